Context: an optimization exercise on an open-source flow, tuned for small area. The choices shown serve that exercise and are no tape-out recipe. In this exercise RTL edits were held to simulation tests only and were not proved equivalent to the original. The runs stand in the order in which they began. Some may have run side by side, so a run need not build on the results above it, and the first need not be the original design. Some runs may be left out. An edit can pass the tests and still lose a function that they never use. The clock port is modelled as an ideal driver; clocking choices that lean on that would not hold on a real chip. No activity file was given, so power comes from the tool's default toggle rates.

===== design/flow/config.mk =====
export PLATFORM = sky130hd
export DESIGN_NAME = vga_top
export DESIGN_NICKNAME = vga_top
export VERILOG_FILES = /design/flow/design.v
export SDC_FILE = /design/flow/constraint.sdc
export NUM_CORES = 4
export LEC_CHECK = 0
export CAP_MARGIN = 20
export CORE_MARGIN = 2
export CORE_UTILIZATION = 40
export PLACE_DENSITY = 0.6
export SLEW_MARGIN = 20

===== design/flow/constraint.sdc =====
create_clock -name core_clock -period 20.0 [get_ports {ClkPort}]
set_input_delay 4.0000 -clock core_clock [delete_from_list [all_inputs] [get_ports {ClkPort}]]
set_output_delay 4.0000 -clock core_clock [all_outputs]
set_load 0.01 [all_outputs]

===== design/flow/design.v =====
module LFSR    (
out             ,   
enable          ,   
clk             ,   
reset               
);
output [7:0] out;
input enable, clk, reset;
reg [7:0] out;
wire        linear_feedback;
assign linear_feedback = !(out[7] ^ out[3]);
always @(posedge clk, posedge reset)
if (reset) begin  
  out <= 8'b0 ;
end else if (enable) begin
  out <= {out[6],out[5],
          out[4],out[3],
          out[2],out[1],
          out[0], linear_feedback};
end 
endmodule  
`timescale 1ns / 1ps
module VGA_generator(RGB_in, vga_r, vga_g, vga_b);
    input wire [7: 0] RGB_in;
    output wire [2: 0] vga_r, vga_g;
    output wire [1: 0] vga_b;
    assign vga_r = RGB_in[7: 5];
    assign vga_g = RGB_in[4: 2];
    assign vga_b = RGB_in[1: 0];
endmodule
module hvsync_generator(clk, reset,vga_h_sync, vga_v_sync, inDisplayArea, CounterX, CounterY);
input clk;
input reset;
output vga_h_sync, vga_v_sync;
output inDisplayArea;
output [9:0] CounterX;
output [9:0] CounterY;
reg [9:0] CounterX;
reg [9:0] CounterY;
reg vga_HS, vga_VS;
reg inDisplayArea;
always @(posedge clk, posedge reset)
begin
   if(reset)
      CounterX <= 0;
   else if(CounterX==10'h320)
	   CounterX <= 0;
   else
	   CounterX <= CounterX +1;
end
always @(posedge clk, posedge reset)
begin
   if(reset)
      CounterY<=0; 
   else if(CounterY==10'h209)     
      CounterY<=0;
   else if(CounterX==10'h320)     
      CounterY <= CounterY + 1;
end
always @(posedge clk, posedge reset)
begin
   if(reset)
   begin
	vga_HS <= 0;
	vga_VS <= 0;
   end
   else
   begin
	vga_HS <= (CounterX>655 && CounterX<752); 	 
	vga_VS <= (CounterY==490 ||CounterY==491); 	 
   end
end 
always @(posedge clk, posedge reset)
   if(reset)
      inDisplayArea<=0;
   else
	   inDisplayArea <= (CounterX<640) && (CounterY<480);
assign vga_h_sync = ~vga_HS;
assign vga_v_sync = ~vga_VS;
endmodule
`timescale 1ns / 1ps
module X_RAM_NOREAD(clk,ce,reset,Start, Stop, Ack, out_pipe, out_coin,
	X_Edge_OO_L,
	X_Edge_O1_L,
	X_Edge_O2_L,
	X_Edge_O3_L,
	X_Edge_O4_L,
	X_Edge_OO_R,
	X_Edge_O1_R,
	X_Edge_O2_R,
	X_Edge_O3_R,
	X_Edge_O4_R,
	X_Coin_OO_L,
	X_Coin_O1_L,
	X_Coin_O2_L,
	X_Coin_O3_L,
	X_Coin_O4_L,
	X_Coin_OO_R,
	X_Coin_O1_R,
	X_Coin_O2_R,
	X_Coin_O3_R,
	X_Coin_O4_R,
	shift_Coin,
	Q_Initial,
	Q_Count,
	Q_Stop);
 input clk,ce,reset;
 input Start, Stop, Ack;
 output [9:0] X_Edge_OO_L;
 output [9:0] X_Edge_O1_L;
 output [9:0] X_Edge_O2_L;
 output [9:0] X_Edge_O3_L;
 output [9:0] X_Edge_O4_L;
 output [9:0] X_Edge_OO_R;
 output [9:0] X_Edge_O1_R;
 output [9:0] X_Edge_O2_R;
 output [9:0] X_Edge_O3_R;
 output [9:0] X_Edge_O4_R;
 output [9:0] X_Coin_OO_L;
 output [9:0] X_Coin_O1_L;
 output [9:0] X_Coin_O2_L;
 output [9:0] X_Coin_O3_L;
 output [9:0] X_Coin_O4_L;
 output [9:0] X_Coin_OO_R;
 output [9:0] X_Coin_O1_R;
 output [9:0] X_Coin_O2_R;
 output [9:0] X_Coin_O3_R;
 output [9:0] X_Coin_O4_R;
 output shift_Coin;
 output	[2:0] out_pipe;
 output  [2:0] out_coin;
 output 	Q_Initial, Q_Count, Q_Stop;
 reg [9:0] array_X_Left [4:0];  
 reg [9:0] array_X_Right [4:0];  
 reg [9:0] array_X_Coin_Left [4:0];  
 reg [9:0] array_X_Coin_Right [4:0];  
 reg [2:0] out_pipe;
 reg [2:0] out_coin;
 reg shift_Coin;
 reg[2:0] state;
 parameter PIPE_WIDTH = 61;
 parameter COIN_WIDTH = 20;
 parameter INTERVAL = 142;
 localparam
			QInitial = 3'b001,
			QCount	= 3'b010,
			QStop = 3'b100;
	assign {Q_Stop, Q_Count,
			Q_Initial } = state;
	parameter X0_init = 0;
	parameter X1_init = INTERVAL;
	parameter X2_init = 2*INTERVAL;
	parameter X3_init = 3*INTERVAL;
	parameter X4_init = 4*INTERVAL;
	parameter X0_init_2 = PIPE_WIDTH;
	parameter X1_init_2 = PIPE_WIDTH + INTERVAL;
	parameter X2_init_2 = PIPE_WIDTH + 2*INTERVAL;
	parameter X3_init_2 = PIPE_WIDTH + 3*INTERVAL;
	parameter X4_init_2 = PIPE_WIDTH + 4*INTERVAL;
	parameter X0_init_coin = 0;
	parameter X1_init_coin = INTERVAL;
	parameter X2_init_coin = 2*INTERVAL;
	parameter X3_init_coin = 3*INTERVAL;
	parameter X4_init_coin = 4*INTERVAL;
	parameter X0_init_coin_2 = COIN_WIDTH;
	parameter X1_init_coin_2 = COIN_WIDTH + INTERVAL;
	parameter X2_init_coin_2 = COIN_WIDTH + 2*INTERVAL;
	parameter X3_init_coin_2 = COIN_WIDTH + 3*INTERVAL;
	parameter X4_init_coin_2 = COIN_WIDTH + 4*INTERVAL;
	reg [2:0] out_temp_1;
	reg [2:0] out_temp_2;
	reg [2:0] out_temp_3;
	reg [2:0] out_temp_4;
	reg [2:0] out_coin_1;
	reg [2:0] out_coin_2;
	reg [2:0] out_coin_3;
	reg [2:0] out_coin_4;
integer i;
 always @ (posedge clk, posedge reset)
	begin  : X_RAM_logic
		if(reset)
		begin
			state <= QInitial;
			shift_Coin <= 0;
						array_X_Left[0] <= X0_init;
						array_X_Left[1] <= X1_init;
						array_X_Left[2] <= X2_init;
						array_X_Left[3] <= X3_init;
						array_X_Left[4] <= X4_init;
						array_X_Right[0] <= X0_init_2;
						array_X_Right[1] <= X1_init_2;
						array_X_Right[2] <= X2_init_2;
						array_X_Right[3] <= X3_init_2;
						array_X_Right[4] <= X4_init_2;
						array_X_Coin_Left[0] <= X0_init_coin;
						array_X_Coin_Left[1] <= X1_init_coin;
						array_X_Coin_Left[2] <= X2_init_coin;
						array_X_Coin_Left[3] <= X3_init_coin;
						array_X_Coin_Left[4] <= X4_init_coin;
						array_X_Coin_Right[0] <= X0_init_coin_2;
						array_X_Coin_Right[1] <= X1_init_coin_2;
						array_X_Coin_Right[2] <= X2_init_coin_2;
						array_X_Coin_Right[3] <= X3_init_coin_2;
						array_X_Coin_Right[4] <= X4_init_coin_2;
						out_pipe <= 2;  
						out_temp_1 <= 3;
						out_temp_2 <= 4;
						out_temp_3 <= 0;
						out_temp_4 <= 1;
						out_coin <= 2;  
						out_coin_1 <= 3;
						out_coin_2 <= 4;
						out_coin_3 <= 0;
						out_coin_4 <= 1;
		end
		else if (ce)
		begin
			case(state)	 
				QInitial:
				begin
						array_X_Left[0] <= X0_init;
						array_X_Left[1] <= X1_init;
						array_X_Left[2] <= X2_init;
						array_X_Left[3] <= X3_init;
						array_X_Left[4] <= X4_init;
						array_X_Right[0] <= X0_init_2;
						array_X_Right[1] <= X1_init_2;
						array_X_Right[2] <= X2_init_2;
						array_X_Right[3] <= X3_init_2;
						array_X_Right[4] <= X4_init_2;
						array_X_Coin_Left[0] <= X0_init_coin;
						array_X_Coin_Left[1] <= X1_init_coin;
						array_X_Coin_Left[2] <= X2_init_coin;
						array_X_Coin_Left[3] <= X3_init_coin;
						array_X_Coin_Left[4] <= X4_init_coin;
						array_X_Coin_Right[0] <= X0_init_coin_2;
						array_X_Coin_Right[1] <= X1_init_coin_2;
						array_X_Coin_Right[2] <= X2_init_coin_2;
						array_X_Coin_Right[3] <= X3_init_coin_2;
						array_X_Coin_Right[4] <= X4_init_coin_2;
						out_pipe <= 2;  
						out_temp_1 <= 3;
						out_temp_2 <= 4;
						out_temp_3 <= 0;
						out_temp_4 <= 1;
						out_coin <= 2;  
						out_coin_1 <= 3;
						out_coin_2 <= 4;
						out_coin_3 <= 0;
						out_coin_4 <= 1;
					if(Start)  
						state <= QCount;
				end	
				QCount:
				begin
					if(Stop)
					begin
						state <= QStop;
					end
						for(i = 0; i < 5; i = i + 1)  
						begin
							array_X_Left[i] <= array_X_Left[i]-10'd1;
							array_X_Right[i] <= array_X_Right[i]-10'd1;
							array_X_Coin_Left[i] <= array_X_Coin_Left[i]-10'd1;
							array_X_Coin_Right[i] <= array_X_Coin_Right[i]-10'd1;
							if(array_X_Left[i] == 0)
							begin
								array_X_Left[i] <= 0;
							end
							if(array_X_Right[i] == 0)
							begin
								array_X_Left[i] <= 10'd640;
								array_X_Right[i] <= 10'd640 + PIPE_WIDTH;
							end
							if(array_X_Coin_Left[i] == 0)
							begin
								array_X_Coin_Left[i] <= 0;
							end
							if(array_X_Coin_Right[i] == 0)
							begin
								array_X_Coin_Left[i] <= 10'd640 + PIPE_WIDTH - COIN_WIDTH;
								array_X_Coin_Right[i] <= 10'd640 + PIPE_WIDTH;
							end
						end
						if(array_X_Right[out_pipe] < 230)  
						begin  
							out_pipe <= out_pipe + 1;
							if(out_pipe == 4)
								out_pipe <= 0;
							out_temp_1 <= out_temp_1 + 1;
							if(out_temp_1 == 4)
								out_temp_1 <= 0;
							out_temp_2 <= out_temp_2 + 1;
							if(out_temp_2 == 4)
								out_temp_2 <= 0;
							out_temp_3 <= out_temp_3 + 1;
							if(out_temp_3 == 4)
								out_temp_3 <= 0;
							out_temp_4 <= out_temp_4 + 1;
							if(out_temp_4 == 4)
								out_temp_4 <= 0;	
						end
						if(array_X_Coin_Right[out_coin] < 230)  
						begin  
							out_coin <= out_coin + 1;
							if(out_coin == 4)
								out_coin <= 0;
							out_coin_1 <= out_coin_1 + 1;
							if(out_coin_1 == 4)
								out_coin_1 <= 0;
							out_coin_2 <= out_coin_2 + 1;
							if(out_coin_2 == 4)
								out_coin_2 <= 0;
							out_coin_3 <= out_coin_3 + 1;
							if(out_coin_3 == 4)
								out_coin_3 <= 0;
							out_coin_4 <= out_coin_4 + 1;
							if(out_coin_4 == 4)
								out_coin_4 <= 0;
						end
						if(array_X_Coin_Right[out_coin] == 230)
							shift_Coin <= 1;
						else shift_Coin <= 0;
				end  
				QStop:
				begin
					if(Ack)
						state <= QInitial;
				end
				default:
					state <= 3'b000;
			endcase
		end
	end
 assign X_Edge_OO_L = array_X_Left[out_pipe];
 assign X_Edge_O1_L = array_X_Left[out_temp_1];
 assign X_Edge_O2_L = array_X_Left[out_temp_2];
 assign X_Edge_O3_L = array_X_Left[out_temp_3];
 assign X_Edge_O4_L = array_X_Left[out_temp_4];
 assign X_Edge_OO_R = array_X_Right[out_pipe];
 assign X_Edge_O1_R = array_X_Right[out_temp_1];
 assign X_Edge_O2_R = array_X_Right[out_temp_2];
 assign X_Edge_O3_R = array_X_Right[out_temp_3];
 assign X_Edge_O4_R = array_X_Right[out_temp_4];
 assign X_Coin_OO_L = array_X_Coin_Left[out_coin];
 assign X_Coin_O1_L = array_X_Coin_Left[out_coin_1];
 assign X_Coin_O2_L = array_X_Coin_Left[out_coin_2];
 assign X_Coin_O3_L = array_X_Coin_Left[out_coin_3];
 assign X_Coin_O4_L = array_X_Coin_Left[out_coin_4];
 assign X_Coin_OO_R = array_X_Coin_Right[out_coin];
 assign X_Coin_O1_R = array_X_Coin_Right[out_coin_1];
 assign X_Coin_O2_R = array_X_Coin_Right[out_coin_2];
 assign X_Coin_O3_R = array_X_Coin_Right[out_coin_3];
 assign X_Coin_O4_R = array_X_Coin_Right[out_coin_4];
endmodule
`timescale 1ns / 1ps
module Y_ROM(clk, reset, I, IC,
	YEdge0T, YEdge0B,
	YEdge1T, YEdge1B,
	YEdge2T, YEdge2B,
	YEdge3T, YEdge3B,
	YEdge4T, YEdge4B,
	YCoin0, YCoin1, YCoin2, YCoin3, YCoin4
	);
	parameter ET0 = 50;
	parameter ET1 = 100;
	parameter ET2 = 150;
	parameter ET3 = 110;
	parameter ET4 = 80;
	parameter EB0 = 400 - 50;
	parameter EB1 = 400 - 80;
	parameter EB2 = 400 - 30;
	parameter EB3 = 400 - 50;
	parameter EB4 = 400 - 10;
	reg [9:0] C0;
	reg [9:0] C1;
	reg [9:0] C2;
	reg [9:0] C3;
	reg [9:0] C4;
	reg [2:0] IC_prev;
	input [2:0] I;
	input [2:0] IC;
	input clk;
	input reset;
	output [9:0] YEdge0T;
	output [9:0] YEdge0B;
	output [9:0] YEdge1T;
	output [9:0] YEdge1B;
	output [9:0] YEdge2T;
	output [9:0] YEdge2B;
	output [9:0] YEdge3T;
	output [9:0] YEdge3B;
	output [9:0] YEdge4T;
	output [9:0] YEdge4B;
	output [9:0] YCoin0;
	output [9:0] YCoin1;
	output [9:0] YCoin2;
	output [9:0] YCoin3;
	output [9:0] YCoin4;
	reg [9:0] YEdge0T;
	reg [9:0] YEdge0B;
	reg [9:0] YEdge1T;
	reg [9:0] YEdge1B;
	reg [9:0] YEdge2T;
	reg [9:0] YEdge2B;
	reg [9:0] YEdge3T;
	reg [9:0] YEdge3B;
	reg [9:0] YEdge4T;
	reg [9:0] YEdge4B;
	reg [9:0] YCoin0;
	reg [9:0] YCoin1;
	reg [9:0] YCoin2;
	reg [9:0] YCoin3;
	reg [9:0] YCoin4;	
	wire [12:0] random;
	wire [7:0] lfsr_out;
	assign random = {5'b00000, lfsr_out};
	wire enable = IC[0] & ~IC_prev[0];
	LFSR lfsr(.clk(clk), .reset(reset), .out(lfsr_out), .enable(enable));
   always @(*)
         case (I)
            3'b000: 
				begin 
					YEdge0T = ET0;
					YEdge0B = EB0;
					YEdge1T = ET1;
					YEdge1B = EB1;
					YEdge2T = ET2;
					YEdge2B = EB2;
					YEdge3T = ET3;
					YEdge3B = EB3;
					YEdge4T = ET4;
					YEdge4B = EB4;
				end
            3'b001:
				begin 
					YEdge0T = ET1;
					YEdge0B = EB1;
					YEdge1T = ET2;
					YEdge1B = EB2;
					YEdge2T = ET3;
					YEdge2B = EB3;
					YEdge3T = ET4;
					YEdge3B = EB4;
					YEdge4T = ET0;
					YEdge4B = EB0;
				end
            3'b010:
				begin 
					YEdge0T = ET2;
					YEdge0B = EB2;
					YEdge1T = ET3;
					YEdge1B = EB3;
					YEdge2T = ET4;
					YEdge2B = EB4;
					YEdge3T = ET0;
					YEdge3B = EB0;
					YEdge4T = ET1;
					YEdge4B = EB1;
				end
            3'b011:
				begin 
					YEdge0T = ET3;
					YEdge0B = EB3;
					YEdge1T = ET4;
					YEdge1B = EB4;
					YEdge2T = ET0;
					YEdge2B = EB0;
					YEdge3T = ET1;
					YEdge3B = EB1;
					YEdge4T = ET2;
					YEdge4B = EB2;
				end
			3'b100:
				begin 
					YEdge0T = ET4;
					YEdge0B = EB4;
					YEdge1T = ET0;
					YEdge1B = EB0;
					YEdge2T = ET1;
					YEdge2B = EB1;
					YEdge3T = ET2;
					YEdge3B = EB2;
					YEdge4T = ET3;
					YEdge4B = EB3;
				end
            default:
				begin 
					YEdge0T = 10'd0;
					YEdge0B = 10'd0;
					YEdge1T = 10'd0;
					YEdge1B = 10'd0;
					YEdge2T = 10'd0;
					YEdge2B = 10'd0;
					YEdge3T = 10'd0;
					YEdge3B = 10'd0;
					YEdge4T = 10'd0;
					YEdge4B = 10'd0;
				end
         endcase	 
	always @(*)  
         case (IC)
            3'b000: 
				begin 
					YCoin0 = C0;
					YCoin1 = C1;
					YCoin2 = (ET2+10)+random%((EB2-30)-(ET2+10));
					YCoin3 = C3;
					YCoin4 = C4;	
				end
            3'b001:
				begin 
					YCoin0 = C1;
					YCoin1 = C2;
					YCoin2 = (ET3+10)+random%((EB3-30)-(ET3+10));
					YCoin3 = C4;
					YCoin4 = C0;	
				end
            3'b010:
				begin 
					YCoin0 = C2;
					YCoin1 = C3;
					YCoin2 = (ET4+10)+random%((EB4-30)-(ET4+10));
					YCoin3 = C0;
					YCoin4 = C1;	
				end
            3'b011:
				begin 
					YCoin0 = C3;
					YCoin1 = C4;
					YCoin2 = (ET0+10)+random%((EB0-30)-(ET0+10));
					YCoin3 = C1;
					YCoin4 = C2;	
				end
			3'b100:
				begin 
					YCoin0 = C4;
					YCoin1 = C0;
					YCoin2 = (ET1+10)+random%((EB1-30)-(ET1+10));
					YCoin3 = C2;
					YCoin4 = C3;
				end
            default:
				begin 
					YCoin0 = 10'd0;
					YCoin1 = 10'd0;
					YCoin2 = 10'd0;
					YCoin3 = 10'd0;
					YCoin4 = 10'd0;
				end
         endcase
	always @(posedge clk, posedge reset)
	if (reset)
	begin
		IC_prev <= 3'd2;
		C0 <= (ET0+10);
		C1 <= (ET1+10);
		C2 <= (ET2+10);
		C3 <= (ET3+10);
		C4 <= (ET4+10);
	end
	else if (IC != IC_prev)
	begin
		IC_prev <= IC;
         case (IC)
            3'b000: 
				begin 
					C2 <= (ET2+10)+random%((EB2-30)-(ET2+10));
				end
            3'b001:
				begin 
					C3 <= (ET3+10)+random%((EB3-30)-(ET3+10));
				end
            3'b010:
				begin 
					C4 <= (ET4+10)+random%((EB4-30)-(ET4+10));
				end
            3'b011:
				begin 
					C0 <= (ET0+10)+random%((EB0-30)-(ET0+10));	
				end
			3'b100:
				begin 
					C1 <= (ET1+10)+random%((EB1-30)-(ET1+10));
				end
			default: ;
         endcase
	end
endmodule
`timescale 1ns / 1ps
module obstacle_logic(
	Clk,reset,
	Q_Initial,
	Q_Check,
	Q_Lose, 
	Start, Ack, 
	X_Edge_Left,
	X_Edge_Right,
	Y_Edge_Top,
	Y_Edge_Bottom,
	Bird_X_L, Bird_X_R, Bird_Y_T, Bird_Y_B
	);
input 	Clk, reset, Start, Ack;
input [9:0] Bird_X_L;  
input [9:0] Bird_Y_T;  
input [9:0] Bird_X_R;  
input [9:0] Bird_Y_B;  
input	[9:0] X_Edge_Left;  
input	[9:0] X_Edge_Right;  
input	[9:0] Y_Edge_Top;  
input	[9:0] Y_Edge_Bottom;  
output 	Q_Initial,
			Q_Check, Q_Lose;
reg [2:0] state;
integer loseCounter;
assign {Q_Lose, Q_Check,
			Q_Initial } = state;
localparam
			QInitial = 3'b001,
			QCheck	= 3'b010,
			QLose 	= 3'b100;
always @ (posedge Clk, posedge reset)
begin
	if(reset)
	begin
		state <= QInitial;
		loseCounter <= 0;
	end
	else
	begin
		case(state)
			QInitial:
			begin
				if(Start)  
					state <= QCheck;
			end	
			QCheck:
			begin
				if( (Bird_Y_B >= Y_Edge_Bottom || Bird_Y_T <= Y_Edge_Top)
					&& (Bird_X_R > X_Edge_Left && Bird_X_L < X_Edge_Right) )
					begin
						state <= QLose;
					end
			end	
			QLose:
			begin
				loseCounter <= loseCounter+1;
				if(Ack && loseCounter>=1600)
					begin						
						state <= QInitial;
						loseCounter <= 0;
					end
			end
			default:
				state <= 3'b000;
		endcase
	end
end
endmodule
`timescale 1ns / 1ps
module coin_logic(
	Clk,reset,
	get_Zero,
	Start, Ack, 
	X_Coin_OO_L,
	X_Coin_OO_R,
	Y_Coin_00,
	Bird_X_L, Bird_X_R, Bird_Y_T, Bird_Y_B,
	Score
	);
	input 	Clk, reset, Start, Ack;
	input [9:0] Bird_X_L;  
	input [9:0] Bird_Y_T;  
	input [9:0] Bird_X_R;  
	input [9:0] Bird_Y_B;  
	input [9:0] X_Coin_OO_L;  
	input [9:0] X_Coin_OO_R;  
	input [9:0] Y_Coin_00;
	output [1:0] get_Zero;
	output [9:0] Score;
	reg [1:0] get_Zero;
	reg [1:0] pre_Get_Zero;
	reg [9:0] Score;
	parameter COIN_HEIGHT = 20;
	always @ (posedge Clk, posedge reset)
	begin
		if(reset)
		begin
			Score = 0;
			get_Zero = 0;
			pre_Get_Zero = 0;
		end
		else begin
			if(((Bird_Y_B >= Y_Coin_00 && Bird_Y_B <= Y_Coin_00+COIN_HEIGHT) || (Bird_Y_T <= Y_Coin_00+COIN_HEIGHT && Bird_Y_T >= Y_Coin_00))
				&& (Bird_X_R > X_Coin_OO_L && Bird_X_L < X_Coin_OO_R))
				begin
					pre_Get_Zero = get_Zero;
					get_Zero = 1;
				end
			else 
			begin	
				pre_Get_Zero = get_Zero;
				get_Zero = 0;
			end
			if (!pre_Get_Zero && get_Zero)
				Score = Score + 4'd1;
		end
	end
endmodule
`timescale 1ns / 1ps
module flight_control(Clk, ce, reset, Start, Ack, Stop, BtnU, BtnD, Bird_X_L, Bird_X_R, Bird_Y_T, Bird_Y_B,
   q_Initial, q_Flight, q_Stop);
input 	Clk, ce, reset, Start, Ack, Stop;
input 	BtnU, BtnD;
output [9:0] Bird_X_L;
output [9:0] Bird_X_R;
output [9:0] Bird_Y_T;
output [9:0] Bird_Y_B;
output q_Initial, q_Flight, q_Stop;
reg [2:0] state;
assign {q_Stop, q_Flight, q_Initial} = state;
reg [9:0] Bird_X_L;
reg [9:0] Bird_X_R;
reg [9:0] Bird_Y_T;
reg [9:0] Bird_Y_B;
localparam
			QInitial = 3'b001,
			QFlight	= 3'b010,
			QStop 	= 3'b100;
parameter step = 4;
parameter MIN_BIRD_Y = step;
parameter MAX_BIRD_Y = 767 - 128;
always @ (posedge Clk, posedge reset)
begin	
	if(reset)
	begin
		state <= QInitial;
		Bird_X_L <= 10'd230;
		Bird_X_R <= 10'd249;
		Bird_Y_T <= 10'd220;
		Bird_Y_B <= 10'd239;
	end
	else if (ce)
	begin
		case(state)
			QInitial:
			begin
				if(Start)  
					state <= QFlight;
				Bird_X_L <= 10'd230;  
				Bird_X_R <= 10'd249;  
				Bird_Y_T <= 10'd220; 
				Bird_Y_B <= 10'd239;  
			end	
			QFlight:
			begin
				if(Stop)
					state <= QStop;
				else 
				begin
					if (BtnU & Bird_Y_T > MIN_BIRD_Y)
						begin
						Bird_Y_T <= Bird_Y_T - step;
						Bird_Y_B <= Bird_Y_B - step;
						end
					else if (BtnD & Bird_Y_B < MAX_BIRD_Y)
						begin
						Bird_Y_T <= Bird_Y_T + step;
						Bird_Y_B <= Bird_Y_B + step;
						end
				end
			end	
			QStop:
			begin
				if(Ack)
					state <= QInitial;
			end
			default:
				state <= 3'b000;
		endcase
	end
end
endmodule
`timescale 1ns / 1ps
module vga_top(ClkPort, BtnR, BtnC, BtnU, BtnD,
	vga_h_sync, vga_v_sync, vga_r, vga_g, vga_b,
	An0, An1, An2, An3,
	Ca, Cb, Cc, Cd, Ce, Cf, Cg, Dp);
	input 	ClkPort;
	input 	BtnR, BtnC, BtnU, BtnD;
	output 	vga_h_sync, vga_v_sync;
	output [2:0] vga_r;
	output [2:0] vga_g;
	output [1:0] vga_b;
	output 	An0, An1, An2, An3;
	output	Ca, Cb, Cc, Cd, Ce, Cf, Cg, Dp;
	wire	Reset, sys_clk;
	wire [2:0] X_Index;  
	wire [2:0] X_Index_Coin;  
	wire [9:0] X_Edge_OO_L;
	wire [9:0] X_Edge_OO_R;
	wire [9:0] X_Edge_O1_L;
	wire [9:0] X_Edge_O1_R;
	wire [9:0] X_Edge_O2_L;
	wire [9:0] X_Edge_O2_R;
	wire [9:0] X_Edge_O3_L;
	wire [9:0] X_Edge_O3_R;
	wire [9:0] X_Edge_O4_L;
	wire [9:0] X_Edge_O4_R;
	wire [9:0] X_Coin_OO_L;
	wire [9:0] X_Coin_O1_L;
	wire [9:0] X_Coin_O2_L;
	wire [9:0] X_Coin_O3_L;
	wire [9:0] X_Coin_O4_L;
	wire [9:0] X_Coin_OO_R;
	wire [9:0] X_Coin_O1_R;
	wire [9:0] X_Coin_O2_R;
	wire [9:0] X_Coin_O3_R;
	wire [9:0] X_Coin_O4_R;
	wire [9:0] Y_Edge_00_Top;
	wire [9:0] Y_Edge_00_Bottom;
	wire [9:0] Y_Edge_01_Top;
	wire [9:0] Y_Edge_01_Bottom;
	wire [9:0] Y_Edge_02_Top;
	wire [9:0] Y_Edge_02_Bottom;
	wire [9:0] Y_Edge_03_Top;
	wire [9:0] Y_Edge_03_Bottom;
	wire [9:0] Y_Edge_04_Top;
	wire [9:0] Y_Edge_04_Bottom;
	wire [9:0] Y_Coin_00;
	wire [9:0] Y_Coin_01;
	wire [9:0] Y_Coin_02;
	wire [9:0] Y_Coin_03;
	wire [9:0] Y_Coin_04;
	reg [4:0] Show_Coin;
	wire [1:0] get_Zero;
	wire shift_Coin;
	wire q_Initial, q_Check, q_Lose;
	wire q_InitialX, q_Count, q_Stop;
	wire q_InitialF, q_Flight, q_StopF;
	wire [9:0]	Score;
	wire [9:0] Bird_X_L;
	wire [9:0] Bird_Y_T;
	wire [9:0] Bird_X_R;
	wire [9:0] Bird_Y_B;
	wire [1:0] 	ssdscan_clk;
	assign sys_clk = ClkPort;
	assign Reset = BtnR;
	reg [11:0]	DIV_CLK;
	always @ (posedge sys_clk, posedge Reset)  
	begin : CLOCK_DIVIDER
      if (Reset)
			begin
				DIV_CLK <= 0;
			end
      else
			DIV_CLK <= DIV_CLK + 1'b1;
	end	
	wire tick_x     = (DIV_CLK[8:0] == 9'h0ff);  
	wire tick_fly   = (DIV_CLK[9:0] == 10'h1ff);  
	wire tick_flash = (DIV_CLK[11:0] == 12'h7ff);  
	wire inDisplayArea;
	wire [9:0] CounterX;
	wire [9:0] CounterY;
	hvsync_generator syncgen(.clk(sys_clk), .reset(Reset),.vga_h_sync(vga_h_sync), .vga_v_sync(vga_v_sync), .inDisplayArea(inDisplayArea), .CounterX(CounterX), .CounterY(CounterY));
	always @ (posedge sys_clk, posedge Reset)
	begin
	if (Reset)
		Show_Coin <= 5'b00000;
	else if (tick_x)
	begin
	if (q_Initial)
		Show_Coin <= 5'b00000;
	if (get_Zero != 2'b00)
	begin
		Show_Coin[0] <= 0;
	end
	if (shift_Coin)
	begin
		if (Show_Coin[4] == 1) Show_Coin[3] <= 1;
		else Show_Coin[3] <= 0;
		if (Show_Coin[0] == 1) Show_Coin[4] <= 1;
		else Show_Coin[4] <= 0;
		if (Show_Coin[1] == 1) Show_Coin[0] <= 1;
		else Show_Coin[0] <= 0;
		if (Show_Coin[2] == 1) Show_Coin[1] <= 1;
		else Show_Coin[1] <= 0;
		Show_Coin[2] <= 1;
	end
	end
	end
	reg [7:0] RGB_in;
	VGA_generator generator(RGB_in, vga_r, vga_g, vga_b);
	reg Flash_Blue;
	always @(posedge sys_clk, posedge Reset)
		if (Reset)
			Flash_Blue <= 0;
		else if (tick_flash)
		begin
			Flash_Blue <= 0;
			if (q_Lose)
				Flash_Blue <= ~Flash_Blue;				
		end
	wire Bird = (CounterY>=(Bird_Y_T) && CounterY<=(Bird_Y_B) && 
		CounterX>=(Bird_X_L) && CounterX<=(Bird_X_R));
	wire Pipe = ((CounterX>=X_Edge_OO_L && CounterX<=X_Edge_OO_R && (CounterY<=Y_Edge_00_Top || CounterY>=Y_Edge_00_Bottom)) ||
		(CounterX>=X_Edge_O1_L && CounterX<=X_Edge_O1_R && (CounterY<=Y_Edge_01_Top || CounterY>=Y_Edge_01_Bottom)) ||
		(CounterX>=X_Edge_O2_L && CounterX<=X_Edge_O2_R && (CounterY<=Y_Edge_02_Top || CounterY>=Y_Edge_02_Bottom)) ||
		(CounterX>=X_Edge_O3_L && CounterX<=X_Edge_O3_R && (CounterY<=Y_Edge_03_Top || CounterY>=Y_Edge_03_Bottom)) ||
		(CounterX>=X_Edge_O4_L && CounterX<=X_Edge_O4_R && (CounterY<=Y_Edge_04_Top || CounterY>=Y_Edge_04_Bottom)));
	wire Coin_0 = Show_Coin[0] && CounterX>=X_Coin_OO_L && CounterX<=X_Coin_OO_R && CounterY>=Y_Coin_00 && CounterY<=Y_Coin_00+20;
	wire Coin_1 = Show_Coin[1] && CounterX>=X_Coin_O1_L && CounterX<=X_Coin_O1_R && CounterY>=Y_Coin_01 && CounterY<=Y_Coin_01+20;
	wire Coin_2 = Show_Coin[2] && CounterX>=X_Coin_O2_L && CounterX<=X_Coin_O2_R && CounterY>=Y_Coin_02 && CounterY<=Y_Coin_02+20;
	wire Coin_3 = Show_Coin[3] && CounterX>=X_Coin_O3_L && CounterX<=X_Coin_O3_R && CounterY>=Y_Coin_03 && CounterY<=Y_Coin_03+20;
	wire Coin_4 = Show_Coin[4] && CounterX>=X_Coin_O4_L && CounterX<=X_Coin_O4_R && CounterY>=Y_Coin_04 && CounterY<=Y_Coin_04+20;
	wire R = Bird;
	wire G = Pipe;
	wire B = Flash_Blue || Coin_0 || Coin_1 || Coin_2 || Coin_3 || Coin_4;
	always @(posedge sys_clk, posedge Reset)
	begin
		if (Reset)
			RGB_in <= 8'd0;
		else
		begin
			RGB_in[7:5] <= {R & inDisplayArea, R & inDisplayArea, R & inDisplayArea};
			RGB_in[4:2] <= {G & inDisplayArea, G & inDisplayArea, G & inDisplayArea};
			RGB_in[1:0] <= {B & inDisplayArea, B & inDisplayArea};
		end
	end
	reg 	[3:0]	SSD;
	wire 	[3:0]	SSD0, SSD1, SSD2, SSD3;
	assign SSD0 = Score[9:0]%10; 
	assign SSD1 = (Score[9:0]/10)%10;
	assign SSD2 = (Score[9:0]/100)%10;
	assign SSD3 = 0;
	assign ssdscan_clk = DIV_CLK[8:7];	
	assign An0	= !(~(ssdscan_clk[1]) && ~(ssdscan_clk[0]));   
	assign An1	= !(~(ssdscan_clk[1]) &&  (ssdscan_clk[0]));   
	assign An2	= !( (ssdscan_clk[1]) && ~(ssdscan_clk[0]));   
	assign An3	= !( (ssdscan_clk[1]) &&  (ssdscan_clk[0]));   
	always @ (*)
	begin : SSD_SCAN_OUT
		case (ssdscan_clk) 
				  2'b00: SSD =     SSD0 ;
				  2'b01: SSD =     SSD1;
				  2'b10: SSD =     SSD2;
				  2'b11: SSD =     SSD3;
		endcase 
	end
	reg [6:0]  SSD_CATHODES;
	assign {Ca, Cb, Cc, Cd, Ce, Cf, Cg, Dp} = {SSD_CATHODES, 1'b1};
	always @ (*) 
	begin : HEX_TO_SSD
		case (SSD)		
			4'b1111: SSD_CATHODES = 7'b1111111 ;  
			4'b0000: SSD_CATHODES = 7'b0000001 ;  
			4'b0001: SSD_CATHODES = 7'b1001111 ;  
			4'b0010: SSD_CATHODES = 7'b0010010 ;  
			4'b0011: SSD_CATHODES = 7'b0000110 ;  
			4'b0100: SSD_CATHODES = 7'b1001100 ;  
			4'b0101: SSD_CATHODES = 7'b0100100 ;  
			4'b0110: SSD_CATHODES = 7'b0100000 ;  
			4'b0111: SSD_CATHODES = 7'b0001111 ;  
			4'b1000: SSD_CATHODES = 7'b0000000 ;  
			4'b1001: SSD_CATHODES = 7'b0000100 ;  
			4'b1010: SSD_CATHODES = 7'b0001000 ;  
			default: SSD_CATHODES = 7'b1111111 ;
		endcase
	end
	X_RAM_NOREAD x_ram(.clk(sys_clk),.ce(tick_x),.reset(BtnR),.Start(BtnC), .Stop(q_Lose), .Ack(BtnD), .out_pipe(X_Index), .out_coin(X_Index_Coin),
		.X_Edge_OO_L(X_Edge_OO_L), .X_Edge_O1_L(X_Edge_O1_L), .X_Edge_O2_L(X_Edge_O2_L), .X_Edge_O3_L(X_Edge_O3_L),.X_Edge_O4_L(X_Edge_O4_L), 
		.X_Edge_OO_R(X_Edge_OO_R), .X_Edge_O1_R(X_Edge_O1_R), .X_Edge_O2_R(X_Edge_O2_R), .X_Edge_O3_R(X_Edge_O3_R), .X_Edge_O4_R(X_Edge_O4_R), 
		.X_Coin_OO_L(X_Coin_OO_L), .X_Coin_O1_L(X_Coin_O1_L), .X_Coin_O2_L(X_Coin_O2_L), .X_Coin_O3_L(X_Coin_O3_L), .X_Coin_O4_L(X_Coin_O4_L),
		.X_Coin_OO_R(X_Coin_OO_R), .X_Coin_O1_R(X_Coin_O1_R), .X_Coin_O2_R(X_Coin_O2_R), .X_Coin_O3_R(X_Coin_O3_R), .X_Coin_O4_R(X_Coin_O4_R),
		.shift_Coin(shift_Coin),
		.Q_Initial(q_InitialX), .Q_Count(q_Count), .Q_Stop(q_Stop));	
	Y_ROM y_rom(.clk(sys_clk), .reset(BtnR), .I(X_Index), .IC(X_Index_Coin),
		.YEdge0T(Y_Edge_00_Top), 
		.YEdge0B(Y_Edge_00_Bottom),
		.YEdge1T(Y_Edge_01_Top), 
		.YEdge1B(Y_Edge_01_Bottom),
		.YEdge2T(Y_Edge_02_Top),
		.YEdge2B(Y_Edge_02_Bottom),
		.YEdge3T(Y_Edge_03_Top),
		.YEdge3B(Y_Edge_03_Bottom),
		.YEdge4T(Y_Edge_04_Top),
		.YEdge4B(Y_Edge_04_Bottom),
		.YCoin0(Y_Coin_00), 
		.YCoin1(Y_Coin_01),
		.YCoin2(Y_Coin_02),
		.YCoin3(Y_Coin_03),
		.YCoin4(Y_Coin_04)
		);
	obstacle_logic obs_log(.Clk(sys_clk),.reset(BtnR),.Q_Initial(q_Initial),.Q_Check(q_Check),.Q_Lose(q_Lose),
		.Start(BtnC), .Ack(BtnC), 
		.X_Edge_Left(X_Edge_OO_L),
		.X_Edge_Right(X_Edge_OO_R),
		.Y_Edge_Top(Y_Edge_00_Top),
		.Y_Edge_Bottom(Y_Edge_00_Bottom),
		.Bird_X_L(Bird_X_L), .Bird_X_R(Bird_X_R), .Bird_Y_T(Bird_Y_T), .Bird_Y_B(Bird_Y_B));
	coin_logic coin_log(.Clk(sys_clk),.reset(BtnR), .Score(Score),
		.Start(BtnC), .Ack(BtnC), 
		.X_Coin_OO_L(X_Coin_OO_L),
		.X_Coin_OO_R(X_Coin_OO_R),
		.Y_Coin_00(Y_Coin_00),
		.get_Zero(get_Zero),
		.Bird_X_L(Bird_X_L), .Bird_X_R(Bird_X_R), .Bird_Y_T(Bird_Y_T), .Bird_Y_B(Bird_Y_B));
	flight_control flight_control(.Clk(sys_clk), .ce(tick_fly), .reset(BtnR), .Start(BtnC), .Ack(BtnC), .Stop(q_Lose),
		.BtnU(BtnU), .BtnD(BtnD), .Bird_X_L(Bird_X_L),  .Bird_X_R(Bird_X_R), .Bird_Y_T(Bird_Y_T),  .Bird_Y_B(Bird_Y_B),
		.q_Initial(q_InitialF), .q_Flight(q_Flight), .q_Stop(q_StopF));
endmodule

===== design/flow/run.sh =====
#!/bin/bash
# synth_recipe.tcl (not shown) runs the flow's synth.tcl, then flattens the netlist and writes it again
# the make line also repeats each setting of config.mk as NAME=value (left out here)
make -C /OpenROAD-flow-scripts/flow DESIGN_CONFIG=/design/flow/config.mk WORK_HOME=/design/flow/orfs CLKGATE_MAP_FILE= SYNTH_SCRIPT=/design/flow/synth_recipe.tcl finish

==> results.sh, run 1 <==
export IMPL_status="no timing/DRC/antenna violations"
export IMPL_reg2reg_depth=23
export IMPL_drt_total_wl_um=151000
export IMPL_final_hold_violation_count=0
export IMPL_ys_flop_type="dfrtp_1"
export IMPL_critPathRequiredTime_ps=16000
export IMPL_power_frac_seq=0.440
export IMPL_crit_path_max_incr_delay_ps=490
export IMPL_drv_slew=0
export IMPL_synth_mux_area_frac=0.00977
export IMPL_hpwl_um=103000
export IMPL_globalplace_congestion=0.916
export IMPL_critPathCapture="Cd"
export IMPL_drcViolationCount=0
export IMPL_area_delta_synth_final_pct=7.48
export IMPL_r2r_start="x_ram.out_coin[0]$_DFFE_PP0P_"
export IMPL_synthAdderAreaFrac=0.164
export IMPL_overflow=0
export IMPL_synth_area_leaders="ha_1 (16%), dfrtp_1 (16%), dfstp_2 (7.5%)"
export IMPL_grt_max_degree=75
export IMPL_core_area_um2=109000
export IMPL_fmax_ghz=0.0531
export IMPL_initial_core_util=0.403
export IMPL_synth_distinct_cells=117
export IMPL_cts_root_buf="clkbuf_16"
export IMPL_max_slew_margin=0.185
export IMPL_use_met3=0.0504
export IMPL_nets=5958
export IMPL_grt_use_met1=0.365
export IMPL_dp_cells=6723
export IMPL_power_leakage_nw=18.7
export IMPL_die_h_um=335
export IMPL_place_ws_ps=71.4
export IMPL_avgSynthCellArea_um2=7.77
export IMPL_synth_edf_count=0
export IMPL_vias=43400
export IMPL_crit_type="reg2out"
export IMPL_utilization=0.433
export IMPL_die_width_um=335
export IMPL_io_buffers=25
export IMPL_synth_top_family_by_area="compound AO/OA/AOI/OAI gates"
export IMPL_yosysTopAreaCell="ha_1"
export IMPL_drive_above_1_share=0.0907
export IMPL_grt_pass1_wl_um=235000
export IMPL_netSwitchingFraction=0.252
export IMPL_antenna_found_initial=1
export IMPL_worst_slack_ps=1160
export IMPL_irDropWorstVdd_uv=56.2
export IMPL_viasPerCell=6.34
export IMPL_synth_compound_gate_area_share=0.288
export IMPL_placed_area_um2=44900
export IMPL_fin_crit_sh=0.942
export IMPL_htree_levels=2
export IMPL_yosys_area_top_type_share=0.163
export IMPL_synth_commonest_cells="o21ai_0 (590), ha_1 (571), a22oi_1 (406)"
export IMPL_yosysMostFrequentCell="o21ai_0"
export IMPL_synth_seq_cells=403
export IMPL_yosysWarnings=12
export IMPL_finalSetupViolCount=0
export IMPL_worst_slew_pin_slew_ps=1220
export IMPL_worst_skew_pair_late_latency_ps=650
export IMPL_dr_pass1_iters=9
export IMPL_ios=27
export IMPL_grt_pass1_vias=40000
export IMPL_numCtsBuffers=51
export IMPL_path_clk_slew_ps=60
export IMPL_reg2reg_slack_ps=13110
export IMPL_synthXorXnorAreaFrac=0.0348
export IMPL_p_switching_uw=489
export IMPL_hold_class="reg2reg"
export IMPL_synthSimpleGateAreaFrac=0.208
export IMPL_grtUsageMet2=0.399
export IMPL_grt_total_usage=0.259
export IMPL_ys_async_sr_fraction=1.00
export IMPL_dr_first_iter_drc_count=5291
export IMPL_yosysSeqAreaShare=0.234
export IMPL_row_count=121
export IMPL_intPower_mw=1.45
export IMPL_worstReg2RegEnd="coin_log.Score[7]$_DFFE_PP0P_"
export IMPL_crit_path_start="DIV_CLK[7]$_DFF_PP0_"
export IMPL_fin_area_um2=47100
export IMPL_timing_hold_ws_ps=406
export IMPL_crit_fanout=40
export IMPL_cts_sinks=403
export IMPL_end_kind="output port"
export IMPL_crit_path_frequent_cell="nand2_1"
export IMPL_p_per_area_nw_per_um2=41.2
export IMPL_min_delay_start="x_ram.out_coin[1]$_DFFE_PP1P_"
export IMPL_fin_worst_skew_ps=36.3
export IMPL_max_cap_viol_count=0
export IMPL_grt_busiest_layer="met2"
export IMPL_antenna_cells=0
export IMPL_synthesis_area_um2=43800
export IMPL_start_kind="flop"
export IMPL_clock_path_buffers=3
export IMPL_dieArea_um2=112000
export IMPL_critical_path_arrival_ps=14840
export IMPL_period_needed_ps=18840
export IMPL_wl_per_cell_um=22.1
export IMPL_p_clk_frac=0.514
export IMPL_synthCells=5633
export IMPL_cts_tree="done"
export IMPL_fin_cells=6838
export IMPL_worst_path_max_delay_cell="clkdlybuf4s50_1"
export IMPL_final_antenna_net_count=0
export IMPL_combPwrFrac=0.045
## cell type report
| cell class | instances | area, um^2 |
|---|---|---|
| multi-input combinational | 4525 | 31100 |
| timing repair buffer | 155 | 1230 |
| tap | 1414 | 1770 |
| sequential | 403 | 10200 |
| clock buffer | 64 | 1420 |
| inverter | 245 | 927 |
| clock inverter | 32 | 369 |
| fill | 10800 | 61600 |
## cell families (layout without fill, tap and decap cells)
family | count (synthesis) | count (layout)
simple gates | 1802 | 1802
other cells | 1 | 1
fa+ha+maj | 574 | 574
flops | 403 | 403
xor+xnor | 172 | 172
compound gates | 1938 | 1938
mux | 38 | 38
buf+inv | 705 | 496
## flip-flops by register name, indices dropped and copies added (netlist names), 5 cells and up
signal	flops
Show_Coin	5
x_ram.array_X_Coin_Right	50
y_rom.C1	10
y_rom.C2	10
obs_log.loseCounter	32
coin_log.Score	10
DIV_CLK	12
x_ram.array_X_Left	50
y_rom.lfsr.out	8
y_rom.C4	9
x_ram.array_X_Right	50
x_ram.array_X_Coin_Left	50
y_rom.C3	10
flight_control.Bird_Y_B	9
syncgen.CounterX	10
syncgen.CounterY	10
y_rom.C0	9
flight_control.Bird_Y_T	8
## power groups by stage
stage	clock network [mW]	registers, mW	logic (mW)
6_report	0.997	0.854	0.0880
5_1_grt	1.05	0.856	0.101
4_1_cts	1.02	0.853	0.0899
3_5_place_dp	0	0.867	0.0894
3_3_place_gp	0	0.867	0.0881
2_1_floorplan	0	0.862	0.0696
## per-stage QoR
stage	total power [mW]	TNS, ps
after floorplan	0.932	0
after global placement	0.955	0
after detailed placement	0.956	0
after CTS	1.97	0
after global routing	2.01	-6.36
final	1.94	0
## how the worst min path moves through the flow
stage / to / slack [ps] / depth (start not counted)
CTS: y_rom.IC_prev[1]$_DFFE_PP1P_ / 410 / 0
global placement: y_rom.IC_prev[1]$_DFFE_PP1P_ / 390 / 0
floorplan: DIV_CLK[0]$_DFF_PP0_ / 440 / 1
finish: y_rom.IC_prev[1]$_DFFE_PP1P_ / 410 / 0
global route: y_rom.IC_prev[1]$_DFFE_PP1P_ / 410 / 0
detailed placement: y_rom.IC_prev[1]$_DFFE_PP1P_ / 400 / 0
## timing repair
item	4_1_cts	5_1_grt
buffers inserted	3	16
gates resized for setup	8	27
hold buffers	0	0
pin swaps	2	12
endpoints found under the setup margin	7	7
## layout by cell type (no fill, tap or decap), drive strengths merged, types with 30 or more instances in the layout
cell type / instances
a21o: 80
a21oi: 361
a222oi: 39
a22oi: 406
a31oi: 72
and2: 35
buf: 130
clkbuf: 64
dfrtp: 278
dfstp: 125
ha: 571
inv: 249
nand2: 390
nand2b: 120
nand3: 260
nand4: 71
nor2: 391
nor2b: 124
nor3: 148
nor4: 52
o21ai: 603
o31ai: 41
or3: 76
or4: 30
xnor2: 123
xor2: 49
## worst max-delay path: cells and delay by family (launching register included)
family | cells | cell delay [ps]
AO/OA/AOI/OAI | 25 | 4570
AND/OR/NAND/NOR | 24 | 3930
adder cells (fa/ha/maj) | 9 | 2830
buffers and inverters | 8 | 1580
XOR/XNOR | 4 | 790
flip-flops | 1 | 410
multiplexers | 1 | 70
## layer usage
metal  share of wire  vias to the layer above  wire length [um]
met3           0.097                      274             14600
met5        0.000086                        -                13
li1                -                    20400                 -
met1            0.44                    20700             66400
met4           0.029                        2              4340
met2            0.43                     2024             65400
==> run 2: changes to the inputs <==
==> design/flow/design.v (replaced) <==
`timescale 1ns / 1ps
module vga_top(ClkPort, BtnR, BtnC, BtnU, BtnD,
	vga_h_sync, vga_v_sync, vga_r, vga_g, vga_b,
	An0, An1, An2, An3,
	Ca, Cb, Cc, Cd, Ce, Cf, Cg, Dp);
	input 	ClkPort;
	input 	BtnR, BtnC, BtnU, BtnD;
	output 	vga_h_sync, vga_v_sync;
	output [2:0] vga_r;
	output [2:0] vga_g;
	output [1:0] vga_b;
	output 	An0, An1, An2, An3;
	output	Ca, Cb, Cc, Cd, Ce, Cf, Cg, Dp;
	wire clk = ClkPort;
	wire rst = BtnR;
	function [9:0] coin_y;
		input [2:0] j;
		input [3:0] l;
		begin
			case ({j, l})
				{3'd0, 4'd0}: coin_y = 60;  {3'd0, 4'd1}: coin_y = 61;
				{3'd0, 4'd2}: coin_y = 63;  {3'd0, 4'd3}: coin_y = 67;
				{3'd0, 4'd4}: coin_y = 75;  {3'd0, 4'd5}: coin_y = 90;
				{3'd0, 4'd6}: coin_y = 120; {3'd0, 4'd7}: coin_y = 180;
				{3'd0, 4'd8}: coin_y = 300; {3'd0, 4'd9}: coin_y = 284;
				{3'd0, 4'd10}: coin_y = 252; {3'd0, 4'd11}: coin_y = 188;
				{3'd1, 4'd0}: coin_y = 110; {3'd1, 4'd1}: coin_y = 111;
				{3'd1, 4'd2}: coin_y = 113; {3'd1, 4'd3}: coin_y = 117;
				{3'd1, 4'd4}: coin_y = 125; {3'd1, 4'd5}: coin_y = 140;
				{3'd1, 4'd6}: coin_y = 170; {3'd1, 4'd7}: coin_y = 230;
				{3'd1, 4'd8}: coin_y = 170; {3'd1, 4'd9}: coin_y = 154;
				{3'd1, 4'd10}: coin_y = 122; {3'd1, 4'd11}: coin_y = 238;
				{3'd2, 4'd0}: coin_y = 160; {3'd2, 4'd1}: coin_y = 161;
				{3'd2, 4'd2}: coin_y = 163; {3'd2, 4'd3}: coin_y = 167;
				{3'd2, 4'd4}: coin_y = 175; {3'd2, 4'd5}: coin_y = 190;
				{3'd2, 4'd6}: coin_y = 220; {3'd2, 4'd7}: coin_y = 280;
				{3'd2, 4'd8}: coin_y = 220; {3'd2, 4'd9}: coin_y = 204;
				{3'd2, 4'd10}: coin_y = 172; {3'd2, 4'd11}: coin_y = 288;
				{3'd3, 4'd0}: coin_y = 120; {3'd3, 4'd1}: coin_y = 121;
				{3'd3, 4'd2}: coin_y = 123; {3'd3, 4'd3}: coin_y = 127;
				{3'd3, 4'd4}: coin_y = 135; {3'd3, 4'd5}: coin_y = 150;
				{3'd3, 4'd6}: coin_y = 180; {3'd3, 4'd7}: coin_y = 240;
				{3'd3, 4'd8}: coin_y = 160; {3'd3, 4'd9}: coin_y = 144;
				{3'd3, 4'd10}: coin_y = 312; {3'd3, 4'd11}: coin_y = 248;
				{3'd4, 4'd0}: coin_y = 90;  {3'd4, 4'd1}: coin_y = 91;
				{3'd4, 4'd2}: coin_y = 93;  {3'd4, 4'd3}: coin_y = 97;
				{3'd4, 4'd4}: coin_y = 105; {3'd4, 4'd5}: coin_y = 120;
				{3'd4, 4'd6}: coin_y = 150; {3'd4, 4'd7}: coin_y = 210;
				{3'd4, 4'd8}: coin_y = 330; {3'd4, 4'd9}: coin_y = 314;
				{3'd4, 4'd10}: coin_y = 282; {3'd4, 4'd11}: coin_y = 218;
				default: coin_y = 0;
			endcase
		end
	endfunction
	reg [11:0] div;
	always @(posedge clk, posedge rst)
		if (rst) div <= 0;
		else div <= div + 1'b1;
	wire tick_x     = (div[8:0] == 9'h0ff);
	wire tick_fly   = (div[9:0] == 10'h1ff);
	wire tick_flash = (div[11:0] == 12'h7ff);
	reg [9:0] cx, cy;
	reg hs, vs, de;
	always @(posedge clk, posedge rst)
		if (rst) begin
			cx <= 0; cy <= 0; hs <= 0; vs <= 0; de <= 0;
		end else begin
			cx <= (cx == 10'd800) ? 10'd0 : cx + 1'b1;
			if (cy == 10'd521) cy <= 0;
			else if (cx == 10'd800) cy <= cy + 1'b1;
			hs <= (cx > 655) && (cx < 752);
			vs <= (cy == 490) || (cy == 491);
			de <= (cx < 640) && (cy < 480);
		end
	assign vga_h_sync = ~hs;
	assign vga_v_sync = ~vs;
	reg [1:0] xs;       
	reg [9:0] p;        
	reg [2:0] ic;       
	reg shc;            
	reg [1:0] os;       
	reg [31:0] lc;      
	reg [1:0] fs;       
	reg [7:0] a;        
	reg [4:0] show;
	reg flash;
	reg gz;
	reg [3:0] d0, d1, d2;
	reg th;
	reg [3:0] sc0, sc1, sc2, sc3, sc4;
	reg [3:0] lf;
	reg pend;
	wire q_Lose = (os == 2'd2);
	wire q_Initial = (os == 2'd0);
	wire adv = (p == 10'd270) || (p == 10'd128) || (p == 10'd688) || (p == 10'd546) || (p == 10'd404);
	wire at230 = (p == 10'd271) || (p == 10'd129) || (p == 10'd689) || (p == 10'd547) || (p == 10'd405);
	reg [2:0] ic_n;
	always @(*) begin
		ic_n = ic;
		if (tick_x) begin
			if (xs == 2'd0) ic_n = 3'd2;
			else if (xs == 2'd1 && adv) ic_n = (ic == 3'd4) ? 3'd0 : ic + 1'b1;
		end
	end
	wire chg = (ic_n != ic);
	wire [2:0] icw = (ic_n >= 3'd3) ? ic_n - 3'd3 : ic_n + 3'd2;
	always @(posedge clk, posedge rst)
		if (rst) begin
			xs <= 0; p <= 10'd61; ic <= 3'd2; shc <= 0;
		end else begin
			ic <= ic_n;
			if (tick_x) case (xs)
				2'd0: begin
					p <= 10'd61;
					if (BtnC) xs <= 2'd1;
				end
				2'd1: begin
					if (q_Lose) xs <= 2'd2;
					p <= (p == 0) ? 10'd701 : p - 1'b1;
					shc <= at230;
				end
				default: if (BtnD) xs <= 2'd0;
			endcase
		end
	always @(posedge clk, posedge rst)
		if (rst) begin
			sc0 <= 0; sc1 <= 0; sc2 <= 0; sc3 <= 0; sc4 <= 0; lf <= 0; pend <= 0;
		end else begin
			pend <= chg & ic_n[0] & ~ic[0];
			if (pend) lf <= (lf == 4'd11) ? 4'd0 : lf + 1'b1;
			if (chg) case (icw)
				3'd0: sc0 <= lf;
				3'd1: sc1 <= lf;
				3'd2: sc2 <= lf;
				3'd3: sc3 <= lf;
				default: sc4 <= lf;
			endcase
		end
	always @(posedge clk, posedge rst)
		if (rst) begin
			fs <= 0; a <= 8'd55;
		end else if (tick_fly) case (fs)
			2'd0: begin
				a <= 8'd55;
				if (BtnC) fs <= 2'd1;
			end
			2'd1: begin
				if (q_Lose) fs <= 2'd2;
				else if (BtnU && a > 8'd1) a <= a - 1'b1;
				else if (BtnD && a < 8'd155) a <= a + 1'b1;
			end
			default: if (BtnC) fs <= 2'd0;
		endcase
	wire hx0 = (p >= 231) && (p <= 309);
	wire hx1 = (p >= 89) && (p <= 167);
	wire hx2 = (p >= 649) || (p <= 25);
	wire hx3 = (p >= 507) && (p <= 585);
	wire hx4 = (p >= 365) && (p <= 443);
	wire hit = (hx0 && (a >= 83 || a <= 12)) || (hx1 && (a >= 76 || a <= 25)) ||
		(hx2 && (a >= 88 || a <= 37)) || (hx3 && (a >= 83 || a <= 27)) ||
		(hx4 && (a >= 93 || a <= 20));
	always @(posedge clk, posedge rst)
		if (rst) begin
			os <= 0; lc <= 0;
		end else case (os)
			2'd0: if (BtnC) os <= 2'd1;
			2'd1: if (hit) os <= 2'd2;
			default: begin
				lc <= lc + 1;
				if (BtnC && !lc[31] && lc[30:0] >= 1600) begin
					os <= 2'd0;
					lc <= 0;
				end
			end
		endcase
	wire cx0 = (p >= 272) && (p <= 309);
	wire cx1 = (p >= 130) && (p <= 167);
	wire cx2 = (p >= 690) || (p <= 25);
	wire cx3 = (p >= 548) && (p <= 585);
	wire cx4 = (p >= 406) && (p <= 443);
	reg [2:0] cj;
	reg [3:0] cl;
	always @(*) begin
		cj = 3'd0; cl = sc0;
		if (cx1) begin cj = 3'd1; cl = sc1; end
		if (cx2) begin cj = 3'd2; cl = sc2; end
		if (cx3) begin cj = 3'd3; cl = sc3; end
		if (cx4) begin cj = 3'd4; cl = sc4; end
	end
	wire [9:0] cyc = coin_y(cj, cl);
	wire [10:0] cdiff = {1'b0, a, 2'b00} + 11'd19 - {1'b0, cyc};
	wire ccond = (cx0 || cx1 || cx2 || cx3 || cx4) && (cdiff <= 11'd39);
	always @(posedge clk, posedge rst)
		if (rst) begin
			gz <= 0; d0 <= 0; d1 <= 0; d2 <= 0; th <= 0;
		end else begin
			gz <= ccond;
			if (ccond && !gz) begin
				if (th && d2 == 0 && d1 == 2 && d0 == 3) begin
					th <= 0; d1 <= 0; d0 <= 0;
				end else if (d0 != 9) d0 <= d0 + 1'b1;
				else begin
					d0 <= 0;
					if (d1 != 9) d1 <= d1 + 1'b1;
					else begin
						d1 <= 0;
						if (d2 != 9) d2 <= d2 + 1'b1;
						else begin
							d2 <= 0; th <= 1;
						end
					end
				end
			end
		end
	always @(posedge clk, posedge rst)
		if (rst) show <= 0;
		else if (tick_x) begin
			if (shc) show <= {show[0], show[4], 1'b1, show[2], show[1]};
			else begin
				show <= q_Initial ? 5'b0 : show;
				if (gz) show[0] <= 1'b0;
			end
		end
	always @(posedge clk, posedge rst)
		if (rst) flash <= 0;
		else if (tick_flash) flash <= q_Lose ? ~flash : 1'b0;
	wire [10:0] s = {1'b0, p} + 11'd800 - {1'b0, cx};
	function inr;
		input [10:0] v;
		input integer lo, hi;
		inr = (v >= lo + 800) && (v <= hi + 800);
	endfunction
	wire px0 = inr(s, 0, 61);
	wire px1 = inr(s, -142, -81) || inr(s, 560, 621);
	wire px2 = inr(s, -284, -223) || inr(s, 418, 479);
	wire px3 = inr(s, -426, -365) || inr(s, 276, 337);
	wire px4 = inr(s, -568, -507) || inr(s, 134, 195);
	wire Pipe = (px0 && (cy <= 50 || cy >= 350)) || (px1 && (cy <= 100 || cy >= 320)) ||
		(px2 && (cy <= 150 || cy >= 370)) || (px3 && (cy <= 110 || cy >= 350)) ||
		(px4 && (cy <= 80 || cy >= 390));
	wire kx0 = inr(s, 41, 61);
	wire kx1 = inr(s, -101, -81) || inr(s, 601, 621);
	wire kx2 = inr(s, -243, -223) || inr(s, 459, 479);
	wire kx3 = inr(s, -385, -365) || inr(s, 317, 337);
	wire kx4 = inr(s, -527, -507) || inr(s, 175, 195);
	reg [2:0] kj;
	always @(*) begin
		kj = 3'd0;
		if (kx1) kj = 3'd1;
		if (kx2) kj = 3'd2;
		if (kx3) kj = 3'd3;
		if (kx4) kj = 3'd4;
	end
	wire [2:0] krel = (kj >= ic) ? kj - ic : kj + 3'd5 - ic;
	wire [2:0] ic2 = (ic >= 3'd3) ? ic - 3'd3 : ic + 3'd2;
	reg [3:0] kl;
	always @(*)
		if (kj == ic2) kl = lf;
		else case (kj)
			3'd0: kl = sc0;
			3'd1: kl = sc1;
			3'd2: kl = sc2;
			3'd3: kl = sc3;
			default: kl = sc4;
		endcase
	wire [9:0] kyc = coin_y(kj, kl);
	wire [10:0] kdiff = {1'b0, cy} - {1'b0, kyc};
	wire Coin = (kx0 || kx1 || kx2 || kx3 || kx4) && show[krel] && (kdiff <= 11'd20);
	wire [7:0] bdy = cy[9:2] - a;
	wire Bird = (cx >= 230) && (cx <= 249) && (bdy <= 8'd4);
	reg rr, gg, bb;
	always @(posedge clk, posedge rst)
		if (rst) begin
			rr <= 0; gg <= 0; bb <= 0;
		end else begin
			rr <= Bird & de;
			gg <= Pipe & de;
			bb <= (flash | Coin) & de;
		end
	assign vga_r = {rr, rr, rr};
	assign vga_g = {gg, gg, gg};
	assign vga_b = {bb, bb};
	wire [1:0] scan = div[8:7];
	assign An0 = !(scan == 2'd0);
	assign An1 = !(scan == 2'd1);
	assign An2 = !(scan == 2'd2);
	assign An3 = !(scan == 2'd3);
	reg [3:0] digit;
	always @(*)
		case (scan)
			2'd0: digit = d0;
			2'd1: digit = d1;
			2'd2: digit = d2;
			default: digit = 4'd0;
		endcase
	reg [6:0] seg;
	always @(*)
		case (digit)
			4'd0: seg = 7'b0000001;
			4'd1: seg = 7'b1001111;
			4'd2: seg = 7'b0010010;
			4'd3: seg = 7'b0000110;
			4'd4: seg = 7'b1001100;
			4'd5: seg = 7'b0100100;
			4'd6: seg = 7'b0100000;
			4'd7: seg = 7'b0001111;
			4'd8: seg = 7'b0000000;
			default: seg = 7'b0000100;
		endcase
	assign {Ca, Cb, Cc, Cd, Ce, Cf, Cg, Dp} = {seg, 1'b1};
endmodule
==> run 2 against run 1 <==
Via count is 74% lower. Largest cell class unchanged. Sequential share of layout area is 4.5 points higher. Maximum frequency is 130% higher. Final area is 71% lower. Register-to-register slack worse by 1200 ps. Non-clock buffer count is 123 lower. Clock skew is 25 ps lower. Critical endpoint is now bb$_DFF_PP0_. Global-route usage is 5.6 points lower. First-iteration DRC count is 80% lower. Hold slack better by 53 ps. Critical path depth is 40 lower. Routed wire length is 78% lower.
==> results.sh, run 2 <==
export IMPL_status="no timing/DRC/antenna violations"
export IMPL_fmax_ghz=0.124
export IMPL_dieArea_um2=32900
export IMPL_period_needed_ps=8050
export IMPL_synth_mux_area_frac=0.0532
export IMPL_yosysSeqAreaShare=0.285
export IMPL_synth_distinct_cells=100
export IMPL_drt_total_wl_um=33300
export IMPL_worstReg2RegEnd="bb$_DFF_PP0_"
export IMPL_dp_cells=1901
export IMPL_ff_latch_area_um2=3590
export IMPL_crit_fanout=11
export IMPL_yosysTopAreaCell="dfrtp_1"
export IMPL_synth_top_family_by_area="compound AO/OA/AOI/OAI gates"
export IMPL_synth_seq_cells=143
export IMPL_drive_above_1_share=0.0703
export IMPL_start_kind="flop"
export IMPL_multi_input_area_um2=8280
export IMPL_synth_edf_count=0
export IMPL_globalplace_congestion=0.948
export IMPL_dr_first_iter_drc_count=1074
export IMPL_row_count=64
export IMPL_worst_skew_pair_late_latency_ps=430
export IMPL_grt_busiest_layer="met2"
export IMPL_cts_root_buf="clkbuf_16"
export IMPL_antenna_cells=0
export IMPL_die_width_um=181
export IMPL_synthAdderAreaFrac=0.119
export IMPL_synth_compound_gate_area_share=0.217
export IMPL_yosysWarnings=1
export IMPL_vias=11400
export IMPL_cts_sinks=143
export IMPL_top_register="lc"
export IMPL_synthCells=1550
export IMPL_r2r_start="p[0]$_DFFE_PP1P_"
export IMPL_ys_async_sr_fraction=1.00
export IMPL_min_delay_start="div[11]$_DFF_PP0_"
export IMPL_area_delta_synth_final_pct=8.51
export IMPL_finalSetupViolCount=0
export IMPL_cts_tree="done"
export IMPL_clock_path_buffers=2
export IMPL_wl_per_cell_um=17.2
export IMPL_synthSimpleGateAreaFrac=0.213
export IMPL_use_met3=0.0299
export IMPL_critical_path_arrival_ps=8400
export IMPL_grt_pass1_vias=10500
export IMPL_worst_slew_pin_slew_ps=1010
export IMPL_crit_type="reg2reg"
export IMPL_hpwl_um=24700
export IMPL_ios=27
export IMPL_grt_max_degree=89
export IMPL_largest_register_ffs=32
export IMPL_fin_worst_skew_ps=11.6
export IMPL_reg_largest_list="lc: 32 flops, div: 12 flops"
export IMPL_antenna_found_initial=0
export IMPL_grt_pass1_wl_um=55100
export IMPL_end_kind="flop"
export IMPL_cts_hold_buffers=0
export IMPL_viasPerCell=5.91
export IMPL_synthesis_area_um2=12600
export IMPL_die_h_um=181
export IMPL_final_antenna_net_count=0
export IMPL_min_path_cells=1
export IMPL_final_hold_violation_count=0
export IMPL_final_cell_mix="nor2_1 (175), nand2_1 (146), dfrtp_1 (132)"
export IMPL_synthXorXnorAreaFrac=0.0534
export IMPL_grtUsageMet2=0.320
export IMPL_synth_area_leaders="dfrtp_1 (26%), ha_1 (11%), nor2_1 (5.2%)"
export IMPL_final_common_cell="nor2_1"
export IMPL_avgSynthCellArea_um2=8.12
export IMPL_drcViolationCount=0
export IMPL_synth_commonest_cells="nor2_1 (175), nand2_1 (146), dfrtp_1 (132)"
export IMPL_hold_path_end="div[11]$_DFF_PP0_"
export IMPL_fin_crit_sh=0.402
export IMPL_io_buffers=25
export IMPL_yosys_area_top_type_share=0.262
export IMPL_initial_core_util=0.408
export IMPL_grt_use_met1=0.289
export IMPL_max_cap_viol_count=0
export IMPL_critPathRequiredTime_ps=20350
export IMPL_reg2reg_slack_ps=11950
export IMPL_overflow=0
export IMPL_cts_repair_resized=0
export IMPL_worst_path_max_delay_cell="mux2i_1"
export IMPL_max_slew_margin=0.321
export IMPL_core_area_um2=30800
export IMPL_fin_setup_tns_ps=0
export IMPL_grt_total_usage=0.203
export IMPL_cts_setup_buffers=0
export IMPL_htree_levels=4
export IMPL_numCtsBuffers=17
export IMPL_crit_path_max_incr_delay_ps=700
export IMPL_nets=1647
export IMPL_dr_pass1_iters=6
export IMPL_fin_cells=1933
export IMPL_fillCellCount=3009
export IMPL_ys_flop_type="dfrtp_1"
export IMPL_hold_class="reg2reg"
export IMPL_drv_slew=0
export IMPL_path_clk_slew_ps=70
export IMPL_grt_setup_unrepaired="false"
export IMPL_yosysMostFrequentCell="nor2_1"
export IMPL_reg2reg_depth=31
## run 2: worst max-delay path by stage
stage	end	slack [ps]	from
floorplan	a[3]$_DFFE_PP0P_	12180	BtnR
global placement	bb$_DFF_PP0_	12440	p[0]$_DFFE_PP1P_
detailed placement	bb$_DFF_PP0_	12090	p[0]$_DFFE_PP1P_
CTS	bb$_DFF_PP0_	12050	p[0]$_DFFE_PP1P_
global route	d1[3]$_DFFE_PP0P_	11150	p[0]$_DFFE_PP1P_
finish	bb$_DFF_PP0_	11950	p[0]$_DFFE_PP1P_
## run 2: final cells by class
type                       instances  share of cell area
multi-input combinational       1230               0.606
clock inverter                    12              0.0108
tap                              396              0.0363
sequential                       143               0.263
clock buffer                      20              0.0342
timing repair buffer              32              0.0222
inverter                         100              0.0278
## run 2: critical path: cells and delay by family, from the launching register on
family / cells / cell delay, ps
compound gates: 14 / 3310
simple gates: 7 / 1410
mux: 1 / 700
buf+inv: 4 / 520
fa+ha+maj: 5 / 1430
flops: 1 / 590
## run 2: per-layer routing
metal | vias up | routed length (um)
li1 | 5530 | -
met1 | 5394 | 15800
met2 | 429 | 14900
met3 | 63 | 1980
met4 | 0 | 668
met5 | - | 0
## run 2: logic make-up after synthesis
group | Yosys count
xor+xnor | 75
buf+inv | 177
other cells | 1
fa+ha+maj | 118
mux | 60
flops | 143
simple gates | 561
compound gates | 415
## run 2: metrics by stage
step	utilization	hold slack [ps]	instance area, um^2	setup WS [ps]
floorplan	-	433	12600	12180
detailed placement	0.423	453	13000	12090
CTS	0.443	465	13700	12050
global placement	0.423	450	13000	12440
global route	0.443	493	13700	11150
finish	0.443	459	13700	11950
Power of run 2 is not shown: the default activity estimate is doubtful for this run.
==> run 3: changes to the inputs <==
--- a/design/flow/design.v
+++ b/design/flow/design.v
@@ -61,14 +61,22 @@
 	wire tick_flash = (div[11:0] == 12'h7ff);
-	reg [9:0] cx, cy;
+	reg [2:0] cx1;      
+	reg [7:0] cx0;
+	reg [9:0] cy;
 	reg hs, vs, de;
+	wire eol = (cx1 == 3'd5) && (cx0 == 8'd90);    
 	always @(posedge clk, posedge rst)
 		if (rst) begin
-			cx <= 0; cy <= 0; hs <= 0; vs <= 0; de <= 0;
+			cx1 <= 0; cx0 <= 0; cy <= 0; hs <= 0; vs <= 0; de <= 0;
 		end else begin
-			cx <= (cx == 10'd800) ? 10'd0 : cx + 1'b1;
+			if (eol) begin
+				cx1 <= 0; cx0 <= 0;
+			end else if (cx0 == 8'd141) begin
+				cx1 <= cx1 + 1'b1; cx0 <= 0;
+			end else
+				cx0 <= cx0 + 1'b1;
 			if (cy == 10'd521) cy <= 0;
-			else if (cx == 10'd800) cy <= cy + 1'b1;
-			hs <= (cx > 655) && (cx < 752);
+			else if (eol) cy <= cy + 1'b1;
+			hs <= (cx1 == 3'd4 && cx0 >= 8'd88) || (cx1 == 3'd5 && cx0 <= 8'd41);
 			vs <= (cy == 490) || (cy == 491);
-			de <= (cx < 640) && (cy < 480);
+			de <= (cx1 < 3'd4 || (cx1 == 3'd4 && cx0 < 8'd72)) && (cy < 480);
 		end
@@ -77,4 +85,4 @@
 	reg [1:0] xs;       
-	reg [9:0] p;        
-	reg [2:0] ic;       
+	reg [2:0] w1;       
+	reg [7:0] w0;
 	reg shc;            
@@ -94,32 +102,34 @@
 	wire q_Initial = (os == 2'd0);
-	wire adv = (p == 10'd270) || (p == 10'd128) || (p == 10'd688) || (p == 10'd546) || (p == 10'd404);
-	wire at230 = (p == 10'd271) || (p == 10'd129) || (p == 10'd689) || (p == 10'd547) || (p == 10'd405);
-	reg [2:0] ic_n;
-	always @(*) begin
-		ic_n = ic;
-		if (tick_x) begin
-			if (xs == 2'd0) ic_n = 3'd2;
-			else if (xs == 2'd1 && adv) ic_n = (ic == 3'd4) ? 3'd0 : ic + 1'b1;
-		end
-	end
-	wire chg = (ic_n != ic);
-	wire [2:0] icw = (ic_n >= 3'd3) ? ic_n - 3'd3 : ic_n + 3'd2;
+	wire lo2 = (w1 <= 3'd1);
+	wire [7:0] thr = lo2 ? 8'd136 : 8'd128;
+	wire h = (w0 >= thr);
+	wire [2:0] icx = 3'd7 - w1 - h;           
+	wire [2:0] ic = (icx >= 3'd5) ? icx - 3'd5 : icx;
+	wire adv = (w0 == thr);                   
+	wire at230 = (w0 == thr + 8'd1);
 	always @(posedge clk, posedge rst)
 		if (rst) begin
-			xs <= 0; p <= 10'd61; ic <= 3'd2; shc <= 0;
-		end else begin
-			ic <= ic_n;
-			if (tick_x) case (xs)
-				2'd0: begin
-					p <= 10'd61;
-					if (BtnC) xs <= 2'd1;
-				end
-				2'd1: begin
-					if (q_Lose) xs <= 2'd2;
-					p <= (p == 0) ? 10'd701 : p - 1'b1;
-					shc <= at230;
-				end
-				default: if (BtnD) xs <= 2'd0;
-			endcase
-		end
+			xs <= 0; w1 <= 3'd0; w0 <= 8'd69; shc <= 0;
+		end else if (tick_x) case (xs)
+			2'd0: begin
+				w1 <= 3'd0; w0 <= 8'd69;
+				if (BtnC) xs <= 2'd1;
+			end
+			2'd1: begin
+				if (q_Lose) xs <= 2'd2;
+				if (w1 == 3'd0 && w0 == 8'd8) begin
+					w1 <= 3'd4; w0 <= 8'd141;
+				end else if (w0 == 8'd0) begin
+					w1 <= w1 - 1'b1; w0 <= 8'd141;
+				end else
+					w0 <= w0 - 1'b1;
+				shc <= at230;
+			end
+			default: if (BtnD) xs <= 2'd0;
+		endcase
+	wire restart = tick_x && (xs == 2'd0) && (ic != 3'd2);
+	wire step = tick_x && (xs == 2'd1) && adv;
+	wire chg = restart || step;
+	wire [2:0] icw = restart ? 3'd4 : (ic >= 3'd2) ? ic - 3'd2 : ic + 3'd3;
+	wire rise = restart ? 1'b0 : ((ic == 3'd0) || (ic == 3'd2));
 	always @(posedge clk, posedge rst)
@@ -128,3 +138,3 @@
 		end else begin
-			pend <= chg & ic_n[0] & ~ic[0];
+			pend <= chg & rise;
 			if (pend) lf <= (lf == 4'd11) ? 4'd0 : lf + 1'b1;
@@ -153,10 +163,19 @@
 		endcase
-	wire hx0 = (p >= 231) && (p <= 309);
-	wire hx1 = (p >= 89) && (p <= 167);
-	wire hx2 = (p >= 649) || (p <= 25);
-	wire hx3 = (p >= 507) && (p <= 585);
-	wire hx4 = (p >= 365) && (p <= 443);
-	wire hit = (hx0 && (a >= 83 || a <= 12)) || (hx1 && (a >= 76 || a <= 25)) ||
-		(hx2 && (a >= 88 || a <= 37)) || (hx3 && (a >= 83 || a <= 27)) ||
-		(hx4 && (a >= 93 || a <= 20));
+	function ycond;
+		input [2:0] j;
+		input [7:0] a;
+		case (j)
+			3'd0: ycond = (a >= 83 || a <= 12);
+			3'd1: ycond = (a >= 76 || a <= 25);
+			3'd2: ycond = (a >= 88 || a <= 37);
+			3'd3: ycond = (a >= 83 || a <= 27);
+			default: ycond = (a >= 93 || a <= 20);
+		endcase
+	endfunction
+	wire hup = lo2 ? (w0 >= 8'd97) : (w0 >= 8'd89);
+	wire hlo = (w1 <= 3'd2) ? (w0 <= 8'd33) : (w0 <= 8'd25);
+	wire [2:0] jup = (w1 == 3'd0) ? 3'd1 : (w1 == 3'd1) ? 3'd0 : 3'd6 - w1;
+	wire [2:0] jlo = (w1 <= 3'd2) ? 3'd2 - w1 : 3'd7 - w1;
+	wire hit = (hup && ycond(jup, a)) || (hlo && ycond(jlo, a));
+	wire lose_exit = BtnC && !lc[31] && lc[30:0] >= 1600;
 	always @(posedge clk, posedge rst)
@@ -164,30 +183,15 @@
 			os <= 0; lc <= 0;
-		end else case (os)
-			2'd0: if (BtnC) os <= 2'd1;
-			2'd1: if (hit) os <= 2'd2;
-			default: begin
-				lc <= lc + 1;
-				if (BtnC && !lc[31] && lc[30:0] >= 1600) begin
-					os <= 2'd0;
-					lc <= 0;
-				end
-			end
-		endcase
-	wire cx0 = (p >= 272) && (p <= 309);
-	wire cx1 = (p >= 130) && (p <= 167);
-	wire cx2 = (p >= 690) || (p <= 25);
-	wire cx3 = (p >= 548) && (p <= 585);
-	wire cx4 = (p >= 406) && (p <= 443);
-	reg [2:0] cj;
-	reg [3:0] cl;
-	always @(*) begin
-		cj = 3'd0; cl = sc0;
-		if (cx1) begin cj = 3'd1; cl = sc1; end
-		if (cx2) begin cj = 3'd2; cl = sc2; end
-		if (cx3) begin cj = 3'd3; cl = sc3; end
-		if (cx4) begin cj = 3'd4; cl = sc4; end
-	end
-	wire [9:0] cyc = coin_y(cj, cl);
-	wire [10:0] cdiff = {1'b0, a, 2'b00} + 11'd19 - {1'b0, cyc};
-	wire ccond = (cx0 || cx1 || cx2 || cx3 || cx4) && (cdiff <= 11'd39);
+		end else begin
+			lc <= (q_Lose && !lose_exit) ? lc + 1'b1 : 32'd0;
+			case (os)
+				2'd0: if (BtnC) os <= 2'd1;
+				2'd1: if (hit) os <= 2'd2;
+				default: if (lose_exit) os <= 2'd0;
+			endcase
+		end
+	wire cnear = lo2 ? (w0 >= 8'd138) : (w0 >= 8'd130);
+	wire cfar = (w1 <= 3'd2) ? (w0 <= 8'd33) : (w0 <= 8'd25);
+	reg [6:0] yc;
+	wire [7:0] cdiff = a - {1'b0, yc} + 8'd4;
+	wire ccond = (cnear || cfar) && (cdiff <= 8'd9);
 	always @(posedge clk, posedge rst)
@@ -226,35 +230,28 @@
 		else if (tick_flash) flash <= q_Lose ? ~flash : 1'b0;
-	wire [10:0] s = {1'b0, p} + 11'd800 - {1'b0, cx};
-	function inr;
-		input [10:0] v;
-		input integer lo, hi;
-		inr = (v >= lo + 800) && (v <= hi + 800);
-	endfunction
-	wire px0 = inr(s, 0, 61);
-	wire px1 = inr(s, -142, -81) || inr(s, 560, 621);
-	wire px2 = inr(s, -284, -223) || inr(s, 418, 479);
-	wire px3 = inr(s, -426, -365) || inr(s, 276, 337);
-	wire px4 = inr(s, -568, -507) || inr(s, 134, 195);
-	wire Pipe = (px0 && (cy <= 50 || cy >= 350)) || (px1 && (cy <= 100 || cy >= 320)) ||
-		(px2 && (cy <= 150 || cy >= 370)) || (px3 && (cy <= 110 || cy >= 350)) ||
-		(px4 && (cy <= 80 || cy >= 390));
-	wire kx0 = inr(s, 41, 61);
-	wire kx1 = inr(s, -101, -81) || inr(s, 601, 621);
-	wire kx2 = inr(s, -243, -223) || inr(s, 459, 479);
-	wire kx3 = inr(s, -385, -365) || inr(s, 317, 337);
-	wire kx4 = inr(s, -527, -507) || inr(s, 175, 195);
-	reg [2:0] kj;
-	always @(*) begin
-		kj = 3'd0;
-		if (kx1) kj = 3'd1;
-		if (kx2) kj = 3'd2;
-		if (kx3) kj = 3'd3;
-		if (kx4) kj = 3'd4;
-	end
-	wire [2:0] krel = (kj >= ic) ? kj - ic : kj + 3'd5 - ic;
-	wire [2:0] ic2 = (ic >= 3'd3) ? ic - 3'd3 : ic + 3'd2;
+	wire [8:0] dx = {1'b0, w0} - {1'b0, cx0};
+	wire bx = dx[8];
+	wire [7:0] rx = bx ? dx[7:0] + 8'd142 : dx[7:0];
+	wire [3:0] cxb = {1'b0, cx1} + bx;
+	wire mpos = ({1'b0, w1} > cxb);
+	wire pipe_x = mpos ? (rx <= 8'd61) : (rx >= 8'd8) && (rx <= 8'd69);
+	wire coin_x = mpos ? (rx >= 8'd41) && (rx <= 8'd61) : (rx >= 8'd49) && (rx <= 8'd69);
+	wire [3:0] jt = {1'b0, cx1} + bx + 4'd5 - w1;
+	wire [2:0] pj = (jt >= 4'd5) ? jt - 4'd5 : jt;
+	wire [3:0] kt = {1'b0, cx1} + bx + h + 4'd3;
+	wire [2:0] kk = (kt >= 4'd10) ? kt - 4'd10 : (kt >= 4'd5) ? kt - 4'd5 : kt;
+	reg pyc;
+	always @(*)
+		case (pj)
+			3'd0: pyc = (cy <= 50 || cy >= 350);
+			3'd1: pyc = (cy <= 100 || cy >= 320);
+			3'd2: pyc = (cy <= 150 || cy >= 370);
+			3'd3: pyc = (cy <= 110 || cy >= 350);
+			default: pyc = (cy <= 80 || cy >= 390);
+		endcase
+	wire Pipe = pipe_x && pyc;
+	wire [2:0] tj = coin_x ? pj : ic;
 	reg [3:0] kl;
 	always @(*)
-		if (kj == ic2) kl = lf;
-		else case (kj)
+		if (coin_x && kk == 3'd2) kl = lf;
+		else case (tj)
 			3'd0: kl = sc0;
@@ -265,7 +262,10 @@
 		endcase
-	wire [9:0] kyc = coin_y(kj, kl);
+	wire [9:0] kyc = coin_y(tj, kl);
 	wire [10:0] kdiff = {1'b0, cy} - {1'b0, kyc};
-	wire Coin = (kx0 || kx1 || kx2 || kx3 || kx4) && show[krel] && (kdiff <= 11'd20);
+	always @(posedge clk, posedge rst)
+		if (rst) yc <= 7'd40;
+		else if (!coin_x) yc <= kyc[8:2];
+	wire Coin = coin_x && show[kk] && (kdiff <= 11'd20);
 	wire [7:0] bdy = cy[9:2] - a;
-	wire Bird = (cx >= 230) && (cx <= 249) && (bdy <= 8'd4);
+	wire Bird = (cx1 == 3'd1) && (cx0 >= 8'd88) && (cx0 <= 8'd107) && (bdy <= 8'd4);
 	reg rr, gg, bb;
--- a/design/flow/config.mk
+++ b/design/flow/config.mk
@@ -7,2 +7,3 @@
 export LEC_CHECK = 0
+export ABC_AREA = 1
 export CAP_MARGIN = 20
==> run 3 against run 2 <==
Final area decreased by 5.3%. Synthesized cell count grew 6.1%. Clock skew is essentially flat. Area after synthesis decreased by 6.6%. Global-route usage decreased by 0.68 points. Routed wire length decreased by 12%. Largest cell class unchanged.
==> results.sh, run 3 <==
export IMPL_antenna_found_initial=0
export IMPL_r2r_start="w0[0]$_DFFE_PP1P_"
export IMPL_hold_class="reg2reg"
export IMPL_ys_flop_type="dfrtp_1"
export IMPL_place_ws_ps=11180
export IMPL_fin_area_um2=12900
export IMPL_dr_pass1_iters=5
export IMPL_die_width_um=175
export IMPL_grt_max_degree=93
export IMPL_min_path_cells=1
export IMPL_period_needed_ps=8890
export IMPL_reg_largest_list="lc: 32 flops, div: 12 flops, cy: 10 flops"
export IMPL_clock_path_buffers=2
export IMPL_row_count=62
export IMPL_cts_repair_resized=0
export IMPL_fillCellCount=2932
export IMPL_drcViolationCount=0
export IMPL_p_per_area_nw_per_um2=53.7
export IMPL_avgSynthCellArea_um2=7.15
export IMPL_final_cell_mix="nand2_1 (313), inv_1 (275), nor2_1 (174)"
export IMPL_hpwl_um=22100
export IMPL_grtUsageMet2=0.309
export IMPL_ios=27
export IMPL_use_met3=0.0340
export IMPL_grt_pass1_wl_um=49300
export IMPL_dr_first_iter_drc_count=766
export IMPL_multi_input_area_um2=6780
export IMPL_synth_seq_cells=149
export IMPL_globalplace_congestion=0.884
export IMPL_cts_tree="done"
export IMPL_drt_total_wl_um=29200
export IMPL_max_slew_margin=0.397
export IMPL_synthCells=1645
export IMPL_crit_fanout=22
export IMPL_synthXorXnorAreaFrac=0.0320
export IMPL_ff_latch_area_um2=3740
export IMPL_cts_root_buf="clkbuf_16"
export IMPL_dp_cells=2028
export IMPL_worst_skew_pair_late_latency_ps=440
export IMPL_end_kind="flop"
export IMPL_worstReg2RegEnd="bb$_DFF_PP0_"
export IMPL_yosysMostFrequentCell="nand2_1"
export IMPL_grt_total_usage=0.196
export IMPL_grt_busiest_layer="met2"
export IMPL_reg2reg_depth=48
export IMPL_synth_top_family_by_area="simple AND/OR/NAND/NOR gates"
export IMPL_fin_setup_tns_ps=0
export IMPL_worst_slack_ps=11110
export IMPL_hold_path_end="div[0]$_DFF_PP0_"
export IMPL_die_h_um=175
export IMPL_start_kind="flop"
export IMPL_nets=1777
export IMPL_power_leakage_nw=6.25
export IMPL_path_buf_inv=7
export IMPL_crit_path_max_incr_delay_ps=790
export IMPL_fin_cells=2060
export IMPL_ys_async_sr_fraction=1.00
export IMPL_largest_register_ffs=32
export IMPL_final_common_cell="nand2_1"
export IMPL_crit_type="reg2reg"
export IMPL_max_cap_viol_count=0
export IMPL_synthesis_area_um2=11800
export IMPL_antenna_cells=0
export IMPL_worst_slew_pin_slew_ps=904
export IMPL_yosys_area_top_type_share=0.296
export IMPL_worst_path_max_delay_cell="o21ai_2"
export IMPL_synthAdderAreaFrac=0.118
export IMPL_area_delta_synth_final_pct=10.1
export IMPL_critical_path_arrival_ps=9240
export IMPL_grt_pass1_vias=9995
export IMPL_htree_levels=4
export IMPL_grt_setup_unrepaired="false"
export IMPL_cts_setup_buffers=0
export IMPL_cp_top_family="compound AO/OA/AOI/OAI gates"
export IMPL_reg2reg_slack_ps=11110
export IMPL_finalSetupViolCount=0
export IMPL_min_delay_start="div[0]$_DFF_PP0_"
export IMPL_vias=10600
export IMPL_synth_compound_gate_area_share=0.155
export IMPL_viasPerCell=5.15
export IMPL_critPathRequiredTime_ps=20360
export IMPL_synthSimpleGateAreaFrac=0.271
export IMPL_yosysSeqAreaShare=0.318
export IMPL_irDropWorstVdd_uv=55.7
export IMPL_crit_path_frequent_cell="inv_1"
export IMPL_dieArea_um2=30800
export IMPL_drv_slew=0
export IMPL_synth_commonest_cells="nand2_1 (313), inv_1 (276), nor2_1 (174)"
export IMPL_wl_per_cell_um=14.2
export IMPL_cts_sinks=149
export IMPL_final_antenna_net_count=0
export IMPL_top_register="lc"
export IMPL_overflow=0
export IMPL_io_buffers=25
export IMPL_synth_edf_count=0
export IMPL_yosysWarnings=1
export IMPL_final_hold_violation_count=0
export IMPL_synth_area_leaders="dfrtp_1 (30%), ha_1 (11%), nand2_1 (10%)"
export IMPL_grt_use_met1=0.281
export IMPL_synth_mux_area_frac=0
export IMPL_yosysTopAreaCell="dfrtp_1"
export IMPL_fin_worst_skew_ps=11.2
export IMPL_initial_core_util=0.407
export IMPL_numCtsBuffers=17
export IMPL_drive_above_1_share=0.0585
export IMPL_cts_hold_buffers=0
export IMPL_core_area_um2=28900
export IMPL_fin_crit_sh=0.444
export IMPL_synth_distinct_cells=59
export IMPL_path_clk_slew_ps=70
export IMPL_placed_area_um2=12300
export IMPL_status="no timing/DRC/antenna violations"
export IMPL_fmax_ghz=0.113
-- run 3: cell count changes after synthesis, sizes merged, moves of 22 or more --
cell	before	now
nand2	147	329
nor3	32	54
xnor2	41	13
inv	99	281
clkbuf	56	12
mux2	29	0
o21ai	89	128
nand3	55	94
mux2i	30	0
nand2b	22	0
-- run 3: final cells by class --
type,instances,share of cell area
multi-input combinational,1186,0.524
timing repair buffer,27,0.0205
tap,384,0.0371
sequential,149,0.289
inverter,282,0.0822
clock inverter,15,0.0146
clock buffer,17,0.0329
-- run 3: layer usage --
layer	wire, um	part of all wire	vias to the layer above
li1	-	-	5456
met1	14800	0.51	4909
met2	12900	0.44	222
met3	1260	0.043	31
met4	343	0.012	0
met5	0	0	-
-- run 3: how the worst max path moves through the flow --
stage                       from               end  slack (ps)  cells after the start
4_1_cts        w0[0]$_DFFE_PP1P_      bb$_DFF_PP0_       11120                     48
3_5_place_dp   w0[0]$_DFFE_PP1P_      bb$_DFF_PP0_       11180                     48
3_3_place_gp   w0[0]$_DFFE_PP1P_      bb$_DFF_PP0_       11490                     48
2_1_floorplan               BtnR  a[3]$_DFFE_PP0P_       12010                      1
5_1_grt        w0[0]$_DFFE_PP1P_      bb$_DFF_PP0_       10230                     53
6_report       w0[0]$_DFFE_PP1P_      bb$_DFF_PP0_       11110                     48
-- run 3: kinds of logic (layout without fill, tap and decap cells) --
family,Yosys count,in the layout
flip-flops,149,149
buffers and inverters,310,341
XOR/XNOR,43,43
adder cells (fa/ha/maj),109,109
AND/OR/NAND/NOR,722,722
other,1,1
AO/OA/AOI/OAI,311,311
-- run 3: metrics by stage --
| stage | util | hold slack (ps) | total power [mW] |
|---|---|---|---|
| after floorplan | - | 421 | 0.345 |
| after global placement | 0.427 | 448 | 0.357 |
| after detailed placement | 0.427 | 451 | 0.358 |
| after CTS | 0.448 | 461 | 0.704 |
| after global routing | 0.448 | 474 | 0.722 |
| final | 0.448 | 452 | 0.694 |
-- run 3: power breakdown --
group / internal (mW) / switching [mW] / leakage (nW)
clock: 0.190 / 0.153 / 0.296
combinational: 0.0115 / 0.0317 / 3.97
sequential: 0.305 / 0.00325 / 1.98
total: 0.507 / 0.188 / 6.25
==> run 4: changes to the inputs <==
--- a/design/flow/design.v
+++ b/design/flow/design.v
@@ -15,38 +15,44 @@
 	wire rst = BtnR;
-	function [9:0] coin_y;
-		input [2:0] j;
+	function [7:0] coin_v;
+		input [1:0] c;
 		input [3:0] l;
 		begin
-			case ({j, l})
-				{3'd0, 4'd0}: coin_y = 60;  {3'd0, 4'd1}: coin_y = 61;
-				{3'd0, 4'd2}: coin_y = 63;  {3'd0, 4'd3}: coin_y = 67;
-				{3'd0, 4'd4}: coin_y = 75;  {3'd0, 4'd5}: coin_y = 90;
-				{3'd0, 4'd6}: coin_y = 120; {3'd0, 4'd7}: coin_y = 180;
-				{3'd0, 4'd8}: coin_y = 300; {3'd0, 4'd9}: coin_y = 284;
-				{3'd0, 4'd10}: coin_y = 252; {3'd0, 4'd11}: coin_y = 188;
-				{3'd1, 4'd0}: coin_y = 110; {3'd1, 4'd1}: coin_y = 111;
-				{3'd1, 4'd2}: coin_y = 113; {3'd1, 4'd3}: coin_y = 117;
-				{3'd1, 4'd4}: coin_y = 125; {3'd1, 4'd5}: coin_y = 140;
-				{3'd1, 4'd6}: coin_y = 170; {3'd1, 4'd7}: coin_y = 230;
-				{3'd1, 4'd8}: coin_y = 170; {3'd1, 4'd9}: coin_y = 154;
-				{3'd1, 4'd10}: coin_y = 122; {3'd1, 4'd11}: coin_y = 238;
-				{3'd2, 4'd0}: coin_y = 160; {3'd2, 4'd1}: coin_y = 161;
-				{3'd2, 4'd2}: coin_y = 163; {3'd2, 4'd3}: coin_y = 167;
-				{3'd2, 4'd4}: coin_y = 175; {3'd2, 4'd5}: coin_y = 190;
-				{3'd2, 4'd6}: coin_y = 220; {3'd2, 4'd7}: coin_y = 280;
-				{3'd2, 4'd8}: coin_y = 220; {3'd2, 4'd9}: coin_y = 204;
-				{3'd2, 4'd10}: coin_y = 172; {3'd2, 4'd11}: coin_y = 288;
-				{3'd3, 4'd0}: coin_y = 120; {3'd3, 4'd1}: coin_y = 121;
-				{3'd3, 4'd2}: coin_y = 123; {3'd3, 4'd3}: coin_y = 127;
-				{3'd3, 4'd4}: coin_y = 135; {3'd3, 4'd5}: coin_y = 150;
-				{3'd3, 4'd6}: coin_y = 180; {3'd3, 4'd7}: coin_y = 240;
-				{3'd3, 4'd8}: coin_y = 160; {3'd3, 4'd9}: coin_y = 144;
-				{3'd3, 4'd10}: coin_y = 312; {3'd3, 4'd11}: coin_y = 248;
-				{3'd4, 4'd0}: coin_y = 90;  {3'd4, 4'd1}: coin_y = 91;
-				{3'd4, 4'd2}: coin_y = 93;  {3'd4, 4'd3}: coin_y = 97;
-				{3'd4, 4'd4}: coin_y = 105; {3'd4, 4'd5}: coin_y = 120;
-				{3'd4, 4'd6}: coin_y = 150; {3'd4, 4'd7}: coin_y = 210;
-				{3'd4, 4'd8}: coin_y = 330; {3'd4, 4'd9}: coin_y = 314;
-				{3'd4, 4'd10}: coin_y = 282; {3'd4, 4'd11}: coin_y = 218;
-				default: coin_y = 0;
+			case ({c, l})
+				{2'd0, 4'd0}: coin_v = 0;
+				{2'd0, 4'd1}: coin_v = 1;
+				{2'd0, 4'd2}: coin_v = 3;
+				{2'd0, 4'd3}: coin_v = 7;
+				{2'd0, 4'd4}: coin_v = 15;
+				{2'd0, 4'd5}: coin_v = 30;
+				{2'd0, 4'd6}: coin_v = 60;
+				{2'd0, 4'd7}: coin_v = 120;
+				{2'd0, 4'd8}: coin_v = 240;
+				{2'd0, 4'd9}: coin_v = 224;
+				{2'd0, 4'd10}: coin_v = 192;
+				{2'd0, 4'd11}: coin_v = 128;
+				{2'd1, 4'd0}: coin_v = 0;
+				{2'd1, 4'd1}: coin_v = 1;
+				{2'd1, 4'd2}: coin_v = 3;
+				{2'd1, 4'd3}: coin_v = 7;
+				{2'd1, 4'd4}: coin_v = 15;
+				{2'd1, 4'd5}: coin_v = 30;
+				{2'd1, 4'd6}: coin_v = 60;
+				{2'd1, 4'd7}: coin_v = 120;
+				{2'd1, 4'd8}: coin_v = 60;
+				{2'd1, 4'd9}: coin_v = 44;
+				{2'd1, 4'd10}: coin_v = 12;
+				{2'd1, 4'd11}: coin_v = 128;
+				{2'd2, 4'd0}: coin_v = 0;
+				{2'd2, 4'd1}: coin_v = 1;
+				{2'd2, 4'd2}: coin_v = 3;
+				{2'd2, 4'd3}: coin_v = 7;
+				{2'd2, 4'd4}: coin_v = 15;
+				{2'd2, 4'd5}: coin_v = 30;
+				{2'd2, 4'd6}: coin_v = 60;
+				{2'd2, 4'd7}: coin_v = 120;
+				{2'd2, 4'd8}: coin_v = 40;
+				{2'd2, 4'd9}: coin_v = 24;
+				{2'd2, 4'd10}: coin_v = 192;
+				{2'd2, 4'd11}: coin_v = 128;
+				default: coin_v = 0;
 			endcase
@@ -64,3 +70,3 @@
 	reg [9:0] cy;
-	reg hs, vs, de;
+	reg vs, de;
 	wire eol = (cx1 == 3'd5) && (cx0 == 8'd90);    
@@ -68,3 +74,3 @@
 		if (rst) begin
-			cx1 <= 0; cx0 <= 0; cy <= 0; hs <= 0; vs <= 0; de <= 0;
+			cx1 <= 0; cx0 <= 0; cy <= 0; de <= 0;
 		end else begin
@@ -78,6 +84,7 @@
 			else if (eol) cy <= cy + 1'b1;
-			hs <= (cx1 == 3'd4 && cx0 >= 8'd88) || (cx1 == 3'd5 && cx0 <= 8'd41);
-			vs <= (cy == 490) || (cy == 491);
 			de <= (cx1 < 3'd4 || (cx1 == 3'd4 && cx0 < 8'd72)) && (cy < 480);
 		end
+	wire hs = (cx1 == 3'd4 && cx0 >= 8'd89) || (cx1 == 3'd5 && cx0 <= 8'd42);
+	always @(posedge clk)
+		vs <= (cy == 490) || (cy == 491);
 	assign vga_h_sync = ~hs;
@@ -176,17 +183,20 @@
 	wire hlo = (w1 <= 3'd2) ? (w0 <= 8'd33) : (w0 <= 8'd25);
-	wire [2:0] jup = (w1 == 3'd0) ? 3'd1 : (w1 == 3'd1) ? 3'd0 : 3'd6 - w1;
-	wire [2:0] jlo = (w1 <= 3'd2) ? 3'd2 - w1 : 3'd7 - w1;
-	wire hit = (hup && ycond(jup, a)) || (hlo && ycond(jlo, a));
+	wire [2:0] jx = 3'd7 - w1 - hup;          
+	wire hit = (hup || hlo) && ycond((jx >= 3'd5) ? jx - 3'd5 : jx, a);
 	wire lose_exit = BtnC && !lc[31] && lc[30:0] >= 1600;
-	always @(posedge clk, posedge rst)
-		if (rst) begin
-			os <= 0; lc <= 0;
-		end else begin
-			lc <= (q_Lose && !lose_exit) ? lc + 1'b1 : 32'd0;
-			case (os)
-				2'd0: if (BtnC) os <= 2'd1;
-				2'd1: if (hit) os <= 2'd2;
-				default: if (lose_exit) os <= 2'd0;
-			endcase
-		end
+	wire [31:0] lcc;       
+	assign lcc[0] = 1'b1;
+	genvar gi;
+	generate for (gi = 1; gi < 32; gi = gi + 1) begin : lcinc
+		assign lcc[gi] = lcc[gi-1] & lc[gi-1];
+	end endgenerate
+	always @(posedge clk)
+		lc <= (lc ^ lcc) & {32{q_Lose && !lose_exit}};
+	always @(posedge clk, posedge rst)
+		if (rst) os <= 0;
+		else case (os)
+			2'd0: if (BtnC) os <= 2'd1;
+			2'd1: if (hit) os <= 2'd2;
+			default: if (lose_exit) os <= 2'd0;
+		endcase
 	wire cnear = lo2 ? (w0 >= 8'd138) : (w0 >= 8'd130);
@@ -196,7 +206,8 @@
 	wire ccond = (cnear || cfar) && (cdiff <= 8'd9);
+	always @(posedge clk)
+		gz <= ccond;
 	always @(posedge clk, posedge rst)
 		if (rst) begin
-			gz <= 0; d0 <= 0; d1 <= 0; d2 <= 0; th <= 0;
+			d0 <= 0; d1 <= 0; d2 <= 0; th <= 0;
 		end else begin
-			gz <= ccond;
 			if (ccond && !gz) begin
@@ -262,7 +273,16 @@
 		endcase
-	wire [9:0] kyc = coin_y(tj, kl);
-	wire [10:0] kdiff = {1'b0, cy} - {1'b0, kyc};
-	always @(posedge clk, posedge rst)
-		if (rst) yc <= 7'd40;
-		else if (!coin_x) yc <= kyc[8:2];
+	reg [9:0] kb;
+	reg [1:0] kc;
+	always @(*)
+		case (tj)
+			3'd0: begin kb = 10'd60; kc = 2'd0; end
+			3'd1: begin kb = 10'd110; kc = 2'd1; end
+			3'd2: begin kb = 10'd160; kc = 2'd1; end
+			3'd3: begin kb = 10'd120; kc = 2'd2; end
+			default: begin kb = 10'd90; kc = 2'd0; end
+		endcase
+	wire [9:0] ky = cy | {10{~coin_x}};
+	wire [10:0] kdiff = {1'b0, ky} - {1'b0, kb} - {3'b0, coin_v(kc, kl)};
+	always @(posedge clk)
+		if (!coin_x) yc <= ~kdiff[8:2];
 	wire Coin = coin_x && show[kk] && (kdiff <= 11'd20);
@@ -271,10 +291,7 @@
 	reg rr, gg, bb;
-	always @(posedge clk, posedge rst)
-		if (rst) begin
-			rr <= 0; gg <= 0; bb <= 0;
-		end else begin
-			rr <= Bird & de;
-			gg <= Pipe & de;
-			bb <= (flash | Coin) & de;
-		end
+	always @(posedge clk) begin
+		rr <= Bird & de;
+		gg <= Pipe & de;
+		bb <= (flash | Coin) & de;
+	end
 	assign vga_r = {rr, rr, rr};
==> design/flow/flow/run.sh (new file) <==
#!/bin/bash
# Own layout flow: the standard ORFS flow (standard.sh) with changes that
# only affect how the layout is made:
#  - synthesis maps the logic with an area-oriented ABC script
#    (flow/abc_area.script); yosys's own passes, and so the registers, are
#    those of the standard synthesis;
#  - ports are buffered with the smallest buffer;
#  - clock tree synthesis uses clkbuf_8 buffers and no dummy loads.
# Each tool's output stays in orfs/logs; make's own output goes to flow_make.log.
set -euo pipefail
here=$(pwd)
rm -rf "$here/scripts_local"
cp -r "$FLOW_HOME/scripts" "$here/scripts_local"
cp "$here/flow/abc_area.script" "$here/scripts_local/abc_area.script"
bash "$here/standard.sh" "SCRIPTS_DIR=$here/scripts_local" \
	"BUFFER_PORTS_ARGS=-buffer_cell sky130_fd_sc_hd__buf_1" \
	"CTS_ARGS=-sink_clustering_enable -repair_clock_nets -dont_use_dummy_load -sink_clustering_size 30 -sink_clustering_max_diameter 100 -buf_list sky130_fd_sc_hd__clkbuf_8" \
	finish > "$here/flow_make.log" 2>&1
==> design/flow/flow/abc_area.script (new file) <==
strash
&get -n
&deepsyn -T 60
&dch -f
&nf -R 1000
&put
topo
==> design/flow/standard.sh (new file) <==
#!/bin/bash
# synth_recipe.tcl (not shown) runs the flow's synth.tcl, then flattens the netlist and writes it again
# the make line also repeats each setting of config.mk as NAME=value (left out here)
make -C /OpenROAD-flow-scripts/flow DESIGN_CONFIG=/design/flow/config.mk WORK_HOME=/design/flow/orfs CLKGATE_MAP_FILE= SYNTH_SCRIPT=/design/flow/synth_recipe.tcl "${@:-finish}"
removed: design/flow/run.sh
==> run 4 against run 3 <==
Core utilization shrank 1.7 points. Area after synthesis shrank 14%. Clock-buffer cell count did not move. Critical path depth fell by 5. Maximum frequency decreased by 12%. Register-to-register slack lost 1200 ps. Sequential cell count down 1. Cell count fell by 29%. First-iteration DRC count down 32%. Die area down 14%. Via count is 27% lower. Final area is 17% lower. Highest routed layer is now met5.
==> results.sh, run 4 <==
export IMPL_max_cap_viol_count=0
export IMPL_io_buffers=25
export IMPL_ys_flop_type="dfrtp_1"
export IMPL_grt_pass1_vias=7493
export IMPL_ios=27
export IMPL_status="no timing/DRC/antenna violations"
export IMPL_reg2reg_depth=43
export IMPL_hpwl_um=16400
export IMPL_start_kind="flop"
export IMPL_dr_max_layer_used="met5"
export IMPL_drive_above_1_share=0.0275
export IMPL_yosysWarnings=1
export IMPL_initial_core_util=0.403
export IMPL_finalSetupViolCount=0
export IMPL_critPathRequiredTime_ps=20370
export IMPL_crit_fanout=10
export IMPL_crit_path_max_incr_delay_ps=530
export IMPL_crit_type="reg2reg"
export IMPL_cts_sinks=148
export IMPL_hold_class="reg2reg"
export IMPL_critical_path_arrival_ps=10460
export IMPL_die_width_um=163
export IMPL_avgSynthCellArea_um2=9.21
export IMPL_worst_path_max_delay_cell="mux2i_1"
export IMPL_min_path_cells=1
export IMPL_ys_async_sr_fraction=0.703
export IMPL_placed_area_um2=10500
export IMPL_fin_setup_tns_ps=0
export IMPL_fin_area_um2=10800
export IMPL_numCtsBuffers=17
export IMPL_synthesis_area_um2=10100
export IMPL_synth_edf_count=7
export IMPL_fmax_ghz=0.0991
export IMPL_path_clk_slew_ps=80
export IMPL_row_count=58
export IMPL_cts_repair_resized=0
export IMPL_dr_first_iter_drc_count=523
export IMPL_area_delta_synth_final_pct=7.05
export IMPL_cts_hold_buffers=0
export IMPL_viasPerCell=5.35
export IMPL_final_cell_mix="ha_1 (129), dfrtp_1 (96), clkinv_1 (94), nand2_1 (94), nor2_1 (92)"
export IMPL_grt_total_usage=0.171
export IMPL_core_area_um2=25000
export IMPL_die_h_um=163
export IMPL_cts_setup_buffers=0
export IMPL_met1_length_um=10900
export IMPL_end_kind="flop"
export IMPL_fin_crit_sh=0.504
export IMPL_drt_total_wl_um=21600
export IMPL_drcViolationCount=0
export IMPL_reg2reg_slack_ps=9910
export IMPL_dieArea_um2=26400
export IMPL_overflow=0
export IMPL_top_register="lc"
export IMPL_htree_levels=4
export IMPL_reg_largest_list="lc: 32 flops, div: 12 flops, cy: 10 flops"
export IMPL_yosysSeqAreaShare=0.354
export IMPL_synth_seq_cells=148
export IMPL_dp_cells=1441
export IMPL_max_slew_margin=0.457
export IMPL_vias=7803
export IMPL_final_hold_violation_count=0
export IMPL_worst_skew_pair_late_latency_ps=460
export IMPL_yosys_area_top_type_share=0.239
export IMPL_wl_met3_um=817
export IMPL_antenna_found_initial=1
export IMPL_synth_distinct_cells=60
export IMPL_synthCells=1092
export IMPL_drv_slew=0
export IMPL_dr_pass1_iters=5
export IMPL_globalplace_congestion=0.846
export IMPL_dr_wl_met2_um=9620
export IMPL_clock_path_buffers=2
export IMPL_antenna_cells=0
export IMPL_synth_area_leaders="dfrtp_1 (24%), ha_1 (16%), dfxtp_1 (7.4%)"
export IMPL_wl_per_cell_um=14.8
export IMPL_grt_setup_unrepaired="false"
export IMPL_synth_commonest_cells="ha_1 (129), dfrtp_1 (96), clkinv_1 (95)"
export IMPL_fin_worst_skew_ps=31.7
export IMPL_largest_register_ffs=32
export IMPL_grt_pass1_wl_um=36700
export IMPL_yosysMostFrequentCell="ha_1"
export IMPL_cts_root_buf="clkbuf_8"
export IMPL_final_antenna_net_count=0
export IMPL_worst_slew_pin_slew_ps=815
export IMPL_grt_max_degree=66
export IMPL_final_common_cell="ha_1"
export IMPL_period_needed_ps=10090
export IMPL_yosysTopAreaCell="dfrtp_1"
export IMPL_fin_cells=1458
export IMPL_cts_tree="done"
export IMPL_nets=1274
## run 4: changes by cell type in the layout (fill, tap and decap cells not counted), sizes merged, moves of 26 or more
cell and delta:
o21ai -86, a21oi -29, xnor2 +30, inv -288, buf +26, dfxtp +37, nand3 -74, nor3 -28
nand2 -235, nor2 -90, clkinv +90, dfrtp -43, and2 +37
## run 4: area by class of cell
cell class,count,area [um^2]
sequential,148,3560
timing repair buffer,28,116
multi-input combinational,840,6080
clock buffer,17,234
inverter,95,359
fill,2473,14200
tap,330,413
## run 4: routing by layer
layer	global-route usage	vias up
met1	0.238	3751
li1	-	3927
met4	0.0418	2
met3	0.0374	20
met2	0.273	103
met5	0	-
## run 4: worst max-delay path, delay by kind of cell (launching register included)
kind	cells	cell delay, ps
fa+ha+maj	8	2570
buf+inv	2	190
xor+xnor	4	730
flops	1	470
mux	1	530
simple gates	12	2470
compound gates	16	3010
## run 4: path summary, 6_finish.rpt
kind / to / startpoint
max: bb$_DFF_P_ / cx0[0]$_DFF_PP0_
min: div[11]$_DFF_PP0_ / div[11]$_DFF_PP0_
max reg2reg: bb$_DFF_P_ / cx0[0]$_DFF_PP0_
min reg2reg: div[11]$_DFF_PP0_ / div[11]$_DFF_PP0_
max in group asynchronous: cx0[3]$_DFF_PP0_ / BtnR
min in group asynchronous: sc4[3]$_DFFE_PP0P_ / BtnR
## run 4: logic make-up (layout without fill, tap and decap cells)
| kind of cell | count (synthesis) | in the layout | share of synthesized area |
|---|---|---|---|
| flip-flops | 148 | 148 | 0.354 |
| AO/OA/AOI/OAI | 227 | 227 | 0.147 |
| AND/OR/NAND/NOR | 382 | 382 | 0.190 |
| XOR/XNOR | 62 | 62 | 0.0540 |
| multiplexers | 28 | 28 | 0.0306 |
| buffers and inverters | 104 | 140 | 0.0422 |
| adder cells (fa/ha/maj) | 140 | 140 | 0.181 |
| other | 1 | 1 | 0.000373 |
## run 4: metrics by stage
| step | utilization | setup WS (ps) | hold WS (ps) |
|---|---|---|---|
| floorplan | - | 10590 | 435 |
| global placement | 0.422 | 10240 | 458 |
| detailed placement | 0.422 | 9960 | 460 |
| CTS | 0.431 | 9900 | 480 |
| global route | 0.431 | 8750 | 488 |
| finish | 0.431 | 9910 | 482 |
Power of run 4 is not shown: the default activity estimate is doubtful for this run.
==> run 5: changes to the inputs <==
--- a/design/flow/design.v
+++ b/design/flow/design.v
@@ -71,3 +71,3 @@
 	reg vs, de;
-	wire eol = (cx1 == 3'd5) && (cx0 == 8'd90);    
+	wire eol = cx1[2] && cx1[0] && cx0[6] && cx0[4] && cx0[3] && cx0[1];
 	always @(posedge clk, posedge rst)
@@ -78,3 +78,3 @@
 				cx1 <= 0; cx0 <= 0;
-			end else if (cx0 == 8'd141) begin
+			end else if (cx0[7] && cx0[3] && cx0[2] && cx0[0]) begin    
 				cx1 <= cx1 + 1'b1; cx0 <= 0;
@@ -82,3 +82,3 @@
 				cx0 <= cx0 + 1'b1;
-			if (cy == 10'd521) cy <= 0;
+			if (cy[9] && cy[3] && cy[0]) cy <= 0;    
 			else if (eol) cy <= cy + 1'b1;
@@ -146,3 +146,3 @@
 			pend <= chg & rise;
-			if (pend) lf <= (lf == 4'd11) ? 4'd0 : lf + 1'b1;
+			if (pend) lf <= (lf[3] && lf[1] && lf[0]) ? 4'd0 : lf + 1'b1;    
 			if (chg) case (icw)
@@ -165,4 +165,4 @@
 				if (q_Lose) fs <= 2'd2;
-				else if (BtnU && a > 8'd1) a <= a - 1'b1;
-				else if (BtnD && a < 8'd155) a <= a + 1'b1;
+				else if (BtnU && a != 8'd1) a <= a - 1'b1;      
+				else if (BtnD && a != 8'd155) a <= a + 1'b1;
 			end
@@ -213,11 +213,11 @@
 			if (ccond && !gz) begin
-				if (th && d2 == 0 && d1 == 2 && d0 == 3) begin
+				if (th && d1[1] && d0[1] && d0[0]) begin    
 					th <= 0; d1 <= 0; d0 <= 0;
-				end else if (d0 != 9) d0 <= d0 + 1'b1;
+				end else if (!(d0[3] && d0[0])) d0 <= d0 + 1'b1;    
 				else begin
 					d0 <= 0;
-					if (d1 != 9) d1 <= d1 + 1'b1;
+					if (!(d1[3] && d1[0])) d1 <= d1 + 1'b1;
 					else begin
 						d1 <= 0;
-						if (d2 != 9) d2 <= d2 + 1'b1;
+						if (!(d2[3] && d2[0])) d2 <= d2 + 1'b1;
 						else begin
@@ -312,16 +312,12 @@
 		endcase
-	reg [6:0] seg;
-	always @(*)
-		case (digit)
-			4'd0: seg = 7'b0000001;
-			4'd1: seg = 7'b1001111;
-			4'd2: seg = 7'b0010010;
-			4'd3: seg = 7'b0000110;
-			4'd4: seg = 7'b1001100;
-			4'd5: seg = 7'b0100100;
-			4'd6: seg = 7'b0100000;
-			4'd7: seg = 7'b0001111;
-			4'd8: seg = 7'b0000000;
-			default: seg = 7'b0000100;
-		endcase
+	wire [3:0] x = digit;
+	wire [6:0] seg;
+	assign seg[6] = (!x[3] && !x[2] && !x[1] && x[0]) || (x[2] && !x[1] && !x[0]);    
+	assign seg[5] = (x[2] && !x[1] && x[0]) || (x[2] && x[1] && !x[0]);               
+	assign seg[4] = !x[2] && x[1] && !x[0];                                           
+	assign seg[3] = (x[2] && !x[1] && !x[0]) || (x[2] && x[1] && x[0]) ||
+		(!x[3] && !x[2] && !x[1] && x[0]);                                            
+	assign seg[2] = x[0] || (x[2] && !x[1]);                                          
+	assign seg[1] = (!x[2] && x[1]) || (x[1] && x[0]) || (!x[3] && !x[2] && x[0]);    
+	assign seg[0] = (!x[3] && !x[2] && !x[1]) || (x[2] && x[1] && x[0]);              
 	assign {Ca, Cb, Cc, Cd, Ce, Cf, Cg, Dp} = {seg, 1'b1};
==> design/flow/flow/abc_area.script (replaced) <==
strash
&get -n
&deepsyn -T 180
&dch -f
&nf -R 1000
&put
topo
==> run 5 against run 4 <==
Register-to-register slack better by 440 ps. Synthesized cell count is 1.2% lower. Clock-buffer cell count unchanged. First-iteration DRC count down 17%. Routed wire length rose by 1.5%. Non-clock buffer count unchanged. Maximum frequency up 4.6%. Final area down 2.0%. Setup slack gained 440 ps. Clock skew rose by 1.0 ps. Via count shrank 1.2%. Highest routed layer is now met4.
==> results.sh, run 5 <==
export IMPL_status="no timing/DRC/antenna violations"
export IMPL_synthesis_area_um2=9860
export IMPL_initial_core_util=0.407
export IMPL_reg_largest_list="lc: 32 flops, div: 12 flops, cy: 10 flops"
export IMPL_drcViolationCount=0
export IMPL_crit_fanout=10
export IMPL_antenna_found_initial=0
export IMPL_worst_skew_pair_late_latency_ps=460
export IMPL_synth_edf_count=7
export IMPL_largest_register_ffs=32
export IMPL_viasPerCell=5.36
export IMPL_utilization=0.435
export IMPL_final_cell_mix="ha_1 (123), nor2_1 (102), clkinv_1 (96), dfrtp_1 (96), nand2_1 (92)"
export IMPL_path_clk_slew_ps=70
export IMPL_core_area_um2=24200
export IMPL_start_kind="flop"
export IMPL_fin_worst_skew_ps=32.7
export IMPL_max_slew_margin=0.326
export IMPL_synth_seq_cells=148
export IMPL_cts_setup_buffers=0
export IMPL_drt_total_wl_um=21900
export IMPL_yosysTopAreaCell="dfrtp_1"
export IMPL_synth_commonest_cells="ha_1 (123), nor2_1 (102), clkinv_1 (97)"
export IMPL_clock_path_buffers=2
export IMPL_htree_levels=4
export IMPL_synth_distinct_cells=57
export IMPL_crit_path_max_incr_delay_ps=560
export IMPL_fmax_ghz=0.104
export IMPL_yosysSeqAreaShare=0.361
export IMPL_die_h_um=161
export IMPL_yosysMostFrequentCell="ha_1"
export IMPL_overflow=0
export IMPL_fin_crit_sh=0.482
export IMPL_period_needed_ps=9650
export IMPL_dr_first_iter_drc_count=434
export IMPL_dieArea_um2=25900
export IMPL_cts_sinks=148
export IMPL_fin_setup_tns_ps=0
export IMPL_reg2reg_slack_ps=10350
export IMPL_final_hold_violation_count=0
export IMPL_yosys_area_top_type_share=0.244
export IMPL_worst_slew_pin_slew_ps=1010
export IMPL_drv_slew=0
export IMPL_worst_path_max_delay_cell="dfstp_2"
export IMPL_avgSynthCellArea_um2=9.14
export IMPL_globalplace_congestion=0.872
export IMPL_numCtsBuffers=17
export IMPL_grt_pass1_wl_um=37300
export IMPL_ios=27
export IMPL_finalSetupViolCount=0
export IMPL_final_antenna_net_count=0
export IMPL_vias=7708
export IMPL_wl_per_cell_um=15.2
export IMPL_critical_path_arrival_ps=10030
export IMPL_reg2reg_depth=47
export IMPL_critPathRequiredTime_ps=20380
export IMPL_hold_class="reg2reg"
export IMPL_max_cap_viol_count=0
export IMPL_cts_root_buf="clkbuf_8"
export IMPL_synthCells=1079
export IMPL_ys_async_sr_fraction=0.703
export IMPL_top_register="lc"
export IMPL_crit_type="reg2reg"
export IMPL_drive_above_1_share=0.0269
export IMPL_cts_repair_resized=0
export IMPL_final_common_cell="ha_1"
export IMPL_dr_pass1_iters=5
export IMPL_fin_area_um2=10600
export IMPL_min_path_cells=1
export IMPL_cts_hold_buffers=0
export IMPL_ys_flop_type="dfrtp_1"
export IMPL_row_count=57
export IMPL_antenna_cells=0
export IMPL_die_width_um=161
export IMPL_grt_setup_unrepaired="false"
export IMPL_grt_total_usage=0.176
export IMPL_cts_tree="done"
export IMPL_synth_area_leaders="dfrtp_1 (24%), ha_1 (16%), dfxtp_1 (7.5%)"
export IMPL_placed_area_um2=10300
export IMPL_nets=1255
export IMPL_grt_pass1_vias=7524
export IMPL_grt_max_degree=68
export IMPL_hpwl_um=16900
export IMPL_yosysWarnings=1
export IMPL_end_kind="flop"
export IMPL_io_buffers=25
export IMPL_area_delta_synth_final_pct=7.03
==> run 5: changes by cell type in the layout (fill, tap and decap cells not counted), moves of 6 or more <==
cell,change
and2_0,-32
and3_1,+36
ha_1,-6
nand3_1,+12
nor2_1,+10
nor2b_1,-8
o41ai_1,+6
or2_0,-11
==> run 5: per-stage QoR <==
step / hold slack [ps] / setup WS [ps] / std cells
after floorplan: 433 / 11050 / 1079
after global placement: 458 / 10670 / 1422
after detailed placement: 472 / 10380 / 1422
after CTS: 486 / 10310 / 1439
after global routing: 506 / 9000 / 1439
final: 480 / 10350 / 1439
==> run 5: worst max-delay path: cells and delay by family (launching register included) <==
kind            cells  cell delay, ps
xor+xnor            2             560
mux                 2             670
simple gates       12            2110
compound gates     18            2770
buf+inv             6             900
fa+ha+maj           7            2000
flops               1             560
==> run 5: worst paths after layout <==
path                                         from                 to
worst max register to register  w0[0]$_DFFE_PP1P_         bb$_DFF_P_
worst max-delay path            w0[0]$_DFFE_PP1P_         bb$_DFF_P_
max in group asynchronous                    BtnR  w1[0]$_DFFE_PP0P_
min in group asynchronous                    BtnR  lf[1]$_DFFE_PP0P_
worst min register to register      lc[0]$_DFF_P_      lc[0]$_DFF_P_
worst min-delay path                lc[0]$_DFF_P_      lc[0]$_DFF_P_
==> run 5: layout make-up <==
type	count	area, um^2
fillers	2399	13700
multi-input cells	825	5870
flip-flops and latches	148	3560
well taps	324	405
inverters	97	367
clock buffers	17	234
repair buffers	28	116
==> run 5: per-layer routing <==
layer | up-vias | wire length [um] | track usage | share of wire
li1 | 3898 | - | - | -
met1 | 3658 | 11200 | 0.249 | 0.51
met2 | 131 | 9590 | 0.278 | 0.44
met3 | 21 | 762 | 0.0272 | 0.035
met4 | 0 | 348 | 0.0540 | 0.016
met5 | - | 0 | 0 | 0
==> run 5: cell families after synthesis <==
logic type | count (synthesis) | share of synthesized area
compound gates | 217 | 0.140
xor+xnor | 62 | 0.0551
mux | 33 | 0.0365
other cells | 1 | 0.000380
fa+ha+maj | 133 | 0.176
simple gates | 379 | 0.186
buf+inv | 106 | 0.0438
flops | 148 | 0.361
Power of run 5 is not shown: the default activity estimate is doubtful for this run.
==> run 6: changes to the inputs <==
--- a/design/flow/design.v
+++ b/design/flow/design.v
@@ -155,15 +155,14 @@
 		end
+	wire fly = tick_fly && (fs == 2'd1) && !q_Lose;
+	wire a_up = fly && BtnU && (a != 8'd1);                  
+	wire a_dn = fly && !a_up && BtnD && (a != 8'd155);
 	always @(posedge clk, posedge rst)
-		if (rst) begin
-			fs <= 0; a <= 8'd55;
-		end else if (tick_fly) case (fs)
-			2'd0: begin
-				a <= 8'd55;
-				if (BtnC) fs <= 2'd1;
-			end
-			2'd1: begin
-				if (q_Lose) fs <= 2'd2;
-				else if (BtnU && a != 8'd1) a <= a - 1'b1;      
-				else if (BtnD && a != 8'd155) a <= a + 1'b1;
-			end
+		if (rst) a <= 8'd55;
+		else if (tick_fly && fs == 2'd0) a <= 8'd55;
+		else a <= a + {{7{a_up}}, a_up | a_dn};
+	always @(posedge clk, posedge rst)
+		if (rst) fs <= 0;
+		else if (tick_fly) case (fs)
+			2'd0: if (BtnC) fs <= 2'd1;
+			2'd1: if (q_Lose) fs <= 2'd2;
 			default: if (BtnC) fs <= 2'd0;
--- a/design/flow/flow/run.sh
+++ b/design/flow/flow/run.sh
@@ -3,4 +3,5 @@
 # only affect how the layout is made:
-#  - synthesis maps the logic with an area-oriented ABC script
-#    (flow/abc_area.script); yosys's own passes, and so the registers, are
+#  - synthesis maps all logic, adders included, with an area-oriented ABC
+#    script (flow/abc_area.script) instead of first mapping adders to
+#    half/full-adder cells; yosys's own passes, and so the registers, are
 #    those of the standard synthesis;
@@ -15,2 +16,3 @@
 bash "$here/standard.sh" "SCRIPTS_DIR=$here/scripts_local" \
+	"ADDER_MAP_FILE=" \
 	"BUFFER_PORTS_ARGS=-buffer_cell sky130_fd_sc_hd__buf_1" \
==> run 6 against run 5 <==
Via count shrank 0.90%. Clock-buffer cell count is the same. Routed wire length shrank 3.4%. Area after synthesis shrank 12%. Sequential share of layout area grew 4.6 points. Critical endpoint unchanged. Global-route usage grew 2.2 points.
==> results.sh, run 6 <==
export IMPL_fillCellCount=2116
export IMPL_synth_edf_count=7
export IMPL_io_buffers=25
export IMPL_yosysWarnings=1
export IMPL_drt_total_wl_um=21200
export IMPL_die_h_um=151
export IMPL_dieArea_um2=22900
export IMPL_vias=7639
export IMPL_cts_setup_buffers=0
export IMPL_place_ws_ps=9700
export IMPL_cts_sinks=148
export IMPL_crit_type="reg2reg"
export IMPL_worst_path_max_delay_cell="o21ai_1"
export IMPL_multi_input_area_um2=4880
export IMPL_cts_tree="done"
export IMPL_cts_hold_buffers=0
export IMPL_hold_class="reg2reg"
export IMPL_cts_root_buf="clkbuf_8"
export IMPL_globalplace_congestion=0.924
export IMPL_yosysTopAreaCell="dfrtp_1"
export IMPL_crit_fanout=24
export IMPL_htree_levels=4
export IMPL_clock_path_buffers=2
export IMPL_yosysSeqAreaShare=0.411
export IMPL_grt_pass1_vias=7130
export IMPL_initial_core_util=0.410
export IMPL_worst_skew_pair_late_latency_ps=480
export IMPL_utilization=0.439
export IMPL_grt_total_usage=0.198
export IMPL_antenna_cells=0
export IMPL_grt_pass1_wl_um=35800
export IMPL_ff_latch_area_um2=3560
export IMPL_start_kind="flop"
export IMPL_numCtsBuffers=17
export IMPL_critical_path_arrival_ps=10210
export IMPL_worst_slack_ps=10180
export IMPL_core_area_um2=21200
export IMPL_die_width_um=151
export IMPL_max_cap_viol_count=0
export IMPL_dr_first_iter_drc_count=478
export IMPL_antenna_found_initial=0
export IMPL_dr_pass1_iters=6
export IMPL_crit_path_frequent_cell="a21oi_1"
export IMPL_cts_repair_resized=0
export IMPL_yosysMostFrequentCell="nor2_1"
export IMPL_fmax_ghz=0.102
export IMPL_largest_register_ffs=32
export IMPL_crit_path_max_incr_delay_ps=610
export IMPL_final_common_cell="nor2_1"
export IMPL_period_needed_ps=9820
export IMPL_row_count=53
export IMPL_synthesis_area_um2=8670
export IMPL_drcViolationCount=0
export IMPL_viasPerCell=5.67
export IMPL_end_kind="flop"
export IMPL_synth_area_leaders="dfrtp_1 (28%), dfxtp_1 (8.5%), nor2_1 (6.1%)"
export IMPL_worst_slew_pin_slew_ps=992
export IMPL_reg_largest_list="lc: 32 flops, div: 12 flops, cy: 10 flops"
export IMPL_drv_slew=0
export IMPL_avgSynthCellArea_um2=8.36
export IMPL_yosys_area_top_type_share=0.277
export IMPL_synth_distinct_cells=62
export IMPL_hpwl_um=15600
export IMPL_fin_setup_tns_ps=0
export IMPL_ios=27
export IMPL_ys_async_sr_fraction=0.703
export IMPL_synth_seq_cells=148
export IMPL_final_hold_violation_count=0
export IMPL_fin_worst_skew_ps=37.4
export IMPL_finalSetupViolCount=0
export IMPL_final_cell_mix="nor2_1 (141), nand2_1 (103), dfrtp_1 (96)"
export IMPL_timing_hold_ws_ps=470
export IMPL_max_slew_margin=0.337
export IMPL_wl_per_cell_um=15.7
export IMPL_synthCells=1037
export IMPL_fin_crit_sh=0.491
export IMPL_critPathRequiredTime_ps=20380
export IMPL_area_delta_synth_final_pct=7.26
export IMPL_final_antenna_net_count=0
export IMPL_synth_commonest_cells="nor2_1 (141), nand2_1 (103), dfrtp_1 (96)"
export IMPL_drive_above_1_share=0.0270
export IMPL_overflow=0
export IMPL_grt_max_degree=55
export IMPL_status="no timing/DRC/antenna violations"
export IMPL_ys_flop_type="dfrtp_1"
export IMPL_nets=1080
export IMPL_grt_setup_unrepaired="false"
export IMPL_top_register="lc"
export IMPL_path_clk_slew_ps=70
==> run 6: cell count changes after synthesis, moves of 19 or more <==
| cell | before | now |
|---|---|---|
| nor3_1 | 29 | 64 |
| ha_1 | 123 | 0 |
| a21oi_1 | 61 | 91 |
| clkinv_1 | 97 | 41 |
| and3_1 | 45 | 26 |
| nor2_1 | 102 | 141 |
==> run 6: final cells by class <==
type | instances | share of cell area
multi-input combinational | 839 | 0.525
timing repair buffer | 28 | 0.0125
clock buffer | 17 | 0.0252
sequential | 148 | 0.383
inverter | 41 | 0.0168
tap | 275 | 0.0370
==> run 6: cell families (layout without fill, tap and decap cells) <==
logic type,count (synthesis),after routing,share of synthesized area
simple gates,474,474,0.264
xor+xnor,72,72,0.0728
other cells,1,1,0.000433
compound gates,259,259,0.185
mux,28,28,0.0352
fa+ha+maj,5,5,0.00578
flops,148,148,0.411
buf+inv,50,86,0.0256
==> run 6: worst max-delay path: cells and delay by family (launching register included) <==
kind                       cells  cell delay [ps]
xor gates and xnor gates       3              570
AOI/OAI and AO/OA             16             3970
buffers and inverters          3              410
DFF                            1              560
adders and majority gates      5             1860
and+or+nand+nor               14             2380
==> run 6: routing by layer <==
layer  wire length, um  GRT usage
met5                 0          0
met4               611     0.0818
met3               733     0.0301
met2              9190      0.301
met1             10600      0.281
==> run 6: per-stage QoR <==
stage | cells | area, um^2
5_1_grt | 1348 | 9300
3_3_place_gp | 1331 | 9060
4_1_cts | 1348 | 9300
6_report | 1348 | 9300
2_1_floorplan | 1037 | 8670
3_5_place_dp | 1331 | 9060
==> run 6: path summary, 6_finish.rpt <==
check	from	end	slack (ps)	cells past startpoint
setup / recovery	w0[2]$_DFFE_PP1P_	bb$_DFF_P_	10180	41
hold / removal	fs[0]$_DFFE_PP0P_	a[5]$_DFF_PP1_	470	1
setup reg to reg	w0[2]$_DFFE_PP1P_	bb$_DFF_P_	10180	41
hold reg to reg	fs[0]$_DFFE_PP0P_	a[5]$_DFF_PP1_	470	1
max in group asynchronous	BtnR	w0[3]$_DFFE_PP0P_	15230	3
min in group asynchronous	BtnR	div[0]$_DFF_PP0_	3600	2
Power of run 6 is not shown: the default activity estimate is doubtful for this run.
==> run 7: changes to the inputs <==
--- a/design/flow/flow/run.sh
+++ b/design/flow/flow/run.sh
@@ -7,3 +7,4 @@
 #    those of the standard synthesis;
-#  - ports are buffered with the smallest buffer;
+#  - ports, and nets that feed several ports, are buffered with the
+#    smallest buffer;
 #  - clock tree synthesis uses clkbuf_8 buffers and no dummy loads.
@@ -16,3 +17,3 @@
 bash "$here/standard.sh" "SCRIPTS_DIR=$here/scripts_local" \
-	"ADDER_MAP_FILE=" \
+	"ADDER_MAP_FILE=" "MIN_BUF_CELL_AND_PORTS=sky130_fd_sc_hd__buf_1 A X" \
 	"BUFFER_PORTS_ARGS=-buffer_cell sky130_fd_sc_hd__buf_1" \
==> run 7 against run 6 <==
Core utilization increased by 0.14 points. Die area decreased by 0.38%. Critical endpoint unchanged. Register-to-register slack got worse by 360 ps. Critical path type unchanged. Sequential cell count unchanged. Synthesized cell count unchanged. Hold slack got worse by 1.5 ps. Cell count unchanged. First-iteration DRC count decreased by 2.5%.
==> results.sh, run 7 <==
export IMPL_hpwl_um=15600
export IMPL_ys_async_sr_fraction=0.703
export IMPL_grt_use_met1=0.272
export IMPL_r2r_start="w0[2]$_DFFE_PP1P_"
export IMPL_cts_root_buf="clkbuf_8"
export IMPL_critPathRequiredTime_ps=20380
export IMPL_grt_total_usage=0.193
export IMPL_worstReg2RegEnd="bb$_DFF_P_"
export IMPL_cts_sinks=148
export IMPL_synth_distinct_cells=62
export IMPL_crit_path_start="w0[2]$_DFFE_PP1P_"
export IMPL_final_hold_violation_count=0
export IMPL_overflow=0
export IMPL_synthCells=1037
export IMPL_drive_above_1_share=0.0270
export IMPL_synth_commonest_cells="nor2_1 (141), nand2_1 (103), dfrtp_1 (96)"
export IMPL_reg2reg_depth=40
export IMPL_dr_first_iter_drc_count=466
export IMPL_final_antenna_net_count=0
export IMPL_min_delay_start="lc[0]$_DFF_P_"
export IMPL_fin_crit_sh=0.509
export IMPL_reg2reg_slack_ps=9820
export IMPL_synth_edf_count=7
export IMPL_cts_setup_buffers=0
export IMPL_yosys_area_top_type_share=0.278
export IMPL_yosysMostFrequentCell="nor2_1"
export IMPL_clock_path_buffers=2
export IMPL_crit_fanout=24
export IMPL_cts_repair_resized=0
export IMPL_row_count=53
export IMPL_htree_levels=4
export IMPL_status="no timing/DRC/antenna violations"
export IMPL_dieArea_um2=22800
export IMPL_grtUsageMet2=0.307
export IMPL_initial_core_util=0.409
export IMPL_worst_path_max_delay_cell="o21ai_0"
export IMPL_crit_path_max_incr_delay_ps=830
export IMPL_drt_total_wl_um=20900
export IMPL_grt_pass1_vias=6930
export IMPL_fmax_ghz=0.0982
export IMPL_antenna_cells=0
export IMPL_worst_slew_pin_slew_ps=991
export IMPL_ys_flop_type="dfrtp_1"
export IMPL_grt_max_degree=62
export IMPL_vias=7547
export IMPL_use_met3=0.0313
export IMPL_dr_pass1_iters=5
export IMPL_top_register="lc"
export IMPL_synthesis_area_um2=8630
export IMPL_numCtsBuffers=17
export IMPL_antenna_found_initial=0
export IMPL_final_common_cell="nor2_1"
export IMPL_ios=27
export IMPL_core_area_um2=21100
export IMPL_largest_register_ffs=32
export IMPL_yosysTopAreaCell="dfrtp_1"
export IMPL_fin_setup_tns_ps=0
export IMPL_min_path_cells=1
export IMPL_hold_class="reg2reg"
export IMPL_critical_path_arrival_ps=10560
export IMPL_yosysWarnings=1
export IMPL_period_needed_ps=10180
export IMPL_worst_skew_pair_late_latency_ps=460
export IMPL_drcViolationCount=0
export IMPL_globalplace_congestion=0.900
export IMPL_wl_per_cell_um=15.5
export IMPL_io_buffers=25
export IMPL_end_kind="flop"
export IMPL_grt_pass1_wl_um=35100
export IMPL_synth_seq_cells=148
export IMPL_crit_path_frequent_cell="a21oi_1"
export IMPL_max_slew_margin=0.332
export IMPL_die_h_um=151
export IMPL_drv_slew=0
export IMPL_start_kind="flop"
export IMPL_cts_hold_buffers=0
export IMPL_avgSynthCellArea_um2=8.32
export IMPL_die_width_um=151
export IMPL_reg_largest_list="lc: 32 flops, div: 12 flops, cy: 10 flops"
export IMPL_path_buf_inv=2
export IMPL_max_cap_viol_count=0
export IMPL_crit_type="reg2reg"
export IMPL_cts_tree="done"
export IMPL_path_clk_slew_ps=80
export IMPL_grt_setup_unrepaired="false"
export IMPL_grt_busiest_layer="met2"
export IMPL_cp_top_family="compound AO/OA/AOI/OAI gates"
export IMPL_area_delta_synth_final_pct=7.68
export IMPL_fin_worst_skew_ps=38.2
export IMPL_final_cell_mix="nor2_1 (141), nand2_1 (103), dfrtp_1 (96)"
export IMPL_synth_area_leaders="dfrtp_1 (28%), dfxtp_1 (8.6%), nor2_1 (6.1%)"
export IMPL_viasPerCell=5.60
export IMPL_nets=1080
export IMPL_yosysSeqAreaShare=0.413
export IMPL_finalSetupViolCount=0
export IMPL_hold_path_end="lc[0]$_DFF_P_"
## run 7: routing by layer
layer,share of wire,vias to the layer above
met4,0.016,0
li1,-,3827
met2,0.45,161
met5,0,-
met1,0.50,3537
met3,0.033,22
## run 7: kinds of logic (layout without fill, tap and decap cells)
kind of cell               count (synthesis)  count (layout)  synth area share
other                                      1               1          0.000434
adders and majority gates                  5               5           0.00580
and+or+nand+nor                          474             474             0.265
DFF                                      148             148             0.413
xor gates and xnor gates                  72              72            0.0731
AOI/OAI and AO/OA                        259             259             0.186
muxes                                     28              28            0.0354
buffers and inverters                     50              86            0.0217
## run 7: layout make-up
class / count / area, um^2
flip-flops and latches: 148 / 3560
inverters: 41 / 156
clock buffers: 17 / 234
multi-input cells: 839 / 4880
well taps: 275 / 344
fillers: 2112 / 11800
repair buffers: 28 / 116
## run 7: worst max path at each step
stage                     cells after the start  slack [ps]         endpoint
after global routing                         40        8830       bb$_DFF_P_
after floorplan                              39       10860  yc[6]$_DFFE_PP_
after CTS                                    40        9920       bb$_DFF_P_
after detailed placement                     40       10000       bb$_DFF_P_
after global placement                       39       10200  yc[6]$_DFFE_PP_
final                                        40        9820       bb$_DFF_P_
## run 7: per-stage QoR
step / instance area [um^2] / hold WS [ps] / std cells / setup WS (ps) / util
after floorplan: 8630 / 433 / 1037 / 10860 / -
after global placement: 9060 / 447 / 1331 / 10200 / 0.430
after detailed placement: 9060 / 452 / 1331 / 10000 / 0.430
after CTS: 9300 / 471 / 1348 / 9920 / 0.441
after global routing: 9300 / 500 / 1348 / 8830 / 0.441
final: 9300 / 469 / 1348 / 9820 / 0.441
Power of run 7 is not shown: the default activity estimate is doubtful for this run.
==> run 8: changes to the inputs <==
==> design/flow/flow/abc_area.script (replaced) <==
strash
&get -n
&deepsyn -T 180
&put
dch -f
amap
topo
==> run 8 against run 7 <==
Hold slack got worse by 9.7 ps. Sequential cell count did not move. Global-route usage rose by 1.2 points. Register-to-register slack got worse by 230 ps. Cell count rose by 8.5%. Synthesized cell count rose by 11%. Core utilization fell by 0.49 points. Via count rose by 6.9%. Clock skew rose by 2.6 ps. Die area fell by 2.0%. Final area fell by 2.0%. Critical endpoint unchanged. Largest cell class unchanged.
==> results.sh, run 8 <==
export IMPL_die_h_um=149
export IMPL_io_buffers=25
export IMPL_yosysMostFrequentCell="nor2_1"
export IMPL_yosysSeqAreaShare=0.422
export IMPL_cts_tree="done"
export IMPL_multi_input_area_um2=4260
export IMPL_synth_compound_gate_area_share=0.255
export IMPL_synth_area_leaders="dfrtp_1 (28%), nor2_1 (12%), dfxtp_1 (8.8%)"
export IMPL_dr_first_iter_drc_count=569
export IMPL_htree_levels=4
export IMPL_max_cap_viol_count=0
export IMPL_synthCells=1154
export IMPL_synthSimpleGateAreaFrac=0.247
export IMPL_grt_pass1_wl_um=36200
export IMPL_overflow=0
export IMPL_crit_path_frequent_cell="nor2_1"
export IMPL_min_delay_start="lc[31]$_DFF_P_"
export IMPL_drt_total_wl_um=22000
export IMPL_dp_cells=1446
export IMPL_synthXorXnorAreaFrac=0
export IMPL_reg2reg_slack_ps=9590
export IMPL_cts_root_buf="clkbuf_8"
export IMPL_cts_repair_resized=0
export IMPL_synth_mux_area_frac=0
export IMPL_ios=27
export IMPL_hpwl_um=16900
export IMPL_synthAdderAreaFrac=0
export IMPL_crit_path_max_incr_delay_ps=630
export IMPL_antenna_found_initial=0
export IMPL_final_common_cell="nor2_1"
export IMPL_dieArea_um2=22300
export IMPL_fin_setup_tns_ps=0
export IMPL_wl_per_cell_um=15.0
export IMPL_cts_setup_buffers=0
export IMPL_cts_hold_buffers=0
export IMPL_synth_top_family_by_area="compound AO/OA/AOI/OAI gates"
export IMPL_r2r_start="w0[2]$_DFFE_PP1P_"
export IMPL_area_delta_synth_final_pct=7.74
export IMPL_path_buf_inv=7
export IMPL_start_kind="flop"
export IMPL_drcViolationCount=0
export IMPL_vias=8071
export IMPL_reg_largest_list="lc: 32 flops, div: 12 flops, cy: 10 flops"
export IMPL_final_hold_violation_count=0
export IMPL_initial_core_util=0.405
export IMPL_viasPerCell=5.52
export IMPL_cts_sinks=148
export IMPL_worst_path_max_delay_cell="clkinv_1"
export IMPL_dr_pass1_iters=8
export IMPL_cp_top_family="compound AO/OA/AOI/OAI gates"
export IMPL_period_needed_ps=10410
export IMPL_row_count=53
export IMPL_top_register="lc"
export IMPL_fin_worst_skew_ps=40.8
export IMPL_fin_cells=1463
export IMPL_clock_path_buffers=2
export IMPL_final_antenna_net_count=0
export IMPL_yosys_area_top_type_share=0.284
export IMPL_core_area_um2=20900
export IMPL_irDropWorstVdd_uv=36.1
export IMPL_ys_flop_type="dfrtp_1"
export IMPL_grt_pass1_vias=7221
export IMPL_hold_class="reg2reg"
export IMPL_crit_type="reg2reg"
export IMPL_drv_slew=0
export IMPL_synth_edf_count=7
export IMPL_grt_total_usage=0.204
export IMPL_p_per_area_nw_per_um2=56.5
export IMPL_numCtsBuffers=17
export IMPL_synth_seq_cells=148
export IMPL_fmax_ghz=0.0961
export IMPL_crit_fanout=16
export IMPL_critPathRequiredTime_ps=20340
export IMPL_power_leakage_nw=3.44
export IMPL_path_clk_slew_ps=90
export IMPL_die_width_um=149
export IMPL_synthesis_area_um2=8450
export IMPL_fillCellCount=2131
export IMPL_avgSynthCellArea_um2=7.32
export IMPL_largest_register_ffs=32
export IMPL_worst_skew_pair_late_latency_ps=480
export IMPL_synth_commonest_cells="nor2_1 (279), clkinv_1 (161), dfrtp_1 (96)"
export IMPL_drive_above_1_share=0.0236
export IMPL_ff_latch_area_um2=3560
export IMPL_nets=1195
export IMPL_grt_setup_unrepaired="false"
export IMPL_grt_max_degree=57
export IMPL_worstReg2RegEnd="bb$_DFF_P_"
export IMPL_max_slew_margin=0.340
export IMPL_final_cell_mix="nor2_1 (279), clkinv_1 (160), dfrtp_1 (96)"
export IMPL_status="no timing/DRC/antenna violations"
export IMPL_reg2reg_depth=50
export IMPL_worst_slew_pin_slew_ps=983
export IMPL_hold_path_end="lc[31]$_DFF_P_"
export IMPL_synth_distinct_cells=51
export IMPL_end_kind="flop"
export IMPL_yosysTopAreaCell="dfrtp_1"
export IMPL_critical_path_arrival_ps=10750
export IMPL_ys_async_sr_fraction=0.703
export IMPL_min_path_cells=1
export IMPL_antenna_cells=0
export IMPL_fin_crit_sh=0.520
export IMPL_globalplace_congestion=0.931
export IMPL_finalSetupViolCount=0
export IMPL_yosysWarnings=1
## run 8: cell types whose count changed after synthesis, sizes merged, moves of 23 or more
cell | previous run | this run
nor3 | 64 | 41
xnor2 | 49 | 0
nor2 | 141 | 279
xor2 | 23 | 0
clkinv | 41 | 161
a211oi | 9 | 33
o22ai | 11 | 45
## run 8: per-stage QoR
step	setup slack (ps)	cell area, um^2	util	hold WS, ps	power [mW]
after floorplan	11650	8450	-	418	0.334
after global placement	10350	8860	0.424	437	0.345
after detailed placement	9930	8860	0.424	445	0.345
after CTS	9870	9100	0.436	457	0.520
after global routing	8470	9100	0.436	481	0.537
final	9590	9100	0.436	459	0.514
## run 8: area by class of cell
class	instances	area share
Clock buffer	17	0.0257
Tap cell	275	0.0378
Sequential cell	148	0.391
Multi-Input combinational cell	836	0.467
Inverter	161	0.0666
Timing Repair Buffer	26	0.0111
## run 8: how the worst max path moves through the flow
stage,end,startpoint,depth (start not counted)
after floorplan,bb$_DFF_P_,w0[2]$_DFFE_PP1P_,50
after global placement,bb$_DFF_P_,w0[2]$_DFFE_PP1P_,50
after detailed placement,bb$_DFF_P_,w0[2]$_DFFE_PP1P_,50
after CTS,bb$_DFF_P_,w0[2]$_DFFE_PP1P_,50
after global routing,bb$_DFF_P_,w0[2]$_DFFE_PP1P_,50
final,bb$_DFF_P_,w0[2]$_DFFE_PP1P_,50
## run 8: metal layers
metal | GRT usage | share of wire | vias up
met1 | 0.286 | 0.49 | 3662
met3 | 0.0398 | 0.050 | 44
met4 | 0.0738 | 0.026 | 0
met5 | 0 | 0 | -
met2 | 0.314 | 0.44 | 234
li1 | - | - | 4131
## run 8: where the power goes
part	switching [mW]	leakage (nW)	internal, mW
clock network	0.100	0.122	0.0748
logic	0.0256	1.58	0.00580
registers	0.00337	1.74	0.304
total	0.129	3.44	0.385
## run 8: cell families after synthesis
group                  after synthesis
buffers and inverters              170
other                                1
AND/OR/NAND/NOR                    494
AO/OA/AOI/OAI                      341
flip-flops                         148
==> run 9: changes to the inputs <==
--- a/design/flow/flow/run.sh
+++ b/design/flow/flow/run.sh
@@ -7,5 +7,6 @@
 #    those of the standard synthesis;
-#  - ports, and nets that feed several ports, are buffered with the
-#    smallest buffer;
-#  - clock tree synthesis uses clkbuf_8 buffers and no dummy loads.
+#  - ports are buffered with the smallest buffer;
+#  - clock tree synthesis uses clkbuf_8 buffers and no dummy loads, and then
+#    (flow/post_cts.tcl) leaf buffers that drive at most 9 flip-flops are
+#    downsized to clkbuf_4.
 # Each tool's output stays in orfs/logs; make's own output goes to flow_make.log.
@@ -20,2 +21,3 @@
 	"CTS_ARGS=-sink_clustering_enable -repair_clock_nets -dont_use_dummy_load -sink_clustering_size 30 -sink_clustering_max_diameter 100 -buf_list sky130_fd_sc_hd__clkbuf_8" \
+	"POST_CTS_TCL=$here/flow/post_cts.tcl" "CLK_DOWNSIZE_FANOUT=9" \
 	finish > "$here/flow_make.log" 2>&1
==> design/flow/flow/post_cts.tcl (new file) <==
# Clock tree leaf buffers that drive only a few flip-flops are downsized to
# clkbuf_4, which keeps their clock pins' slew well inside the limit; then
# the placement is legalized again.
set n 0
foreach inst [get_cells clkbuf_*] {
  if {[get_property $inst ref_name] != "sky130_fd_sc_hd__clkbuf_8"} { continue }
  set o [get_pins -of_objects $inst -filter "direction==output"]
  set loads [expr {[llength [get_pins -of_objects [get_nets -of_objects $o]]] - 1}]
  set leaf 1
  foreach p [get_pins -of_objects [get_nets -of_objects $o]] {
    if {[get_property $p direction] == "input" && [string match "clkbuf_*" [get_full_name [get_cells -of_objects $p]]]} { set leaf 0 }
  }
  if {$leaf && $loads <= $::env(CLK_DOWNSIZE_FANOUT)} {
    puts "downsizing [get_full_name $inst] ($loads loads)"
    replace_cell $inst sky130_fd_sc_hd__clkbuf_4
    incr n
  }
}
puts "downsized $n clock buffers"
if {$n > 0} { detailed_placement }
==> run 9 against run 8 <==
Area after synthesis unchanged. Die area unchanged. Critical path type unchanged. Still clean. Clock-buffer cell count is the same. Total power fell by 4.6%. Cell count about the same. Critical endpoint unchanged. Synthesized cell count did not move. Highest routed layer unchanged. Final area fell by 0.66%.
==> results.sh, run 9 <==
export IMPL_overflow=0
export IMPL_grt_use_met1=0.287
export IMPL_worst_skew_pair_late_latency_ps=450
export IMPL_p_clk_frac=0.309
export IMPL_status="no timing/DRC/antenna violations"
export IMPL_drcViolationCount=0
export IMPL_area_delta_synth_final_pct=7.03
export IMPL_fin_crit_sh=0.521
export IMPL_synth_area_leaders="dfrtp_1 (28%), nor2_1 (12%), dfxtp_1 (8.8%)"
export IMPL_yosys_area_top_type_share=0.284
export IMPL_fin_worst_skew_ps=28.7
export IMPL_globalplace_congestion=0.931
export IMPL_grt_max_degree=57
export IMPL_p_per_area_nw_per_um2=54.2
export IMPL_yosysSeqAreaShare=0.422
export IMPL_io_buffers=25
export IMPL_path_clk_slew_ps=100
export IMPL_power_frac_seq=0.627
export IMPL_final_cell_mix="nor2_1 (279), clkinv_1 (160), dfrtp_1 (96)"
export IMPL_fin_setup_tns_ps=0
export IMPL_synthCells=1154
export IMPL_drive_above_1_share=0.0236
export IMPL_final_antenna_net_count=0
export IMPL_largest_register_ffs=32
export IMPL_synth_commonest_cells="nor2_1 (279), clkinv_1 (161), dfrtp_1 (96)"
export IMPL_critPathCapture="bb$_DFF_P_"
export IMPL_utilization=0.433
export IMPL_synthesis_area_um2=8450
export IMPL_cts_tree="done"
export IMPL_yosysTopAreaCell="dfrtp_1"
export IMPL_cp_top_family="compound AO/OA/AOI/OAI gates"
export IMPL_end_kind="flop"
export IMPL_p_total_uw=490
export IMPL_reg2reg_slack_ps=9580
export IMPL_fillCellCount=2138
export IMPL_grt_busiest_layer="met2"
export IMPL_crit_type="reg2reg"
export IMPL_crit_path_max_incr_delay_ps=640
export IMPL_critPathRequiredTime_ps=20350
export IMPL_die_width_um=149
export IMPL_max_cap_viol_count=0
export IMPL_final_common_cell="nor2_1"
export IMPL_path_buf_inv=7
export IMPL_period_needed_ps=10420
export IMPL_drt_total_wl_um=22000
export IMPL_vias=8071
export IMPL_cp_depth=50
export IMPL_grt_pass1_wl_um=36200
export IMPL_r2r_start="w0[2]$_DFFE_PP1P_"
export IMPL_fmax_ghz=0.0960
export IMPL_hold_class="reg2reg"
export IMPL_dr_first_iter_drc_count=578
export IMPL_start_kind="flop"
export IMPL_ios=27
export IMPL_core_area_um2=20900
export IMPL_netSwitchingFraction=0.257
export IMPL_viasPerCell=5.51
export IMPL_drv_slew=0
export IMPL_power_leakage_nw=3.42
export IMPL_initial_core_util=0.405
export IMPL_top_register="lc"
export IMPL_reg2reg_depth=50
export IMPL_dieArea_um2=22300
export IMPL_ys_flop_type="dfrtp_1"
export IMPL_grtUsageMet2=0.312
export IMPL_p_switching_uw=126
export IMPL_use_met3=0.0398
export IMPL_ys_async_sr_fraction=0.703
export IMPL_min_path_cells=1
export IMPL_irDropWorstVdd_uv=32.3
export IMPL_combPwrFrac=0.064
export IMPL_reg_largest_list="lc: 32 flops, div: 12 flops, cy: 10 flops"
export IMPL_crit_fanout=16
export IMPL_max_slew_margin=0.338
export IMPL_die_h_um=149
export IMPL_worst_path_max_delay_cell="clkinv_1"
export IMPL_avgSynthCellArea_um2=7.32
export IMPL_wl_per_cell_um=15.0
export IMPL_antenna_found_initial=1
export IMPL_synth_edf_count=7
export IMPL_critical_path_arrival_ps=10770
export IMPL_finalSetupViolCount=0
export IMPL_grt_setup_unrepaired="false"
export IMPL_grt_pass1_vias=7216
export IMPL_crit_path_frequent_cell="nor2_1"
export IMPL_hpwl_um=16900
export IMPL_cts_sinks=148
export IMPL_grt_total_usage=0.204
export IMPL_intPower_uw=364
export IMPL_row_count=53
export IMPL_final_hold_violation_count=0
export IMPL_nets=1195
export IMPL_worstReg2RegEnd="bb$_DFF_P_"
export IMPL_crit_path_start="w0[2]$_DFFE_PP1P_"
export IMPL_worst_slew_pin_slew_ps=985
export IMPL_yosysWarnings=1
export IMPL_synth_seq_cells=148
export IMPL_dr_pass1_iters=7
export IMPL_synth_distinct_cells=51
export IMPL_yosysMostFrequentCell="nor2_1"
-- run 9: cell types whose count changed in the layout (fill, tap and decap cells not counted) --
cell      before  now
clkbuf_8      17    7
diode_2        0    1
clkbuf_4       0   10
-- run 9: routing by layer --
metal	share of wire	wire, um
met1	0.49	10700
met2	0.44	9590
met3	0.052	1140
met4	0.025	558
met5	0	0
-- run 9: layout make-up --
cell class                 count  area (um^2)  area share
sequential                   148         3560       0.394
inverter                     161          607      0.0671
antenna                        1         2.50    0.000277
tap                          275          344      0.0380
clock buffer                  17          171      0.0190
multi-input combinational    836         4260       0.470
timing repair buffer          26          101      0.0112
-- run 9: cells by family after synthesis --
logic type / count (synthesis) / synth area share
other cells: 1 / 0.000444
buf+inv: 170 / 0.0755
simple gates: 494 / 0.247
flops: 148 / 0.422
compound gates: 341 / 0.255
-- run 9: metrics by stage --
step	area, um^2	setup WS (ps)	instances	hold WS, ps
global route	9040	8470	1464	481
global placement	8860	10350	1446	437
detailed placement	8860	9930	1446	445
finish	9040	9580	1464	459
floorplan	8450	11650	1154	418
-- run 9: worst min-delay path by stage --
stage,startpoint,endpoint,slack (ps)
2_1_floorplan,lc[0]$_DFF_P_,lc[0]$_DFF_P_,420
3_3_place_gp,lc[0]$_DFF_P_,lc[0]$_DFF_P_,440
3_5_place_dp,lc[31]$_DFF_P_,lc[31]$_DFF_P_,440
5_1_grt,lc[31]$_DFF_P_,lc[31]$_DFF_P_,480
6_report,fs[1]$_DFFE_PP0P_,fs[0]$_DFFE_PP0P_,460
-- run 9: power by group through the flow --
stage / logic [mW] / registers (mW) / clock network (mW)
floorplan: 0.0217 / 0.313 / 0
global placement: 0.0319 / 0.313 / 0
global route: 0.0363 / 0.308 / 0.169
detailed placement: 0.0319 / 0.313 / 0
finish: 0.0313 / 0.307 / 0.152
==> run 10: changes to the inputs <==
--- a/design/flow/config.mk
+++ b/design/flow/config.mk
@@ -10,4 +10,4 @@
 export CORE_MARGIN = 2
-export CORE_UTILIZATION = 40
-export PLACE_DENSITY = 0.6
+export CORE_UTILIZATION = 65
+export PLACE_DENSITY = 0.75
 export SLEW_MARGIN = 20
==> run 10 against run 9 <==
Critical path type unchanged. Sequential share of layout area rose by 0.52 points. Largest cell class unchanged. Synthesized cell count did not move. Cell count fell by 7.1%.
==> results.sh, run 10 <==
export IMPL_status="no timing/DRC/antenna violations"
export IMPL_finalSetupViolCount=0
export IMPL_largest_register_ffs=32
export IMPL_fin_crit_sh=0.509
export IMPL_worst_slew_pin_slew_ps=991
export IMPL_antenna_found_initial=0
export IMPL_end_kind="flop"
export IMPL_viasPerCell=6.11
export IMPL_grt_max_degree=54
export IMPL_drt_total_wl_um=21200
export IMPL_fin_area_um2=8930
export IMPL_placed_area_um2=8740
export IMPL_yosysSeqAreaShare=0.422
export IMPL_cts_sinks=148
export IMPL_timing_hold_ws_ps=450
export IMPL_antenna_cells=0
export IMPL_initial_core_util=0.667
export IMPL_crit_path_start="w0[2]$_DFFE_PP1P_"
export IMPL_grt_setup_unrepaired="false"
export IMPL_dr_first_iter_drc_count=962
export IMPL_combPwrFrac=0.062
export IMPL_top_register="lc"
export IMPL_ios=27
export IMPL_yosysTopAreaCell="dfrtp_1"
export IMPL_grt_pass1_wl_um=35100
export IMPL_min_delay_start="fs[1]$_DFFE_PP0P_"
export IMPL_dp_cells=1343
export IMPL_max_cap_viol_count=0
export IMPL_p_switching_uw=123
export IMPL_cts_tree="done"
export IMPL_io_buffers=25
export IMPL_hold_class="reg2reg"
export IMPL_nets=1195
export IMPL_synth_distinct_cells=51
export IMPL_crit_path_max_incr_delay_ps=640
export IMPL_power_frac_seq=0.626
export IMPL_avgSynthCellArea_um2=7.32
export IMPL_fin_worst_skew_ps=30.2
export IMPL_worst_path_max_delay_cell="a31oi_1"
export IMPL_power_leakage_nw=3.42
export IMPL_synth_commonest_cells="nor2_1 (279), clkinv_1 (161), dfrtp_1 (96)"
export IMPL_final_hold_violation_count=0
export IMPL_fmax_ghz=0.0983
export IMPL_die_width_um=118
export IMPL_synthesis_area_um2=8450
export IMPL_crit_path_frequent_cell="nor2_1"
export IMPL_synthCells=1154
export IMPL_irDropWorstVdd_uv=61.2
export IMPL_critical_path_arrival_ps=10490
export IMPL_grt_total_usage=0.313
export IMPL_yosys_area_top_type_share=0.284
export IMPL_ys_flop_type="dfrtp_1"
export IMPL_fin_cells=1360
export IMPL_final_cell_mix="nor2_1 (279), clkinv_1 (160), dfrtp_1 (96)"
export IMPL_vias=8313
export IMPL_wl_per_cell_um=15.6
export IMPL_fin_setup_tns_ps=0
export IMPL_netSwitchingFraction=0.250
export IMPL_critPathRequiredTime_ps=20320
export IMPL_die_h_um=118
export IMPL_final_antenna_net_count=0
export IMPL_row_count=41
export IMPL_area_delta_synth_final_pct=5.63
export IMPL_p_per_area_nw_per_um2=55.0
export IMPL_globalplace_congestion=0.962
export IMPL_crit_fanout=16
export IMPL_start_kind="flop"
export IMPL_synth_edf_count=7
export IMPL_place_ws_ps=10170
export IMPL_worst_skew_pair_late_latency_ps=450
export IMPL_core_area_um2=12700
export IMPL_yosysMostFrequentCell="nor2_1"
export IMPL_p_total_uw=491
export IMPL_max_slew_margin=0.334
export IMPL_drcViolationCount=0
export IMPL_drv_slew=0
export IMPL_crit_type="reg2reg"
export IMPL_dr_pass1_iters=7
export IMPL_synth_seq_cells=148
export IMPL_drive_above_1_share=0.0236
export IMPL_final_common_cell="nor2_1"
export IMPL_period_needed_ps=10180
export IMPL_yosysWarnings=1
export IMPL_reg_largest_list="lc: 32 flops, div: 12 flops, cy: 10 flops"
export IMPL_hpwl_um=16100
export IMPL_dieArea_um2=13900
export IMPL_worst_slack_ps=9820
export IMPL_synth_area_leaders="dfrtp_1 (28%), nor2_1 (12%), dfxtp_1 (8.8%)"
export IMPL_utilization=0.704
export IMPL_r2r_start="w0[2]$_DFFE_PP1P_"
export IMPL_path_clk_slew_ps=90
export IMPL_intPower_uw=368
export IMPL_overflow=0
export IMPL_ys_async_sr_fraction=0.703
export IMPL_grt_pass1_vias=7446
export IMPL_p_clk_frac=0.312
[run 10: cell counts after synthesis]
Identical to the previous run, type by type.
[run 10: layout make-up]
| class | instances | area (um^2) |
|---|---|---|
| Fill cell | 1098 | 3740 |
| Multi-Input combinational cell | 836 | 4260 |
| Timing Repair Buffer | 26 | 101 |
| Clock buffer | 17 | 184 |
| Inverter | 161 | 607 |
| Tap cell | 172 | 215 |
| Sequential cell | 148 | 3560 |
[run 10: worst max-delay path: cells and delay by family, from the launching register on]
| family | cells | cell delay, ps |
|---|---|---|
| buffers and inverters | 9 | 2020 |
| AOI/OAI and AO/OA | 26 | 5780 |
| DFF | 1 | 550 |
| and+or+nand+nor | 12 | 1690 |
[run 10: worst paths after layout]
| path | slack, ps | cells past startpoint | endpoint |
|---|---|---|---|
| setup / recovery | 9820 | 47 | bb$_DFF_P_ |
| hold / removal | 450 | 1 | fs[0]$_DFFE_PP0P_ |
| setup reg to reg | 9820 | 47 | bb$_DFF_P_ |
| hold reg to reg | 450 | 1 | fs[0]$_DFFE_PP0P_ |
| max in group asynchronous | 15230 | 3 | fs[1]$_DFFE_PP0P_ |
| min in group asynchronous | 3660 | 2 | sc1[3]$_DFFE_PP0P_ |
[run 10: kinds of logic (layout without fill, tap and decap cells)]
group | count (synthesis) | in the layout | synth area share
buffers and inverters | 170 | 204 | 0.0755
DFF | 148 | 148 | 0.422
other | 1 | 1 | 0.000444
and+or+nand+nor | 494 | 494 | 0.247
AOI/OAI and AO/OA | 341 | 341 | 0.255
[run 10: routing by layer]
metal / global-route usage / part of all wire / up-vias
met5: 0 / 0 / -
met4: 0.121 / 0.033 / 0
met3: 0.0775 / 0.085 / 61
met2: 0.484 / 0.44 / 342
met1: 0.425 / 0.44 / 3754
li1: - / - / 4156
[run 10: power by group through the flow]
stage | sequential [mW] | combinational, mW | clock [mW]
2_1_floorplan | 0.313 | 0.0217 | 0
3_3_place_gp | 0.313 | 0.0300 | 0
3_5_place_dp | 0.313 | 0.0307 | 0
5_1_grt | 0.308 | 0.0353 | 0.168
6_report | 0.308 | 0.0302 | 0.153
==> run 11: changes to the inputs <==
--- a/design/flow/design.v
+++ b/design/flow/design.v
@@ -91,2 +91,6 @@
 	assign vga_v_sync = ~vs;
+	reg started;
+	always @(posedge clk, posedge rst)
+		if (rst) started <= 0;
+		else started <= 1'b1;
 	reg [1:0] xs;       
@@ -118,16 +122,7 @@
 		if (rst) begin
-			xs <= 0; w1 <= 3'd0; w0 <= 8'd69; shc <= 0;
+			xs <= 0; shc <= 0;
 		end else if (tick_x) case (xs)
-			2'd0: begin
-				w1 <= 3'd0; w0 <= 8'd69;
-				if (BtnC) xs <= 2'd1;
-			end
+			2'd0: if (BtnC) xs <= 2'd1;
 			2'd1: begin
 				if (q_Lose) xs <= 2'd2;
-				if (w1 == 3'd0 && w0 == 8'd8) begin
-					w1 <= 3'd4; w0 <= 8'd141;
-				end else if (w0 == 8'd0) begin
-					w1 <= w1 - 1'b1; w0 <= 8'd141;
-				end else
-					w0 <= w0 - 1'b1;
 				shc <= at230;
@@ -136,2 +131,13 @@
 		endcase
+	always @(posedge clk)
+		if (!started || (tick_x && xs == 2'd0)) begin
+			w1 <= 3'd0; w0 <= 8'd69;
+		end else if (tick_x && xs == 2'd1) begin
+			if (w1 == 3'd0 && w0 == 8'd8) begin
+				w1 <= 3'd4; w0 <= 8'd141;
+			end else if (w0 == 8'd0) begin
+				w1 <= w1 - 1'b1; w0 <= 8'd141;
+			end else
+				w0 <= w0 - 1'b1;
+		end
 	wire restart = tick_x && (xs == 2'd0) && (ic != 3'd2);
@@ -143,3 +149,3 @@
 		if (rst) begin
-			sc0 <= 0; sc1 <= 0; sc2 <= 0; sc3 <= 0; sc4 <= 0; lf <= 0; pend <= 0;
+			lf <= 0; pend <= 0;
 		end else begin
@@ -147,10 +153,10 @@
 			if (pend) lf <= (lf[3] && lf[1] && lf[0]) ? 4'd0 : lf + 1'b1;    
-			if (chg) case (icw)
-				3'd0: sc0 <= lf;
-				3'd1: sc1 <= lf;
-				3'd2: sc2 <= lf;
-				3'd3: sc3 <= lf;
-				default: sc4 <= lf;
-			endcase
 		end
+	always @(posedge clk) begin
+		if (!started || (chg && icw == 3'd0)) sc0 <= lf;
+		if (!started || (chg && icw == 3'd1)) sc1 <= lf;
+		if (!started || (chg && icw == 3'd2)) sc2 <= lf;
+		if (!started || (chg && icw == 3'd3)) sc3 <= lf;
+		if (!started || (chg && icw == 3'd4)) sc4 <= lf;
+	end
 	wire fly = tick_fly && (fs == 2'd1) && !q_Lose;
@@ -158,5 +164,4 @@
 	wire a_dn = fly && !a_up && BtnD && (a != 8'd155);
-	always @(posedge clk, posedge rst)
-		if (rst) a <= 8'd55;
-		else if (tick_fly && fs == 2'd0) a <= 8'd55;
+	always @(posedge clk)
+		if (!started || (tick_fly && fs == 2'd0)) a <= 8'd55;
 		else a <= a + {{7{a_up}}, a_up | a_dn};
@@ -211,3 +216,3 @@
 		end else begin
-			if (ccond && !gz) begin
+			if (ccond && !gz && started) begin
 				if (th && d1[1] && d0[1] && d0[0]) begin    
--- a/design/flow/config.mk
+++ b/design/flow/config.mk
@@ -10,4 +10,4 @@
 export CORE_MARGIN = 2
-export CORE_UTILIZATION = 65
-export PLACE_DENSITY = 0.75
+export CORE_UTILIZATION = 40
+export PLACE_DENSITY = 0.6
 export SLEW_MARGIN = 20
==> run 11 against run 10 <==
Register-to-register slack worse by 320 ps. Global-route usage decreased by 11 points. Synthesized cell count decreased by 4.3%. First-iteration DRC count decreased by 44%. Largest cell class unchanged. Final area decreased by 0.27%. Routed wire length shrank 0.64%. Clock power barely moved. Clock skew grew 6.0 ps. Die area increased by 57%. Cell count rose by 3.7%. Total power decreased by 0.17%.
==> results.sh, run 11 <==
export IMPL_status="no timing/DRC/antenna violations"
export IMPL_dr_first_iter_drc_count=537
export IMPL_dieArea_um2=21900
export IMPL_cp_top_family="compound AO/OA/AOI/OAI gates"
export IMPL_irDropWorstVdd_uv=33.6
export IMPL_final_common_cell="nor2_1"
export IMPL_start_kind="flop"
export IMPL_io_buffers=25
export IMPL_synth_distinct_cells=52
export IMPL_reg_largest_list="lc: 32 flops, div: 12 flops, cy: 10 flops"
export IMPL_grt_pass1_wl_um=35200
export IMPL_synth_commonest_cells="nor2_1 (238), clkinv_1 (165), o21ai_0 (92)"
export IMPL_max_slew_margin=0.299
export IMPL_combPwrFrac=0.044
export IMPL_crit_path_max_incr_delay_ps=540
export IMPL_fmax_ghz=0.0953
export IMPL_grt_total_usage=0.198
export IMPL_netSwitchingFraction=0.232
export IMPL_place_ws_ps=9700
export IMPL_grt_pass1_vias=7151
export IMPL_synthesis_area_um2=8300
export IMPL_worst_slack_ps=9510
export IMPL_grt_setup_unrepaired="false"
export IMPL_power_frac_seq=0.640
export IMPL_critical_path_arrival_ps=10820
export IMPL_reg2reg_depth=57
export IMPL_end_kind="flop"
export IMPL_core_area_um2=20300
export IMPL_top_register="lc"
export IMPL_drcViolationCount=0
export IMPL_dp_cells=1393
export IMPL_nets=1147
export IMPL_fin_cells=1410
export IMPL_worst_skew_pair_late_latency_ps=450
export IMPL_avgSynthCellArea_um2=7.52
export IMPL_fin_setup_tns_ps=0
export IMPL_worst_slew_pin_slew_ps=1040
export IMPL_yosysWarnings=1
export IMPL_path_buf_inv=7
export IMPL_fillCellCount=2068
export IMPL_fin_worst_skew_ps=36.2
export IMPL_antenna_found_initial=0
export IMPL_crit_type="reg2reg"
export IMPL_cp_depth=57
export IMPL_p_per_area_nw_per_um2=55.1
export IMPL_synthCells=1104
export IMPL_critPathRequiredTime_ps=20330
export IMPL_synth_seq_cells=149
export IMPL_fin_crit_sh=0.525
export IMPL_yosys_area_top_type_share=0.199
export IMPL_globalplace_congestion=0.934
export IMPL_synth_area_leaders="dfrtp_1 (20%), dfxtp_1 (14%), nor2_1 (11%)"
export IMPL_yosysMostFrequentCell="nor2_1"
export IMPL_p_total_uw=490
export IMPL_finalSetupViolCount=0
export IMPL_max_cap_viol_count=0
export IMPL_hold_class="reg2reg"
export IMPL_ys_async_sr_fraction=0.443
export IMPL_die_width_um=148
export IMPL_cts_tree="done"
export IMPL_overflow=0
export IMPL_yosysTopAreaCell="dfrtp_1"
export IMPL_largest_register_ffs=32
export IMPL_synth_edf_count=27
export IMPL_wl_per_cell_um=14.9
export IMPL_power_leakage_nw=3.22
export IMPL_cts_sinks=149
export IMPL_final_antenna_net_count=0
export IMPL_ys_flop_type="dfrtp_1"
export IMPL_vias=7771
export IMPL_p_switching_uw=114
export IMPL_antenna_cells=0
export IMPL_row_count=52
export IMPL_yosysSeqAreaShare=0.432
export IMPL_drv_slew=0
export IMPL_ios=27
export IMPL_grt_max_degree=67
export IMPL_die_h_um=148
export IMPL_worst_path_max_delay_cell="a31oi_1"
export IMPL_drt_total_wl_um=21000
export IMPL_hpwl_um=16100
export IMPL_intPower_uw=377
export IMPL_path_clk_slew_ps=100
export IMPL_period_needed_ps=10490
export IMPL_area_delta_synth_final_pct=7.23
export IMPL_p_clk_frac=0.316
export IMPL_initial_core_util=0.409
export IMPL_min_path_cells=1
export IMPL_viasPerCell=5.51
export IMPL_dr_pass1_iters=7
export IMPL_crit_path_frequent_cell="nor2_1"
export IMPL_drive_above_1_share=0.0175
export IMPL_final_hold_violation_count=0
export IMPL_final_cell_mix="nor2_1 (238), clkinv_1 (164), o21ai_0 (91)"
export IMPL_crit_fanout=21
export IMPL_utilization=0.439
-- run 11: cell count changes in the layout (fill, tap and decap cells not counted), moves of 12 or more --
cell	before	now
a21oi_1	82	65
nor2_1	279	238
dfxtp_1	37	56
edfxtp_1	7	27
nand3_1	27	15
dfrtp_1	96	66
-- run 11: path summary, 6_finish.rpt --
kind	start	end	slack [ps]
max reg2reg	cx0[2]$_DFF_PP0_	bb$_DFF_P_	9510
max in group asynchronous	BtnR	started$_DFF_PP0_	15610
max	cx0[2]$_DFF_PP0_	bb$_DFF_P_	9510
min in group asynchronous	BtnR	lf[3]$_DFFE_PP0P_	3760
min	lc[0]$_DFF_P_	lc[0]$_DFF_P_	460
min reg2reg	lc[0]$_DFF_P_	lc[0]$_DFF_P_	460
-- run 11: power by group through the flow --
stage,Clock [mW],Sequential [mW],Combinational [mW]
final,0.155,0.314,0.0215
after global placement,0,0.320,0.0216
after detailed placement,0,0.320,0.0216
after global routing,0.172,0.314,0.0249
after floorplan,0,0.319,0.0165
-- run 11: area by class of cell --
class / instances / area [um^2] / share of cell area
Tap cell: 270 / 338 / 0.0379
Multi-Input combinational cell: 782 / 4070 / 0.457
Inverter: 165 / 619 / 0.0696
Clock buffer: 17 / 184 / 0.0207
Timing Repair Buffer: 27 / 109 / 0.0122
Sequential cell: 149 / 3580 / 0.403
-- run 11: per-stage QoR --
stage / hold slack [ps] / area (um^2)
2_1_floorplan: 418 / 8310
3_3_place_gp: 436 / 8720
6_report: 464 / 8900
5_1_grt: 479 / 8900
3_5_place_dp: 445 / 8720
-- run 11: kinds of logic (layout without fill, tap and decap cells) --
logic type | Yosys count | after routing | synth area share
DFF | 149 | 149 | 0.432
AOI/OAI and AO/OA | 339 | 339 | 0.263
buffers and inverters | 174 | 209 | 0.0787
and+or+nand+nor | 441 | 441 | 0.226
other | 1 | 2 | 0.000452
-- run 11: layer usage --
layer,vias to the layer above,GRT usage,part of all wire
met5,-,0,0
met4,0,0.0686,0.020
met3,34,0.0393,0.056
met2,210,0.316,0.46
met1,3517,0.269,0.47
li1,4010,-,-

[afterwards: timing with drivers on the ports]
How much do the figures lean on ideal ports? The routed layouts below were timed once more, with nothing changed but the port constraints. Step 1 sets driving cells, clkbuf_16 on the clock port and buf_2 on the other inputs (assumed; they add their load-dependent delay and slew). Step 2 adds t to the input delays and takes it off the output delays; t is the mean of the earliest and latest rising clock arrival at the registers after step 1. Input paths then give back, and output paths get back, about the clock's delay inside the block. Slacks: ideal ports / drivers / drivers and shift; pairs: ideal ports / drivers.
run	t, ns	setup slack, ns	pins driven straight from the clock port
run 1	0.704	1.160 / 1.087 / 1.791	1
run 2	0.470	11.954 / 11.954 / 11.954	1
run 3	0.488	11.112 / 11.112 / 11.112	1
run 4	0.487	9.911 / 9.911 / 9.911	1
run 5	0.485	10.351 / 10.351 / 10.351	1
run 6	0.501	10.176 / 10.176 / 10.176	1
run 7	0.482	9.821 / 9.821 / 9.821	1
run 8	0.497	9.594 / 9.594 / 9.594	1
run 9	0.484	9.583 / 9.583 / 9.583	1
run 10	0.472	9.824 / 9.824 / 9.824	1
run 11	0.471	9.505 / 9.505 / 9.505	1
After both steps setup and hold are still met in every run listed.
